Background: an optimization exercise with open tools, aiming at small area. Do not read the settings as production practice. Where RTL was checked, it was by simulation tests only, not by an equivalence proof against the original. Order is by start time. A run may have started before the one above it ended, and the first run may already hold edits. Not every run is shown, and edits may drop behaviour that the tests do not exercise. No functional check of the RTL was part of run 4. Power and IR drop assume default switching activity.

[flow/design.v]
module tv80_alu ( 
  Q, F_Out, 
  Arith16, Z16, ALU_Op, IR, ISet, BusA, BusB, F_In
  );
  parameter		Mode   = 0;
  parameter		Flag_C = 0;
  parameter		Flag_N = 1;
  parameter		Flag_P = 2;
  parameter		Flag_X = 3;
  parameter		Flag_H = 4;
  parameter		Flag_Y = 5;
  parameter		Flag_Z = 6;
  parameter		Flag_S = 7;
  input 		Arith16;
  input 		Z16;
  input [3:0]           ALU_Op ;
  input [5:0]           IR;
  input [1:0]           ISet;
  input [7:0]           BusA;
  input [7:0]           BusB;
  input [7:0]           F_In;
  output [7:0]          Q;
  output [7:0]          F_Out;
  reg [7:0]             Q;
  reg [7:0]             F_Out;
  function [4:0] AddSub4;
    input [3:0] A;
    input [3:0] B;
    input Sub;
    input Carry_In;
    begin
      AddSub4 = { 1'b0, A } + { 1'b0, (Sub)?~B:B } + Carry_In;
    end
  endfunction  
  function [3:0] AddSub3;
    input [2:0] A;
    input [2:0] B;
    input Sub;
    input Carry_In;
    begin
      AddSub3 = { 1'b0, A } + { 1'b0, (Sub)?~B:B } + Carry_In;
    end
  endfunction  
  function [1:0] AddSub1;
    input A;
    input B;
    input Sub;
    input Carry_In;
    begin
      AddSub1 = { 1'b0, A } + { 1'b0, (Sub)?~B:B } + Carry_In;
    end
  endfunction  
  reg UseCarry;
  reg Carry7_v;
  reg OverFlow_v;
  reg HalfCarry_v;
  reg Carry_v;
  reg [7:0] Q_v;
  reg [7:0] BitMask;
  always @( ALU_Op or BusA or BusB or F_In or IR)
    begin
      case (IR[5:3])
        3'b000 : BitMask = 8'b00000001;
        3'b001 : BitMask = 8'b00000010;
        3'b010 : BitMask = 8'b00000100; 
        3'b011 : BitMask = 8'b00001000; 
        3'b100 : BitMask = 8'b00010000; 
        3'b101 : BitMask = 8'b00100000; 
        3'b110 : BitMask = 8'b01000000; 
        default: BitMask = 8'b10000000; 
      endcase  
      UseCarry = ~ ALU_Op[2] && ALU_Op[0];
      { HalfCarry_v, Q_v[3:0] } = AddSub4(BusA[3:0], BusB[3:0], ALU_Op[1], ALU_Op[1] ^ (UseCarry && F_In[Flag_C]) );
      { Carry7_v, Q_v[6:4]  } = AddSub3(BusA[6:4], BusB[6:4], ALU_Op[1], HalfCarry_v);
      { Carry_v, Q_v[7] } = AddSub1(BusA[7], BusB[7], ALU_Op[1], Carry7_v);
      OverFlow_v = Carry_v ^ Carry7_v;
    end  
  reg [7:0] Q_t;
  reg [8:0] DAA_Q;
  always @ ( ALU_Op or Arith16 or BitMask or BusA or BusB
	    or Carry_v or F_In or HalfCarry_v or IR or ISet
	    or OverFlow_v or Q_v or Z16)
    begin
      Q_t = 8'h00;
      DAA_Q = 9'b0;
      F_Out = F_In;
      case (ALU_Op)
	4'b0000, 4'b0001,  4'b0010, 4'b0011, 4'b0100, 4'b0101, 4'b0110, 4'b0111 :
          begin
	    F_Out[Flag_N] = 1'b0;
	    F_Out[Flag_C] = 1'b0;
	    case (ALU_Op[2:0])
	      3'b000, 3'b001 :  
                begin
		  Q_t = Q_v;
		  F_Out[Flag_C] = Carry_v;
		  F_Out[Flag_H] = HalfCarry_v;
		  F_Out[Flag_P] = OverFlow_v;
                end
	      3'b010, 3'b011, 3'b111 :  
                begin
		  Q_t = Q_v;
		  F_Out[Flag_N] = 1'b1;
		  F_Out[Flag_C] = ~ Carry_v;
		  F_Out[Flag_H] = ~ HalfCarry_v;
		  F_Out[Flag_P] = OverFlow_v;
                end
	      3'b100 :  
                begin
		  Q_t[7:0] = BusA & BusB;
		  F_Out[Flag_H] = 1'b1;
                end
	      3'b101 :  
                begin
		  Q_t[7:0] = BusA ^ BusB;
		  F_Out[Flag_H] = 1'b0;
                end
	      default :  
                begin
		  Q_t[7:0] = BusA | BusB;
		  F_Out[Flag_H] = 1'b0;
                end
	    endcase  
	    if (ALU_Op[2:0] == 3'b111 ) 
              begin  
		F_Out[Flag_X] = BusB[3];
		F_Out[Flag_Y] = BusB[5];
	      end 
            else 
              begin
		F_Out[Flag_X] = Q_t[3];
		F_Out[Flag_Y] = Q_t[5];
	      end
	    if (Q_t[7:0] == 8'b00000000 ) 
              begin
		F_Out[Flag_Z] = 1'b1;
		if (Z16 == 1'b1 ) 
                  begin
		    F_Out[Flag_Z] = F_In[Flag_Z];	 
		  end
	      end 
            else 
              begin
		F_Out[Flag_Z] = 1'b0;
	      end  
	    F_Out[Flag_S] = Q_t[7];
	    case (ALU_Op[2:0])
	      3'b000, 3'b001, 3'b010, 3'b011, 3'b111 :  
                ;
	      default :
	        F_Out[Flag_P] = ~(^Q_t);                    
	    endcase  
	    if (Arith16 == 1'b1 ) 
              begin
		F_Out[Flag_S] = F_In[Flag_S];
		F_Out[Flag_Z] = F_In[Flag_Z];
		F_Out[Flag_P] = F_In[Flag_P];
	      end
          end  
	4'b1100 :
          begin
	    F_Out[Flag_H] = F_In[Flag_H];
	    F_Out[Flag_C] = F_In[Flag_C];
	    DAA_Q[7:0] = BusA;
	    DAA_Q[8] = 1'b0;
	    if (F_In[Flag_N] == 1'b0 ) 
              begin
		if (DAA_Q[3:0] > 9 || F_In[Flag_H] == 1'b1 ) 
                  begin
		    if ((DAA_Q[3:0] > 9) ) 
                      begin
			F_Out[Flag_H] = 1'b1;
		      end 
                    else 
                      begin
			F_Out[Flag_H] = 1'b0;
		      end
		    DAA_Q = DAA_Q + 6;
		  end  
		if (DAA_Q[8:4] > 9 || F_In[Flag_C] == 1'b1 ) 
                  begin
		    DAA_Q = DAA_Q + 96;  
		  end
	      end 
            else 
              begin
		if (DAA_Q[3:0] > 9 || F_In[Flag_H] == 1'b1 ) 
                  begin
		    if (DAA_Q[3:0] > 5 ) 
                      begin
			F_Out[Flag_H] = 1'b0;
		      end
		    DAA_Q[7:0] = DAA_Q[7:0] - 6;
		  end
		if (BusA > 153 || F_In[Flag_C] == 1'b1 ) 
                  begin
		    DAA_Q = DAA_Q - 352;  
		  end
	      end  
	    F_Out[Flag_X] = DAA_Q[3];
	    F_Out[Flag_Y] = DAA_Q[5];
	    F_Out[Flag_C] = F_In[Flag_C] || DAA_Q[8];
	    Q_t = DAA_Q[7:0];
	    if (DAA_Q[7:0] == 8'b00000000 ) 
              begin
		F_Out[Flag_Z] = 1'b1;
	      end 
            else 
              begin
		F_Out[Flag_Z] = 1'b0;
	      end
	    F_Out[Flag_S] = DAA_Q[7];
	    F_Out[Flag_P] = ~ (^DAA_Q);
          end  
	4'b1101, 4'b1110 :
          begin
	    Q_t[7:4] = BusA[7:4];
	    if (ALU_Op[0] == 1'b1 ) 
              begin
		Q_t[3:0] = BusB[7:4];
	      end 
            else 
              begin
		Q_t[3:0] = BusB[3:0];
	      end
	    F_Out[Flag_H] = 1'b0;
	    F_Out[Flag_N] = 1'b0;
	    F_Out[Flag_X] = Q_t[3];
	    F_Out[Flag_Y] = Q_t[5];
	    if (Q_t[7:0] == 8'b00000000 ) 
              begin
		F_Out[Flag_Z] = 1'b1;
	      end 
            else 
              begin
		F_Out[Flag_Z] = 1'b0;
	      end
	    F_Out[Flag_S] = Q_t[7];
            F_Out[Flag_P] = ~(^Q_t);
          end  
	4'b1001 :
          begin
	    Q_t[7:0] = BusB & BitMask;
	    F_Out[Flag_S] = Q_t[7];
	    if (Q_t[7:0] == 8'b00000000 ) 
              begin
		F_Out[Flag_Z] = 1'b1;
		F_Out[Flag_P] = 1'b1;
	      end 
            else 
              begin
		F_Out[Flag_Z] = 1'b0;
		F_Out[Flag_P] = 1'b0;
	      end
	    F_Out[Flag_H] = 1'b1;
	    F_Out[Flag_N] = 1'b0;
	    F_Out[Flag_X] = 1'b0;
	    F_Out[Flag_Y] = 1'b0;
	    if (IR[2:0] != 3'b110 ) 
              begin
		F_Out[Flag_X] = BusB[3];
		F_Out[Flag_Y] = BusB[5];
	      end
          end  
	4'b1010 :
	  Q_t[7:0] = BusB | BitMask;
	4'b1011 :
	  Q_t[7:0] = BusB & ~ BitMask;
	4'b1000 :
          begin
	    case (IR[5:3])
	      3'b000 :  
                begin
		  Q_t[7:1] = BusA[6:0];
		  Q_t[0] = BusA[7];
		  F_Out[Flag_C] = BusA[7];
                end
	      3'b010 :  
                begin
		  Q_t[7:1] = BusA[6:0];
		  Q_t[0] = F_In[Flag_C];
		  F_Out[Flag_C] = BusA[7];
                end
	      3'b001 :  
                begin
		  Q_t[6:0] = BusA[7:1];
		  Q_t[7] = BusA[0];
		  F_Out[Flag_C] = BusA[0];
                end
	      3'b011 :  
                begin                        
		  Q_t[6:0] = BusA[7:1];
		  Q_t[7] = F_In[Flag_C];
		  F_Out[Flag_C] = BusA[0];
                end
	      3'b100 :  
                begin
		  Q_t[7:1] = BusA[6:0];
		  Q_t[0] = 1'b0;
		  F_Out[Flag_C] = BusA[7];
                end
	      3'b110 :  
                begin
		  if (Mode == 3 ) 
                    begin
		      Q_t[7:4] = BusA[3:0];
		      Q_t[3:0] = BusA[7:4];
		      F_Out[Flag_C] = 1'b0;                            
		    end 
                  else 
                    begin
		      Q_t[7:1] = BusA[6:0];
		      Q_t[0] = 1'b1;
		      F_Out[Flag_C] = BusA[7];
		    end  
                end  
	      3'b101 :  
                begin
		  Q_t[6:0] = BusA[7:1];
		  Q_t[7] = BusA[7];
		  F_Out[Flag_C] = BusA[0];
                end
	      default :  
                begin
		  Q_t[6:0] = BusA[7:1];
		  Q_t[7] = 1'b0;
		  F_Out[Flag_C] = BusA[0];
                end
	    endcase  
	    F_Out[Flag_H] = 1'b0;
	    F_Out[Flag_N] = 1'b0;
	    F_Out[Flag_X] = Q_t[3];
	    F_Out[Flag_Y] = Q_t[5];
	    F_Out[Flag_S] = Q_t[7];
	    if (Q_t[7:0] == 8'b00000000 ) 
              begin
		F_Out[Flag_Z] = 1'b1;
	      end 
            else 
              begin
		F_Out[Flag_Z] = 1'b0;
	      end
            F_Out[Flag_P] = ~(^Q_t);
	    if (ISet == 2'b00 ) 
              begin
		F_Out[Flag_P] = F_In[Flag_P];
		F_Out[Flag_S] = F_In[Flag_S];
		F_Out[Flag_Z] = F_In[Flag_Z];
	      end
          end  
	default :
	  ;
      endcase  
      Q = Q_t;
    end  
endmodule  
module tv80_mcode 
  ( 
   MCycles, TStates, Prefix, Inc_PC, Inc_WZ, IncDec_16, Read_To_Reg, 
   Read_To_Acc, Set_BusA_To, Set_BusB_To, ALU_Op, Save_ALU, PreserveC, 
   Arith16, Set_Addr_To, IORQ, Jump, JumpE, JumpXY, Call, RstP, LDZ, 
   LDW, LDSPHL, Special_LD, ExchangeDH, ExchangeRp, ExchangeAF, 
   ExchangeRS, I_DJNZ, I_CPL, I_CCF, I_SCF, I_RETN, I_BT, I_BC, I_BTR, 
   I_RLD, I_RRD, I_INRC, SetDI, SetEI, IMode, Halt, NoRead, Write, 
   IR, ISet, MCycle, F, NMICycle, IntCycle
   );
  parameter             Mode   = 0;
  parameter             Flag_C = 0;
  parameter             Flag_N = 1;
  parameter             Flag_P = 2;
  parameter             Flag_X = 3;
  parameter             Flag_H = 4;
  parameter             Flag_Y = 5;
  parameter             Flag_Z = 6;
  parameter             Flag_S = 7;
  input [7:0]           IR;
  input [1:0]           ISet                    ;
  input [6:0]           MCycle                  ;
  input [7:0]           F                       ;
  input                 NMICycle                ;
  input                 IntCycle                ;
  output [2:0]          MCycles                 ;
  output [2:0]          TStates                 ;
  output [1:0]          Prefix                  ;  
  output                Inc_PC                  ;
  output                Inc_WZ                  ;
  output [3:0]          IncDec_16               ;  
  output                Read_To_Reg             ;
  output                Read_To_Acc             ;
  output [3:0]          Set_BusA_To     ;  
  output [3:0]          Set_BusB_To     ;  
  output [3:0]          ALU_Op                  ;
  output                Save_ALU                ;
  output                PreserveC               ;
  output                Arith16                 ;
  output [2:0]          Set_Addr_To             ;  
  output                IORQ                    ;
  output                Jump                    ;
  output                JumpE                   ;
  output                JumpXY                  ;
  output                Call                    ;
  output                RstP                    ;
  output                LDZ                     ;
  output                LDW                     ;
  output                LDSPHL                  ;
  output [2:0]          Special_LD              ;  
  output                ExchangeDH              ;
  output                ExchangeRp              ;
  output                ExchangeAF              ;
  output                ExchangeRS              ;
  output                I_DJNZ                  ;
  output                I_CPL                   ;
  output                I_CCF                   ;
  output                I_SCF                   ;
  output                I_RETN                  ;
  output                I_BT                    ;
  output                I_BC                    ;
  output                I_BTR                   ;
  output                I_RLD                   ;
  output                I_RRD                   ;
  output                I_INRC                  ;
  output                SetDI                   ;
  output                SetEI                   ;
  output [1:0]          IMode                   ;
  output                Halt                    ;
  output                NoRead                  ;
  output                Write   ;                
  reg [2:0]             MCycles                 ;
  reg [2:0]             TStates                 ;
  reg [1:0]             Prefix                  ;  
  reg                   Inc_PC                  ;
  reg                   Inc_WZ                  ;
  reg [3:0]             IncDec_16               ;  
  reg                   Read_To_Reg             ;
  reg                   Read_To_Acc             ;
  reg [3:0]             Set_BusA_To     ;  
  reg [3:0]             Set_BusB_To     ;  
  reg [3:0]             ALU_Op                  ;
  reg                   Save_ALU                ;
  reg                   PreserveC               ;
  reg                   Arith16                 ;
  reg [2:0]             Set_Addr_To             ;  
  reg                   IORQ                    ;
  reg                   Jump                    ;
  reg                   JumpE                   ;
  reg                   JumpXY                  ;
  reg                   Call                    ;
  reg                   RstP                    ;
  reg                   LDZ                     ;
  reg                   LDW                     ;
  reg                   LDSPHL                  ;
  reg [2:0]             Special_LD              ;  
  reg                   ExchangeDH              ;
  reg                   ExchangeRp              ;
  reg                   ExchangeAF              ;
  reg                   ExchangeRS              ;
  reg                   I_DJNZ                  ;
  reg                   I_CPL                   ;
  reg                   I_CCF                   ;
  reg                   I_SCF                   ;
  reg                   I_RETN                  ;
  reg                   I_BT                    ;
  reg                   I_BC                    ;
  reg                   I_BTR                   ;
  reg                   I_RLD                   ;
  reg                   I_RRD                   ;
  reg                   I_INRC                  ;
  reg                   SetDI                   ;
  reg                   SetEI                   ;
  reg [1:0]             IMode                   ;
  reg                   Halt                    ;
  reg                   NoRead                  ;
  reg                   Write   ;                
  parameter             aNone   = 3'b111;
  parameter             aBC     = 3'b000;
  parameter             aDE     = 3'b001;
  parameter             aXY     = 3'b010;
  parameter             aIOA    = 3'b100;
  parameter             aSP     = 3'b101;
  parameter             aZI     = 3'b110;
  function is_cc_true;
    input [7:0] F;
    input [2:0] cc;
    begin
      if (Mode == 3 ) 
        begin
          case (cc)
            3'b000  : is_cc_true = F[7] == 1'b0;  
            3'b001  : is_cc_true = F[7] == 1'b1;  
            3'b010  : is_cc_true = F[4] == 1'b0;  
            3'b011  : is_cc_true = F[4] == 1'b1;  
            3'b100  : is_cc_true = 0;
            3'b101  : is_cc_true = 0;
            3'b110  : is_cc_true = 0;
            3'b111  : is_cc_true = 0;
          endcase
        end 
      else 
        begin
          case (cc)
            3'b000  : is_cc_true = F[6] == 1'b0;  
            3'b001  : is_cc_true = F[6] == 1'b1;  
            3'b010  : is_cc_true = F[0] == 1'b0;  
            3'b011  : is_cc_true = F[0] == 1'b1;  
            3'b100  : is_cc_true = F[2] == 1'b0;  
            3'b101  : is_cc_true = F[2] == 1'b1;  
            3'b110  : is_cc_true = F[7] == 1'b0;  
            3'b111  : is_cc_true = F[7] == 1'b1;  
          endcase
        end
    end
  endfunction  
  reg [2:0] DDD;
  reg [2:0] SSS;
  reg [1:0] DPAIR;
  reg [7:0] IRB;
  always @ ( F or IR or ISet or IntCycle or MCycle
            or NMICycle)
    begin
      DDD = IR[5:3];
      SSS = IR[2:0];
      DPAIR = IR[5:4];
      IRB = IR;
      MCycles = 3'b001;
      if (MCycle[0] ) 
        begin
          TStates = 3'b100;
        end 
      else 
        begin
          TStates = 3'b011;
        end
      Prefix = 2'b00;
      Inc_PC = 1'b0;
      Inc_WZ = 1'b0;
      IncDec_16 = 4'b0000;
      Read_To_Acc = 1'b0;
      Read_To_Reg = 1'b0;
      Set_BusB_To = 4'b0000;
      Set_BusA_To = 4'b0000;
      ALU_Op = { 1'b0, IR[5:3] };
      Save_ALU = 1'b0;
      PreserveC = 1'b0;
      Arith16 = 1'b0;
      IORQ = 1'b0;
      Set_Addr_To = aNone;
      Jump = 1'b0;
      JumpE = 1'b0;
      JumpXY = 1'b0;
      Call = 1'b0;
      RstP = 1'b0;
      LDZ = 1'b0;
      LDW = 1'b0;
      LDSPHL = 1'b0;
      Special_LD = 3'b000;
      ExchangeDH = 1'b0;
      ExchangeRp = 1'b0;
      ExchangeAF = 1'b0;
      ExchangeRS = 1'b0;
      I_DJNZ = 1'b0;
      I_CPL = 1'b0;
      I_CCF = 1'b0;
      I_SCF = 1'b0;
      I_RETN = 1'b0;
      I_BT = 1'b0;
      I_BC = 1'b0;
      I_BTR = 1'b0;
      I_RLD = 1'b0;
      I_RRD = 1'b0;
      I_INRC = 1'b0;
      SetDI = 1'b0;
      SetEI = 1'b0;
      IMode = 2'b11;
      Halt = 1'b0;
      NoRead = 1'b0;
      Write = 1'b0;
      case (ISet)
        2'b00  :
          begin
            casex (IRB)
              8'b01xxxxxx :
                begin
                  if (IRB[5:0] == 6'b110110)
                    Halt = 1'b1;
                  else if (IRB[2:0] == 3'b110)
                    begin
                      MCycles = 3'b010;
                      if (MCycle[0])
                        Set_Addr_To = aXY;
                      if (MCycle[1])
                        begin
                          Set_BusA_To[2:0] = DDD;
                          Read_To_Reg = 1'b1;
                        end
                    end  
                  else if (IRB[5:3] == 3'b110)
                    begin
                      MCycles = 3'b010;
                      if (MCycle[0])
                        begin
                          Set_Addr_To = aXY;
                          Set_BusB_To[2:0] = SSS;
                          Set_BusB_To[3] = 1'b0;
                        end
                      if (MCycle[1])
                        Write = 1'b1;
                    end  
                  else
                    begin
                      Set_BusB_To[2:0] = SSS;
                      ExchangeRp = 1'b1;
                      Set_BusA_To[2:0] = DDD;
                      Read_To_Reg = 1'b1;
                    end  
                end  
              8'b00xxx110 :
                begin
                  if (IRB[5:3] == 3'b110)
                    begin
                      MCycles = 3'b011;
                      if (MCycle[1])
                        begin
                          Inc_PC = 1'b1;
                          Set_Addr_To = aXY;
                          Set_BusB_To[2:0] = SSS;
                          Set_BusB_To[3] = 1'b0;
                        end
                      if (MCycle[2])
                        Write = 1'b1;
                    end  
                  else
                    begin
                      MCycles = 3'b010;
                      if (MCycle[1])
                        begin
                          Inc_PC = 1'b1;
                          Set_BusA_To[2:0] = DDD;
                          Read_To_Reg = 1'b1;
                        end
                    end
                end
              8'b00001010  :
                begin
                  MCycles = 3'b010;
                  if (MCycle[0])
                    Set_Addr_To = aBC;
                  if (MCycle[1])
                    Read_To_Acc = 1'b1;
                end  
              8'b00011010  :
                begin
                  MCycles = 3'b010;
                  if (MCycle[0])
                    Set_Addr_To = aDE;
                  if (MCycle[1])
                    Read_To_Acc = 1'b1;
                end  
              8'b00111010  :
                begin
                  if (Mode == 3 ) 
                    begin
                      MCycles = 3'b010;
                      if (MCycle[0])
                        Set_Addr_To = aXY;
                      if (MCycle[1])
                        begin
                          Read_To_Acc = 1'b1;
                          IncDec_16 = 4'b1110;
                        end
                    end 
                  else 
                    begin
                      MCycles = 3'b100;
                      if (MCycle[1])
                        begin
                          Inc_PC = 1'b1;
                          LDZ = 1'b1;
                        end
                      if (MCycle[2])
                        begin
                          Set_Addr_To = aZI;
                          Inc_PC = 1'b1;
                        end
                      if (MCycle[3])
                        begin
                          Read_To_Acc = 1'b1;
                        end
                    end  
                end  
              8'b00000010  :
                begin
                  MCycles = 3'b010;
                  if (MCycle[0])
                    begin
                      Set_Addr_To = aBC;
                      Set_BusB_To = 4'b0111;
                    end
                  if (MCycle[1])
                    begin
                      Write = 1'b1;
                    end
                end  
              8'b00010010  :
                begin
                  MCycles = 3'b010;
                  case (1'b1)  
                    MCycle[0] :
                      begin
                        Set_Addr_To = aDE;
                        Set_BusB_To = 4'b0111;
                      end
                    MCycle[1] :
                      Write = 1'b1;
                    default :;
                  endcase  
                end  
              8'b00110010  :
                begin
                  if (Mode == 3 ) 
                    begin
                      MCycles = 3'b010;
                      case (1'b1)  
                        MCycle[0] :
                          begin
                            Set_Addr_To = aXY;
                            Set_BusB_To = 4'b0111;
                          end
                        MCycle[1] :
                          begin
                            Write = 1'b1;
                            IncDec_16 = 4'b1110;
                          end
                        default :;
                      endcase  
                    end 
                  else 
                    begin
                      MCycles = 3'b100;
                      case (1'b1)  
                        MCycle[1] :
                          begin
                            Inc_PC = 1'b1;
                            LDZ = 1'b1;
                          end
                        MCycle[2] :
                          begin
                            Set_Addr_To = aZI;
                            Inc_PC = 1'b1;
                            Set_BusB_To = 4'b0111;
                          end
                        MCycle[3] :
                          begin
                            Write = 1'b1;
                          end
                        default :;
                      endcase
                    end  
                end  
              8'b00000001,8'b00010001,8'b00100001,8'b00110001  :
                begin
                  MCycles = 3'b011;
                  case (1'b1)  
                    MCycle[1] :
                      begin
                        Inc_PC = 1'b1;
                        Read_To_Reg = 1'b1;
                        if (DPAIR == 2'b11 ) 
                          begin
                            Set_BusA_To[3:0] = 4'b1000;
                          end 
                        else 
                          begin
                            Set_BusA_To[2:1] = DPAIR;
                            Set_BusA_To[0] = 1'b1;
                          end
                      end  
                    MCycle[2] :
                      begin
                        Inc_PC = 1'b1;
                        Read_To_Reg = 1'b1;
                        if (DPAIR == 2'b11 ) 
                          begin
                            Set_BusA_To[3:0] = 4'b1001;
                          end 
                        else 
                          begin
                            Set_BusA_To[2:1] = DPAIR;
                            Set_BusA_To[0] = 1'b0;
                          end
                      end  
                    default :;
                  endcase  
                end  
              8'b00101010  :
                begin
                  if (Mode == 3 ) 
                    begin
                      MCycles = 3'b010;
                      case (1'b1)  
                        MCycle[0] :
                          Set_Addr_To = aXY;
                        MCycle[1] :
                          begin
                            Read_To_Acc = 1'b1;
                            IncDec_16 = 4'b0110;
                          end
                        default :;
                      endcase
                    end 
                  else 
                    begin
                      MCycles = 3'b101;
                      case (1'b1)  
                        MCycle[1] :
                          begin
                            Inc_PC = 1'b1;
                            LDZ = 1'b1;
                          end
                        MCycle[2] :
                          begin
                            Set_Addr_To = aZI;
                            Inc_PC = 1'b1;
                            LDW = 1'b1;
                          end
                        MCycle[3] :
                          begin
                            Set_BusA_To[2:0] = 3'b101;  
                            Read_To_Reg = 1'b1;
                            Inc_WZ = 1'b1;
                            Set_Addr_To = aZI;
                          end
                        MCycle[4] :
                          begin
                            Set_BusA_To[2:0] = 3'b100;  
                            Read_To_Reg = 1'b1;
                          end
                        default :;
                      endcase
                    end  
                end  
              8'b00100010  :
                begin
                  if (Mode == 3 ) 
                    begin
                      MCycles = 3'b010;
                      case (1'b1)  
                        MCycle[0] :
                          begin
                            Set_Addr_To = aXY;
                            Set_BusB_To = 4'b0111;
                          end
                        MCycle[1] :
                          begin
                            Write = 1'b1;
                            IncDec_16 = 4'b0110;
                          end
                        default :;
                      endcase
                    end 
                  else 
                    begin
                      MCycles = 3'b101;
                      case (1'b1)  
                        MCycle[1] :
                          begin
                            Inc_PC = 1'b1;
                            LDZ = 1'b1;
                          end
                        MCycle[2] :
                          begin
                            Set_Addr_To = aZI;
                            Inc_PC = 1'b1;
                            LDW = 1'b1;
                            Set_BusB_To = 4'b0101;  
                          end
                        MCycle[3] :
                          begin
                            Inc_WZ = 1'b1;
                            Set_Addr_To = aZI;
                            Write = 1'b1;
                            Set_BusB_To = 4'b0100;  
                          end
                        MCycle[4] :                          
                          Write = 1'b1;
                        default :;
                      endcase
                    end  
                end  
              8'b11111001  :
                begin
                  TStates = 3'b110;
                  LDSPHL = 1'b1;
                end
              8'b11xx0101 :
                begin
                  MCycles = 3'b011;
                  case (1'b1)  
                    MCycle[0] :
                      begin
                        TStates = 3'b101;
                        IncDec_16 = 4'b1111;
                        Set_Addr_To = aSP;
                        if (DPAIR == 2'b11 ) 
                          begin
                            Set_BusB_To = 4'b0111;
                          end 
                        else
                          begin
                            Set_BusB_To[2:1] = DPAIR;
                            Set_BusB_To[0] = 1'b0;
                            Set_BusB_To[3] = 1'b0;
                          end
                      end  
                    MCycle[1] :
                      begin
                        IncDec_16 = 4'b1111;
                        Set_Addr_To = aSP;
                        if (DPAIR == 2'b11 ) 
                          begin
                            Set_BusB_To = 4'b1011;
                          end 
                        else 
                          begin
                            Set_BusB_To[2:1] = DPAIR;
                            Set_BusB_To[0] = 1'b1;
                            Set_BusB_To[3] = 1'b0;
                          end
                        Write = 1'b1;
                      end  
                    MCycle[2] :
                      Write = 1'b1;
                    default :;
                  endcase  
                end  
              8'b11xx0001 :
                begin
                  MCycles = 3'b011;
                  case (1'b1)  
                    MCycle[0] :
                      Set_Addr_To = aSP;
                    MCycle[1] :
                      begin
                        IncDec_16 = 4'b0111;
                        Set_Addr_To = aSP;
                        Read_To_Reg = 1'b1;
                        if (DPAIR == 2'b11 ) 
                          begin
                            Set_BusA_To[3:0] = 4'b1011;
                          end 
                        else 
                          begin
                            Set_BusA_To[2:1] = DPAIR;
                            Set_BusA_To[0] = 1'b1;
                          end
                      end  
                    MCycle[2] :
                      begin
                        IncDec_16 = 4'b0111;
                        Read_To_Reg = 1'b1;
                        if (DPAIR == 2'b11 ) 
                          begin
                            Set_BusA_To[3:0] = 4'b0111;
                          end 
                        else 
                          begin
                            Set_BusA_To[2:1] = DPAIR;
                            Set_BusA_To[0] = 1'b0;
                          end
                      end  
                    default :;
                  endcase  
                end  
              8'b11101011  :
                begin
                  if (Mode != 3 ) 
                    begin
                      ExchangeDH = 1'b1;
                    end
                end
              8'b00001000  :
                begin
                  if (Mode == 3 ) 
                    begin
                      MCycles = 3'b101;
                      case (1'b1)  
                        MCycle[1] :
                          begin
                            Inc_PC = 1'b1;
                            LDZ = 1'b1;
                          end
                        MCycle[2] :
                          begin
                            Set_Addr_To = aZI;
                            Inc_PC = 1'b1;
                            LDW = 1'b1;
                            Set_BusB_To = 4'b1000;
                          end
                        MCycle[3] :
                          begin
                            Inc_WZ = 1'b1;
                            Set_Addr_To = aZI;
                            Write = 1'b1;
                            Set_BusB_To = 4'b1001;
                          end
                        MCycle[4] :
                          Write = 1'b1;
                        default :;
                      endcase
                    end 
                  else if (Mode < 2 ) 
                    begin
                      ExchangeAF = 1'b1;
                    end
                end  
              8'b11011001  :
                begin
                  if (Mode == 3 ) 
                    begin
                      MCycles = 3'b011;
                      case (1'b1)  
                        MCycle[0] :
                          Set_Addr_To = aSP;
                        MCycle[1] :
                          begin
                            IncDec_16 = 4'b0111;
                            Set_Addr_To = aSP;
                            LDZ = 1'b1;
                          end
                        MCycle[2] :
                          begin
                            Jump = 1'b1;
                            IncDec_16 = 4'b0111;
                            I_RETN = 1'b1;
                            SetEI = 1'b1;
                          end
                        default :;
                      endcase
                    end 
                  else if (Mode < 2 ) 
                    begin
                      ExchangeRS = 1'b1;
                    end
                end  
              8'b11100011  :
                begin
                  if (Mode != 3 ) 
                    begin
                      MCycles = 3'b101;
                      case (1'b1)  
                        MCycle[0] :
                          Set_Addr_To = aSP;
                        MCycle[1] :
                          begin
                            Read_To_Reg = 1'b1;
                            Set_BusA_To = 4'b0101;
                            Set_BusB_To = 4'b0101;
                            Set_Addr_To = aSP;
                          end
                        MCycle[2] :
                          begin
                            IncDec_16 = 4'b0111;
                            Set_Addr_To = aSP;
                            TStates = 3'b100;
                            Write = 1'b1;
                          end
                        MCycle[3] :
                          begin
                            Read_To_Reg = 1'b1;
                            Set_BusA_To = 4'b0100;
                            Set_BusB_To = 4'b0100;
                            Set_Addr_To = aSP;
                          end
                        MCycle[4] :
                          begin
                            IncDec_16 = 4'b1111;
                            TStates = 3'b101;
                            Write = 1'b1;
                          end
                        default :;
                      endcase
                    end  
                end  
              8'b10xxxxxx :
                begin
                  if (IR[2:0] == 3'b110)
                    begin
                      MCycles = 3'b010;
                      case (1'b1)  
                        MCycle[0] :
                          Set_Addr_To = aXY;
                        MCycle[1] :
                          begin
                            Read_To_Reg = 1'b1;
                            Save_ALU = 1'b1;
                            Set_BusB_To[2:0] = SSS;
                            Set_BusA_To[2:0] = 3'b111;
                          end
                        default :;
                      endcase  
                    end  
                  else
                    begin
                      Set_BusB_To[2:0] = SSS;
                      Set_BusA_To[2:0] = 3'b111;
                      Read_To_Reg = 1'b1;
                      Save_ALU = 1'b1;
                    end  
                end  
              8'b11xxx110 :
                begin
                  MCycles = 3'b010;
                  if (MCycle[1] ) 
                    begin
                      Inc_PC = 1'b1;
                      Read_To_Reg = 1'b1;
                      Save_ALU = 1'b1;
                      Set_BusB_To[2:0] = SSS;
                      Set_BusA_To[2:0] = 3'b111;
                    end
                end
              8'b00xxx100 :
                begin
                  if (IRB[5:3] == 3'b110)
                    begin
                      MCycles = 3'b011;
                      case (1'b1)  
                        MCycle[0] :
                          Set_Addr_To = aXY;
                        MCycle[1] :
                          begin
                            TStates = 3'b100;
                            Set_Addr_To = aXY;
                            Read_To_Reg = 1'b1;
                            Save_ALU = 1'b1;
                            PreserveC = 1'b1;
                            ALU_Op = 4'b0000;
                            Set_BusB_To = 4'b1010;
                            Set_BusA_To[2:0] = DDD;
                          end  
                        MCycle[2] :
                          Write = 1'b1;
                        default :;
                      endcase  
                    end  
                  else
                    begin
                      Set_BusB_To = 4'b1010;
                      Set_BusA_To[2:0] = DDD;
                      Read_To_Reg = 1'b1;
                      Save_ALU = 1'b1;
                      PreserveC = 1'b1;
                      ALU_Op = 4'b0000;
                    end
                end
              8'b00xxx101 :
                begin               
                  if (IRB[5:3] == 3'b110)
                    begin
                      MCycles = 3'b011;
                      case (1'b1)  
                        MCycle[0] :
                          Set_Addr_To = aXY;
                        MCycle[1] :
                          begin
                            TStates = 3'b100;
                            Set_Addr_To = aXY;
                            ALU_Op = 4'b0010;
                            Read_To_Reg = 1'b1;
                            Save_ALU = 1'b1;
                            PreserveC = 1'b1;
                            Set_BusB_To = 4'b1010;
                            Set_BusA_To[2:0] = DDD;
                          end  
                        MCycle[2] :
                          Write = 1'b1;
                        default :;
                      endcase  
                    end
                  else
                    begin
                      Set_BusB_To = 4'b1010;
                      Set_BusA_To[2:0] = DDD;
                      Read_To_Reg = 1'b1;
                      Save_ALU = 1'b1;
                      PreserveC = 1'b1;
                      ALU_Op = 4'b0010;
                    end
                end
              8'b00100111  :
                begin
                  Set_BusA_To[2:0] = 3'b111;
                  Read_To_Reg = 1'b1;
                  ALU_Op = 4'b1100;
                  Save_ALU = 1'b1;
                end
              8'b00101111  :
                I_CPL = 1'b1;
              8'b00111111  :
                I_CCF = 1'b1;
              8'b00110111  :
                I_SCF = 1'b1;
              8'b00000000  :
                begin
                  if (NMICycle == 1'b1 ) 
                    begin
                      MCycles = 3'b011;
                      case (1'b1)  
                        MCycle[0] :
                          begin
                            TStates = 3'b101;
                            IncDec_16 = 4'b1111;
                            Set_Addr_To = aSP;
                            Set_BusB_To = 4'b1101;
                          end
                        MCycle[1] :
                          begin
                            TStates = 3'b100;
                            Write = 1'b1;
                            IncDec_16 = 4'b1111;
                            Set_Addr_To = aSP;
                            Set_BusB_To = 4'b1100;
                          end
                        MCycle[2] :
                          begin
                            TStates = 3'b100;
                            Write = 1'b1;
                          end
                        default :;
                      endcase  
                    end 
                  else if (IntCycle == 1'b1 ) 
                    begin
                      MCycles = 3'b101;
                      case (1'b1)  
                        MCycle[0] :
                          begin
                            LDZ = 1'b1;
                            TStates = 3'b101;
                            IncDec_16 = 4'b1111;
                            Set_Addr_To = aSP;
                            Set_BusB_To = 4'b1101;
                          end
                        MCycle[1] :
                          begin
                            TStates = 3'b100;
                            Write = 1'b1;
                            IncDec_16 = 4'b1111;
                            Set_Addr_To = aSP;
                            Set_BusB_To = 4'b1100;
                          end
                        MCycle[2] :
                          begin
                            TStates = 3'b100;
                            Write = 1'b1;
                          end
                        MCycle[3] :
                          begin
                            Inc_PC = 1'b1;
                            LDZ = 1'b1;
                          end
                        MCycle[4] :
                          Jump = 1'b1;
                        default :;
                      endcase
                    end
                end  
              8'b11110011  :
                SetDI = 1'b1;
              8'b11111011  :
                SetEI = 1'b1;
              8'b00001001,8'b00011001,8'b00101001,8'b00111001  :
                begin
                  MCycles = 3'b011;
                  case (1'b1)  
                    MCycle[1] :
                      begin
                        NoRead = 1'b1;
                        ALU_Op = 4'b0000;
                        Read_To_Reg = 1'b1;
                        Save_ALU = 1'b1;
                        Set_BusA_To[2:0] = 3'b101;
                        case (IR[5:4])
                          0,1,2  :
                            begin
                              Set_BusB_To[2:1] = IR[5:4];
                              Set_BusB_To[0] = 1'b1;
                            end
                          default :
                            Set_BusB_To = 4'b1000;
                        endcase  
                        TStates = 3'b100;
                        Arith16 = 1'b1;
                      end  
                    MCycle[2] :
                      begin
                        NoRead = 1'b1;
                        Read_To_Reg = 1'b1;
                        Save_ALU = 1'b1;
                        ALU_Op = 4'b0001;
                        Set_BusA_To[2:0] = 3'b100;
                        case (IR[5:4])
                          0,1,2  :
                            Set_BusB_To[2:1] = IR[5:4];
                          default :
                            Set_BusB_To = 4'b1001;
                        endcase
                        Arith16 = 1'b1;
                      end  
                    default :;
                  endcase  
                end  
              8'b00000011,8'b00010011,8'b00100011,8'b00110011  :
                begin
                  TStates = 3'b110;
                  IncDec_16[3:2] = 2'b01;
                  IncDec_16[1:0] = DPAIR;
                end
              8'b00001011,8'b00011011,8'b00101011,8'b00111011  :
                begin
                  TStates = 3'b110;
                  IncDec_16[3:2] = 2'b11;
                  IncDec_16[1:0] = DPAIR;
                end
              8'b00000111,
                  8'b00010111,
                  8'b00001111,
                  8'b00011111 :
                    begin
                      Set_BusA_To[2:0] = 3'b111;
                      ALU_Op = 4'b1000;
                      Read_To_Reg = 1'b1;
                      Save_ALU = 1'b1;
                    end  
              8'b11000011  :
                begin
                  MCycles = 3'b011;
                  if (MCycle[1])
                    begin
                      Inc_PC = 1'b1;
                      LDZ = 1'b1;
                    end
                  if (MCycle[2])
                    begin
                      Inc_PC = 1'b1;
                      Jump = 1'b1;
                    end
                end  
              8'b11000010,8'b11001010,8'b11010010,8'b11011010,8'b11100010,8'b11101010,8'b11110010,8'b11111010  :
                begin
                  if (IR[5] == 1'b1 && Mode == 3 ) 
                    begin
                      case (IRB[4:3])
                        2'b00  :
                          begin
                            MCycles = 3'b010;
                            case (1'b1)  
                              MCycle[0] :
                                begin
                                  Set_Addr_To = aBC;
                                  Set_BusB_To   = 4'b0111;
                                end
                              MCycle[1] :
                                begin
                                  Write = 1'b1;
                                  IORQ = 1'b1;
                                end
                              default :;
                            endcase  
                          end  
                        2'b01  :
                          begin
                            MCycles = 3'b100;
                            case (1'b1)  
                              MCycle[1] :
                                begin
                                  Inc_PC = 1'b1;
                                  LDZ = 1'b1;
                                end
                              MCycle[2] :
                                begin
                                  Set_Addr_To = aZI;
                                  Inc_PC = 1'b1;
                                  Set_BusB_To = 4'b0111;
                                end
                              MCycle[3] :
                                Write = 1'b1;
                              default :;
                            endcase  
                          end  
                        2'b10  :
                          begin
                            MCycles = 3'b010;
                            case (1'b1)  
                              MCycle[0] :
                                Set_Addr_To = aBC;
                              MCycle[1] :
                                begin
                                  Read_To_Acc = 1'b1;
                                  IORQ = 1'b1;
                                end
                              default :;
                            endcase  
                          end  
                        2'b11  :
                          begin
                            MCycles = 3'b100;
                            case (1'b1)  
                              MCycle[1] :
                                begin
                                  Inc_PC = 1'b1;
                                  LDZ = 1'b1;
                                end
                              MCycle[2] :
                                begin
                                  Set_Addr_To = aZI;
                                  Inc_PC = 1'b1;
                                end
                              MCycle[3] :
                                Read_To_Acc = 1'b1;
                              default :;
                            endcase  
                          end
                      endcase
                    end 
                  else 
                    begin
                      MCycles = 3'b011;
                      case (1'b1)  
                        MCycle[1] :
                          begin
                            Inc_PC = 1'b1;
                            LDZ = 1'b1;
                          end
                        MCycle[2] :
                          begin
                            Inc_PC = 1'b1;
                            if (is_cc_true(F, IR[5:3]) ) 
                              begin
                                Jump = 1'b1;
                              end
                          end
                        default :;
                      endcase
                    end  
                end  
              8'b00011000  :
                begin
                  if (Mode != 2 ) 
                    begin
                      MCycles = 3'b011;
                      case (1'b1)  
                        MCycle[1] :
                          Inc_PC = 1'b1;
                        MCycle[2] :
                          begin
                            NoRead = 1'b1;
                            JumpE = 1'b1;
                            TStates = 3'b101;
                          end
                        default :;
                      endcase
                    end  
                end  
              8'b00111000  :
                begin
                  if (Mode != 2 ) 
                    begin
                      MCycles = 3'b011;
                      case (1'b1)  
                        MCycle[1] :
                          begin
                            Inc_PC = 1'b1;
                            if (F[Flag_C] == 1'b0 ) 
                              begin
                                MCycles = 3'b010;
                              end
                          end
                        MCycle[2] :
                          begin
                            NoRead = 1'b1;
                            JumpE = 1'b1;
                            TStates = 3'b101;
                          end
                        default :;
                      endcase
                    end  
                end  
              8'b00110000  :
                begin
                  if (Mode != 2 ) 
                    begin
                      MCycles = 3'b011;
                      case (1'b1)  
                        MCycle[1] :
                          begin
                            Inc_PC = 1'b1;
                            if (F[Flag_C] == 1'b1 ) 
                              begin
                                MCycles = 3'b010;
                              end
                          end
                        MCycle[2] :
                          begin
                            NoRead = 1'b1;
                            JumpE = 1'b1;
                            TStates = 3'b101;
                          end
                        default :;
                      endcase
                    end  
                end  
              8'b00101000  :
                begin
                  if (Mode != 2 ) 
                    begin
                      MCycles = 3'b011;
                      case (1'b1)  
                        MCycle[1] :
                          begin
                            Inc_PC = 1'b1;
                            if (F[Flag_Z] == 1'b0 ) 
                              begin
                                MCycles = 3'b010;
                              end
                          end
                        MCycle[2] :
                          begin
                            NoRead = 1'b1;
                            JumpE = 1'b1;
                            TStates = 3'b101;
                          end
                        default :;
                      endcase
                    end  
                end  
              8'b00100000  :
                begin
                  if (Mode != 2 ) 
                    begin
                      MCycles = 3'b011;
                      case (1'b1)  
                        MCycle[1] :
                          begin
                            Inc_PC = 1'b1;
                            if (F[Flag_Z] == 1'b1 ) 
                              begin
                                MCycles = 3'b010;
                              end
                          end
                        MCycle[2] :
                          begin                            
                            NoRead = 1'b1;
                            JumpE = 1'b1;
                            TStates = 3'b101;
                          end
                        default :;
                      endcase
                    end  
                end  
              8'b11101001  :
                JumpXY = 1'b1;
              8'b00010000  :
                begin
                  if (Mode == 3 ) 
                    begin
                      I_DJNZ = 1'b1;
                    end 
                  else if (Mode < 2 ) 
                    begin
                      MCycles = 3'b011;
                      case (1'b1)  
                        MCycle[0] :
                          begin
                            TStates = 3'b101;
                            I_DJNZ = 1'b1;
                            Set_BusB_To = 4'b1010;
                            Set_BusA_To[2:0] = 3'b000;
                            Read_To_Reg = 1'b1;
                            Save_ALU = 1'b1;
                            ALU_Op = 4'b0010;
                          end
                        MCycle[1] :
                          begin
                            I_DJNZ = 1'b1;
                            Inc_PC = 1'b1;
                          end
                        MCycle[2] :
                          begin
                            NoRead = 1'b1;
                            JumpE = 1'b1;
                            TStates = 3'b101;
                          end
                        default :;
                      endcase
                    end  
                end  
              8'b11001101  :
                begin
                  MCycles = 3'b101;
                  case (1'b1)  
                    MCycle[1] :
                      begin
                        Inc_PC = 1'b1;
                        LDZ = 1'b1;
                      end
                    MCycle[2] :
                      begin
                        IncDec_16 = 4'b1111;
                        Inc_PC = 1'b1;
                        TStates = 3'b100;
                        Set_Addr_To = aSP;
                        LDW = 1'b1;
                        Set_BusB_To = 4'b1101;
                      end
                    MCycle[3] :
                      begin
                        Write = 1'b1;
                        IncDec_16 = 4'b1111;
                        Set_Addr_To = aSP;
                        Set_BusB_To = 4'b1100;
                      end
                    MCycle[4] :
                      begin
                        Write = 1'b1;
                        Call = 1'b1;
                      end
                    default :;
                  endcase  
                end  
              8'b11000100,8'b11001100,8'b11010100,8'b11011100,8'b11100100,8'b11101100,8'b11110100,8'b11111100  :
                begin
                  if (IR[5] == 1'b0 || Mode != 3 ) 
                    begin
                      MCycles = 3'b101;
                      case (1'b1)  
                        MCycle[1] :
                          begin
                            Inc_PC = 1'b1;
                            LDZ = 1'b1;
                          end
                        MCycle[2] :
                          begin
                            Inc_PC = 1'b1;
                            LDW = 1'b1;
                            if (is_cc_true(F, IR[5:3]) ) 
                              begin
                                IncDec_16 = 4'b1111;
                                Set_Addr_To = aSP;
                                TStates = 3'b100;
                                Set_BusB_To = 4'b1101;
                              end 
                            else 
                              begin
                                MCycles = 3'b011;
                              end  
                          end  
                        MCycle[3] :
                          begin
                            Write = 1'b1;
                            IncDec_16 = 4'b1111;
                            Set_Addr_To = aSP;
                            Set_BusB_To = 4'b1100;
                          end
                        MCycle[4] :
                          begin
                            Write = 1'b1;
                            Call = 1'b1;
                          end
                        default :;
                      endcase
                    end  
                end  
              8'b11001001  :
                begin
                  MCycles = 3'b011;
                  case (1'b1)  
                    MCycle[0] :
                      begin
                        TStates = 3'b101;
                        Set_Addr_To = aSP;
                      end
                    MCycle[1] :
                      begin
                        IncDec_16 = 4'b0111;
                        Set_Addr_To = aSP;
                        LDZ = 1'b1;
                      end
                    MCycle[2] :
                      begin
                        Jump = 1'b1;
                        IncDec_16 = 4'b0111;
                      end
                    default :;
                  endcase  
                end  
              8'b11000000,8'b11001000,8'b11010000,8'b11011000,8'b11100000,8'b11101000,8'b11110000,8'b11111000  :
                begin                  
                  if (IR[5] == 1'b1 && Mode == 3 ) 
                    begin
                      case (IRB[4:3])
                        2'b00  :
                          begin
                            MCycles = 3'b011;
                            case (1'b1)  
                              MCycle[1] :
                                begin
                                  Inc_PC = 1'b1;
                                  Set_Addr_To = aIOA;
                                  Set_BusB_To   = 4'b0111;
                                end
                              MCycle[2] :
                                Write = 1'b1;
                              default :;
                            endcase  
                          end  
                        2'b01  :
                          begin
                            MCycles = 3'b011;
                            case (1'b1)  
                              MCycle[1] :
                                begin
                                  ALU_Op = 4'b0000;
                                  Inc_PC = 1'b1;
                                  Read_To_Reg = 1'b1;
                                  Save_ALU = 1'b1;
                                  Set_BusA_To = 4'b1000;
                                  Set_BusB_To = 4'b0110;
                                end
                              MCycle[2] :
                                begin
                                  NoRead = 1'b1;
                                  Read_To_Reg = 1'b1;
                                  Save_ALU = 1'b1;
                                  ALU_Op = 4'b0001;
                                  Set_BusA_To = 4'b1001;
                                  Set_BusB_To = 4'b1110;         
                                end
                              default :;
                            endcase  
                          end  
                        2'b10  :
                          begin
                            MCycles = 3'b011;
                            case (1'b1)  
                              MCycle[1] :
                                begin
                                  Inc_PC = 1'b1;
                                  Set_Addr_To = aIOA;
                                end
                              MCycle[2] :
                                Read_To_Acc = 1'b1;
                              default :;
                            endcase  
                          end  
                        2'b11  :
                          begin
                            MCycles = 3'b101;
                            case (1'b1)  
                              MCycle[1] :
                                begin
                                  Inc_PC = 1'b1;
                                  LDZ = 1'b1;
                                end
                              MCycle[2] :
                                begin
                                  Set_Addr_To = aZI;
                                  Inc_PC = 1'b1;
                                  LDW = 1'b1;
                                end
                              MCycle[3] :
                                begin
                                  Set_BusA_To[2:0] = 3'b101;  
                                  Read_To_Reg = 1'b1;
                                  Inc_WZ = 1'b1;
                                  Set_Addr_To = aZI;
                                end
                              MCycle[4] :
                                begin
                                  Set_BusA_To[2:0] = 3'b100;  
                                  Read_To_Reg = 1'b1;
                                end
                              default :;
                            endcase  
                          end  
                      endcase  
                    end 
                  else 
                    begin
                      MCycles = 3'b011;
                      case (1'b1)  
                        MCycle[0] :
                          begin
                            if (is_cc_true(F, IR[5:3]) )                              
                              begin
                                Set_Addr_To = aSP;
                              end 
                            else 
                              begin
                                MCycles = 3'b001;
                              end
                            TStates = 3'b101;
                          end  
                        MCycle[1] :
                          begin
                            IncDec_16 = 4'b0111;
                            Set_Addr_To = aSP;
                            LDZ = 1'b1;
                          end
                        MCycle[2] :
                          begin
                            Jump = 1'b1;
                            IncDec_16 = 4'b0111;
                          end
                        default :;
                      endcase
                    end  
                end  
              8'b11000111,8'b11001111,8'b11010111,8'b11011111,8'b11100111,8'b11101111,8'b11110111,8'b11111111  :
                begin
                  MCycles = 3'b011;
                  case (1'b1)  
                    MCycle[0] :
                      begin
                        TStates = 3'b101;
                        IncDec_16 = 4'b1111;
                        Set_Addr_To = aSP;
                        Set_BusB_To = 4'b1101;
                      end
                    MCycle[1] :
                      begin
                        Write = 1'b1;
                        IncDec_16 = 4'b1111;
                        Set_Addr_To = aSP;
                        Set_BusB_To = 4'b1100;
                      end
                    MCycle[2] :
                      begin
                        Write = 1'b1;
                        RstP = 1'b1;
                      end
                    default :;
                  endcase  
                end  
              8'b11011011  :
                begin
                  if (Mode != 3 ) 
                    begin
                      MCycles = 3'b011;
                      case (1'b1)  
                        MCycle[1] :
                          begin
                            Inc_PC = 1'b1;
                            Set_Addr_To = aIOA;
                          end
                        MCycle[2] :
                          begin
                            Read_To_Acc = 1'b1;
                            IORQ = 1'b1;
                          end
                        default :;
                      endcase
                    end  
                end  
              8'b11010011  :
                begin
                  if (Mode != 3 ) 
                    begin
                      MCycles = 3'b011;
                      case (1'b1)  
                        MCycle[1] :
                          begin
                            Inc_PC = 1'b1;
                            Set_Addr_To = aIOA;
                            Set_BusB_To = 4'b0111;
                          end
                        MCycle[2] :
                          begin
                            Write = 1'b1;
                            IORQ = 1'b1;
                          end
                        default :;
                      endcase
                    end  
                end  
              8'b11001011  :
                begin
                  if (Mode != 2 ) 
                    begin
                      Prefix = 2'b01;
                    end
                end              
              8'b11101101  :
                begin
                  if (Mode < 2 ) 
                    begin
                      Prefix = 2'b10;
                    end
                end
              8'b11011101,8'b11111101  :
                begin
                  if (Mode < 2 ) 
                    begin
                      Prefix = 2'b11;
                    end
                end
            endcase  
          end  
        2'b01  :
          begin
            Set_BusA_To[2:0] = IR[2:0];
            Set_BusB_To[2:0] = IR[2:0];
            case (IRB)
              8'b00000000,8'b00000001,8'b00000010,8'b00000011,8'b00000100,8'b00000101,8'b00000111,
              8'b00010000,8'b00010001,8'b00010010,8'b00010011,8'b00010100,8'b00010101,8'b00010111,
              8'b00001000,8'b00001001,8'b00001010,8'b00001011,8'b00001100,8'b00001101,8'b00001111,
              8'b00011000,8'b00011001,8'b00011010,8'b00011011,8'b00011100,8'b00011101,8'b00011111,
              8'b00100000,8'b00100001,8'b00100010,8'b00100011,8'b00100100,8'b00100101,8'b00100111,
              8'b00101000,8'b00101001,8'b00101010,8'b00101011,8'b00101100,8'b00101101,8'b00101111,
              8'b00110000,8'b00110001,8'b00110010,8'b00110011,8'b00110100,8'b00110101,8'b00110111,
              8'b00111000,8'b00111001,8'b00111010,8'b00111011,8'b00111100,8'b00111101,8'b00111111 :
                begin
                  if (MCycle[0] ) begin
                    ALU_Op = 4'b1000;
                    Read_To_Reg = 1'b1;
                    Save_ALU = 1'b1;
                  end
                end  
              8'b00000110,8'b00010110,8'b00001110,8'b00011110,8'b00101110,8'b00111110,8'b00100110,8'b00110110  :
                begin
                  MCycles = 3'b011;
                  case (1'b1)  
                    MCycle[0], MCycle[6] :
                      Set_Addr_To = aXY;
                    MCycle[1] :
                      begin
                        ALU_Op = 4'b1000;
                        Read_To_Reg = 1'b1;
                        Save_ALU = 1'b1;
                        Set_Addr_To = aXY;
                        TStates = 3'b100;
                      end
                    MCycle[2] :
                      Write = 1'b1;
                    default :;
                  endcase  
                end  
              8'b01000000,8'b01000001,8'b01000010,8'b01000011,8'b01000100,8'b01000101,8'b01000111,
                  8'b01001000,8'b01001001,8'b01001010,8'b01001011,8'b01001100,8'b01001101,8'b01001111,
                  8'b01010000,8'b01010001,8'b01010010,8'b01010011,8'b01010100,8'b01010101,8'b01010111,
                  8'b01011000,8'b01011001,8'b01011010,8'b01011011,8'b01011100,8'b01011101,8'b01011111,
                  8'b01100000,8'b01100001,8'b01100010,8'b01100011,8'b01100100,8'b01100101,8'b01100111,
                  8'b01101000,8'b01101001,8'b01101010,8'b01101011,8'b01101100,8'b01101101,8'b01101111,
                  8'b01110000,8'b01110001,8'b01110010,8'b01110011,8'b01110100,8'b01110101,8'b01110111,
                  8'b01111000,8'b01111001,8'b01111010,8'b01111011,8'b01111100,8'b01111101,8'b01111111 :
                    begin
                      if (MCycle[0] )
                        begin
                          Set_BusB_To[2:0] = IR[2:0];
                          ALU_Op = 4'b1001;
                        end
                    end  
              8'b01000110,8'b01001110,8'b01010110,8'b01011110,8'b01100110,8'b01101110,8'b01110110,8'b01111110  :
                begin
                  MCycles = 3'b010;
                  case (1'b1)  
                    MCycle[0], MCycle[6] :
                      Set_Addr_To = aXY;
                    MCycle[1] :
                      begin
                        ALU_Op = 4'b1001;
                        TStates = 3'b100;
                      end
                    default :;
                  endcase  
                end  
              8'b11000000,8'b11000001,8'b11000010,8'b11000011,8'b11000100,8'b11000101,8'b11000111,
                  8'b11001000,8'b11001001,8'b11001010,8'b11001011,8'b11001100,8'b11001101,8'b11001111,
                  8'b11010000,8'b11010001,8'b11010010,8'b11010011,8'b11010100,8'b11010101,8'b11010111,
                  8'b11011000,8'b11011001,8'b11011010,8'b11011011,8'b11011100,8'b11011101,8'b11011111,
                  8'b11100000,8'b11100001,8'b11100010,8'b11100011,8'b11100100,8'b11100101,8'b11100111,
                  8'b11101000,8'b11101001,8'b11101010,8'b11101011,8'b11101100,8'b11101101,8'b11101111,
                  8'b11110000,8'b11110001,8'b11110010,8'b11110011,8'b11110100,8'b11110101,8'b11110111,
                  8'b11111000,8'b11111001,8'b11111010,8'b11111011,8'b11111100,8'b11111101,8'b11111111 :
                    begin
                      if (MCycle[0] ) 
                        begin
                          ALU_Op = 4'b1010;
                          Read_To_Reg = 1'b1;
                          Save_ALU = 1'b1;
                        end
                    end  
              8'b11000110,8'b11001110,8'b11010110,8'b11011110,8'b11100110,8'b11101110,8'b11110110,8'b11111110  :
                begin
                  MCycles = 3'b011;
                  case (1'b1)  
                    MCycle[0], MCycle[6] :
                      Set_Addr_To = aXY;
                    MCycle[1] :
                      begin
                        ALU_Op = 4'b1010;
                        Read_To_Reg = 1'b1;
                        Save_ALU = 1'b1;
                        Set_Addr_To = aXY;
                        TStates = 3'b100;
                      end
                    MCycle[2] :
                      Write = 1'b1;
                    default :;
                  endcase  
                end  
              8'b10000000,8'b10000001,8'b10000010,8'b10000011,8'b10000100,8'b10000101,8'b10000111,
                  8'b10001000,8'b10001001,8'b10001010,8'b10001011,8'b10001100,8'b10001101,8'b10001111,
                  8'b10010000,8'b10010001,8'b10010010,8'b10010011,8'b10010100,8'b10010101,8'b10010111,
                  8'b10011000,8'b10011001,8'b10011010,8'b10011011,8'b10011100,8'b10011101,8'b10011111,
                  8'b10100000,8'b10100001,8'b10100010,8'b10100011,8'b10100100,8'b10100101,8'b10100111,
                  8'b10101000,8'b10101001,8'b10101010,8'b10101011,8'b10101100,8'b10101101,8'b10101111,
                  8'b10110000,8'b10110001,8'b10110010,8'b10110011,8'b10110100,8'b10110101,8'b10110111,
                  8'b10111000,8'b10111001,8'b10111010,8'b10111011,8'b10111100,8'b10111101,8'b10111111 :
                    begin
                      if (MCycle[0] ) 
                        begin
                          ALU_Op = 4'b1011;
                          Read_To_Reg = 1'b1;
                          Save_ALU = 1'b1;
                        end
                    end  
              8'b10000110,8'b10001110,8'b10010110,8'b10011110,8'b10100110,8'b10101110,8'b10110110,8'b10111110  :
                begin
                  MCycles = 3'b011;
                  case (1'b1)  
                    MCycle[0], MCycle[6] :
                      Set_Addr_To = aXY;
                    MCycle[1] :
                      begin
                        ALU_Op = 4'b1011;
                        Read_To_Reg = 1'b1;
                        Save_ALU = 1'b1;
                        Set_Addr_To = aXY;
                        TStates = 3'b100;
                      end
                    MCycle[2] :
                      Write = 1'b1;
                    default :;
                  endcase  
                end  
            endcase  
          end  
        default :
          begin : default_ed_block
            case (IRB)
              8'b00000000,8'b00000001,8'b00000010,8'b00000011,8'b00000100,8'b00000101,8'b00000110,8'b00000111
                ,8'b00001000,8'b00001001,8'b00001010,8'b00001011,8'b00001100,8'b00001101,8'b00001110,8'b00001111
                  ,8'b00010000,8'b00010001,8'b00010010,8'b00010011,8'b00010100,8'b00010101,8'b00010110,8'b00010111
                    ,8'b00011000,8'b00011001,8'b00011010,8'b00011011,8'b00011100,8'b00011101,8'b00011110,8'b00011111
                      ,8'b00100000,8'b00100001,8'b00100010,8'b00100011,8'b00100100,8'b00100101,8'b00100110,8'b00100111
                        ,8'b00101000,8'b00101001,8'b00101010,8'b00101011,8'b00101100,8'b00101101,8'b00101110,8'b00101111
                          ,8'b00110000,8'b00110001,8'b00110010,8'b00110011,8'b00110100,8'b00110101,8'b00110110,8'b00110111
                            ,8'b00111000,8'b00111001,8'b00111010,8'b00111011,8'b00111100,8'b00111101,8'b00111110,8'b00111111
                              ,8'b10000000,8'b10000001,8'b10000010,8'b10000011,8'b10000100,8'b10000101,8'b10000110,8'b10000111
                                ,8'b10001000,8'b10001001,8'b10001010,8'b10001011,8'b10001100,8'b10001101,8'b10001110,8'b10001111
                                  ,8'b10010000,8'b10010001,8'b10010010,8'b10010011,8'b10010100,8'b10010101,8'b10010110,8'b10010111
                                    ,8'b10011000,8'b10011001,8'b10011010,8'b10011011,8'b10011100,8'b10011101,8'b10011110,8'b10011111
                                      ,                                            8'b10100100,8'b10100101,8'b10100110,8'b10100111
                                        ,                                            8'b10101100,8'b10101101,8'b10101110,8'b10101111
                                          ,                                            8'b10110100,8'b10110101,8'b10110110,8'b10110111
                                            ,                                            8'b10111100,8'b10111101,8'b10111110,8'b10111111
                                              ,8'b11000000,8'b11000001,8'b11000010,8'b11000011,8'b11000100,8'b11000101,8'b11000110,8'b11000111
                                                ,8'b11001000,8'b11001001,8'b11001010,8'b11001011,8'b11001100,8'b11001101,8'b11001110,8'b11001111
                                                  ,8'b11010000,8'b11010001,8'b11010010,8'b11010011,8'b11010100,8'b11010101,8'b11010110,8'b11010111
                                                    ,8'b11011000,8'b11011001,8'b11011010,8'b11011011,8'b11011100,8'b11011101,8'b11011110,8'b11011111
                                                      ,8'b11100000,8'b11100001,8'b11100010,8'b11100011,8'b11100100,8'b11100101,8'b11100110,8'b11100111
                                                        ,8'b11101000,8'b11101001,8'b11101010,8'b11101011,8'b11101100,8'b11101101,8'b11101110,8'b11101111
                                                          ,8'b11110000,8'b11110001,8'b11110010,8'b11110011,8'b11110100,8'b11110101,8'b11110110,8'b11110111
                                                            ,8'b11111000,8'b11111001,8'b11111010,8'b11111011,8'b11111100,8'b11111101,8'b11111110,8'b11111111 :
                                                              ;  
              8'b01111110,8'b01111111  :
                ;
              8'b01010111  :
                begin
                  Special_LD = 3'b100;
                  TStates = 3'b101;
                end
              8'b01011111  :
                begin
                  Special_LD = 3'b101;
                  TStates = 3'b101;
                end
              8'b01000111  :
                begin
                  Special_LD = 3'b110;
                  TStates = 3'b101;
                end
              8'b01001111  :
                begin
                  Special_LD = 3'b111;
                  TStates = 3'b101;
                end
              8'b01001011,8'b01011011,8'b01101011,8'b01111011  :
                begin
                  MCycles = 3'b101;
                  case (1'b1)  
                    MCycle[1] :
                      begin
                        Inc_PC = 1'b1;
                        LDZ = 1'b1;
                      end
                    MCycle[2] :
                      begin
                        Set_Addr_To = aZI;
                        Inc_PC = 1'b1;
                        LDW = 1'b1;
                      end
                    MCycle[3] :
                      begin
                        Read_To_Reg = 1'b1;
                        if (IR[5:4] == 2'b11 ) 
                          begin
                            Set_BusA_To = 4'b1000;
                          end 
                        else 
                          begin
                            Set_BusA_To[2:1] = IR[5:4];
                            Set_BusA_To[0] = 1'b1;
                          end
                        Inc_WZ = 1'b1;
                        Set_Addr_To = aZI;
                      end  
                    MCycle[4] :
                      begin
                        Read_To_Reg = 1'b1;
                        if (IR[5:4] == 2'b11 ) 
                          begin
                            Set_BusA_To = 4'b1001;
                          end 
                        else 
                          begin
                            Set_BusA_To[2:1] = IR[5:4];
                            Set_BusA_To[0] = 1'b0;
                          end
                      end  
                    default :;
                  endcase  
                end  
              8'b01000011,8'b01010011,8'b01100011,8'b01110011  :
                begin
                  MCycles = 3'b101;
                  case (1'b1)  
                    MCycle[1] :
                      begin
                        Inc_PC = 1'b1;
                        LDZ = 1'b1;
                      end
                    MCycle[2] :
                      begin
                        Set_Addr_To = aZI;
                        Inc_PC = 1'b1;
                        LDW = 1'b1;
                        if (IR[5:4] == 2'b11 ) 
                          begin
                            Set_BusB_To = 4'b1000;
                          end 
                        else 
                          begin
                            Set_BusB_To[2:1] = IR[5:4];
                            Set_BusB_To[0] = 1'b1;
                            Set_BusB_To[3] = 1'b0;
                          end
                      end  
                    MCycle[3] :
                      begin
                        Inc_WZ = 1'b1;
                        Set_Addr_To = aZI;
                        Write = 1'b1;
                        if (IR[5:4] == 2'b11 ) 
                          begin
                            Set_BusB_To = 4'b1001;
                          end 
                        else 
                          begin
                            Set_BusB_To[2:1] = IR[5:4];
                            Set_BusB_To[0] = 1'b0;
                            Set_BusB_To[3] = 1'b0;
                          end
                      end  
                    MCycle[4] :
                      begin
                        Write = 1'b1;
                      end
                    default :;
                  endcase  
                end  
              8'b10100000 , 8'b10101000 , 8'b10110000 , 8'b10111000  :
                begin
                  MCycles = 3'b100;
                  case (1'b1)  
                    MCycle[0] :
                      begin
                        Set_Addr_To = aXY;
                        IncDec_16 = 4'b1100;  
                      end
                    MCycle[1] :
                      begin
                        Set_BusB_To = 4'b0110;
                        Set_BusA_To[2:0] = 3'b111;
                        ALU_Op = 4'b0000;
                        Set_Addr_To = aDE;
                        if (IR[3] == 1'b0 ) 
                          begin
                            IncDec_16 = 4'b0110;  
                          end 
                        else 
                          begin
                            IncDec_16 = 4'b1110;
                          end
                      end  
                    MCycle[2] :
                      begin
                        I_BT = 1'b1;
                        TStates = 3'b101;
                        Write = 1'b1;
                        if (IR[3] == 1'b0 ) 
                          begin
                            IncDec_16 = 4'b0101;  
                          end 
                        else 
                          begin
                            IncDec_16 = 4'b1101;
                          end
                      end  
                    MCycle[3] :
                      begin
                        NoRead = 1'b1;
                        TStates = 3'b101;
                      end
                    default :;
                  endcase  
                end  
              8'b10100001 , 8'b10101001 , 8'b10110001 , 8'b10111001  :
                begin
                  MCycles = 3'b100;
                  case (1'b1)  
                    MCycle[0] :
                      begin
                        Set_Addr_To = aXY;
                        IncDec_16 = 4'b1100;  
                      end
                    MCycle[1] :
                      begin
                        Set_BusB_To = 4'b0110;
                        Set_BusA_To[2:0] = 3'b111;
                        ALU_Op = 4'b0111;
                        Save_ALU = 1'b1;
                        PreserveC = 1'b1;
                        if (IR[3] == 1'b0 ) 
                          begin
                            IncDec_16 = 4'b0110;
                          end 
                        else 
                          begin
                            IncDec_16 = 4'b1110;
                          end
                      end  
                    MCycle[2] :
                      begin
                        NoRead = 1'b1;
                        I_BC = 1'b1;
                        TStates = 3'b101;
                      end
                    MCycle[3] :
                      begin
                        NoRead = 1'b1;
                        TStates = 3'b101;
                      end
                    default :;
                  endcase  
                end  
              8'b01000100,8'b01001100,8'b01010100,8'b01011100,8'b01100100,8'b01101100,8'b01110100,8'b01111100  :
                begin
                  ALU_Op = 4'b0010;
                  Set_BusB_To = 4'b0111;
                  Set_BusA_To = 4'b1010;
                  Read_To_Acc = 1'b1;
                  Save_ALU = 1'b1;
                end
              8'b01000110,8'b01001110,8'b01100110,8'b01101110  :
                begin
                  IMode = 2'b00;
                end
              8'b01010110,8'b01110110  :
                IMode = 2'b01;
              8'b01011110,8'b01110111  :
                IMode = 2'b10;
              8'b01001010,8'b01011010,8'b01101010,8'b01111010  :
                begin
                  MCycles = 3'b011;
                  case (1'b1)  
                    MCycle[1] :
                      begin
                        NoRead = 1'b1;
                        ALU_Op = 4'b0001;
                        Read_To_Reg = 1'b1;
                        Save_ALU = 1'b1;
                        Set_BusA_To[2:0] = 3'b101;
                        case (IR[5:4])
                          0,1,2  :
                            begin
                              Set_BusB_To[2:1] = IR[5:4];
                              Set_BusB_To[0] = 1'b1;
                            end
                          default :
                            Set_BusB_To = 4'b1000;
                        endcase
                        TStates = 3'b100;
                      end  
                    MCycle[2] :
                      begin
                        NoRead = 1'b1;
                        Read_To_Reg = 1'b1;
                        Save_ALU = 1'b1;
                        ALU_Op = 4'b0001;
                        Set_BusA_To[2:0] = 3'b100;
                        case (IR[5:4])
                          0,1,2  :
                            begin
                              Set_BusB_To[2:1] = IR[5:4];
                              Set_BusB_To[0] = 1'b0;
                            end
                          default :
                            Set_BusB_To = 4'b1001;
                        endcase  
                      end  
                    default :;
                  endcase  
                end  
              8'b01000010,8'b01010010,8'b01100010,8'b01110010  :
                begin
                  MCycles = 3'b011;
                  case (1'b1)  
                    MCycle[1] :
                      begin
                        NoRead = 1'b1;
                        ALU_Op = 4'b0011;
                        Read_To_Reg = 1'b1;
                        Save_ALU = 1'b1;
                        Set_BusA_To[2:0] = 3'b101;
                        case (IR[5:4])
                          0,1,2  :
                            begin
                              Set_BusB_To[2:1] = IR[5:4];
                              Set_BusB_To[0] = 1'b1;
                            end
                          default :
                            Set_BusB_To = 4'b1000;
                        endcase
                        TStates = 3'b100;
                      end  
                    MCycle[2] :
                      begin
                        NoRead = 1'b1;
                        ALU_Op = 4'b0011;
                        Read_To_Reg = 1'b1;
                        Save_ALU = 1'b1;
                        Set_BusA_To[2:0] = 3'b100;
                        case (IR[5:4])
                          0,1,2  :
                            Set_BusB_To[2:1] = IR[5:4];
                          default :
                            Set_BusB_To = 4'b1001;
                        endcase
                      end  
                    default :;
                  endcase  
                end  
              8'b01101111  :
                begin
                  MCycles = 3'b100;
                  case (1'b1)  
                    MCycle[1] :
                      begin
                        NoRead = 1'b1;
                        Set_Addr_To = aXY;
                      end
                    MCycle[2] :
                      begin
                        Read_To_Reg = 1'b1;
                        Set_BusB_To[2:0] = 3'b110;
                        Set_BusA_To[2:0] = 3'b111;
                        ALU_Op = 4'b1101;
                        TStates = 3'b100;
                        Set_Addr_To = aXY;
                        Save_ALU = 1'b1;
                      end
                    MCycle[3] :
                      begin
                        I_RLD = 1'b1;
                        Write = 1'b1;
                      end
                    default :;
                  endcase  
                end  
              8'b01100111  :
                begin
                  MCycles = 3'b100;
                  case (1'b1)  
                    MCycle[1] :
                      Set_Addr_To = aXY;
                    MCycle[2] :
                      begin
                        Read_To_Reg = 1'b1;
                        Set_BusB_To[2:0] = 3'b110;
                        Set_BusA_To[2:0] = 3'b111;
                        ALU_Op = 4'b1110;
                        TStates = 3'b100;
                        Set_Addr_To = aXY;
                        Save_ALU = 1'b1;
                      end
                    MCycle[3] :
                      begin
                        I_RRD = 1'b1;
                        Write = 1'b1;
                      end
                    default :;
                  endcase  
                end  
              8'b01000101,8'b01001101,8'b01010101,8'b01011101,8'b01100101,8'b01101101,8'b01110101,8'b01111101  :
                begin
                  MCycles = 3'b011;
                  case (1'b1)  
                    MCycle[0] :
                      Set_Addr_To = aSP;
                    MCycle[1] :
                      begin
                        IncDec_16 = 4'b0111;
                        Set_Addr_To = aSP;
                        LDZ = 1'b1;
                      end
                    MCycle[2] :
                      begin
                        Jump = 1'b1;
                        IncDec_16 = 4'b0111;
                        I_RETN = 1'b1;
                      end
                    default :;
                  endcase  
                end  
              8'b01000000,8'b01001000,8'b01010000,8'b01011000,8'b01100000,8'b01101000,8'b01110000,8'b01111000  :
                begin
                  MCycles = 3'b010;
                  case (1'b1)  
                    MCycle[0] :
                      Set_Addr_To = aBC;
                    MCycle[1] :
                      begin
                        IORQ = 1'b1;
                        if (IR[5:3] != 3'b110 ) 
                          begin
                            Read_To_Reg = 1'b1;
                            Set_BusA_To[2:0] = IR[5:3];
                          end
                        I_INRC = 1'b1;
                      end
                    default :;
                  endcase  
                end  
              8'b01000001,8'b01001001,8'b01010001,8'b01011001,8'b01100001,8'b01101001,8'b01110001,8'b01111001  :
                begin
                  MCycles = 3'b010;
                  case (1'b1)  
                    MCycle[0] :
                      begin
                        Set_Addr_To = aBC;
                        Set_BusB_To[2:0]        = IR[5:3];
                        if (IR[5:3] == 3'b110 ) 
                          begin
                            Set_BusB_To[3] = 1'b1;
                          end
                      end
                    MCycle[1] :
                      begin
                        Write = 1'b1;
                        IORQ = 1'b1;
                      end
                    default :;
                  endcase  
                end  
              8'b10100010 , 8'b10101010 , 8'b10110010 , 8'b10111010  :
                begin
                  MCycles = 3'b100;
                  case (1'b1)  
                    MCycle[0] :
                      begin
                        Set_Addr_To = aBC;
                        Set_BusB_To = 4'b1010;
                        Set_BusA_To = 4'b0000;
                        Read_To_Reg = 1'b1;
                        Save_ALU = 1'b1;
                        ALU_Op = 4'b0010;
                      end
                    MCycle[1] :
                      begin
                        IORQ = 1'b1;
                        Set_BusB_To = 4'b0110;
                        Set_Addr_To = aXY;
                      end
                    MCycle[2] :
                      begin
                        if (IR[3] == 1'b0 ) 
                          begin
			    IncDec_16 = 4'b0110;
                          end 
                        else 
                          begin
			    IncDec_16 = 4'b1110;
                          end
                        TStates = 3'b100;
                        Write = 1'b1;
                        I_BTR = 1'b1;
                      end  
                    MCycle[3] :
                      begin
                        NoRead = 1'b1;
                        TStates = 3'b101;
                      end
                    default :;
                  endcase  
                end  
              8'b10100011 , 8'b10101011 , 8'b10110011 , 8'b10111011  :
                begin
                  MCycles = 3'b100;
                  case (1'b1)  
                    MCycle[0] :
                      begin
                        TStates = 3'b101;
                        Set_Addr_To = aXY;
                        Set_BusB_To = 4'b1010;
                        Set_BusA_To = 4'b0000;
                        Read_To_Reg = 1'b1;
                        Save_ALU = 1'b1;
                        ALU_Op = 4'b0010;
                      end
                    MCycle[1] :
                      begin
                        Set_BusB_To = 4'b0110;
                        Set_Addr_To = aBC;
                        if (IR[3] == 1'b0 ) 
                          begin
                            IncDec_16 = 4'b0110;
                          end 
                        else 
                          begin
                            IncDec_16 = 4'b1110;
                          end
                      end
                    MCycle[2] :
                      begin
                        if (IR[3] == 1'b0 ) 
                          begin
                            IncDec_16 = 4'b0010;
                          end 
                        else 
                          begin
                            IncDec_16 = 4'b1010;
                          end
                        IORQ = 1'b1;
                        Write = 1'b1;
                        I_BTR = 1'b1;
                      end  
                    MCycle[3] :
                      begin
                        NoRead = 1'b1;
                        TStates = 3'b101;
                      end
                    default :;
                  endcase  
                end  
            endcase  
          end  
      endcase  
      if (Mode == 1 ) 
        begin
          if (MCycle[0] ) 
            begin
            end 
          else 
            begin
              TStates = 3'b011;
            end
        end
      if (Mode == 3 ) 
        begin
          if (MCycle[0] ) 
            begin
            end 
          else 
            begin
              TStates = 3'b100;
            end
        end
      if (Mode < 2 ) 
        begin
          if (MCycle[5] ) 
            begin
              Inc_PC = 1'b1;
              if (Mode == 1 ) 
                begin
                  Set_Addr_To = aXY;
                  TStates = 3'b100;
                  Set_BusB_To[2:0] = SSS;
                  Set_BusB_To[3] = 1'b0;
                end
              if (IRB == 8'b00110110 || IRB == 8'b11001011 ) 
                begin
                  Set_Addr_To = aNone;
                end
            end
          if (MCycle[6] ) 
            begin
              if (Mode == 0 ) 
                begin
                  TStates = 3'b101;
                end
              if (ISet != 2'b01 ) 
                begin
                  Set_Addr_To = aXY;
                end
              Set_BusB_To[2:0] = SSS;
              Set_BusB_To[3] = 1'b0;
              if (IRB == 8'b00110110 || ISet == 2'b01 ) 
                begin
                  Inc_PC = 1'b1;
                end 
              else 
                begin
                  NoRead = 1'b1;
                end
            end
        end  
    end  
endmodule  
module tv80_reg ( 
  DOBH, DOAL, DOCL, DOBL, DOCH, DOAH, 
  AddrC, AddrA, AddrB, DIH, DIL, clk, CEN, WEH, WEL
  );
    input  [2:0] AddrC;
    output [7:0] DOBH;
    input  [2:0] AddrA;
    input  [2:0] AddrB;
    input  [7:0] DIH;
    output [7:0] DOAL;
    output [7:0] DOCL;
    input  [7:0] DIL;
    output [7:0] DOBL;
    output [7:0] DOCH;
    output [7:0] DOAH;
    input  clk, CEN, WEH, WEL;
  reg [7:0] RegsH [0:7];
  reg [7:0] RegsL [0:7];
  always @(posedge clk)
    begin
      if (CEN)
        begin
          if (WEH) RegsH[AddrA] <= DIH;
          if (WEL) RegsL[AddrA] <= DIL;
        end
    end
  assign DOAH = RegsH[AddrA];
  assign DOAL = RegsL[AddrA];
  assign DOBH = RegsH[AddrB];
  assign DOBL = RegsL[AddrB];
  assign DOCH = RegsH[AddrC];
  assign DOCL = RegsL[AddrC];
  wire [7:0] H = RegsH[2];
  wire [7:0] L = RegsL[2];
endmodule
module tv80_core ( 
  m1_n, iorq, no_read, write, rfsh_n, halt_n, busak_n, A, dout, mc, ts, 
  intcycle_n, IntE, stop, 
  reset_n, clk, cen, wait_n, int_n, nmi_n, busrq_n, dinst, di
  );
  parameter Mode = 1;    
  parameter IOWait = 1;  
  parameter Flag_C = 0;
  parameter Flag_N = 1;
  parameter Flag_P = 2;
  parameter Flag_X = 3;
  parameter Flag_H = 4;
  parameter Flag_Y = 5;
  parameter Flag_Z = 6;
  parameter Flag_S = 7;
  input     reset_n;            
  input     clk;                
  input     cen;                
  input     wait_n;             
  input     int_n;              
  input     nmi_n;              
  input     busrq_n;            
  output    m1_n;               
  output    iorq;               
  output    no_read;            
  output    write;              
  output    rfsh_n;             
  output    halt_n;             
  output    busak_n;            
  output [15:0] A; 
  input [7:0]   dinst;  
  input [7:0]   di;     
  output [7:0]  dout;     
  output [6:0]  mc;     
  output [6:0]  ts;     
  output        intcycle_n;     
  output        IntE;           
  output        stop;           
  reg    m1_n;          
  reg    iorq;          
  reg    rfsh_n;                
  reg    halt_n;                
  reg    busak_n;               
  reg [15:0] A; 
  reg [7:0]  dout;        
  reg [6:0]  mc;        
  reg [6:0]  ts;        
  reg   intcycle_n;     
  reg   IntE;           
  reg   stop;           
  parameter     aNone    = 3'b111;
  parameter     aBC      = 3'b000;
  parameter     aDE      = 3'b001;
  parameter     aXY      = 3'b010;
  parameter     aIOA     = 3'b100;
  parameter     aSP      = 3'b101;
  parameter     aZI      = 3'b110;
  reg [7:0]     ACC, F;
  reg [7:0]     Ap, Fp;
  reg [7:0]     I;
  reg [7:0]     R;
  reg [15:0]    SP, PC;
  reg [7:0]     RegDIH;
  reg [7:0]     RegDIL;
  wire [15:0]   RegBusA;
  wire [15:0]   RegBusB;
  wire [15:0]   RegBusC;
  reg [2:0]     RegAddrA_r;
  reg [2:0]     RegAddrA;
  reg [2:0]     RegAddrB_r;
  reg [2:0]     RegAddrB;
  reg [2:0]     RegAddrC;
  reg           RegWEH;
  reg           RegWEL;
  reg           Alternate;
  reg [15:0]    TmpAddr;         
  reg [7:0]     IR;              
  reg [1:0]     ISet;            
  reg [15:0]    RegBusA_r;
  reg [15:0]    ID16;
  reg [7:0]     Save_Mux;
  reg [6:0]     tstate;
  reg [6:0]     mcycle;
  reg           last_mcycle, last_tstate;
  reg           IntE_FF1;
  reg           IntE_FF2;
  reg           Halt_FF;
  reg           BusReq_s;
  reg           BusAck;
  reg           ClkEn;
  reg           NMI_s;
  reg           INT_s;
  reg [1:0]     IStatus;
  reg [7:0]     DI_Reg;
  reg           T_Res;
  reg [1:0]     XY_State;
  reg [2:0]     Pre_XY_F_M;
  reg           NextIs_XY_Fetch;
  reg           XY_Ind;
  reg           No_BTR;
  reg           BTR_r;
  reg           Auto_Wait;
  reg           Auto_Wait_t1;
  reg           Auto_Wait_t2;
  reg           IncDecZ;
  reg [7:0]     BusB;
  reg [7:0]     BusA;
  wire [7:0]    ALU_Q;
  wire [7:0]    F_Out;
  reg [4:0]     Read_To_Reg_r;
  reg           Arith16_r;
  reg           Z16_r;
  reg [3:0]     ALU_Op_r;
  reg           Save_ALU_r;
  reg           PreserveC_r;
  reg [2:0]     mcycles;
  wire [2:0]    mcycles_d;
  wire [2:0]    tstates;
  reg           IntCycle;
  reg           NMICycle;
  wire          Inc_PC;
  wire          Inc_WZ;
  wire [3:0]    IncDec_16;
  wire [1:0]    Prefix;
  wire          Read_To_Acc;
  wire          Read_To_Reg;
  wire [3:0]     Set_BusB_To;
  wire [3:0]     Set_BusA_To;
  wire [3:0]     ALU_Op;
  wire           Save_ALU;
  wire           PreserveC;
  wire           Arith16;
  wire [2:0]     Set_Addr_To;
  wire           Jump;
  wire           JumpE;
  wire           JumpXY;
  wire           Call;
  wire           RstP;
  wire           LDZ;
  wire           LDW;
  wire           LDSPHL;
  wire           iorq_i;
  wire [2:0]     Special_LD;
  wire           ExchangeDH;
  wire           ExchangeRp;
  wire           ExchangeAF;
  wire           ExchangeRS;
  wire           I_DJNZ;
  wire           I_CPL;
  wire           I_CCF;
  wire           I_SCF;
  wire           I_RETN;
  wire           I_BT;
  wire           I_BC;
  wire           I_BTR;
  wire           I_RLD;
  wire           I_RRD;
  wire           I_INRC;
  wire           SetDI;
  wire           SetEI;
  wire [1:0]     IMode;
  wire           Halt;
  reg [15:0]     PC16;
  reg [15:0]     PC16_B;
  reg [15:0]     SP16, SP16_A, SP16_B;
  reg [15:0]     ID16_B;
  reg            Oldnmi_n;
  tv80_mcode #(Mode, Flag_C, Flag_N, Flag_P, Flag_X, Flag_H, Flag_Y, Flag_Z, Flag_S) i_mcode
    (
     .IR                   (IR),
     .ISet                 (ISet),
     .MCycle               (mcycle),
     .F                    (F),
     .NMICycle             (NMICycle),
     .IntCycle             (IntCycle),
     .MCycles              (mcycles_d),
     .TStates              (tstates),
     .Prefix               (Prefix),
     .Inc_PC               (Inc_PC),
     .Inc_WZ               (Inc_WZ),
     .IncDec_16            (IncDec_16),
     .Read_To_Acc          (Read_To_Acc),
     .Read_To_Reg          (Read_To_Reg),
     .Set_BusB_To          (Set_BusB_To),
     .Set_BusA_To          (Set_BusA_To),
     .ALU_Op               (ALU_Op),
     .Save_ALU             (Save_ALU),
     .PreserveC            (PreserveC),
     .Arith16              (Arith16),
     .Set_Addr_To          (Set_Addr_To),
     .IORQ                 (iorq_i),
     .Jump                 (Jump),
     .JumpE                (JumpE),
     .JumpXY               (JumpXY),
     .Call                 (Call),
     .RstP                 (RstP),
     .LDZ                  (LDZ),
     .LDW                  (LDW),
     .LDSPHL               (LDSPHL),
     .Special_LD           (Special_LD),
     .ExchangeDH           (ExchangeDH),
     .ExchangeRp           (ExchangeRp),
     .ExchangeAF           (ExchangeAF),
     .ExchangeRS           (ExchangeRS),
     .I_DJNZ               (I_DJNZ),
     .I_CPL                (I_CPL),
     .I_CCF                (I_CCF),
     .I_SCF                (I_SCF),
     .I_RETN               (I_RETN),
     .I_BT                 (I_BT),
     .I_BC                 (I_BC),
     .I_BTR                (I_BTR),
     .I_RLD                (I_RLD),
     .I_RRD                (I_RRD),
     .I_INRC               (I_INRC),
     .SetDI                (SetDI),
     .SetEI                (SetEI),
     .IMode                (IMode),
     .Halt                 (Halt),
     .NoRead               (no_read),
     .Write                (write)
     );
  tv80_alu #(Mode, Flag_C, Flag_N, Flag_P, Flag_X, Flag_H, Flag_Y, Flag_Z, Flag_S) i_alu
    (
     .Arith16              (Arith16_r),
     .Z16                  (Z16_r),
     .ALU_Op               (ALU_Op_r),
     .IR                   (IR[5:0]),
     .ISet                 (ISet),
     .BusA                 (BusA),
     .BusB                 (BusB),
     .F_In                 (F),
     .Q                    (ALU_Q),
     .F_Out                (F_Out)
     );
  function [6:0] number_to_bitvec;
    input [2:0] num;
    begin
      case (num)
        1 : number_to_bitvec = 7'b0000001;
        2 : number_to_bitvec = 7'b0000010;
        3 : number_to_bitvec = 7'b0000100;
        4 : number_to_bitvec = 7'b0001000;
        5 : number_to_bitvec = 7'b0010000;
        6 : number_to_bitvec = 7'b0100000;
        7 : number_to_bitvec = 7'b1000000;
        default : number_to_bitvec = 7'b0;
      endcase  
    end
  endfunction  
  always @( mcycle or mcycles or tstate or tstates)
    begin
      case (mcycles)
        1 : last_mcycle = mcycle[0];
        2 : last_mcycle = mcycle[1];
        3 : last_mcycle = mcycle[2];
        4 : last_mcycle = mcycle[3];
        5 : last_mcycle = mcycle[4];
        6 : last_mcycle = mcycle[5];
        7 : last_mcycle = mcycle[6];
        default : last_mcycle = 1'b0;
      endcase  
      case (tstates)
        0 : last_tstate = tstate[0];
        1 : last_tstate = tstate[1];
        2 : last_tstate = tstate[2];
        3 : last_tstate = tstate[3];
        4 : last_tstate = tstate[4];
        5 : last_tstate = tstate[5];
        6 : last_tstate = tstate[6];
        default : last_tstate = 1'b0;
      endcase
    end  
  always @( ALU_Q or BusAck or BusB or DI_Reg
           or ExchangeRp or IR or Save_ALU_r or Set_Addr_To or XY_Ind
           or XY_State or cen or last_tstate or mcycle)
    begin
      ClkEn = cen && ~ BusAck;
      if (last_tstate)
        T_Res = 1'b1;
      else T_Res = 1'b0;
      if (XY_State != 2'b00 && XY_Ind == 1'b0 &&
          ((Set_Addr_To == aXY) ||
           (mcycle[0] && IR == 8'b11001011) ||
           (mcycle[0] && IR == 8'b00110110)))
        NextIs_XY_Fetch = 1'b1;
      else 
        NextIs_XY_Fetch = 1'b0;
      if (ExchangeRp)
        Save_Mux = BusB;
      else if (!Save_ALU_r)
        Save_Mux = DI_Reg;
      else
        Save_Mux = ALU_Q;
    end  
  always @ (posedge clk)
    begin
      if (reset_n == 1'b0 ) 
        begin
          PC <= 0;   
          A <= 0;
          TmpAddr <= 0;
          IR <= 8'b00000000;
          ISet <= 2'b00;
          XY_State <= 2'b00;
          IStatus <= 2'b00;
          mcycles <= 3'b000;
          dout <= 8'b00000000;
          ACC <= 8'hFF;
          F <= 8'hFF;
          Ap <= 8'hFF;
          Fp <= 8'hFF;
          I <= 0;
          R <= 0;
          SP <= 16'hFFFF;
          Alternate <= 1'b0;
          Read_To_Reg_r <= 5'b00000;
          Arith16_r <= 1'b0;
          BTR_r <= 1'b0;
          Z16_r <= 1'b0;
          ALU_Op_r <= 4'b0000;
          Save_ALU_r <= 1'b0;
          PreserveC_r <= 1'b0;
          XY_Ind <= 1'b0;
        end 
      else 
        begin
          if (ClkEn == 1'b1 ) 
            begin
              ALU_Op_r <= 4'b0000;
              Save_ALU_r <= 1'b0;
              Read_To_Reg_r <= 5'b00000;
              mcycles <= mcycles_d;
              if (IMode != 2'b11 ) 
                begin
                  IStatus <= IMode;
                end
              Arith16_r <= Arith16;
              PreserveC_r <= PreserveC;
              if (ISet == 2'b10 && ALU_Op[2] == 1'b0 && ALU_Op[0] == 1'b1 && mcycle[2] ) 
                begin
                  Z16_r <= 1'b1;
                end 
              else 
                begin
                  Z16_r <= 1'b0;
                end
              if (mcycle[0] && (tstate[1] | tstate[2] | tstate[3] )) 
                begin
                  if (tstate[2] && wait_n == 1'b1 ) 
                    begin
                      if (Mode < 2 ) 
                        begin
                          A[7:0] <= R;
                          A[15:8] <= I;
                          R[6:0] <= R[6:0] + 1;
                        end
                      if (Jump == 1'b0 && Call == 1'b0 && NMICycle == 1'b0 && IntCycle == 1'b0 && ~ (Halt_FF == 1'b1 || Halt == 1'b1) ) 
                        begin
                          PC <= PC16;
                        end
                      if (IntCycle == 1'b1 && IStatus == 2'b01 ) 
                        begin
                          IR <= 8'b11111111;
                        end 
                      else if (Halt_FF == 1'b1 || (IntCycle == 1'b1 && IStatus == 2'b10) || NMICycle == 1'b1 ) 
                        begin
                          IR <= 8'b00000000;
                        end 
                      else 
                        begin
                          IR <= dinst;
                        end
                      ISet <= 2'b00;
                      if (Prefix != 2'b00 ) 
                        begin
                          if (Prefix == 2'b11 ) 
                            begin
                              if (IR[5] == 1'b1 ) 
                                begin
                                  XY_State <= 2'b10;
                                end 
                              else 
                                begin
                                  XY_State <= 2'b01;
                                end
                            end 
                          else 
                            begin
                              if (Prefix == 2'b10 ) 
                                begin
                                  XY_State <= 2'b00;
                                  XY_Ind <= 1'b0;
                                end
                              ISet <= Prefix;
                            end
                        end 
                      else 
                        begin
                          XY_State <= 2'b00;
                          XY_Ind <= 1'b0;
                        end
                    end  
                end 
              else 
                begin
                  if (mcycle[5] ) 
                    begin
                      XY_Ind <= 1'b1;
                      if (Prefix == 2'b01 ) 
                        begin
                          ISet <= 2'b01;
                        end
                    end
                  if (T_Res == 1'b1 ) 
                    begin
                      BTR_r <= (I_BT || I_BC || I_BTR) && ~ No_BTR;
                      if (Jump == 1'b1 ) 
                        begin
                          A[15:8] <= DI_Reg;
                          A[7:0] <= TmpAddr[7:0];
                          PC[15:8] <= DI_Reg;
                          PC[7:0] <= TmpAddr[7:0];
                        end 
                      else if (JumpXY == 1'b1 ) 
                        begin
                          A <= RegBusC;
                          PC <= RegBusC;
                        end else if (Call == 1'b1 || RstP == 1'b1 ) 
                          begin
                            A <= TmpAddr;
                            PC <= TmpAddr;
                          end 
                        else if (last_mcycle && NMICycle == 1'b1 ) 
                          begin
                            A <= 16'b0000000001100110;
                            PC <= 16'b0000000001100110;
                          end 
                        else if (mcycle[2] && IntCycle == 1'b1 && IStatus == 2'b10 ) 
                          begin
                            A[15:8] <= I;
                            A[7:0] <= TmpAddr[7:0];
                            PC[15:8] <= I;
                            PC[7:0] <= TmpAddr[7:0];
                          end 
                        else 
                          begin
                            case (Set_Addr_To)
                              aXY :
                                begin
                                  if (XY_State == 2'b00 ) 
                                    begin
                                      A <= RegBusC;
                                    end 
                                  else 
                                    begin
                                      if (NextIs_XY_Fetch == 1'b1 )
                                        begin
                                          A <= PC;
                                        end 
                                      else 
                                        begin
                                          A <= TmpAddr;
                                        end
                                    end  
                                end  
                              aIOA :
                                begin
                                  if (Mode == 3 ) 
                                    begin
                                      A[15:8] <= 8'hFF;
                                    end 
                                  else if (Mode == 2 ) 
                                    begin
                                      A[15:8] <= DI_Reg;
                                    end 
                                  else 
                                    begin
                                      A[15:8] <= ACC;
                                    end
                                  A[7:0] <= DI_Reg;
                                end  
                              aSP :
                                begin
                                  A <= SP;
                                end
                              aBC :
                                begin
                                  if (Mode == 3 && iorq_i == 1'b1 ) 
                                    begin
                                      A[15:8] <= 8'hFF;
                                      A[7:0] <= RegBusC[7:0];
                                    end 
                                  else 
                                    begin
                                      A <= RegBusC;
                                    end
                                end  
                              aDE :
                                begin
                                  A <= RegBusC;
                                end
                              aZI :
                                begin                                  
                                  if (Inc_WZ == 1'b1 ) 
                                    begin
                                      A <= TmpAddr + 1;
                                    end 
                                  else 
                                    begin
                                      A[15:8] <= DI_Reg;
                                      A[7:0] <= TmpAddr[7:0];
                                    end
                                end  
                              default   :
                                begin                                    
                                  A <= PC;
                                end
                            endcase  
                          end  
                      Save_ALU_r <= Save_ALU;
                      ALU_Op_r <= ALU_Op;
                      if (I_CPL == 1'b1 ) 
                        begin
                          ACC <= ~ ACC;
                          F[Flag_Y] <= ~ ACC[5];
                          F[Flag_H] <= 1'b1;
                          F[Flag_X] <= ~ ACC[3];
                          F[Flag_N] <= 1'b1;
                        end
                      if (I_CCF == 1'b1 ) 
                        begin
                          F[Flag_C] <= ~ F[Flag_C];
                          F[Flag_Y] <= ACC[5];
                          F[Flag_H] <= F[Flag_C];
                          F[Flag_X] <= ACC[3];
                          F[Flag_N] <= 1'b0;
                        end
                      if (I_SCF == 1'b1 ) 
                        begin
                          F[Flag_C] <= 1'b1;
                          F[Flag_Y] <= ACC[5];
                          F[Flag_H] <= 1'b0;
                          F[Flag_X] <= ACC[3];
                          F[Flag_N] <= 1'b0;
                        end
                    end  
                  if (tstate[2] && wait_n == 1'b1 ) 
                    begin
                      if (ISet == 2'b01 && mcycle[6] ) 
                        begin
                          IR <= dinst;
                        end
                      if (JumpE == 1'b1 ) 
                        begin
                          PC <= PC16;
                        end 
                      else if (Inc_PC == 1'b1 ) 
                        begin
                          PC <= PC16;
                        end
                      if (BTR_r == 1'b1 ) 
                        begin
                          PC <= PC16;
                        end
                      if (RstP == 1'b1 ) 
                        begin
                          TmpAddr <= { 10'h0, IR[5:3], 3'h0 };
                        end
                    end
                  if (tstate[3] && mcycle[5] ) 
                    begin
                      TmpAddr <= SP16;
                    end
                  if ((tstate[2] && wait_n == 1'b1) || (tstate[4] && mcycle[0]) ) 
                    begin
                      if (IncDec_16[2:0] == 3'b111 ) 
                        begin
                          SP <= SP16;
                        end
                    end
                  if (LDSPHL == 1'b1 ) 
                    begin
                      SP <= RegBusC;
                    end
                  if (ExchangeAF == 1'b1 ) 
                    begin
                      Ap <= ACC;
                      ACC <= Ap;
                      Fp <= F;
                      F <= Fp;
                    end
                  if (ExchangeRS == 1'b1 ) 
                    begin
                      Alternate <= ~ Alternate;
                    end
                end  
              if (tstate[3] ) 
                begin
                  if (LDZ == 1'b1 ) 
                    begin
                      TmpAddr[7:0] <= DI_Reg;
                    end
                  if (LDW == 1'b1 ) 
                    begin
                      TmpAddr[15:8] <= DI_Reg;
                    end
                  if (Special_LD[2] == 1'b1 ) 
                    begin
                      case (Special_LD[1:0])
                        2'b00 :
                          begin
                            ACC <= I;
                            F[Flag_P] <= IntE_FF2;
                          end
                        2'b01 :
                          begin
                            ACC <= R;
                            F[Flag_P] <= IntE_FF2;
                          end
                        2'b10 :
                          I <= ACC;
                        default :
                          R <= ACC;
                      endcase
                    end
                end  
              if ((I_DJNZ == 1'b0 && Save_ALU_r == 1'b1) || ALU_Op_r == 4'b1001 ) 
                begin
                  if (Mode == 3 ) 
                    begin
                      F[6] <= F_Out[6];
                      F[5] <= F_Out[5];
                      F[7] <= F_Out[7];
                      if (PreserveC_r == 1'b0 ) 
                        begin
                          F[4] <= F_Out[4];
                        end
                    end 
                  else 
                    begin
                      F[7:1] <= F_Out[7:1];
                      if (PreserveC_r == 1'b0 ) 
                        begin
                          F[Flag_C] <= F_Out[0];
                        end
                    end
                end  
              if (T_Res == 1'b1 && I_INRC == 1'b1 ) 
                begin
                  F[Flag_H] <= 1'b0;
                  F[Flag_N] <= 1'b0;
                  if (DI_Reg[7:0] == 8'b00000000 ) 
                    begin
                      F[Flag_Z] <= 1'b1;
                    end 
                  else 
                    begin
                      F[Flag_Z] <= 1'b0;
                    end
                  F[Flag_S] <= DI_Reg[7];
                  F[Flag_P] <= ~ (^DI_Reg[7:0]);
                end  
              if (tstate[1] && Auto_Wait_t1 == 1'b0 ) 
                begin
                  dout <= BusB;
                  if (I_RLD == 1'b1 ) 
                    begin
                      dout[3:0] <= BusA[3:0];
                      dout[7:4] <= BusB[3:0];
                    end
                  if (I_RRD == 1'b1 ) 
                    begin
                      dout[3:0] <= BusB[7:4];
                      dout[7:4] <= BusA[3:0];
                    end
                end
              if (T_Res == 1'b1 ) 
                begin
                  Read_To_Reg_r[3:0] <= Set_BusA_To;
                  Read_To_Reg_r[4] <= Read_To_Reg;
                  if (Read_To_Acc == 1'b1 ) 
                    begin
                      Read_To_Reg_r[3:0] <= 4'b0111;
                      Read_To_Reg_r[4] <= 1'b1;
                    end
                end
              if (tstate[1] && I_BT == 1'b1 ) 
                begin
                  F[Flag_X] <= ALU_Q[3];
                  F[Flag_Y] <= ALU_Q[1];
                  F[Flag_H] <= 1'b0;
                  F[Flag_N] <= 1'b0;
                end
              if (I_BC == 1'b1 || I_BT == 1'b1 ) 
                begin
                  F[Flag_P] <= IncDecZ;
                end
              if ((tstate[1] && Save_ALU_r == 1'b0 && Auto_Wait_t1 == 1'b0) ||
                  (Save_ALU_r == 1'b1 && ALU_Op_r != 4'b0111) ) 
                begin
                  case (Read_To_Reg_r)
                    5'b10111 :
                      ACC <= Save_Mux;
                    5'b10110 :
                      dout <= Save_Mux;
                    5'b11000 :
                      SP[7:0] <= Save_Mux;
                    5'b11001 :
                      SP[15:8] <= Save_Mux;
                    5'b11011 :
                      F <= Save_Mux;
                  endcase
                end  
            end  
        end  
    end
  always @ (posedge clk)
    begin
      if (ClkEn == 1'b1 ) 
        begin
          RegAddrA_r <=  { Alternate, Set_BusA_To[2:1] };
          if (XY_Ind == 1'b0 && XY_State != 2'b00 && Set_BusA_To[2:1] == 2'b10 ) 
            begin
              RegAddrA_r <= { XY_State[1],  2'b11 };
            end
          RegAddrB_r <= { Alternate, Set_BusB_To[2:1] };
          if (XY_Ind == 1'b0 && XY_State != 2'b00 && Set_BusB_To[2:1] == 2'b10 ) 
            begin
              RegAddrB_r <= { XY_State[1],  2'b11 };
            end
          RegAddrC <= { Alternate,  Set_Addr_To[1:0] };
          if ((JumpXY == 1'b1 || LDSPHL == 1'b1) ) 
            begin
              RegAddrC <= { Alternate, 2'b10 };
            end
          if (((JumpXY == 1'b1 || LDSPHL == 1'b1) && XY_State != 2'b00) || (mcycle[5]) ) 
            begin
              RegAddrC <= { XY_State[1],  2'b11 };
            end
          if (I_DJNZ == 1'b1 && Save_ALU_r == 1'b1 && Mode < 2 ) 
            begin
              IncDecZ <= F_Out[Flag_Z];
            end
          if ((tstate[2] || (tstate[3] && mcycle[0])) && IncDec_16[2:0] == 3'b100 ) 
            begin
              if (ID16 == 0 ) 
                begin
                  IncDecZ <= 1'b0;
                end 
              else 
                begin
                  IncDecZ <= 1'b1;
                end
            end
          RegBusA_r <= RegBusA;
        end
    end  
  always @( Alternate or ExchangeDH or IncDec_16
           or RegAddrA_r or RegAddrB_r or XY_State or mcycle or tstate)
    begin
      if ((tstate[2] || (tstate[3] && mcycle[0] && IncDec_16[2] == 1'b1)) && XY_State == 2'b00)
        RegAddrA = { Alternate, IncDec_16[1:0] };
      else if ((tstate[2] || (tstate[3] && mcycle[0] && IncDec_16[2] == 1'b1)) && IncDec_16[1:0] == 2'b10)
        RegAddrA = { XY_State[1], 2'b11 };
      else if (ExchangeDH == 1'b1 && tstate[3])
        RegAddrA = { Alternate, 2'b10 };
      else if (ExchangeDH == 1'b1 && tstate[4])
        RegAddrA = { Alternate, 2'b01 };
      else
        RegAddrA = RegAddrA_r;
      if (ExchangeDH == 1'b1 && tstate[3])
        RegAddrB = { Alternate, 2'b01 };
      else
        RegAddrB = RegAddrB_r;
    end  
  always @( ALU_Op_r or Auto_Wait_t1 or ExchangeDH
           or IncDec_16 or Read_To_Reg_r or Save_ALU_r or mcycle
           or tstate or wait_n)
    begin
      RegWEH = 1'b0;
      RegWEL = 1'b0;
      if ((tstate[1] && Save_ALU_r == 1'b0 && Auto_Wait_t1 == 1'b0) ||
          (Save_ALU_r == 1'b1 && ALU_Op_r != 4'b0111) ) 
        begin
          case (Read_To_Reg_r)
            5'b10000 , 5'b10001 , 5'b10010 , 5'b10011 , 5'b10100 , 5'b10101 :
              begin
                RegWEH = ~ Read_To_Reg_r[0];
                RegWEL = Read_To_Reg_r[0];
              end
          endcase  
        end  
      if (ExchangeDH == 1'b1 && (tstate[3] || tstate[4]) ) 
        begin
          RegWEH = 1'b1;
          RegWEL = 1'b1;
        end
      if (IncDec_16[2] == 1'b1 && ((tstate[2] && wait_n == 1'b1 && mcycle != 3'b001) || (tstate[3] && mcycle[0])) ) 
        begin
          case (IncDec_16[1:0])
            2'b00 , 2'b01 , 2'b10 :
              begin
                RegWEH = 1'b1;
                RegWEL = 1'b1;
              end
          endcase
        end
    end  
  always @( ExchangeDH or ID16 or IncDec_16 or RegBusA_r
           or RegBusB or Save_Mux or mcycle or tstate)
    begin
      RegDIH = Save_Mux;
      RegDIL = Save_Mux;
      if (ExchangeDH == 1'b1 && tstate[3] ) 
        begin
          RegDIH = RegBusB[15:8];
          RegDIL = RegBusB[7:0];
        end
      else if (ExchangeDH == 1'b1 && tstate[4] ) 
        begin
          RegDIH = RegBusA_r[15:8];
          RegDIL = RegBusA_r[7:0];
        end
      else if (IncDec_16[2] == 1'b1 && ((tstate[2] && mcycle != 3'b001) || (tstate[3] && mcycle[0])) ) 
        begin
          RegDIH = ID16[15:8];
          RegDIL = ID16[7:0];
        end
    end
  tv80_reg i_reg
    (
     .clk                  (clk),
     .CEN                  (ClkEn),
     .WEH                  (RegWEH),
     .WEL                  (RegWEL),
     .AddrA                (RegAddrA),
     .AddrB                (RegAddrB),
     .AddrC                (RegAddrC),
     .DIH                  (RegDIH),
     .DIL                  (RegDIL),
     .DOAH                 (RegBusA[15:8]),
     .DOAL                 (RegBusA[7:0]),
     .DOBH                 (RegBusB[15:8]),
     .DOBL                 (RegBusB[7:0]),
     .DOCH                 (RegBusC[15:8]),
     .DOCL                 (RegBusC[7:0])
     );
  always @ (posedge clk)
    begin
      if (ClkEn == 1'b1 ) 
        begin
          case (Set_BusB_To)
            4'b0111 :
              BusB <= ACC;
            4'b0000 , 4'b0001 , 4'b0010 , 4'b0011 , 4'b0100 , 4'b0101 :
              begin
                if (Set_BusB_To[0] == 1'b1 ) 
                  begin
                    BusB <= RegBusB[7:0];
                  end 
                else 
                  begin
                    BusB <= RegBusB[15:8];
                  end
              end
            4'b0110 :
              BusB <= DI_Reg;
            4'b1000 :
              BusB <= SP[7:0];
            4'b1001 :
              BusB <= SP[15:8];
            4'b1010 :
              BusB <= 8'b00000001;
            4'b1011 :
              BusB <= F;
            4'b1100 :
              BusB <= PC[7:0];
            4'b1101 :
              BusB <= PC[15:8];
            4'b1110 :
              BusB <= 8'b00000000;
            default :
              BusB <= 8'h00;
          endcase
          case (Set_BusA_To)
            4'b0111 :
              BusA <= ACC;
            4'b0000 , 4'b0001 , 4'b0010 , 4'b0011 , 4'b0100 , 4'b0101 :
              begin
                if (Set_BusA_To[0] == 1'b1 )
                  begin
                    BusA <= RegBusA[7:0];
                  end 
                else 
                  begin
                    BusA <= RegBusA[15:8];
                  end
              end
            4'b0110 :
              BusA <= DI_Reg;
            4'b1000 :
              BusA <= SP[7:0];
            4'b1001 :
              BusA <= SP[15:8];
            4'b1010 :
              BusA <= 8'b00000000;
            default :
              BusA <=  8'h00;
          endcase
        end
    end
  always @ (posedge clk)
    begin
      if (reset_n == 1'b0 ) 
        begin
          rfsh_n <= 1'b1;
        end 
      else
        begin
          if (cen == 1'b1 ) 
            begin
              if (mcycle[0] && ((tstate[2]  && wait_n == 1'b1) || tstate[3]) ) 
                begin
                  rfsh_n <= 1'b0;
                end 
              else 
                begin
                  rfsh_n <= 1'b1;
                end
            end
        end
    end
  always @( BusAck or Halt_FF or I_DJNZ or IntCycle
           or IntE_FF1 or di or iorq_i or mcycle or tstate)
    begin
      mc = mcycle;
      ts = tstate;
      DI_Reg = di;
      halt_n = ~ Halt_FF;
      busak_n = ~ BusAck;
      intcycle_n = ~ IntCycle;
      IntE = IntE_FF1;
      iorq = iorq_i;
      stop = I_DJNZ;
    end
  always @ (posedge clk)
    begin : sync_inputs
      if (reset_n == 1'b0 ) 
        begin
          BusReq_s <= 1'b0;
          INT_s <= 1'b0;
          NMI_s <= 1'b0;
          Oldnmi_n <= 1'b0;
        end 
      else
        begin
          if (cen == 1'b1 ) 
            begin
              BusReq_s <= ~ busrq_n;
              INT_s <= ~ int_n;
              if (NMICycle == 1'b1 ) 
                begin
                  NMI_s <= 1'b0;
                end 
              else if (nmi_n == 1'b0 && Oldnmi_n == 1'b1 ) 
                begin
                  NMI_s <= 1'b1;
                end
              Oldnmi_n <= nmi_n;
            end
        end
    end
  always @ (posedge clk)
    begin
      if (reset_n == 1'b0 ) 
        begin
          mcycle <= 7'b0000001;
          tstate <= 7'b0000001;
          Pre_XY_F_M <= 3'b000;
          Halt_FF <= 1'b0;
          BusAck <= 1'b0;
          NMICycle <= 1'b0;
          IntCycle <= 1'b0;
          IntE_FF1 <= 1'b0;
          IntE_FF2 <= 1'b0;
          No_BTR <= 1'b0;
          Auto_Wait_t1 <= 1'b0;
          Auto_Wait_t2 <= 1'b0;
          m1_n <= 1'b1;
        end 
      else
        begin
          if (cen == 1'b1 ) 
            begin
              if (T_Res == 1'b1 ) 
                begin
                  Auto_Wait_t1 <= 1'b0;
                end 
              else 
                begin
                  Auto_Wait_t1 <= Auto_Wait || iorq_i;
                end
              Auto_Wait_t2 <= Auto_Wait_t1;
              No_BTR <= (I_BT && (~ IR[4] || ~ F[Flag_P])) ||
                        (I_BC && (~ IR[4] || F[Flag_Z] || ~ F[Flag_P])) ||
                        (I_BTR && (~ IR[4] || F[Flag_Z]));
              if (tstate[2] ) 
                begin
                  if (SetEI == 1'b1 ) 
                    begin
                      IntE_FF1 <= 1'b1;
                      IntE_FF2 <= 1'b1;
                    end
                  if (I_RETN == 1'b1 ) 
                    begin
                      IntE_FF1 <= IntE_FF2;
                    end
                end
              if (tstate[3] ) 
                begin
                  if (SetDI == 1'b1 ) 
                    begin
                      IntE_FF1 <= 1'b0;
                      IntE_FF2 <= 1'b0;
                    end
                end
              if (IntCycle == 1'b1 || NMICycle == 1'b1 ) 
                begin
                  Halt_FF <= 1'b0;
                end
              if (mcycle[0] && tstate[2] && wait_n == 1'b1 ) 
                begin
                  m1_n <= 1'b1;
                end
              if (BusReq_s == 1'b1 && BusAck == 1'b1 ) 
                begin
                end 
              else 
                begin
                  BusAck <= 1'b0;
                  if (tstate[2] && wait_n == 1'b0 ) 
                    begin
                    end 
                  else if (T_Res == 1'b1 ) 
                    begin
                      if (Halt == 1'b1 ) 
                        begin
                          Halt_FF <= 1'b1;
                        end
                      if (BusReq_s == 1'b1 ) 
                        begin
                          BusAck <= 1'b1;
                        end 
                      else 
                        begin
                          tstate <= 7'b0000010;
                          if (NextIs_XY_Fetch == 1'b1 ) 
                            begin
                              mcycle <= 7'b0100000;
                              Pre_XY_F_M <= mcycle;
                              if (IR == 8'b00110110 && Mode == 0 ) 
                                begin
                                  Pre_XY_F_M <= 3'b010;
                                end
                            end 
                          else if ((mcycle[6]) || (mcycle[5] && Mode == 1 && ISet != 2'b01) ) 
                            begin
                              mcycle <= number_to_bitvec(Pre_XY_F_M + 1);
                            end 
                          else if ((last_mcycle) ||
                                   No_BTR == 1'b1 ||
                                   (mcycle[1] && I_DJNZ == 1'b1 && IncDecZ == 1'b1) ) 
                            begin
                              m1_n <= 1'b0;
                              mcycle <= 7'b0000001;
                              IntCycle <= 1'b0;
                              NMICycle <= 1'b0;
                              if (NMI_s == 1'b1 && Prefix == 2'b00 ) 
                                begin
                                  NMICycle <= 1'b1;
                                  IntE_FF1 <= 1'b0;
                                end 
                              else if ((IntE_FF1 == 1'b1 && INT_s == 1'b1) && Prefix == 2'b00 && SetEI == 1'b0 ) 
                                begin
                                  IntCycle <= 1'b1;
                                  IntE_FF1 <= 1'b0;
                                  IntE_FF2 <= 1'b0;
                                end
                            end 
                          else 
                            begin
                              mcycle <= { mcycle[5:0], mcycle[6] };
                            end
                        end
                    end 
                  else 
                    begin    
                      if ( ~(Auto_Wait == 1'b1 && Auto_Wait_t2 == 1'b0) &&
                           ~(IOWait == 1 && iorq_i == 1'b1 && Auto_Wait_t1 == 1'b0) ) 
                        begin
                          tstate <= { tstate[5:0], tstate[6] };
                        end
                    end
                end
              if (tstate[0]) 
                begin
                  m1_n <= 1'b0;
                end
            end
        end
    end
  always @( BTR_r or DI_Reg or IncDec_16 or JumpE or PC
           or RegBusA or RegBusC or SP or tstate)
    begin
      if (JumpE == 1'b1 ) 
        begin
          PC16_B = { {8{DI_Reg[7]}}, DI_Reg };
        end 
      else if (BTR_r == 1'b1 ) 
        begin
          PC16_B = -2;
        end
      else
        begin
          PC16_B = 1;
        end
      if (tstate[3])
        begin
          SP16_A = RegBusC;
          SP16_B = { {8{DI_Reg[7]}}, DI_Reg };
        end
      else
        begin
          SP16_A = SP;
          if (IncDec_16[3] == 1'b1)
            SP16_B = -1;
          else
            SP16_B = 1;
        end
      if (IncDec_16[3])  
        ID16_B = -1;
      else
        ID16_B = 1;
      ID16 = RegBusA + ID16_B;
      PC16 = PC + PC16_B;
      SP16 = SP16_A + SP16_B;
    end  
  always @( IntCycle or NMICycle or mcycle)
    begin
      Auto_Wait = 1'b0;
      if (IntCycle == 1'b1 || NMICycle == 1'b1 ) 
        begin
          if (mcycle[0] ) 
            begin
              Auto_Wait = 1'b1;
            end
        end
    end  
endmodule  
module tv80n ( 
  m1_n, mreq_n, iorq_n, rd_n, wr_n, rfsh_n, halt_n, busak_n, A, dout, 
  reset_n, clk, wait_n, int_n, nmi_n, busrq_n, di
  );
  parameter Mode = 0;     
  parameter T2Write = 0;  
  parameter IOWait  = 1;  
  input         reset_n; 
  input         clk; 
  input         wait_n; 
  input         int_n; 
  input         nmi_n; 
  input         busrq_n; 
  output        m1_n; 
  output        mreq_n; 
  output        iorq_n; 
  output        rd_n; 
  output        wr_n; 
  output        rfsh_n; 
  output        halt_n; 
  output        busak_n; 
  output [15:0] A;
  input [7:0]   di;
  output [7:0]  dout;
  reg           mreq_n; 
  reg           iorq_n; 
  reg           rd_n; 
  reg           wr_n; 
  reg           nxt_mreq_n; 
  reg           nxt_iorq_n; 
  reg           nxt_rd_n; 
  reg           nxt_wr_n; 
  wire          cen;
  wire          intcycle_n;
  wire          no_read;
  wire          write;
  wire          iorq;
  reg [7:0]     di_reg;
  wire [6:0]    mcycle;
  wire [6:0]    tstate;
  assign    cen = 1;
  tv80_core #(Mode, IOWait) i_tv80_core
    (
     .cen (cen),
     .m1_n (m1_n),
     .iorq (iorq),
     .no_read (no_read),
     .write (write),
     .rfsh_n (rfsh_n),
     .halt_n (halt_n),
     .wait_n (wait_n),
     .int_n (int_n),
     .nmi_n (nmi_n),
     .reset_n (reset_n),
     .busrq_n (busrq_n),
     .busak_n (busak_n),
     .clk (clk),
     .IntE (),
     .stop (),
     .A (A),
     .dinst (di),
     .di (di_reg),
     .dout (dout),
     .mc (mcycle),
     .ts (tstate),
     .intcycle_n (intcycle_n)
     );  
  always @*
    begin
      nxt_mreq_n = 1;
      nxt_rd_n   = 1;
      nxt_iorq_n = 1;
      nxt_wr_n   = 1;
      if (mcycle[0])
        begin
	  if (tstate[1] || tstate[2])
            begin
	      nxt_rd_n = ~ intcycle_n;
	      nxt_mreq_n = ~ intcycle_n;
	      nxt_iorq_n = intcycle_n;
	    end
        end  
      else
        begin
	  if ((tstate[1] || tstate[2]) && !no_read && !write)
            begin
	      nxt_rd_n = 1'b0;
	      nxt_iorq_n = ~ iorq;
	      nxt_mreq_n = iorq;
	    end
	  if (T2Write == 0)
            begin                          
	      if (tstate[2] && write)
                begin
		  nxt_wr_n = 1'b0;
		  nxt_iorq_n = ~ iorq;
		  nxt_mreq_n = iorq;
                end
            end
	  else
            begin
	      if ((tstate[1] || (tstate[2] && !wait_n)) && write)
                begin
		  nxt_wr_n = 1'b0;
		  nxt_iorq_n = ~ iorq;
		  nxt_mreq_n = iorq;
		end
	    end  
	end  
    end  
  always @(negedge clk)
    begin
      if (!reset_n)
        begin
	  rd_n   <= 1'b1;
	  wr_n   <= 1'b1;
	  iorq_n <= 1'b1;
	  mreq_n <= 1'b1;
        end
      else
        begin
	  rd_n <= nxt_rd_n;
	  wr_n <= nxt_wr_n;
	  iorq_n <= nxt_iorq_n;
	  mreq_n <= nxt_mreq_n;
	end  
    end  
  always @(posedge clk)
    begin
      if (!reset_n)
        begin
	  di_reg <= 0;
        end
      else
        begin
	  if (tstate[2] && wait_n == 1'b1)
	    di_reg <= di;
	end  
    end  
endmodule  
[flow/run.sh]
#!/bin/bash
# synth_recipe.tcl (not shown) runs the flow's synth.tcl, then flattens the netlist and writes it again
# the make line also repeats each setting of config.mk as NAME=value (left out here)
make -C /OpenROAD-flow-scripts/flow DESIGN_CONFIG=/design/flow/config.mk WORK_HOME=/design/flow/orfs CLKGATE_MAP_FILE= SYNTH_SCRIPT=/design/flow/synth_recipe.tcl finish
[flow/config.mk]
export PLATFORM = sky130hd
export DESIGN_NAME = tv80n
export DESIGN_NICKNAME = tv80n
export VERILOG_FILES = /design/flow/design.v
export SDC_FILE = /design/flow/constraint.sdc
export NUM_CORES = 4
export LEC_CHECK = 0
export CAP_MARGIN = 20
export CORE_MARGIN = 2
export CORE_UTILIZATION = 40
export SLEW_MARGIN = 20
[flow/constraint.sdc]
create_clock -name core_clock -period 20.0 [get_ports {clk}]
set_input_delay 4.0000 -clock core_clock [delete_from_list [all_inputs] [get_ports {clk}]]
set_output_delay 4.0000 -clock core_clock [all_outputs]
set_load 0.01 [all_outputs]
==> results of run 1 <==
## power by group through the flow
| stage | Sequential [mW] | Clock, mW | Combinational [mW] |
|---|---|---|---|
| after floorplan | 1.11 | 0.00156 | 2.75 |
| after global placement | 1.26 | 0.00156 | 4.42 |
| after detailed placement | 1.26 | 0.00156 | 4.42 |
| after CTS | 1.25 | 0.891 | 4.45 |
| after global routing | 1.27 | 0.919 | 4.89 |
| final | 1.27 | 0.890 | 4.75 |
## how the worst max path moves through the flow
stage                                   start           endpoint  slack [ns]
6_report       i_tv80_core.IR[7]$_SDFFE_PN0P_  iorq_n$_SDFF_NN1_        3.83
3_5_place_dp   i_tv80_core.IR[7]$_SDFFE_PN0P_  iorq_n$_SDFF_NN1_        4.24
5_1_grt        i_tv80_core.IR[7]$_SDFFE_PN0P_  iorq_n$_SDFF_NN1_        3.81
3_3_place_gp   i_tv80_core.IR[7]$_SDFFE_PN0P_  iorq_n$_SDFF_NN1_        4.14
4_1_cts        i_tv80_core.IR[7]$_SDFFE_PN0P_  iorq_n$_SDFF_NN1_        4.21
2_1_floorplan                         reset_n    wr_n$_SDFF_NP1_        5.25
## metal layers
metal / wire [µm] / up-vias
li1: - / 18770
met3: 40300 / 1039
met2: 96590 / 4072
met1: 92600 / 22100
met5: 397 / -
met4: 22140 / 32
## critical path, cell delays in order (launching register included)
cell,delay (ns)
dfxtp_2,1.04
buf_4,0.53
or4bb_1,0.63
nor2_1,0.17
o21ai_0,0.22
nand4_1,0.15
nor4_1,0.65
nand2_1,0.20
or4_1,0.79
nor2_1,0.17
a211oi_1,0.06
a221oi_1,0.46
nand2_1,0.13
a21oi_1,0.20
inv_1,0.06
o21ai_0,0.37
nand2_1,0.09
## metrics by stage
stage	total power [mW]	hold slack (ns)	setup WS, ns	utilization (%)	std cells
4_1_cts	6.587	0.4603	4.209	44.37	6169
2_1_floorplan	3.860	0.4401	5.251	-	5075
6_report	6.917	0.4606	3.830	44.42	6177
3_3_place_gp	5.685	0.4465	4.136	42.63	6081
3_5_place_dp	5.689	0.4537	4.239	42.66	6083
5_1_grt	7.085	0.4777	3.810	44.41	6171
## synth_stat cells (19+ instances only)
cell type,count
or2_2,27
buf_1,45
o211ai_1,94
mux4_2,43
mux2_2,27
xnor2_1,73
mux2i_1,97
o221ai_1,24
o21a_1,30
o2111ai_1,24
and3_1,50
o311ai_0,19
a21oi_1,496
or3_1,39
nand4_1,42
buf_2,56
nand2b_1,39
nor2b_1,44
ha_1,98
nor2_1,523
a21o_1,45
o31ai_1,26
a22oi_1,70
inv_1,122
clkbuf_1,348
nor4_1,30
o22ai_1,105
a22o_1,21
a211oi_1,116
a31oi_1,75
o21ai_0,409
and2_1,52
nor3_1,123
a221oi_1,63
xor2_1,34
nand3_1,140
a2111oi_0,19
dfxtp_1,197
nand2_1,627
edfxtp_1,170
## kinds of logic after synthesis
logic type	after synthesis	synth area share [%]
muxes	168	6.099
AOI/OAI and AO/OA	1850	32.48
DFF	367	24.44
xor gates and xnor gates	107	2.531
and+or+nand+nor	1867	23.89
buffers and inverters	608	6.768
adders and majority gates	108	3.798
## area by class of cell
cell class	count	area (µm²)	area share (%)
multi-input cells	4100	25690	63.09
flip-flops and latches	367	9080	22.30
repair buffers	299	2381	5.847
well taps	1186	1484	3.644
clock buffers	52	1174	2.882
inverters	131	496.7	1.220
clock inverters	35	397.9	0.9771
diodes	7	17.52	0.04302
## placed cells by master (no fill, tap or decap), drive strengths merged, types with 30 or more instances in the layout
cell type      synthesis  final
o21a                  30     30
and2                  56     56
ha                    98     98
a31oi                 78     78
xor2                  34     34
nand3                140    140
edfxtp               170    170
nor3                 126    126
dfxtp                197    197
nand4                 43     43
a221oi                65     65
a22oi                 70     70
clkbuf               348     52
mux4                  43     43
inv                  126    137
buf                  128    255
nand2                627    627
nor2                 523    523
nand2b                39     39
a21oi                497    497
a211oi               117    117
clkdlybuf4s50          0     44
xnor2                 73     73
o22ai                105    105
o211ai                94     94
nor2b                 44     44
o21ai                418    418
mux2i                 97     97
and3                  50     50
nor4                  34     34
a21o                  45     45
or3                   40     40
==> impl_metrics.csv, run 1 <==
group,metric,value,unit
layout,final_nets,5069,
run_status,status,"no timing/DRC/antenna violations",
floorplanning,io_pins,46,
sta,setup-violations-final,0,
drt,route.antenna.remaining_nets,0,
critical_path,r2r_setup_slack,3.83,ns
power,switchingPower,3.903,mW
placement,io_buffer_count,45,
synthesis,yosysWarnings,5,
critical_path,crit_type,"flop to flop",
layout,fillers,9403,
layout,drive_gt1_share,10.61,%
synthesis,ys_ff_latch,367,
sta,drv_slew,0,
synthesis,ys_async_sr_fraction,0,%
floorplanning,start_util,40.39,%
sta,finalSetupTns,0,ns
floorplanning,die_w,308.3,µm
grt,grt_usage,51.47,%
critical_path,reg2regPathDepth,16,
sta,max_slew_margin,10.32,%
grt,grt_antenna_before_repair,25,
power,combPwrFrac,68.7,%
clock_tree,ctsResizeCount,0,
drt,dr.pass1.iters,8,
grt,met2_usage,69.76,%
drt,drtIter0Drc,7907,
drt,viasPerCell,7.449,
critical_path,start_kind,"flop",
layout,largestRegisters,"i_tv80_core.i_reg.RegsH x64, i_tv80_core.i_reg.RegsL x64",
floorplanning,core_area,91660,µm²
placement,gp_congestion,1.105,
critical_path,crit_path_end_kind,"flop",
clock_tree,tritoncts,"yes",
synthesis,synth_edf_count,170,
synthesis,netlist_instances,5075,
grt,grt_use_met3,24.50,%
synthesis,ys.flop_type,"dfxtp_1",
critical_path,critical_path_peak_fanout,34,
drt,drt-wirelength-per-cell,40.80,µm
sta,finalHoldViolCount,0,
min_path,hp-class,"flop to flop",
clock_tree,cts_setup_buffers,0,
sta,skew,0.06095,ns
power,powerDensity,169.9,nW/µm²
synthesis,ys_types,108,
job,drv_cap,0,
critical_path,r2r-start,"i_tv80_core.IR[7]$_SDFFE_PN0P_",
layout,area_growth,9.972,%
synthesis,netlist_area,37030,µm²
grt,grt-ovfl-total,0,
power,clockPowerShare,12.9,%
placement,dpl_cell_area,39110,µm²
grt,met1_usage,63.32,%
synthesis,syn_avg_cell_area,7.296,µm²
grt,grt_pass1_wl,343900,µm
floorplanning,rows,111,
power,p_seq_share,18.4,%
power,p_int,3.013,mW
drt,wl,252000,µm
synthesis,synthTopCellsByArea,"edfxtp_1 14%, dfxtp_1 11%, a21oi_1 6.7%",
min_path,holdPathStages,2,
min_path,hold_end,"i_tv80_core.A[0]$_SDFFE_PN0P_",
critical_path,critPathArrivalTime,6.71,ns
clock_tree,cts_buffer_depth,3,
synthesis,yosysTopAreaCell,"edfxtp_1",
power,p_leak,14.76,nW
floorplanning,die-area,95020,µm²
min_path,min_from,"i_tv80_core.A[0]$_SDFFE_PN0P_",
critical_path,r2r_end,"iorq_n$_SDFF_NN1_",
power,vdd_ir_drop_max,0.0001224,V
clock_tree,ctsRootBufferMaster,"clkbuf_16",
synthesis,postSynthNetCount,5195,
critical_path,worstPathRequired,10.54,ns
clock_tree,h-tree-depth,2,
sta,tightest_slew,1.339,ns
layout,fin_area,40720,µm²
synthesis,synth_seq_area_share,24.44,%
synthesis,synth_top_area_share,13.79,%
clock_tree,clock-sinks,367,
drt,vias,46010,
grt,grt_pass1_vias,42070,
floorplanning,die_h,308.3,µm
sta,rsz0062_at_grt,"false",
drt,drc,0,
grt,grt_max_degree,110,
power,p_sw_share,56.43,%
clock_tree,clock_latency,0.68,ns
grt,busiest_layer,"met2",
clock_tree,cts_buffers,46,
clock_tree,cts.clk_slew.worst_paths,0.06,ns
clock_tree,cts_hold_buf,0,
placement,place_hpwl,186200,µm
==> run 2, diff against run 1 <==
==> flow/flow/run.sh (new file) <==
#!/bin/bash
bash standard.sh > standard.log 2>&1
==> flow/standard.sh (new file) <==
#!/bin/bash
# synth_recipe.tcl (not shown) runs the flow's synth.tcl, then flattens the netlist and writes it again
# the make line also repeats each setting of config.mk as NAME=value (left out here)
make -C /OpenROAD-flow-scripts/flow DESIGN_CONFIG=/design/flow/config.mk WORK_HOME=/design/flow/orfs CLKGATE_MAP_FILE= SYNTH_SCRIPT=/design/flow/synth_recipe.tcl "${@:-finish}"
removed: flow/run.sh
==> run 2 against run 1 <==
Critical endpoint unchanged. Count of clock-buffer cells in the layout stayed put. Worst setup slack stayed put. Cell count stayed put. Still clean on timing, DRC and antenna. Synthesized cell count stayed put. Critical path type unchanged.
==> impl_metrics.csv, run 2 <==
group,metric,value,unit
placement,place_hpwl,186200,µm
synthesis,synth_most_common_cell,"nand2_1",
drt,route.antenna.remaining_nets,0,
critical_path,crit_type,"flop to flop",
job,drv_cap,0,
synthesis,ys_types,108,
grt,grt_pass1_wl,343900,µm
drt,wl,252000,µm
sta,max_slew_margin,10.32,%
clock_tree,clock-sinks,367,
drt,drt-wirelength-per-cell,40.80,µm
clock_tree,ctsResizeCount,0,
grt,busiest_layer,"met2",
sta,finalSetupTns,0,ns
critical_path,worstPathRequired,10.54,ns
clock_tree,cts_buffer_depth,3,
power,clockPowerShare,12.9,%
drt,drc,0,
grt,grt_max_degree,110,
synthesis,ys.flop_type,"dfxtp_1",
synthesis,postSynthNetCount,5195,
layout,final_nets,5069,
synthesis,synth_top_family_by_area,"compound AO/OA/AOI/OAI gates",
layout,fillers,9403,
layout,mostFrequentLayoutCell,"nand2_1",
floorplanning,core_area,91660,µm²
critical_path,crit_path_end_kind,"flop",
placement,io_buffer_count,45,
synthesis,post_synth_most_frequent_cells,"627 x nand2_1, 523 x nor2_1, 496 x a21oi_1, 409 x o21ai_0, 348 x clkbuf_1",
floorplanning,io_pins,46,
grt,met1_usage,63.32,%
critical_path,slowest_delay,1.04,ns
run_status,status,"no timing/DRC/antenna violations",
synthesis,syn_avg_cell_area,7.296,µm²
clock_tree,cts.clk_slew.worst_paths,0.06,ns
power,powerDensity,169.9,nW/µm²
clock_tree,clock_latency,0.68,ns
layout,multiInputGateArea,25690,µm²
synthesis,synthMuxAreaShare,6.099,%
sta,drv_slew,0,
power,p_sw_share,56.43,%
placement,gp_congestion,1.105,
floorplanning,die-area,95020,µm²
power,p_leak,14.76,nW
critical_path,critPathArrivalTime,6.71,ns
layout,instances_no_fill,6177,
critical_path,path_common_cell,"nand2_1",
critical_path,path_cells,"buf_4, or4bb_1, nor2_1, o21ai_0, nand4_1, nor4_1, nand2_1, or4_1, nor2_1, a211oi_1, a221oi_1, nand2_1, a21oi_1, inv_1, o21ai_0, nand2_1",
critical_path,path_buf_inv,2,
power,p_seq_share,18.4,%
grt,grt_usage,51.47,%
synthesis,yosysWarnings,5,
sta,setup-violations-final,0,
synthesis,synth_seq_area_share,24.44,%
sta,rsz0062_at_grt,"false",
synthesis,synthXorXnorAreaFrac,2.531,%
clock_tree,cts_hold_buf,0,
synthesis,synthTopCellsByArea,"edfxtp_1 14%, dfxtp_1 11%, a21oi_1 6.7%",
floorplanning,die_w,308.3,µm
synthesis,ys_ff_latch,367,
min_path,hp-class,"flop to flop",
sta,skew,0.06095,ns
synthesis,yosysTopAreaCell,"edfxtp_1",
sta,tightest_slew,1.339,ns
layout,area_growth,9.972,%
synthesis,synth_compound_area_share,32.48,%
grt,grt_antenna_before_repair,25,
grt,grt_use_met3,24.50,%
clock_tree,ctsRootBufferMaster,"clkbuf_16",
critical_path,cp_slowest_cell,"dfxtp_2",
critical_path,crit_family,"simple AND/OR/NAND/NOR gates",
power,combPwrFrac,68.7,%
drt,drtIter0Drc,7907,
clock_tree,cts_setup_buffers,0,
layout,layout_common_cells,"627 x nand2_1, 518 x nor2_1, 495 x a21oi_1, 405 x o21ai_0, 251 x buf_4",
power,switchingPower,3.903,mW
synthesis,synth_top_area_share,13.79,%
layout,largestRegisters,"i_tv80_core.i_reg.RegsH x64, i_tv80_core.i_reg.RegsL x64",
synthesis,synth_simple_gate_area_share,23.89,%
drt,viasPerCell,7.449,
grt,grt-ovfl-total,0,
power,p_int,3.013,mW
critical_path,critical_path_peak_fanout,34,
clock_tree,cts_buffers,46,
sta,finalHoldViolCount,0,
power,vdd_ir_drop_max,0.0001224,V
drt,vias,46010,
drt,dr.pass1.iters,8,
layout,drive_gt1_share,10.61,%
layout,regArea,9080,µm²
synthesis,netlist_area,37030,µm²
placement,place_inst,6083,
critical_path,start_kind,"flop",
synthesis,ys_async_sr_fraction,0,%
grt,grt_pass1_vias,42070,
clock_tree,h-tree-depth,2,
grt,met2_usage,69.76,%
synthesis,netlist_instances,5075,
floorplanning,die_h,308.3,µm
floorplanning,start_util,40.39,%
synthesis,synth_edf_count,170,
synthesis,synth_adder_area_share,3.798,%
clock_tree,tritoncts,"yes",
floorplanning,rows,111,
## run 2: cells by family after synthesis
group | Yosys count
fa+ha+maj | 108
flops | 367
xor+xnor | 107
mux | 168
buf+inv | 608
compound gates | 1850
simple gates | 1867
## run 2: layout make-up
class | instances | area share, %
antenna | 7 | 0.04302
timing repair buffer | 299 | 5.847
clock inverter | 35 | 0.9771
clock buffer | 52 | 2.882
sequential | 367 | 22.30
multi-input combinational | 4100 | 63.09
inverter | 131 | 1.220
tap | 1186 | 3.644
## run 2: tightest hold or removal path, delay by kind of cell, from the launching register on
kind | cells | cell delay, ns
DFF | 1 | 0.31
and+or+nand+nor | 1 | 0.06
AOI/OAI and AO/OA | 1 | 0.05
## run 2: path summary, 6_finish.rpt
| path | endpoint | cells past startpoint | slack [ns] | from |
|---|---|---|---|---|
| min | i_tv80_core.A[0]$_SDFFE_PN0P_ | 2 | 0.46 | i_tv80_core.A[0]$_SDFFE_PN0P_ |
| max reg2reg | iorq_n$_SDFF_NN1_ | 16 | 3.83 | i_tv80_core.IR[7]$_SDFFE_PN0P_ |
| min reg2reg | i_tv80_core.A[0]$_SDFFE_PN0P_ | 2 | 0.46 | i_tv80_core.A[0]$_SDFFE_PN0P_ |
| max | iorq_n$_SDFF_NN1_ | 16 | 3.83 | i_tv80_core.IR[7]$_SDFFE_PN0P_ |
## run 2: through the flow
| step | total power [mW] | cell area [µm²] | util, % | hold slack, ns | setup slack [ns] |
|---|---|---|---|---|---|
| after floorplan | 3.860 | 37030 | - | 0.4401 | 5.251 |
| after global placement | 5.685 | 39080 | 42.63 | 0.4465 | 4.136 |
| after detailed placement | 5.689 | 39110 | 42.66 | 0.4537 | 4.239 |
| after CTS | 6.587 | 40670 | 44.37 | 0.4603 | 4.209 |
| after global routing | 7.085 | 40700 | 44.41 | 0.4777 | 3.810 |
| final | 6.917 | 40720 | 44.42 | 0.4606 | 3.830 |
## run 2: per-layer routing
layer	up-vias	part of all wire (%)
li1	18770	-
met1	22100	37
met2	4072	38
met3	1039	16
met4	32	8.8
met5	-	0.16
## run 2: power groups by stage
stage               Clock (mW)  Sequential (mW)  Combinational (mW)
floorplan              0.00156             1.11                2.75
global placement       0.00156             1.26                4.42
detailed placement     0.00156             1.26                4.42
CTS                      0.891             1.25                4.45
global route             0.919             1.27                4.89
finish                   0.890             1.27                4.75
==> run 3, diff against run 2 <==
==> flow/flow/run.sh (replaced) <==
#!/bin/bash
# Standard synthesis, then a deeper ABC re-optimisation of the combinational
# logic (flip-flops kept as they are), then the standard layout.
set -euo pipefail
FL=$(cd "$(dirname "$0")" && pwd)
R=orfs/results/$FLOW_PLATFORM/tv80n/base
YOSYS=${YOSYS_EXE:-$FLOW_HOME/../tools/install/yosys/bin/yosys}
bash standard.sh synth > synth_standard.log 2>&1
cp $R/1_2_yosys.v std_netlist.v
sed -e "s|@LIB@|$FLOW_HOME/platforms/sky130hd/lib/sky130_fd_sc_hd__tt_025C_1v80.lib|g" \
    -e "s|@IN@|std_netlist.v|g" -e "s|@OUT@|resynth_netlist.v|g" \
    -e "s|@SCRIPT@|$FL/deep.abc|g" $FL/resynth.ys > resynth.ys
"$YOSYS" -l resynth.log -q resynth.ys > resynth_stdout.log 2>&1
cp resynth_netlist.v $R/1_2_yosys.v
rm -f $R/1_synth.odb
bash standard.sh > layout_standard.log 2>&1
==> flow/flow/deep.abc (new file) <==
&get -n
&st
&deepsyn -T 300 -S 1
&put
dch -f
map -a
amap
topo
==> flow/flow/resynth.ys (new file) <==
read_liberty -ignore_miss_func @LIB@
read_verilog @IN@
hierarchy -top tv80n
blackbox sky130_fd_sc_hd__*df*
flatten
opt_clean -purge
tee -o resynth_stat_before.txt stat -liberty @LIB@
abc -liberty @LIB@ -dont_use *lpflow* -dont_use *probe* -script @SCRIPT@
opt_clean -purge
hilomap -singleton -hicell sky130_fd_sc_hd__conb_1 HI -locell sky130_fd_sc_hd__conb_1 LO
insbuf -buf sky130_fd_sc_hd__buf_4 A X
splitnets
opt_clean -purge
tee -o resynth_stat_after.txt stat -liberty @LIB@
write_verilog -noattr -nohex -nodec @OUT@
==> run 3 against run 2 <==
Highest routed layer unchanged. Core utilization up 1.9 points. Worst hold slack better by 0.0014 ns. Critical path depth down 8. Still clean. Sequential cell count unchanged. Wire length down 37%. Largest cell class unchanged. Power down 41%. Critical path type is now primary input to flop. Cell count down 27%. Count of clock-buffer cells in the layout up 2. First-iteration DRC count down 20%.
==> impl_metrics.csv, run 3 <==
group,metric,value,unit
run_status,status,"no timing/DRC/antenna violations",
sta,finalSetupTns,0,ns
placement,io_buffer_count,45,
grt,grt_pass1_vias,29070,
floorplanning,die-area,65590,µm²
clock_tree,cts.clk_slew.worst_paths,0.06,ns
sta,setup-violations-final,0,
synthesis,yosysWarnings,5,
job,drv_cap,0,
critical_path,critPathArrivalTime,6.57,ns
layout,largestRegisters,"i_tv80_core.i_reg.RegsH x64, i_tv80_core.i_reg.RegsL x64",
sta,finalHoldViolCount,0,
clock_tree,cts_buffers,44,
synthesis,netlist_instances,3424,
clock_tree,tritoncts,"yes",
floorplanning,io_pins,46,
power,vdd_ir_drop_max,0.0001021,V
placement,gp_congestion,1.079,
clock_tree,clock_latency,0.64,ns
layout,multiInputGateArea,14090,µm²
critical_path,path_common_cell,"nor2_1",
critical_path,cp_slowest_cell,"nor4b_1",
layout,area_growth,14.74,%
placement,place_hpwl,122600,µm
floorplanning,die_h,256.1,µm
sta,rsz0062_at_grt,"false",
grt,grt-ovfl-total,0,
clock_tree,ctsResizeCount,0,
clock_tree,ctsRootBufferMaster,"clkbuf_16",
layout,fin_area,29170,µm²
min_path,hp-class,"flop to flop",
floorplanning,rows,92,
floorplanning,die_w,256.1,µm
critical_path,critPathLaunch,"reset_n",
grt,grt_max_degree,44,
critical_path,start_kind,"primary input",
placement,place_ws,3.384,ns
drt,drtIter0Drc,6325,
drt,drt-wirelength-per-cell,35.43,µm
critical_path,crit_path_end_kind,"flop",
drt,dr.pass1.iters,10,
critical_path,crit_family,"simple AND/OR/NAND/NOR gates",
power,powerDensity,138.9,nW/µm²
min_path,min_from,"i_tv80_core.A[1]$_SDFFE_PN0P_",
critical_path,path_buf_inv,2,
synthesis,postSynthNetCount,3438,
sta,hold-worst-slack,0.4620,ns
sta,skew,0.03959,ns
drt,wl,159300,µm
layout,final_nets,3623,
layout,fillers,6536,
grt,grt_antenna_before_repair,7,
layout,layout_common_cells,"601 x nor2_1, 589 x clkinv_1, 316 x o21ai_0, 229 x nand2_1, 198 x o22ai_1",
floorplanning,core_area,62970,µm²
critical_path,slowest_delay,0.67,ns
drt,route.antenna.remaining_nets,0,
layout,drive_gt1_share,5.571,%
synthesis,netlist_area,25420,µm²
grt,grt_pass1_wl,221000,µm
power,p_leak,9.263,nW
sta,drv_slew,0,
sta,max_slew_margin,13.52,%
critical_path,worstPathRequired,10.48,ns
sta,tightest_slew,1.297,ns
layout,mostFrequentLayoutCell,"nor2_1",
clock_tree,cts_setup_buffers,0,
placement,dpl_cell_area,27680,µm²
critical_path,critical_path_peak_fanout,29,
critical_path,crit_type,"primary input to flop",
sta,finalWorstSetupSlack,3.915,ns
drt,drc,0,
drt,vias,32180,
critical_path,r2r_setup_slack,5.04,ns
clock_tree,cts_hold_buf,0,
floorplanning,start_util,40.38,%
power,finalPower,4.051,mW
critical_path,r2r-start,"i_tv80_core.IR[0]$_SDFFE_PN0P_",
clock_tree,clock-sinks,367,
critical_path,path_cells,"clkdlybuf4s50_1, buf_4, nand2_1, or4_1, nor4b_1, nor2_1, nor2_1, a31oi_1",
layout,regArea,9049,µm²
drt,viasPerCell,7.158,
grt,grt_usage,46.66,%
clock_tree,h-tree-depth,2,
synthesis,syn_avg_cell_area,7.425,µm²
clock_tree,cts_buffer_depth,3,
-- run 3: report_power, final --
| part | switching [mW] | internal (mW) |
|---|---|---|
| Clock | 0.368 | 0.461 |
| Sequential | 0.118 | 0.901 |
| Combinational | 1.61 | 0.592 |
| Total | 2.10 | 1.95 |
-- run 3: per-stage QoR --
stage	util, %	cells
4_1_cts	46.27	4489
6_report	46.33	4495
5_1_grt	46.31	4490
3_3_place_gp	43.94	4404
2_1_floorplan	-	3424
3_5_place_dp	43.97	4405
-- run 3: cell type report --
cell class                      count  area share [%]
Antenna cell                        5         0.04289
Clock buffer                       54           4.006
Sequential cell                   367           31.02
Clock inverter                     31          0.9779
Multi-Input combinational cell   2448           48.32
Timing Repair Buffer              160           4.495
Tap cell                          846           3.629
Inverter                          584           7.514
-- run 3: tightest hold or removal path, delay by kind of cell (launching register included) --
| family | cells | cell delay (ns) |
|---|---|---|
| AOI/OAI and AO/OA | 1 | 0.06 |
| and+or+nand+nor | 1 | 0.04 |
| DFF | 1 | 0.33 |
-- run 3: routing by layer --
layer / part of all wire [%] / global-route usage [%]
met5: 0.047 / 0
met4: 6.9 / 24.82
met3: 15 / 15.41
met2: 40 / 66.17
met1: 39 / 62.49
-- run 3: final timing paths --
path	cells after the start	to
setup / recovery	8	iorq_n$_SDFF_NN1_
hold / removal	2	i_tv80_core.A[1]$_SDFFE_PN0P_
setup reg to reg	16	iorq_n$_SDFF_NN1_
hold reg to reg	2	i_tv80_core.A[1]$_SDFFE_PN0P_
==> run 4, diff against run 3 <==
--- a/flow/design.v
+++ b/flow/design.v
@@ -2752,3 +2752,3 @@
   reg [1:0]     ISet;            
-  reg [15:0]    RegBusA_r;
+  reg [1:0]     DHswap;          
   reg [15:0]    ID16;
@@ -3429,3 +3429,2 @@
             end
-          RegBusA_r <= RegBusA;
         end
@@ -3442,3 +3441,3 @@
       else if (ExchangeDH == 1'b1 && tstate[4])
-        RegAddrA = { Alternate, 2'b01 };
+        RegAddrA = { Alternate, 2'b10 };
       else
@@ -3467,3 +3466,3 @@
         end  
-      if (ExchangeDH == 1'b1 && (tstate[3] || tstate[4]) ) 
+      if (ExchangeDH == 1'b1 && tstate[3] && reset_n == 1'b0)
         begin
@@ -3483,4 +3482,3 @@
     end  
-  always @( ExchangeDH or ID16 or IncDec_16 or RegBusA_r
-           or RegBusB or Save_Mux or mcycle or tstate)
+  always @(*)
     begin
@@ -3493,7 +3491,2 @@
         end
-      else if (ExchangeDH == 1'b1 && tstate[4] ) 
-        begin
-          RegDIH = RegBusA_r[15:8];
-          RegDIL = RegBusA_r[7:0];
-        end
       else if (IncDec_16[2] == 1'b1 && ((tstate[2] && mcycle != 3'b001) || (tstate[3] && mcycle[0])) ) 
@@ -3504,2 +3497,19 @@
     end
+  function [2:0] phys_addr;
+    input [2:0] a;
+    input [1:0] sw;
+    begin
+      phys_addr = a;
+      if (sw[a[2]] && (a[1] ^ a[0]))
+        phys_addr[1:0] = ~a[1:0];
+    end
+  endfunction
+  always @ (posedge clk)
+    begin
+      if (ClkEn == 1'b1 && ExchangeDH == 1'b1 && tstate[3] && reset_n == 1'b1)
+        DHswap[Alternate] <= ~DHswap[Alternate];
+    end
+  wire [2:0] RegAddrA_p = phys_addr(RegAddrA, DHswap);
+  wire [2:0] RegAddrB_p = phys_addr(RegAddrB, DHswap);
+  wire [2:0] RegAddrC_p = phys_addr(RegAddrC, DHswap);
   tv80_reg i_reg
@@ -3510,5 +3520,5 @@
      .WEL                  (RegWEL),
-     .AddrA                (RegAddrA),
-     .AddrB                (RegAddrB),
-     .AddrC                (RegAddrC),
+     .AddrA                (RegAddrA_p),
+     .AddrB                (RegAddrB_p),
+     .AddrC                (RegAddrC_p),
      .DIH                  (RegDIH),
--- a/flow/flow/run.sh
+++ b/flow/flow/run.sh
@@ -2,3 +2,4 @@
 # Standard synthesis, then a deeper ABC re-optimisation of the combinational
-# logic (flip-flops kept as they are), then the standard layout.
+# logic (flip-flops kept as they are), then the standard layout with CTS
+# without dummy loads.
 set -euo pipefail
@@ -15,2 +16,2 @@
 rm -f $R/1_synth.odb
-bash standard.sh > layout_standard.log 2>&1
+bash standard.sh "CTS_ARGS=-sink_clustering_enable -repair_clock_nets -dont_use_dummy_load" finish > layout_standard.log 2>&1
--- a/flow/config.mk
+++ b/flow/config.mk
@@ -10,2 +10,4 @@
 export CORE_UTILIZATION = 40
+export CTS_BUF_LIST = sky130_fd_sc_hd__clkbuf_4 sky130_fd_sc_hd__clkbuf_8
+export GPL_TIMING_DRIVEN = 0
 export SLEW_MARGIN = 20
==> run 4 against run 3 <==
Via count fell by 7.3%. Synthesized area fell by 3.6%. Worst hold slack better by 0.0058 ns. Global-route usage down 5.2 points. Critical path depth grew 7. Critical path type is now flop to flop. Critical endpoint is now mreq_n$_SDFF_NN1_. Largest cell class unchanged. Largest power group unchanged. Highest routed layer is now met4.
==> impl_metrics.csv, run 4 <==
group,metric,value,unit
floorplanning,start_util,40.54,%
job,drv_cap,0,
layout,area_growth,12.09,%
drt,drt-wirelength-per-cell,32.09,µm
critical_path,r2r_end,"mreq_n$_SDFF_NN1_",
critical_path,critPathArrivalTime,7.70,ns
min_path,min_from,"i_tv80_core.tstate[0]$_SDFFE_PN1P_",
sta,setup-violations-final,0,
sta,drv_slew,0,
layout,largestRegisters,"i_tv80_core.i_reg.RegsH x64, i_tv80_core.i_reg.RegsL x64",
critical_path,start_kind,"flop",
synthesis,yosysWarnings,5,
critical_path,crit_type,"flop to flop",
grt,grt_pass1_vias,27530,
synthesis,netlist_area,24510,µm²
critical_path,slowest_delay,1.02,ns
clock_tree,cts_hold_buf,0,
clock_tree,clock_latency,0.62,ns
clock_tree,cts_buffers,43,
power,powerDensity,131.9,nW/µm²
clock_tree,cts_buffer_depth,3,
critical_path,r2r_setup_slack,2.77,ns
layout,final_nets,3431,
floorplanning,rows,90,
clock_tree,ctsRootBufferMaster,"clkbuf_16",
min_path,hold_end,"i_tv80_core.tstate[1]$_SDFFE_PN0P_",
drt,viasPerCell,7.106,
critical_path,path_buf_inv,5,
sta,finalHoldViolCount,0,
layout,drive_gt1_share,3.748,%
placement,io_buffer_count,45,
floorplanning,die-area,63280,µm²
power,vdd_ir_drop_max,0.00009152,V
layout,layout_common_cells,"634 x nor2_1, 507 x clkinv_1, 331 x o21ai_0, 210 x nand2_1, 194 x dfxtp_1",
placement,place_hpwl,100700,µm
layout,mostFrequentLayoutCell,"nor2_1",
synthesis,postSynthNetCount,3311,
clock_tree,ctsResizeCount,0,
clock_tree,h-tree-depth,2,
grt,grt_usage,41.42,%
floorplanning,io_pins,46,
drt,dr.pass1.iters,9,
critical_path,path_cells,"clkinv_1, nor2_1, clkinv_1, nor2_1, clkinv_1, nor2_1, clkinv_1, nor2_1, clkinv_1, o221ai_1, o41ai_1, nor3_1, nor2_1, nor2_1, a31oi_1",
grt,grt_pass1_wl,193300,µm
min_path,hp-class,"flop to flop",
critical_path,path_common_cell,"nor2_1",
grt,grt_antenna_before_repair,2,
critical_path,worstPathRequired,10.47,ns
sta,rsz0062_at_grt,"false",
run_status,status,"no timing/DRC/antenna violations",
grt,grt-ovfl-total,0,
clock_tree,tritoncts,"yes",
clock_tree,clock-sinks,353,
layout,final_util,45.44,%
clock_tree,cts.clk_slew.worst_paths,0.06,ns
clock_tree,cts_setup_buffers,0,
drt,wl,134700,µm
sta,tightest_slew,1.321,ns
critical_path,crit_family,"simple AND/OR/NAND/NOR gates",
floorplanning,die_w,251.6,µm
synthesis,netlist_instances,3297,
synthesis,syn_avg_cell_area,7.435,µm²
placement,gp_congestion,1.062,
critical_path,r2r-start,"i_tv80_core.IR[1]$_SDFFE_PN0P_",
drt,drtIter0Drc,5178,
drt,drc,0,
power,p_leak,8.627,nW
floorplanning,core_area,60470,µm²
floorplanning,die_h,251.6,µm
critical_path,crit_path_end_kind,"flop",
min_path,holdPathStages,2,
sta,skew,0.05284,ns
sta,finalSetupTns,0,ns
layout,n_antenna_cell,0,
grt,grt_max_degree,40,
critical_path,cp_slowest_cell,"dfxtp_1",
layout,fillers,6296,
drt,route.antenna.remaining_nets,0,
drt,vias,29830,
sta,max_slew_margin,11.58,%
critical_path,reg2regPathDepth,15,
critical_path,critical_path_peak_fanout,16,
==> run 4: cell type report <==
type / instances / area (µm²) / share of cell area, %
inverters: 506 / 1903 / 6.926
clock buffers: 43 / 1076 / 3.916
clock inverters: 4 / 15.01 / 0.05464
plain buffers: 24 / 180.2 / 0.6557
well taps: 782 / 978.4 / 3.561
repair buffers: 72 / 735.7 / 2.678
multi-input cells: 2413 / 13960 / 50.79
flip-flops and latches: 353 / 8632 / 31.42
==> run 4: power breakdown <==
group          switching [mW]  leakage (nW)  internal (mW)
combinational            1.38          5.02          0.544
sequential              0.172          3.07          0.841
clock                   0.310         0.536          0.377
total                    1.86          8.63           1.76
==> run 4: metal layers <==
layer  up-vias  routed length, µm  global-route usage [%]  part of all wire (%)
met4         0               8927                   22.14                   6.6
li1      12800                  -                       -                     -
met1     14190              51640                   55.36                    38
met5         -                  0                       0                     0
met3       503              18440                   11.11                    14
met2      2328              55670                   60.84                    41
==> run 4: worst max-delay path by stage <==
| stage | start | end | slack, ns | depth (start not counted) |
|---|---|---|---|---|
| 2_1_floorplan | reset_n | mreq_n$_SDFF_NN1_ | 5.19 | 6 |
| 3_3_place_gp | i_tv80_core.IR[1]$_SDFFE_PN0P_ | i_tv80_core.i_reg.RegsH[0][5]$_DFFE_PP_ | 2.02 | 15 |
| 3_5_place_dp | i_tv80_core.IR[1]$_SDFFE_PN0P_ | mreq_n$_SDFF_NN1_ | 3.27 | 15 |
| 4_1_cts | i_tv80_core.IR[1]$_SDFFE_PN0P_ | mreq_n$_SDFF_NN1_ | 3.26 | 15 |
| 5_1_grt | i_tv80_core.IR[1]$_SDFFE_PN0P_ | iorq_n$_SDFF_NN1_ | 2.70 | 15 |
| 6_report | i_tv80_core.IR[1]$_SDFFE_PN0P_ | mreq_n$_SDFF_NN1_ | 2.77 | 15 |
==> run 4: worst min-delay path: stages (launching register included) <==
cell and delay (ns):
dfxtp_1 0.30, clkinv_1 0.06, a211oi_1 0.06
==> run 4: per-stage QoR <==
stage	hold WS, ns	setup WS (ns)	std cells	power (mW)	area, µm²
global route	0.4931	2.698	4197	3.753	27480
CTS	0.4710	3.259	4192	3.513	27430
finish	0.4679	2.768	4197	3.625	27480
global placement	0.4540	2.023	4124	2.820	25940
floorplan	0.4263	5.187	3297	2.062	24510
detailed placement	0.4550	3.271	4146	2.839	26340
==> run 5, diff against run 4 <==
--- a/flow/design.v
+++ b/flow/design.v
@@ -79,278 +79,161 @@
   reg [8:0] DAA_Q;
-  always @ ( ALU_Op or Arith16 or BitMask or BusA or BusB
-	    or Carry_v or F_In or HalfCarry_v or IR or ISet
-	    or OverFlow_v or Q_v or Z16)
+  reg       DAA_H;
+  reg [7:0] Rot_Q;
+  reg       Rot_C;
+  wire      Q_zero = (Q_t == 8'b00000000);
+  wire      Q_par  = ~(^Q_t);
+  always @ (*)
+    begin
+      DAA_H = F_In[Flag_H];
+      DAA_Q[7:0] = BusA;
+      DAA_Q[8] = 1'b0;
+      if (F_In[Flag_N] == 1'b0 )
+        begin
+          if (DAA_Q[3:0] > 9 || F_In[Flag_H] == 1'b1 )
+            begin
+              DAA_H = (DAA_Q[3:0] > 9);
+              DAA_Q = DAA_Q + 6;
+            end
+          if (DAA_Q[8:4] > 9 || F_In[Flag_C] == 1'b1 )
+            DAA_Q = DAA_Q + 96;  
+        end
+      else
+        begin
+          if (DAA_Q[3:0] > 9 || F_In[Flag_H] == 1'b1 )
+            begin
+              if (DAA_Q[3:0] > 5 )
+                DAA_H = 1'b0;
+              DAA_Q[7:0] = DAA_Q[7:0] - 6;
+            end
+          if (BusA > 153 || F_In[Flag_C] == 1'b1 )
+            DAA_Q = DAA_Q - 352;  
+        end
+    end
+  always @ (*)
+    begin
+      case (IR[5:3])
+        3'b000 : begin Rot_Q = { BusA[6:0], BusA[7] };    Rot_C = BusA[7]; end  
+        3'b010 : begin Rot_Q = { BusA[6:0], F_In[Flag_C] }; Rot_C = BusA[7]; end  
+        3'b001 : begin Rot_Q = { BusA[0], BusA[7:1] };    Rot_C = BusA[0]; end  
+        3'b011 : begin Rot_Q = { F_In[Flag_C], BusA[7:1] }; Rot_C = BusA[0]; end  
+        3'b100 : begin Rot_Q = { BusA[6:0], 1'b0 };       Rot_C = BusA[7]; end  
+        3'b110 : begin Rot_Q = { BusA[6:0], 1'b1 };       Rot_C = BusA[7]; end  
+        3'b101 : begin Rot_Q = { BusA[7], BusA[7:1] };    Rot_C = BusA[0]; end  
+        default: begin Rot_Q = { 1'b0, BusA[7:1] };       Rot_C = BusA[0]; end  
+      endcase
+    end
+  always @ (*)
+    begin
+      case (ALU_Op)
+        4'b0000, 4'b0001, 4'b0010, 4'b0011, 4'b0111 : Q_t = Q_v;
+        4'b0100 : Q_t = BusA & BusB;
+        4'b0101 : Q_t = BusA ^ BusB;
+        4'b0110 : Q_t = BusA | BusB;
+        4'b1100 : Q_t = DAA_Q[7:0];
+        4'b1101 : Q_t = { BusA[7:4], BusB[7:4] };
+        4'b1110 : Q_t = { BusA[7:4], BusB[3:0] };
+        4'b1001 : Q_t = BusB & BitMask;
+        4'b1010 : Q_t = BusB | BitMask;
+        4'b1011 : Q_t = BusB & ~ BitMask;
+        4'b1000 : Q_t = Rot_Q;
+        default : Q_t = 8'h00;
+      endcase
+      Q = Q_t;
+    end
+  always @ (*)
     begin
-      Q_t = 8'h00;
-      DAA_Q = 9'b0;
       F_Out = F_In;
       case (ALU_Op)
-	4'b0000, 4'b0001,  4'b0010, 4'b0011, 4'b0100, 4'b0101, 4'b0110, 4'b0111 :
+        4'b0000, 4'b0001, 4'b0010, 4'b0011, 4'b0100, 4'b0101, 4'b0110, 4'b0111 :
           begin
-	    F_Out[Flag_N] = 1'b0;
-	    F_Out[Flag_C] = 1'b0;
-	    case (ALU_Op[2:0])
-	      3'b000, 3'b001 :  
-                begin
-		  Q_t = Q_v;
-		  F_Out[Flag_C] = Carry_v;
-		  F_Out[Flag_H] = HalfCarry_v;
-		  F_Out[Flag_P] = OverFlow_v;
-                end
-	      3'b010, 3'b011, 3'b111 :  
+            case (ALU_Op[2:0])
+              3'b000, 3'b001 :  
                 begin
-		  Q_t = Q_v;
-		  F_Out[Flag_N] = 1'b1;
-		  F_Out[Flag_C] = ~ Carry_v;
-		  F_Out[Flag_H] = ~ HalfCarry_v;
-		  F_Out[Flag_P] = OverFlow_v;
+                  F_Out[Flag_N] = 1'b0;
+                  F_Out[Flag_C] = Carry_v;
+                  F_Out[Flag_H] = HalfCarry_v;
+                  F_Out[Flag_P] = OverFlow_v;
+                end
+              3'b010, 3'b011, 3'b111 :  
+                begin
+                  F_Out[Flag_N] = 1'b1;
+                  F_Out[Flag_C] = ~ Carry_v;
+                  F_Out[Flag_H] = ~ HalfCarry_v;
+                  F_Out[Flag_P] = OverFlow_v;
+                end
+              default :  
+                begin
+                  F_Out[Flag_N] = 1'b0;
+                  F_Out[Flag_C] = 1'b0;
+                  F_Out[Flag_H] = (ALU_Op[2:0] == 3'b100);
+                  F_Out[Flag_P] = Q_par;
                 end
-	      3'b100 :  
-                begin
-		  Q_t[7:0] = BusA & BusB;
-		  F_Out[Flag_H] = 1'b1;
-                end
-	      3'b101 :  
-                begin
-		  Q_t[7:0] = BusA ^ BusB;
-		  F_Out[Flag_H] = 1'b0;
-                end
-	      default :  
-                begin
-		  Q_t[7:0] = BusA | BusB;
-		  F_Out[Flag_H] = 1'b0;
-                end
-	    endcase  
-	    if (ALU_Op[2:0] == 3'b111 ) 
+            endcase
+            if (ALU_Op[2:0] == 3'b111 )
               begin  
-		F_Out[Flag_X] = BusB[3];
-		F_Out[Flag_Y] = BusB[5];
-	      end 
-            else 
-              begin
-		F_Out[Flag_X] = Q_t[3];
-		F_Out[Flag_Y] = Q_t[5];
-	      end
-	    if (Q_t[7:0] == 8'b00000000 ) 
-              begin
-		F_Out[Flag_Z] = 1'b1;
-		if (Z16 == 1'b1 ) 
-                  begin
-		    F_Out[Flag_Z] = F_In[Flag_Z];	 
-		  end
-	      end 
-            else 
-              begin
-		F_Out[Flag_Z] = 1'b0;
-	      end  
-	    F_Out[Flag_S] = Q_t[7];
-	    case (ALU_Op[2:0])
-	      3'b000, 3'b001, 3'b010, 3'b011, 3'b111 :  
-                ;
-	      default :
-	        F_Out[Flag_P] = ~(^Q_t);                    
-	    endcase  
-	    if (Arith16 == 1'b1 ) 
+                F_Out[Flag_X] = BusB[3];
+                F_Out[Flag_Y] = BusB[5];
+              end
+            else
               begin
-		F_Out[Flag_S] = F_In[Flag_S];
-		F_Out[Flag_Z] = F_In[Flag_Z];
-		F_Out[Flag_P] = F_In[Flag_P];
-	      end
-          end  
-	4'b1100 :
+                F_Out[Flag_X] = Q_t[3];
+                F_Out[Flag_Y] = Q_t[5];
+              end
+            F_Out[Flag_Z] = Q_zero && (Z16 ? F_In[Flag_Z] : 1'b1);
+            F_Out[Flag_S] = Q_t[7];
+            if (Arith16 == 1'b1 )
+              begin
+                F_Out[Flag_S] = F_In[Flag_S];
+                F_Out[Flag_Z] = F_In[Flag_Z];
+                F_Out[Flag_P] = F_In[Flag_P];
+              end
+          end
+        4'b1100 :
           begin
-	    F_Out[Flag_H] = F_In[Flag_H];
-	    F_Out[Flag_C] = F_In[Flag_C];
-	    DAA_Q[7:0] = BusA;
-	    DAA_Q[8] = 1'b0;
-	    if (F_In[Flag_N] == 1'b0 ) 
-              begin
-		if (DAA_Q[3:0] > 9 || F_In[Flag_H] == 1'b1 ) 
-                  begin
-		    if ((DAA_Q[3:0] > 9) ) 
-                      begin
-			F_Out[Flag_H] = 1'b1;
-		      end 
-                    else 
-                      begin
-			F_Out[Flag_H] = 1'b0;
-		      end
-		    DAA_Q = DAA_Q + 6;
-		  end  
-		if (DAA_Q[8:4] > 9 || F_In[Flag_C] == 1'b1 ) 
-                  begin
-		    DAA_Q = DAA_Q + 96;  
-		  end
-	      end 
-            else 
-              begin
-		if (DAA_Q[3:0] > 9 || F_In[Flag_H] == 1'b1 ) 
-                  begin
-		    if (DAA_Q[3:0] > 5 ) 
-                      begin
-			F_Out[Flag_H] = 1'b0;
-		      end
-		    DAA_Q[7:0] = DAA_Q[7:0] - 6;
-		  end
-		if (BusA > 153 || F_In[Flag_C] == 1'b1 ) 
-                  begin
-		    DAA_Q = DAA_Q - 352;  
-		  end
-	      end  
-	    F_Out[Flag_X] = DAA_Q[3];
-	    F_Out[Flag_Y] = DAA_Q[5];
-	    F_Out[Flag_C] = F_In[Flag_C] || DAA_Q[8];
-	    Q_t = DAA_Q[7:0];
-	    if (DAA_Q[7:0] == 8'b00000000 ) 
-              begin
-		F_Out[Flag_Z] = 1'b1;
-	      end 
-            else 
-              begin
-		F_Out[Flag_Z] = 1'b0;
-	      end
-	    F_Out[Flag_S] = DAA_Q[7];
-	    F_Out[Flag_P] = ~ (^DAA_Q);
-          end  
-	4'b1101, 4'b1110 :
+            F_Out[Flag_H] = DAA_H;
+            F_Out[Flag_X] = Q_t[3];
+            F_Out[Flag_Y] = Q_t[5];
+            F_Out[Flag_C] = F_In[Flag_C] || DAA_Q[8];
+            F_Out[Flag_Z] = Q_zero;
+            F_Out[Flag_S] = Q_t[7];
+            F_Out[Flag_P] = Q_par ^ DAA_Q[8];
+          end
+        4'b1101, 4'b1110 :
           begin
-	    Q_t[7:4] = BusA[7:4];
-	    if (ALU_Op[0] == 1'b1 ) 
-              begin
-		Q_t[3:0] = BusB[7:4];
-	      end 
-            else 
-              begin
-		Q_t[3:0] = BusB[3:0];
-	      end
-	    F_Out[Flag_H] = 1'b0;
-	    F_Out[Flag_N] = 1'b0;
-	    F_Out[Flag_X] = Q_t[3];
-	    F_Out[Flag_Y] = Q_t[5];
-	    if (Q_t[7:0] == 8'b00000000 ) 
-              begin
-		F_Out[Flag_Z] = 1'b1;
-	      end 
-            else 
-              begin
-		F_Out[Flag_Z] = 1'b0;
-	      end
-	    F_Out[Flag_S] = Q_t[7];
-            F_Out[Flag_P] = ~(^Q_t);
-          end  
-	4'b1001 :
+            F_Out[Flag_H] = 1'b0;
+            F_Out[Flag_N] = 1'b0;
+            F_Out[Flag_X] = Q_t[3];
+            F_Out[Flag_Y] = Q_t[5];
+            F_Out[Flag_Z] = Q_zero;
+            F_Out[Flag_S] = Q_t[7];
+            F_Out[Flag_P] = Q_par;
+          end
+        4'b1001 :
           begin
-	    Q_t[7:0] = BusB & BitMask;
-	    F_Out[Flag_S] = Q_t[7];
-	    if (Q_t[7:0] == 8'b00000000 ) 
-              begin
-		F_Out[Flag_Z] = 1'b1;
-		F_Out[Flag_P] = 1'b1;
-	      end 
-            else 
-              begin
-		F_Out[Flag_Z] = 1'b0;
-		F_Out[Flag_P] = 1'b0;
-	      end
-	    F_Out[Flag_H] = 1'b1;
-	    F_Out[Flag_N] = 1'b0;
-	    F_Out[Flag_X] = 1'b0;
-	    F_Out[Flag_Y] = 1'b0;
-	    if (IR[2:0] != 3'b110 ) 
-              begin
-		F_Out[Flag_X] = BusB[3];
-		F_Out[Flag_Y] = BusB[5];
-	      end
-          end  
-	4'b1010 :
-	  Q_t[7:0] = BusB | BitMask;
-	4'b1011 :
-	  Q_t[7:0] = BusB & ~ BitMask;
-	4'b1000 :
+            F_Out[Flag_S] = Q_t[7];
+            F_Out[Flag_Z] = Q_zero;
+            F_Out[Flag_P] = Q_zero;
+            F_Out[Flag_H] = 1'b1;
+            F_Out[Flag_N] = 1'b0;
+            F_Out[Flag_X] = (IR[2:0] != 3'b110) && BusB[3];
+            F_Out[Flag_Y] = (IR[2:0] != 3'b110) && BusB[5];
+          end
+        4'b1000 :
           begin
-	    case (IR[5:3])
-	      3'b000 :  
-                begin
-		  Q_t[7:1] = BusA[6:0];
-		  Q_t[0] = BusA[7];
-		  F_Out[Flag_C] = BusA[7];
-                end
-	      3'b010 :  
-                begin
-		  Q_t[7:1] = BusA[6:0];
-		  Q_t[0] = F_In[Flag_C];
-		  F_Out[Flag_C] = BusA[7];
-                end
-	      3'b001 :  
-                begin
-		  Q_t[6:0] = BusA[7:1];
-		  Q_t[7] = BusA[0];
-		  F_Out[Flag_C] = BusA[0];
-                end
-	      3'b011 :  
-                begin                        
-		  Q_t[6:0] = BusA[7:1];
-		  Q_t[7] = F_In[Flag_C];
-		  F_Out[Flag_C] = BusA[0];
-                end
-	      3'b100 :  
-                begin
-		  Q_t[7:1] = BusA[6:0];
-		  Q_t[0] = 1'b0;
-		  F_Out[Flag_C] = BusA[7];
-                end
-	      3'b110 :  
-                begin
-		  if (Mode == 3 ) 
-                    begin
-		      Q_t[7:4] = BusA[3:0];
-		      Q_t[3:0] = BusA[7:4];
-		      F_Out[Flag_C] = 1'b0;                            
-		    end 
-                  else 
-                    begin
-		      Q_t[7:1] = BusA[6:0];
-		      Q_t[0] = 1'b1;
-		      F_Out[Flag_C] = BusA[7];
-		    end  
-                end  
-	      3'b101 :  
-                begin
-		  Q_t[6:0] = BusA[7:1];
-		  Q_t[7] = BusA[7];
-		  F_Out[Flag_C] = BusA[0];
-                end
-	      default :  
-                begin
-		  Q_t[6:0] = BusA[7:1];
-		  Q_t[7] = 1'b0;
-		  F_Out[Flag_C] = BusA[0];
-                end
-	    endcase  
-	    F_Out[Flag_H] = 1'b0;
-	    F_Out[Flag_N] = 1'b0;
-	    F_Out[Flag_X] = Q_t[3];
-	    F_Out[Flag_Y] = Q_t[5];
-	    F_Out[Flag_S] = Q_t[7];
-	    if (Q_t[7:0] == 8'b00000000 ) 
-              begin
-		F_Out[Flag_Z] = 1'b1;
-	      end 
-            else 
-              begin
-		F_Out[Flag_Z] = 1'b0;
-	      end
-            F_Out[Flag_P] = ~(^Q_t);
-	    if (ISet == 2'b00 ) 
-              begin
-		F_Out[Flag_P] = F_In[Flag_P];
-		F_Out[Flag_S] = F_In[Flag_S];
-		F_Out[Flag_Z] = F_In[Flag_Z];
-	      end
-          end  
-	default :
-	  ;
-      endcase  
-      Q = Q_t;
-    end  
+            F_Out[Flag_C] = Rot_C;
+            F_Out[Flag_H] = 1'b0;
+            F_Out[Flag_N] = 1'b0;
+            F_Out[Flag_X] = Q_t[3];
+            F_Out[Flag_Y] = Q_t[5];
+            if (ISet != 2'b00 )
+              begin
+                F_Out[Flag_S] = Q_t[7];
+                F_Out[Flag_Z] = Q_zero;
+                F_Out[Flag_P] = Q_par;
+              end
+          end
+        default :
+          ;
+      endcase
+    end
 endmodule  
@@ -3420,3 +3303,3 @@
             begin
-              if (ID16 == 0 ) 
+              if (RegBusA == (IncDec_16[3] ? 16'h0001 : 16'hFFFF))
                 begin
@@ -3796,4 +3679,3 @@
     end
-  always @( BTR_r or DI_Reg or IncDec_16 or JumpE or PC
-           or RegBusA or RegBusC or SP or tstate)
+  always @(*)
     begin
@@ -3811,3 +3693,3 @@
         end
-      if (tstate[3])
+      if (tstate[3] && mcycle[5])
         begin
@@ -3818,3 +3700,3 @@
         begin
-          SP16_A = SP;
+          SP16_A = (IncDec_16[1:0] == 2'b11) ? SP : RegBusA;
           if (IncDec_16[3] == 1'b1)
@@ -3824,9 +3706,5 @@
         end
-      if (IncDec_16[3])  
-        ID16_B = -1;
-      else
-        ID16_B = 1;
-      ID16 = RegBusA + ID16_B;
       PC16 = PC + PC16_B;
       SP16 = SP16_A + SP16_B;
+      ID16 = SP16;
     end  
==> flow/flow/run.sh (replaced) <==
#!/bin/bash
# Standard synthesis, then a deeper ABC re-optimisation of the combinational
# logic (flip-flops kept as they are, several seeds in parallel, the smallest
# netlist kept), then the standard layout with smaller clock and port buffers and CTS
# without dummy loads.
set -euo pipefail
FL=$(cd "$(dirname "$0")" && pwd)
R=orfs/results/$FLOW_PLATFORM/tv80n/base
YOSYS=${YOSYS_EXE:-$FLOW_HOME/../tools/install/yosys/bin/yosys}
LIB=$FLOW_HOME/platforms/sky130hd/lib/sky130_fd_sc_hd__tt_025C_1v80.lib
DEEP_T=${DEEP_T:-900}
bash standard.sh synth > synth_standard.log 2>&1
cp $R/1_2_yosys.v std_netlist.v
for S in 1 2 3 4; do
  sed -e "s|@T@|$DEEP_T|; s|@S@|$S|" $FL/deep.abc > deep_$S.abc
  sed -e "s|@LIB@|$LIB|g" -e "s|@IN@|std_netlist.v|g" -e "s|@OUT@|resynth_$S.v|g" \
      -e "s|@SCRIPT@|$PWD/deep_$S.abc|g" -e "s|@STAT@|resynth_stat_$S.txt|g" $FL/resynth.ys > resynth_$S.ys
  "$YOSYS" -l resynth_$S.log -q resynth_$S.ys > resynth_stdout_$S.log 2>&1 &
done
wait
best=""; bestA=""
for S in 1 2 3 4; do
  a=$(grep -o "Chip area for module '.tv80n': [0-9.]*" resynth_stat_$S.txt | awk '{print $NF}') || continue
  echo "seed $S area $a" >> resynth_choice.log
  if [[ -z "$bestA" ]] || awk "BEGIN{exit !($a < $bestA)}"; then best=$S; bestA=$a; fi
done
echo "chosen seed $best area $bestA" >> resynth_choice.log
cp resynth_$best.v $R/1_2_yosys.v
rm -f $R/1_synth.odb
bash standard.sh "CTS_ARGS=-sink_clustering_enable -repair_clock_nets -dont_use_dummy_load -buf_list {sky130_fd_sc_hd__clkbuf_4 sky130_fd_sc_hd__clkbuf_8}" "BUFFER_PORTS_ARGS=-buffer_cell sky130_fd_sc_hd__buf_1" finish > layout_standard.log 2>&1
==> flow/flow/deep.abc (replaced) <==
&get -n
&st
&deepsyn -T @T@ -S @S@
&put
dch -f
amap
topo
--- a/flow/flow/resynth.ys
+++ b/flow/flow/resynth.ys
@@ -6,3 +6,2 @@
 opt_clean -purge
-tee -o resynth_stat_before.txt stat -liberty @LIB@
 abc -liberty @LIB@ -dont_use *lpflow* -dont_use *probe* -script @SCRIPT@
@@ -13,3 +12,3 @@
 opt_clean -purge
-tee -o resynth_stat_after.txt stat -liberty @LIB@
+tee -o @STAT@ stat -liberty @LIB@
 write_verilog -noattr -nohex -nodec @OUT@
--- a/flow/config.mk
+++ b/flow/config.mk
@@ -7,7 +7,6 @@
 export LEC_CHECK = 0
-export CAP_MARGIN = 20
+export CAP_MARGIN = 5
 export CORE_MARGIN = 2
 export CORE_UTILIZATION = 40
-export CTS_BUF_LIST = sky130_fd_sc_hd__clkbuf_4 sky130_fd_sc_hd__clkbuf_8
 export GPL_TIMING_DRIVEN = 0
-export SLEW_MARGIN = 20
+export SLEW_MARGIN = 5
==> run 5 against run 4 <==
Largest power group unchanged. Critical endpoint is now iorq_n$_SDFF_NN1_. Count of clock-buffer cells in the layout increased by 24. Still clean on timing, DRC and antenna. Sequential share of layout area increased by 2.4 points. Clock power decreased by 12%. Sequential power decreased by 8%.
==> impl_metrics.csv, run 5 <==
group,metric,value,unit
sta,rsz0062_at_grt,"false",
layout,final_nets,3252,
grt,grt_antenna_before_repair,7,
power,p_leak,8.045,nW
clock_tree,cts_hold_buf,0,
clock_tree,cts_buffer_depth,3,
layout,drive_gt1_share,4.048,%
floorplanning,io_pins,46,
clock_tree,clock_latency,0.69,ns
clock_tree,clock-sinks,353,
sta,finalSetupTns,0,ns
clock_tree,tritoncts,"yes",
drt,drtIter0Drc,5320,
grt,grt-ovfl-total,0,
run_status,status,"no timing/DRC/antenna violations",
floorplanning,core_area,57480,µm²
drt,route.antenna.remaining_nets,0,
grt,grt_pass1_vias,26800,
min_path,min_from,"i_tv80_core.Pre_XY_F_M[2]$_SDFFE_PN0P_",
critical_path,worstPathRequired,10.47,ns
critical_path,critical_path_peak_fanout,15,
clock_tree,cts_buffers,67,
layout,area_growth,10.20,%
drt,dr.pass1.iters,9,
floorplanning,die_h,244.6,µm
power,vdd_ir_drop_max,0.00006516,V
critical_path,start_kind,"flop",
synthesis,postSynthNetCount,3120,
placement,place_hpwl,102400,µm
clock_tree,cts_setup_buffers,0,
drt,drt-wirelength-per-cell,34.01,µm
floorplanning,die-area,59820,µm²
grt,grt_max_degree,44,
synthesis,yosysWarnings,5,
layout,largestRegisters,"i_tv80_core.i_reg.RegsH x64, i_tv80_core.i_reg.RegsL x64",
critical_path,crit_type,"flop to flop",
sta,tightest_slew,1.418,ns
layout,instances_no_fill,4003,
clock_tree,ctsResizeCount,0,
layout,final_util,44.39,%
sta,max_slew_margin,4.849,%
sta,setup-violations-final,0,
min_path,hp-class,"flop to flop",
drt,wl,136100,µm
drt,drc,0,
job,drv_cap,0,
clock_tree,ctsRootBufferMaster,"clkbuf_8",
sta,skew,0.06975,ns
grt,grt_usage,44.21,%
sta,finalHoldViolCount,0,
grt,grt_pass1_wl,192700,µm
drt,viasPerCell,7.232,
synthesis,netlist_area,23150,µm²
drt,vias,28950,
clock_tree,cts.clk_slew.worst_paths,0.05,ns
floorplanning,die_w,244.6,µm
critical_path,crit_path_end_kind,"flop",
layout,mostFrequentLayoutCell,"nor2_1",
power,finalPower,2.799,mW
power,powerDensity,109.7,nW/µm²
floorplanning,start_util,40.28,%
critical_path,r2r-start,"i_tv80_core.IR[5]$_SDFFE_PN0P_",
critical_path,critPathArrivalTime,8.15,ns
critical_path,critPathLaunch,"i_tv80_core.IR[5]$_SDFFE_PN0P_",
synthesis,syn_avg_cell_area,7.454,µm²
clock_tree,h-tree-depth,3,
sta,drv_slew,0,
placement,place_inst,3931,
layout,layout_common_cells,"665 x nor2_1, 382 x clkinv_1, 222 x nand2_1, 220 x o21ai_0, 196 x dfxtp_1",
floorplanning,rows,88,
synthesis,netlist_instances,3106,
placement,gp_congestion,1.070,
placement,io_buffer_count,45,
==> run 5: metrics by stage <==
step | worst slack [ns] | hold WS [ns] | area [µm²]
6_report | 2.316 | 0.4536 | 25520
5_1_grt | 2.561 | 0.4566 | 25510
4_1_cts | 3.175 | 0.4469 | 25500
3_5_place_dp | 3.207 | 0.4402 | 24570
3_3_place_gp | 0.4587 | 0.4308 | 24280
2_1_floorplan | 4.211 | 0.4117 | 23150
==> run 5: cell type report <==
class	instances	area (µm²)
tap	765	957.2
antenna	2	5.005
fill	5981	31960
clock inverter	4	15.01
clock buffer	67	922.1
multi-input combinational	2347	13010
timing repair buffer	60	359.1
sequential	353	8630
buffer	24	180.2
inverter	381	1434
==> run 5: worst max-delay path, stage by stage (launching register included) <==
cell	delay [ns]
dfxtp_1	1.00
clkinv_1	0.85
nor2_1	1.09
clkinv_1	0.80
nor2_1	1.14
clkinv_1	0.77
nor2_1	0.36
nand2_1	0.36
clkinv_1	0.26
nor3_1	0.11
nor4_1	0.44
nor2b_1	0.12
clkinv_1	0.06
a21oi_1	0.11
==> run 5: final timing paths <==
kind / endpoint / slack [ns] / depth (start not counted)
worst max-delay path: iorq_n$_SDFF_NN1_ / 2.32 / 13
worst min-delay path: i_tv80_core.mcycle[0]$_SDFFE_PN1P_ / 0.45 / 1
worst max register to register: iorq_n$_SDFF_NN1_ / 2.32 / 13
worst min register to register: i_tv80_core.mcycle[0]$_SDFFE_PN1P_ / 0.45 / 1
==> run 5: report_power, final <==
group	internal, mW	switching, mW	total, mW
sequential	0.816	0.112	0.928
clock	0.296	0.307	0.603
combinational	0.324	0.944	1.27
==> run 5: layer usage <==
metal | GRT usage [%] | part of all wire [%] | wire length (µm) | vias to the layer above
li1 | - | - | - | 12060
met1 | 58.32 | 38 | 52240 | 13830
met2 | 62.83 | 40 | 54690 | 2504
met3 | 14.61 | 14 | 19690 | 550
met4 | 25.50 | 7.0 | 9471 | 8
met5 | 0 | 0.034 | 46 | -
==> run 6, diff against run 5 <==
--- a/flow/design.v
+++ b/flow/design.v
@@ -2635,3 +2635,2 @@
   reg [1:0]     ISet;            
-  reg [1:0]     DHswap;          
   reg [15:0]    ID16;
@@ -3324,3 +3323,3 @@
       else if (ExchangeDH == 1'b1 && tstate[4])
-        RegAddrA = { Alternate, 2'b10 };
+        RegAddrA = { Alternate, 2'b01 };
       else
@@ -3349,3 +3348,3 @@
         end  
-      if (ExchangeDH == 1'b1 && tstate[3] && reset_n == 1'b0)
+      if (ExchangeDH == 1'b1 && (tstate[3] || tstate[4]) ) 
         begin
@@ -3374,2 +3373,7 @@
         end
+      else if (ExchangeDH == 1'b1 && tstate[4] ) 
+        begin
+          RegDIH = BusA;
+          RegDIL = BusB;
+        end
       else if (IncDec_16[2] == 1'b1 && ((tstate[2] && mcycle != 3'b001) || (tstate[3] && mcycle[0])) ) 
@@ -3380,19 +3384,2 @@
     end
-  function [2:0] phys_addr;
-    input [2:0] a;
-    input [1:0] sw;
-    begin
-      phys_addr = a;
-      if (sw[a[2]] && (a[1] ^ a[0]))
-        phys_addr[1:0] = ~a[1:0];
-    end
-  endfunction
-  always @ (posedge clk)
-    begin
-      if (ClkEn == 1'b1 && ExchangeDH == 1'b1 && tstate[3] && reset_n == 1'b1)
-        DHswap[Alternate] <= ~DHswap[Alternate];
-    end
-  wire [2:0] RegAddrA_p = phys_addr(RegAddrA, DHswap);
-  wire [2:0] RegAddrB_p = phys_addr(RegAddrB, DHswap);
-  wire [2:0] RegAddrC_p = phys_addr(RegAddrC, DHswap);
   tv80_reg i_reg
@@ -3403,5 +3390,5 @@
      .WEL                  (RegWEL),
-     .AddrA                (RegAddrA_p),
-     .AddrB                (RegAddrB_p),
-     .AddrC                (RegAddrC_p),
+     .AddrA                (RegAddrA),
+     .AddrB                (RegAddrB),
+     .AddrC                (RegAddrC),
      .DIH                  (RegDIH),
@@ -3452,2 +3439,4 @@
           endcase
+          if (ExchangeDH == 1'b1 && tstate[3])
+            BusB <= RegBusA[7:0];
           case (Set_BusA_To)
@@ -3477,2 +3466,4 @@
           endcase
+          if (ExchangeDH == 1'b1 && tstate[3])
+            BusA <= RegBusA[15:8];
         end
--- a/flow/flow/run.sh
+++ b/flow/flow/run.sh
@@ -10,3 +10,3 @@
 LIB=$FLOW_HOME/platforms/sky130hd/lib/sky130_fd_sc_hd__tt_025C_1v80.lib
-DEEP_T=${DEEP_T:-900}
+DEEP_T=${DEEP_T:-1200}
 bash standard.sh synth > synth_standard.log 2>&1
==> run 6 against run 5 <==
Now fails the layout checks on max-capacitance violations, max-slew violations. Global-route usage increased by 2.4 points. Worst hold slack worse by 0.0065 ns. Via count grew 3.8%. Design area increased by 1.5%. Worst setup slack gained 0.23 ns. Power grew 57%. Die area up 1.4%. Synthesized area increased by 1.4%. Count of clock-buffer cells in the layout shrank 1. Sequential share of layout area decreased by 0.72 points. First-iteration DRC count is 5.4% higher. Sequential power grew 21%.
==> impl_metrics.csv, run 6 <==
group,metric,value,unit
layout,drive_gt1_share,4.022,%
drt,route.antenna.remaining_nets,0,
sta,rsz0062_at_grt,"false",
drt,wl,145400,µm
job,drv_cap,4,
critical_path,crit_path_end_kind,"flop",
layout,largestRegisters,"i_tv80_core.i_reg.RegsH x64, i_tv80_core.i_reg.RegsL x64",
clock_tree,clock_latency,0.69,ns
min_path,hp-class,"flop to flop",
clock_tree,h-tree-depth,3,
power,p_sw_share,58.53,%
grt,busiest_layer,"met2",
floorplanning,die_h,246.3,µm
power,clockPowerShare,13.7,%
clock_tree,tritoncts,"yes",
placement,io_buffer_count,45,
power,p_seq_share,25.4,%
power,p_leak,8.032,nW
layout,final_nets,3298,
sta,max_slew_margin,-5.456,%
clock_tree,ctsResizeCount,0,
floorplanning,die-area,60640,µm²
synthesis,syn_avg_cell_area,7.455,µm²
run_status,status,"complete, but fails checks",
power,vdd_ir_drop_max,0.00008653,V
sta,skew,0.1021,ns
power,switchingPower,2.573,mW
synthesis,yosysWarnings,5,
critical_path,critPathArrivalTime,7.96,ns
grt,grt_pass1_vias,27540,
clock_tree,cts.clk_slew.worst_paths,0.07,ns
critical_path,start_kind,"flop",
floorplanning,start_util,40.54,%
floorplanning,io_pins,46,
floorplanning,core_area,57920,µm²
power,combPwrFrac,60.9,%
drt,viasPerCell,7.415,
placement,place_hpwl,109400,µm
grt,met2_usage,65.29,%
critical_path,path_cells,"clkinv_1, nor2_1, clkinv_1, nor2_1, clkinv_1, nor2_1, a31oi_1, nand2_1, or4_1, o221ai_1, nor3_1, nor2_1, o22a_1",
synthesis,postSynthNetCount,3163,
layout,final_util,44.70,%
grt,met1_usage,60.34,%
grt,grt_pass1_wl,202900,µm
layout,area_growth,10.28,%
critical_path,worstPathRequired,10.50,ns
layout,layout_common_cells,"594 x nor2_1, 390 x clkinv_1, 228 x o22ai_1, 228 x o21ai_0, 228 x nand2_1",
grt,grt_max_degree,46,
critical_path,path_buf_inv,3,
placement,gp_congestion,1.076,
clock_tree,ctsRootBufferMaster,"clkbuf_8",
drt,drc,0,
clock_tree,cts_setup_buffers,0,
critical_path,path_common_cell,"nor2_1",
critical_path,critical_path_peak_fanout,14,
grt,grt_antenna_before_repair,8,
power,p_int,1.823,mW
sta,hold-worst-slack,0.4470,ns
floorplanning,rows,88,
grt,grt-ovfl-total,0,
sta,setup-violations-final,0,
sta,drv_slew,7,
synthesis,netlist_area,23480,µm²
drt,drt-wirelength-per-cell,35.88,µm
layout,mostFrequentLayoutCell,"nor2_1",
critical_path,crit_type,"flop to flop",
drt,dr.pass1.iters,7,
clock_tree,clock-sinks,351,
layout,fillers,6054,
sta,tightest_slew,1.574,ns
run_status,violations,"max-capacitance violations, max-slew violations",
clock_tree,cts_buffer_depth,3,
clock_tree,cts_hold_buf,0,
power,powerDensity,169.8,nW/µm²
clock_tree,cts_buffers,66,
critical_path,slowest_delay,1.35,ns
drt,vias,30050,
sta,finalHoldViolCount,0,
floorplanning,die_w,246.3,µm
grt,grt_usage,46.64,%
grt,grt_use_met3,17.45,%
critical_path,cp_slowest_cell,"nor2_1",
synthesis,netlist_instances,3149,
critical_path,crit_family,"simple AND/OR/NAND/NOR gates",
drt,drtIter0Drc,5609,
==> run 6: layout make-up <==
cell class | instances | area, µm² | area share, %
plain buffers | 24 | 180.2 | 0.6959
inverters | 388 | 1459 | 5.635
repair buffers | 64 | 420.4 | 1.624
diodes | 6 | 15.01 | 0.05799
clock inverters | 4 | 15.01 | 0.05799
multi-input cells | 2385 | 13370 | 51.62
well taps | 765 | 957.2 | 3.697
clock buffers | 66 | 908.4 | 3.509
flip-flops and latches | 351 | 8569 | 33.10
==> run 6: worst paths after layout <==
check / start / endpoint / slack (ns) / cells past startpoint
max: i_tv80_core.IR[4]$_SDFFE_PN0P_ / iorq_n$_SDFF_NN1_ / 2.55 / 13
max reg2reg: i_tv80_core.IR[4]$_SDFFE_PN0P_ / iorq_n$_SDFF_NN1_ / 2.55 / 13
min reg2reg: i_tv80_core.I[1]$_SDFFE_PN0P_ / i_tv80_core.A[9]$_SDFFE_PN0P_ / 0.45 / 2
min: i_tv80_core.I[1]$_SDFFE_PN0P_ / i_tv80_core.A[9]$_SDFFE_PN0P_ / 0.45 / 2
==> run 6: through the flow <==
stage               worst slack [ns]  instance area (µm²)  std cells  TNS [ns]  total power [mW]
detailed placement             3.156                24930       3976         0             3.573
CTS                            3.148                25840       4045         0             4.164
global route                   2.619                25880       4048         0             4.457
floorplan                      4.526                23480       3149         0             2.391
finish                         2.545                25890       4053         0             4.396
global placement             -0.9537                24600       3959    -2.828             3.528
==> run 6: power by group through the flow <==
stage | Combinational [mW] | Sequential [mW] | Clock [mW]
after floorplan | 1.40 | 0.989 | 0.00161
after global placement | 2.42 | 1.11 | 0.00161
after detailed placement | 2.46 | 1.11 | 0.00161
after CTS | 2.48 | 1.09 | 0.596
after global routing | 2.73 | 1.11 | 0.623
final | 2.68 | 1.12 | 0.601
==> run 6: tightest hold or removal path: stages (launching register included) <==
cell      delay [ns]
dfxtp_1         0.33
a32oi_1         0.06
o221ai_1        0.06
==> run 6: per-layer routing <==
layer,up-vias,part of all wire [%]
li1,12340,-
met1,14240,38
met2,2809,39
met3,654,15
met4,4,7.7
met5,-,0.016
==> run 7, diff against run 6 <==
--- a/flow/flow/run.sh
+++ b/flow/flow/run.sh
@@ -10,3 +10,3 @@
 LIB=$FLOW_HOME/platforms/sky130hd/lib/sky130_fd_sc_hd__tt_025C_1v80.lib
-DEEP_T=${DEEP_T:-1200}
+DEEP_T=${DEEP_T:-600}
 bash standard.sh synth > synth_standard.log 2>&1
--- a/flow/config.mk
+++ b/flow/config.mk
@@ -7,3 +7,3 @@
 export LEC_CHECK = 0
-export CAP_MARGIN = 5
+export CAP_MARGIN = 20
 export CORE_MARGIN = 2
@@ -11,2 +11,2 @@
 export GPL_TIMING_DRIVEN = 0
-export SLEW_MARGIN = 5
+export SLEW_MARGIN = 20
==> run 7 against run 6 <==
Now clean on timing, DRC and antenna. First-iteration DRC count fell by 5.4%. Worst setup slack got worse by 0.32 ns. Non-clock buffer count fell by 7. Count of clock-buffer cells in the layout rose by 1. Clock power barely moved. Combinational power rose by 4%. Worst hold slack got worse by 0.0018 ns. Power rose by 2.4%. Wire length fell by 4.1%. Register-to-register slack got worse by 0.32 ns. Critical endpoint unchanged. Synthesized area rose by 0.70%.
==> impl_metrics.csv, run 7 <==
group,metric,value,unit
floorplanning,start_util,40.29,%
critical_path,worstPathRequired,10.51,ns
floorplanning,rows,89,
synthesis,netlist_instances,3237,
drt,vias,29540,
grt,grt_use_met3,14.22,%
layout,fillers,6145,
grt,busiest_layer,"met2",
layout,multiInputGateArea,13410,µm²
sta,max_slew_margin,10.56,%
power,finalPower,4.502,mW
placement,io_buffer_count,45,
clock_tree,cts_buffers,67,
power,p_leak,8.314,nW
critical_path,critical_path_peak_fanout,16,
layout,largestRegisters,"i_tv80_core.i_reg.RegsH x64, i_tv80_core.i_reg.RegsL x64",
min_path,hp-class,"flop to flop",
floorplanning,die_h,247.1,µm
placement,dpl_cell_area,25000,µm²
critical_path,crit_family,"buffers and inverters",
critical_path,cp_slowest_cell,"dfxtp_1",
grt,grt_max_degree,62,
critical_path,path_buf_inv,4,
layout,layout_common_cells,"665 x nor2_1, 429 x clkinv_1, 256 x nand2_1, 251 x o22ai_1, 219 x o21ai_0",
layout,regArea,8573,µm²
critical_path,path_cells,"clkinv_1, nor2_1, clkinv_1, nor2_2, clkinv_1, o211ai_1, clkinv_1, nor3_1, o21ai_0, a31oi_1, o41ai_1, nor3_1, nor2_1, o22a_1",
sta,tightest_slew,1.337,ns
clock_tree,ctsRootBufferMaster,"clkbuf_8",
drt,route.antenna.remaining_nets,0,
synthesis,syn_avg_cell_area,7.303,µm²
critical_path,start_kind,"flop",
run_status,status,"no timing/DRC/antenna violations",
placement,place_hpwl,106300,µm
synthesis,yosysWarnings,5,
job,drv_cap,0,
floorplanning,die_w,247.1,µm
drt,dr.pass1.iters,9,
clock_tree,clock_latency,0.71,ns
critical_path,slowest_delay,1.17,ns
clock_tree,cts.clk_slew.worst_paths,0.05,ns
grt,met1_usage,57.37,%
drt,viasPerCell,7.131,
grt,grt_antenna_before_repair,10,
critical_path,critPathArrivalTime,8.28,ns
sta,rsz0062_at_grt,"false",
critical_path,crit_path_end_kind,"flop",
grt,grt_usage,44.90,%
clock_tree,h-tree-depth,3,
sta,setup-violations-final,0,
floorplanning,io_pins,46,
critical_path,crit_type,"flop to flop",
critical_path,path_common_cell,"clkinv_1",
floorplanning,die-area,61060,µm²
layout,final_nets,3380,
sta,finalHoldViolCount,0,
clock_tree,cts_buffer_depth,3,
grt,grt-ovfl-total,0,
layout,area_growth,9.902,%
drt,wl,139400,µm
drt,drtIter0Drc,5308,
clock_tree,cts_setup_buffers,0,
grt,grt_pass1_vias,26650,
floorplanning,core_area,58690,µm²
synthesis,postSynthNetCount,3251,
sta,drv_slew,0,
power,vdd_ir_drop_max,0.0001207,V
clock_tree,tritoncts,"yes",
sta,hold-worst-slack,0.4452,ns
sta,finalSetupTns,0,ns
clock_tree,ctsResizeCount,0,
placement,gp_congestion,1.111,
grt,met2_usage,63.76,%
drt,drt-wirelength-per-cell,33.66,µm
grt,grt_pass1_wl,196500,µm
drt,drc,0,
layout,mostFrequentLayoutCell,"nor2_1",
synthesis,netlist_area,23640,µm²
clock_tree,cts_hold_buf,0,
layout,fin_area,25980,µm²
sta,skew,0.1121,ns
layout,drive_gt1_share,4.043,%
clock_tree,clock-sinks,351,
power,powerDensity,173.3,nW/µm²
-- run 7: path summary, 6_finish.rpt --
check / start / endpoint / slack, ns / cells past startpoint
worst max-delay path: i_tv80_core.IR[4]$_SDFFE_PN0P_ / iorq_n$_SDFF_NN1_ / 2.22 / 14
worst min-delay path: i_tv80_core.Auto_Wait_t1$_SDFF_PP0_ / i_tv80_core.Auto_Wait_t2$_SDFF_PN0_ / 0.45 / 2
worst max register to register: i_tv80_core.IR[4]$_SDFFE_PN0P_ / iorq_n$_SDFF_NN1_ / 2.22 / 14
worst min register to register: i_tv80_core.Auto_Wait_t1$_SDFF_PP0_ / i_tv80_core.Auto_Wait_t2$_SDFF_PN0_ / 0.45 / 2
-- run 7: tightest hold or removal path, cell delays in order, from the launching register on --
cell and delay (ns):
dfxtp_1 0.30, clkinv_1 0.07, nor2_1 0.04
-- run 7: metrics by stage --
stage / instances / utilization [%] / worst slack, ns
after floorplan: 3237 / - / 4.292
after global placement: 4055 / 42.22 / 1.133
after detailed placement: 4066 / 42.60 / 2.862
after CTS: 4136 / 44.19 / 2.809
after global routing: 4141 / 44.27 / 2.378
final: 4142 / 44.27 / 2.224
-- run 7: area by class of cell --
type,instances,area share [%]
inverters,427,6.193
plain buffers,24,0.6934
clock inverters,4,0.05779
multi-input cells,2434,51.60
well taps,773,3.722
flip-flops and latches,351,33.00
diodes,5,0.04816
clock buffers,67,3.549
repair buffers,57,1.141
-- run 7: power by group --
group | total (mW) | internal (mW) | switching, mW | leakage [nW]
clock network | 0.601 | 0.296 | 0.305 | 0.488
registers | 1.11 | 0.902 | 0.207 | 3.06
logic | 2.79 | 0.703 | 2.09 | 4.77
-- run 7: metal layers --
metal | vias to the layer above | part of all wire [%] | wire length, µm
met5 | - | 0.029 | 40
met4 | 6 | 8.5 | 11840
met3 | 665 | 14 | 19080
met2 | 2607 | 41 | 56530
met1 | 13770 | 37 | 51920
li1 | 12490 | - | -
